Source: an optimization exercise on an open RTL-to-GDS flow (aim: small area and a short achievable clock period). Production flows keep margins and buffers that such runs may drop.
Where RTL was checked, it was by simulation tests only, not by an equivalence proof against the original.
The runs stand in the order in which they began. Some may have run side by side, so a run need not build on the results above it, and the first need not be the original design.
The series may have gaps, and a smaller design here may also do less where the tests do not look.
No functional check of the RTL was part of runs 1 and 2.

<file path="constraint.sdc">
create_clock -name core_clock -period 6.0 [get_ports {in_clk}]
set_input_delay 1.2000 -clock core_clock [delete_from_list [all_inputs] [get_ports {in_clk}]]
set_output_delay 1.2000 -clock core_clock [all_outputs]
set_load 0.01 [all_outputs]
</file>
<file path="run.sh">
#!/bin/bash
# synth_recipe.tcl (not shown) runs the flow's synth.tcl, then flattens the netlist and writes it again
# the make line also repeats each setting of config.mk as NAME=value (left out here)
make -C /OpenROAD-flow-scripts/flow DESIGN_CONFIG=/design/flow/config.mk WORK_HOME=/design/flow/orfs CLKGATE_MAP_FILE= SYNTH_SCRIPT=/design/flow/synth_recipe.tcl finish
</file>
<file path="design.v">
`timescale 1ns / 1ps
module OneClauseChecker #(
parameter MAXIMUM_BIT_WIDTH_OF_INTEGER_COEFFICIENT = 4, 
parameter MAXIMUM_BIT_WIDTH_OF_BOOLEAN_COEFFICIENT = 2, 
parameter MAXIMUM_BIT_WIDTH_OF_INTEGER_VARIABLE_INDEX = 1, 
parameter MAXIMUM_BIT_WIDTH_OF_BOOLEAN_VARIABLE_INDEX = 1, 
parameter MAXIMUM_BIT_WIDTH_OF_INTEGER_VARIABLE=4, 
parameter MAXIMUM_BIT_WIDTH_OF_BOOLEAN_VARIABLE=1, 
parameter MAXIMUM_BIT_WIDTH_OF_CLAUSES_INDEX = 3 
)
(
input [ (2**MAXIMUM_BIT_WIDTH_OF_BOOLEAN_VARIABLE_INDEX) - 1 : 0] in_boolean_current_assigmnets, 
input [( (2**MAXIMUM_BIT_WIDTH_OF_BOOLEAN_VARIABLE_INDEX) * 2 ) - 1: 0] in_boolean_coefficients, 
input [(((2**MAXIMUM_BIT_WIDTH_OF_INTEGER_VARIABLE_INDEX))* MAXIMUM_BIT_WIDTH_OF_INTEGER_VARIABLE )-1:0] in_integer_current_assigmnets, 
input [(((2**MAXIMUM_BIT_WIDTH_OF_INTEGER_VARIABLE_INDEX) + 1)* MAXIMUM_BIT_WIDTH_OF_INTEGER_COEFFICIENT )-1:0] in_integer_coefficients, 
input in_enable, 
input in_clk, 
input in_reset, 
output reg out_clause_is_satisfied, 
output reg ready_flag 
); 
reg signed [7:0]  sum_values_integer ;  
integer i; 
reg integer_satisfied , boolean_satisfied;  
reg [ (2**MAXIMUM_BIT_WIDTH_OF_BOOLEAN_VARIABLE_INDEX) - 1 : 0] boolean_buffer ;  
reg  [1:0] exist_coeff;
wire signed [MAXIMUM_BIT_WIDTH_OF_INTEGER_COEFFICIENT -1:0] in_integer_coefficients_array [0:2**MAXIMUM_BIT_WIDTH_OF_INTEGER_VARIABLE_INDEX] ;  
wire signed [MAXIMUM_BIT_WIDTH_OF_INTEGER_VARIABLE-1:0] in_integer_current_assignment_array[0:(2**MAXIMUM_BIT_WIDTH_OF_INTEGER_VARIABLE_INDEX)-1]; 
    genvar j; 
    for( j=0;j<=2**MAXIMUM_BIT_WIDTH_OF_INTEGER_VARIABLE_INDEX;j=j+1)
    begin
    if(j<2**MAXIMUM_BIT_WIDTH_OF_INTEGER_VARIABLE_INDEX)
    begin
        assign in_integer_current_assignment_array[j]=in_integer_current_assigmnets[((MAXIMUM_BIT_WIDTH_OF_INTEGER_VARIABLE-1)+j*(MAXIMUM_BIT_WIDTH_OF_INTEGER_VARIABLE)):(j*MAXIMUM_BIT_WIDTH_OF_INTEGER_VARIABLE)];
        assign in_integer_coefficients_array[j]=in_integer_coefficients[((MAXIMUM_BIT_WIDTH_OF_INTEGER_COEFFICIENT-1)+j*(MAXIMUM_BIT_WIDTH_OF_INTEGER_COEFFICIENT)):(j*MAXIMUM_BIT_WIDTH_OF_INTEGER_COEFFICIENT)];
    end
    else
        assign in_integer_coefficients_array[j]=in_integer_coefficients[((MAXIMUM_BIT_WIDTH_OF_INTEGER_COEFFICIENT-1)+j*(MAXIMUM_BIT_WIDTH_OF_INTEGER_COEFFICIENT)):(j*MAXIMUM_BIT_WIDTH_OF_INTEGER_COEFFICIENT)];
    end  
always @(posedge in_clk)
    begin
        if(!in_reset)
            begin
            if(in_enable)
            begin
                sum_values_integer = 0; 
                for(i = 0 ; i < (2**MAXIMUM_BIT_WIDTH_OF_INTEGER_VARIABLE_INDEX) ; i = i + 1  )  
                    begin   
                        sum_values_integer = sum_values_integer + in_integer_current_assignment_array[i] * in_integer_coefficients_array[i]; 
                    end
                sum_values_integer = sum_values_integer + in_integer_coefficients_array[(2**MAXIMUM_BIT_WIDTH_OF_INTEGER_VARIABLE_INDEX)];
                if( $signed (sum_values_integer) <= 0)
                    integer_satisfied = 1;  
                else
                    integer_satisfied = 0;
                for(i = 0 ; i < (2**MAXIMUM_BIT_WIDTH_OF_BOOLEAN_VARIABLE_INDEX) ; i = i + 1  )  
                    begin
                        exist_coeff = in_boolean_coefficients[i*2 +: 2];  
                        if(exist_coeff >= 2)  
                            if(exist_coeff[0] == in_boolean_current_assigmnets[i])
                                boolean_buffer[i] = 1;    
                             else
                                boolean_buffer[i] = 0;  
                        else
                            boolean_buffer[i] = 0;  
                    end
                    if(boolean_buffer == 0)
                            boolean_satisfied = 0;    
                    else
                            boolean_satisfied = 1;
               out_clause_is_satisfied = integer_satisfied | boolean_satisfied;
               ready_flag=1; 
               end
            else 
            begin
                      ready_flag=0;
                      out_clause_is_satisfied=0;
            end     
            end
        else
            begin
                ready_flag=0;
                out_clause_is_satisfied=0;
                integer_satisfied=0;
                boolean_satisfied=0;
                boolean_buffer=0;
                exist_coeff=0;
            end
    end
endmodule
`timescale 1ns / 1ps
module ClauseRegister_IntegerLiteral
#(
    parameter MAXIMUM_BIT_WIDTH_OF_INTEGER_COEFFICIENT=2,
    parameter NUMBER_OF_INTEGER_VARIABLES=2,
    parameter MODULE_IDENTIFIER=1,
    parameter MAX_BIT_WIDTH_OF_CLAUSES_INDEX=1
)(
     input [(MAXIMUM_BIT_WIDTH_OF_INTEGER_COEFFICIENT * (NUMBER_OF_INTEGER_VARIABLES+1 
     )) -1 : 0 ] in_clause_coefficients,
     input [MAX_BIT_WIDTH_OF_CLAUSES_INDEX-1:0]in_clause_index,
     input in_reset,
     input in_clk,                                                                    
     output reg [(MAXIMUM_BIT_WIDTH_OF_INTEGER_COEFFICIENT * (NUMBER_OF_INTEGER_VARIABLES+1 
     )) -1 : 0  ] out_clause_coefficients
    );
    always @(posedge in_clk)
    begin
       if(in_reset)
        out_clause_coefficients <= {(MAXIMUM_BIT_WIDTH_OF_INTEGER_COEFFICIENT * NUMBER_OF_INTEGER_VARIABLES)  {1'b0}};
        else begin
           if(in_clause_index==MODULE_IDENTIFIER)
            out_clause_coefficients <= in_clause_coefficients;
           else
            out_clause_coefficients<=out_clause_coefficients;
        end          
    end
endmodule
module ClauseRegister_BooleanLiteral
#(
 parameter MAXIMUM_BIT_WIDTH_OF_BOOLEAN_COEFFICIENT=2,
 parameter NUMBER_OF_BOOLEAN_VARIABLES=2,
 parameter MODULE_IDENTIFIER=1,
 parameter MAX_BIT_WIDTH_OF_CLAUSES_INDEX=1
)
(
input [(MAXIMUM_BIT_WIDTH_OF_BOOLEAN_COEFFICIENT*NUMBER_OF_BOOLEAN_VARIABLES)-1 : 0 ] in_clause_coefficients,
     input [MAX_BIT_WIDTH_OF_CLAUSES_INDEX-1:0]in_clause_index,
     input in_reset,
     input in_clk,
     output reg [(MAXIMUM_BIT_WIDTH_OF_BOOLEAN_COEFFICIENT*NUMBER_OF_BOOLEAN_VARIABLES) -1 : 0  ] out_clause_coefficients
);
always @(posedge in_clk)
    begin
       if(in_reset)
        out_clause_coefficients <= {(MAXIMUM_BIT_WIDTH_OF_BOOLEAN_COEFFICIENT * NUMBER_OF_BOOLEAN_VARIABLES)  {1'b0}};
        else begin
           if(in_clause_index==MODULE_IDENTIFIER)
            out_clause_coefficients <= in_clause_coefficients;
           else
            out_clause_coefficients<=out_clause_coefficients;
        end          
    end
endmodule
`timescale 1ns / 1ps
module formulaChecker
#(
parameter MAXIMUM_BIT_WIDTH_OF_INTEGER_COEFFICIENT = 4, 
parameter MAXIMUM_BIT_WIDTH_OF_BOOLEAN_COEFFICIENT = 2, 
parameter MAXIMUM_BIT_WIDTH_OF_INTEGER_VARIABLE_INDEX = 2, 
parameter MAXIMUM_BIT_WIDTH_OF_BOOLEAN_VARIABLE_INDEX = 2, 
parameter MAXIMUM_BIT_WIDTH_OF_INTEGER_VARIABLE=4, 
parameter MAXIMUM_BIT_WIDTH_OF_BOOLEAN_VARIABLE=1, 
parameter MAXIMUM_BIT_WIDTH_OF_CLAUSES_INDEX = 4 
)
(
input in_clk, 
input in_reset, 
input [(2**MAXIMUM_BIT_WIDTH_OF_CLAUSES_INDEX)-1:0] in_clause_enable, 
input [((2**MAXIMUM_BIT_WIDTH_OF_INTEGER_VARIABLE_INDEX)+1 
)*MAXIMUM_BIT_WIDTH_OF_INTEGER_COEFFICIENT-1:0]in_clause_coefficients_integer, 
input [(MAXIMUM_BIT_WIDTH_OF_BOOLEAN_COEFFICIENT*(2**MAXIMUM_BIT_WIDTH_OF_BOOLEAN_VARIABLE_INDEX))-1 : 0 ] in_clause_coefficients_boolean, 
input [MAXIMUM_BIT_WIDTH_OF_CLAUSES_INDEX-1:0] in_clause_index, 
input [MAXIMUM_BIT_WIDTH_OF_INTEGER_VARIABLE*(2**MAXIMUM_BIT_WIDTH_OF_INTEGER_VARIABLE_INDEX)-1:0]in_integer_assignment_after_move,
input [MAXIMUM_BIT_WIDTH_OF_BOOLEAN_VARIABLE*(2**MAXIMUM_BIT_WIDTH_OF_BOOLEAN_VARIABLE_INDEX)-1:0]in_boolean_assignment_after_move,
input in_enable,
output wire [2**MAXIMUM_BIT_WIDTH_OF_CLAUSES_INDEX-1:0] all_satisfied,
output  satisfied
 );
 wire [((2**MAXIMUM_BIT_WIDTH_OF_INTEGER_VARIABLE_INDEX)+1 
 )*MAXIMUM_BIT_WIDTH_OF_INTEGER_COEFFICIENT-1:0]clauses_coefficients_integer[0:(2**MAXIMUM_BIT_WIDTH_OF_CLAUSES_INDEX)-1];
 wire [(2**MAXIMUM_BIT_WIDTH_OF_BOOLEAN_VARIABLE_INDEX)*MAXIMUM_BIT_WIDTH_OF_BOOLEAN_COEFFICIENT-1:0]clauses_coefficients_boolean[0:(2**MAXIMUM_BIT_WIDTH_OF_CLAUSES_INDEX)-1];
 wire [2**MAXIMUM_BIT_WIDTH_OF_CLAUSES_INDEX-1:0] clause_satisfied ;
 wire checker_ready_flag[0:2**MAXIMUM_BIT_WIDTH_OF_CLAUSES_INDEX-1];
 integer k; 
assign satisfied =(clause_satisfied | ~(in_clause_enable))==  {2**MAXIMUM_BIT_WIDTH_OF_CLAUSES_INDEX{1'b1}}? 1:0;
 assign all_satisfied = clause_satisfied;
generate 
 genvar i,j;
 for(i=0;i<(2**MAXIMUM_BIT_WIDTH_OF_CLAUSES_INDEX);i=i+1)begin:generate_formula_and_check_satisfiability
 ClauseRegister_IntegerLiteral
 #( 
 .MAXIMUM_BIT_WIDTH_OF_INTEGER_COEFFICIENT(MAXIMUM_BIT_WIDTH_OF_INTEGER_COEFFICIENT),
 .NUMBER_OF_INTEGER_VARIABLES(2**MAXIMUM_BIT_WIDTH_OF_INTEGER_VARIABLE_INDEX),
 .MODULE_IDENTIFIER(i),
 .MAX_BIT_WIDTH_OF_CLAUSES_INDEX(MAXIMUM_BIT_WIDTH_OF_CLAUSES_INDEX)
 )
     clause_register_integer(
          .in_clause_coefficients(in_clause_coefficients_integer),
          .in_clause_index(in_clause_index),
          .in_reset(in_reset),
          .in_clk(in_clk),
          .out_clause_coefficients(clauses_coefficients_integer[i])
         );
  ClauseRegister_BooleanLiteral
          #( 
          .MAXIMUM_BIT_WIDTH_OF_BOOLEAN_COEFFICIENT(MAXIMUM_BIT_WIDTH_OF_BOOLEAN_COEFFICIENT),
          .NUMBER_OF_BOOLEAN_VARIABLES(2**MAXIMUM_BIT_WIDTH_OF_BOOLEAN_VARIABLE_INDEX),
          .MODULE_IDENTIFIER(i),
          .MAX_BIT_WIDTH_OF_CLAUSES_INDEX(MAXIMUM_BIT_WIDTH_OF_CLAUSES_INDEX)
          )
              clause_register_boolean(
                   .in_clause_coefficients(in_clause_coefficients_boolean),
                   .in_clause_index(in_clause_index),
                   .in_reset(in_reset),
                   .in_clk(in_clk),
                   .out_clause_coefficients(clauses_coefficients_boolean[i])
                  );   
       OneClauseChecker #(
                  .MAXIMUM_BIT_WIDTH_OF_INTEGER_COEFFICIENT(MAXIMUM_BIT_WIDTH_OF_INTEGER_COEFFICIENT),
                  .MAXIMUM_BIT_WIDTH_OF_BOOLEAN_COEFFICIENT(MAXIMUM_BIT_WIDTH_OF_BOOLEAN_COEFFICIENT),
                  .MAXIMUM_BIT_WIDTH_OF_INTEGER_VARIABLE_INDEX(MAXIMUM_BIT_WIDTH_OF_INTEGER_VARIABLE_INDEX),
                  .MAXIMUM_BIT_WIDTH_OF_BOOLEAN_VARIABLE_INDEX(MAXIMUM_BIT_WIDTH_OF_BOOLEAN_VARIABLE_INDEX),
                  .MAXIMUM_BIT_WIDTH_OF_INTEGER_VARIABLE(MAXIMUM_BIT_WIDTH_OF_INTEGER_VARIABLE),
                  .MAXIMUM_BIT_WIDTH_OF_BOOLEAN_VARIABLE(MAXIMUM_BIT_WIDTH_OF_BOOLEAN_VARIABLE),
                  .MAXIMUM_BIT_WIDTH_OF_CLAUSES_INDEX(MAXIMUM_BIT_WIDTH_OF_CLAUSES_INDEX)
                  )
                  check_on_clause 
                  (
                    .in_boolean_current_assigmnets(in_boolean_assignment_after_move),
                    .in_boolean_coefficients(clauses_coefficients_boolean[i]),          
                    .in_integer_current_assigmnets(in_integer_assignment_after_move),
                    .in_integer_coefficients(clauses_coefficients_integer[i]),  
                    .in_enable(in_clause_enable[i]&in_enable),
                    .in_clk(in_clk),
                    .in_reset(in_reset),
                    .out_clause_is_satisfied(clause_satisfied[i]),
                    .ready_flag(checker_ready_flag[i])
                  ); 
end
endgenerate
endmodule
</file>
<file path="config.mk">
export PLATFORM = sky130hd
export DESIGN_NAME = formulaChecker
export DESIGN_NICKNAME = formulaChecker
export VERILOG_FILES = /design/flow/design.v
export SDC_FILE = /design/flow/constraint.sdc
export NUM_CORES = 4
export LEC_CHECK = 0
export CAP_MARGIN = 20
export CORE_MARGIN = 2
export CORE_UTILIZATION = 40
export SLEW_MARGIN = 20
</file>
==> results of run 1 <==
[worst register-to-register path: stages (launching register included)]
cell and delay (ps):
dfxtp_1 650, nand2b_1 150, fa_1 520, inv_1 50, fa_1 520, inv_1 50
fa_1 490, fa_1 430, fa_1 500, inv_1 50, fa_1 450, ha_1 330
buf_4 150, a21oi_1 150, mux2i_1 220, nor3_1 70, a21oi_1 330, a21oi_1 120
[what timing repair did]
item,CTS,global route
resized for setup,0,6
endpoints found under the setup margin,0,5
setup buffers,0,0
[metal layers]
| metal | vias to the layer above | wire, µm | global-route usage [%] | part of all wire [%] |
|---|---|---|---|---|
| li1 | 22200 | - | - | - |
| met5 | - | 48 | 0 | 0.026 |
| met4 | 8 | 4550 | 5.17 | 2.4 |
| met3 | 216 | 11600 | 3.07 | 6.2 |
| met2 | 1305 | 89700 | 39.5 | 48 |
| met1 | 24200 | 82100 | 32.7 | 44 |
[final cells by class]
| type | count | area share [%] |
|---|---|---|
| flip-flops and latches | 464 | 12.7 |
| clock buffers | 73 | 2.23 |
| well taps | 2160 | 3.70 |
| multi-input cells | 5115 | 67.5 |
| inverters | 1315 | 6.76 |
| clock inverters | 43 | 0.731 |
| repair buffers | 528 | 6.37 |
[worst paths after layout]
kind	endpoint	slack, ps	cells past startpoint
min reg2reg	register	460	2
max	register	240	21
min	register	460	2
max reg2reg	register	620	17
[layout by cell type, fill, tap and decap left out, drive strengths merged, types with 4 or more instances in the layout]
cell / n
nand2: 1381
inv: 1320
fa: 1168
ha: 592
a21oi: 537
buf: 477
dfxtp: 464
xnor2: 419
and2: 365
nand2b: 194
o21ai: 87
clkbuf: 73
nor2: 55
clkdlybuf4s50: 51
xor2: 50
mux2i: 38
a22oi: 29
a21o: 27
nor2b: 26
nor3: 21
clkinv: 21
nand3: 20
xnor3: 16
o211ai: 10
nor4: 10
clkinvlp: 9
nor3b: 8
bufinv: 8
o31ai: 7
a22o: 7
o22ai: 6
mux2: 6
a31oi: 5
o2111ai: 4
a221oi: 4
[logic make-up after synthesis]
logic type / count (synthesis) / synth area share, %
xor+xnor: 485 / 6.91
buf+inv: 1656 / 9.71
fa+ha+maj: 1760 / 47.5
flops: 464 / 14.3
mux: 44 / 0.692
simple gates: 2091 / 14.7
compound gates: 735 / 6.14
[through the flow]
| stage | area, µm² | std cells | setup WS [ps] | util [%] | setup TNS (ps) |
|---|---|---|---|---|---|
| 2_1_floorplan | 64900 | 7235 | -61.4 | - | -61.4 |
| 3_3_place_gp | 70800 | 9580 | -488 | 44.1 | -5790 |
| 3_5_place_dp | 70800 | 9581 | -637 | 44.1 | -6800 |
| 4_1_cts | 73000 | 9697 | 2.08 | 45.4 | 0 |
| 5_1_grt | 73100 | 9698 | 5.46 | 45.4 | 0 |
| 6_report | 73100 | 9698 | 244 | 45.4 | 0 |
==> impl_metrics.ini, run 1 <==
[status]
result_of_the_run = timing/DRC/antenna clean

[critical_path]
timing.critical_path.from = in_integer_assignment_after_move[15]
cp_num_buf_inv = 8
critPathMaxFanout = 37
timing.critical_path.mode_cell = fa_1
critical_path.top_delay_family = adder cells
critical_path.max_stage_delay_ps = 550
worst-endpoint-required_ps = 6570
timing.critical_path.to_type = register
timing.critical_path.arrival_ps = 6320
worst_path_max_delay_cell = fa_1
critical_path_class = input port to register
cp_cell_instances = buf_8, buf_12, and2_1, buf_4, fa_1, inv_1, fa_1, inv_1, fa_1, inv_1, fa_1, fa_1, fa_1, inv_1, ha_1, inv_1, nor3_1, nor2_1, a22o_1, a31oi_1, a21oi_1
setup.worst_path.start_class = input port

[die]
dieArea_um2 = 165000
initial_utilization_pct = 40.3
core_region_area_um2 = 161000
die-height_um = 406
die_w_um = 406
io-pin-count = 88
fp-row-count = 147

[synth]
synth_sequential_area_ratio_pct = 14.3
synthesis.nets = 9066
synth-edff-count = 0
syn-mean-instance-area_um2 = 8.95
syn_inst = 7235
synth.lib_cells_used.distinct = 50
ys_top_cells_by_count = 1381 x nand2_1, 1315 x inv_1, 1168 x fa_1
synth.yosys.warnings = 34
synth.most_common_cell = nand2_1
netlist_area_um2 = 64800
synth_top_flop_cell = dfxtp_1
synth.top_cells.by_area = fa_1 36%, dfxtp_1 14%, ha_1 11%
async_flop_share_pct = 0
synth_top_cell_area_share_pct = 36.1
netlist.top_cell.by_area = fa_1
ys_seq_elements = 464

[place]
place.detailed.hpwl_mm = 146
gp_routability_congestion = 0.913
i_o_buffers = 87

[layout]
num_antenna_cells = 0
syn2layout_area_growth_pct = 12.8
footprint_of_the_multi_input_gates_um2 = 49300
post_route_cells_drive_above_1_share_pct = 8.38
number_of_nets_in_the_finished_design = 9316
sequential_cell_area_um2 = 9290
fillerInstances = 15600

[timing]
fmax_ghz = 0.174
setup_viol_count_final = 0
timing_hold_violations_final = 0
finClkSkew_ps = 23.1
fin_crit_ps = 5760
whs_ps = 456
tightest_slew_margin_relative_to_the_limit_pct = 17.9
rsz0062_at_grt = no
tightestPinTransition_ps = 1230
pins_over_their_slew_limit = 0
finalCritPeriodShare_pct = 95.9

[global_routing]
first_pass_grt_wire_length_mm = 297
globalRouteTotalUtil_pct = 23.6
antenna_found_initial = 11
first_global_vias = 50700
maximum_number_of_pins_on_one_net_before_global_route_repair = 225
overflow = 0

[route]
drt-initial-drc-count = 3441
detailedRoute.firstPassIterationCount = 5
vias = 48000
route.antenna.remaining_nets = 0
number_of_remaining_drc_errors = 0
routed_wirelength_mm = 188
avgRoutedWirePerCell_um = 19.4
routed_via_density = 4.94

[clock_network]
cts.htree.levels = 2
clock_tree.root_cell = clkbuf_16
clk_transition_reported_paths_ps = 60
clock_tree.buffer_depth = 3
clock_insertion_delay_worst_skew_ps = 710
cts_bufs_inserted = 61
clkSinkCount = 464
tritoncts = done
ctsHoldBuffers = 0

[min_path]
hold_class = register to register

[job]
drv_cap = 0
Power of run 1 is not shown: the default activity estimate is doubtful for this run.
==> run 2: changes to the inputs <==
==> design.v (replaced) <==
module OneClauseChecker (
  input  [19:0] coef_int,    
  input  [7:0]  coef_bool,   
  input         valid,       
  input         gate,        
  input  [3:0]  x,           
  input  [14:0] pos0,        
  input  [14:0] pos1,        
  output d                   
);
  wire [3:0] c0 = coef_int[3:0], c1 = coef_int[7:4], c2 = coef_int[11:8], c3 = coef_int[15:12];
  wire [3:0] bq = coef_int[19:16];
  wire sa00 = c0[0] & ~c1[0];
  wire sb00 = ~c0[0] & c1[0];
  wire sab00 = c0[0] & c1[0];
  wire [4:0] rn00;   
  aoi222 u_rn00_0 (.a1(sa00), .a2(pos0[0]), .b1(sb00), .b2(pos0[5]), .c1(sab00), .c2(pos0[10]), .y(rn00[0]));
  aoi222 u_rn00_1 (.a1(sa00), .a2(pos0[1]), .b1(sb00), .b2(pos0[6]), .c1(sab00), .c2(pos0[11]), .y(rn00[1]));
  aoi222 u_rn00_2 (.a1(sa00), .a2(pos0[2]), .b1(sb00), .b2(pos0[7]), .c1(sab00), .c2(pos0[12]), .y(rn00[2]));
  aoi222 u_rn00_3 (.a1(sa00), .a2(pos0[3]), .b1(sb00), .b2(pos0[8]), .c1(sab00), .c2(pos0[13]), .y(rn00[3]));
  aoi222 u_rn00_4 (.a1(sa00), .a2(pos0[4]), .b1(sb00), .b2(pos0[9]), .c1(sab00), .c2(pos0[14]), .y(rn00[4]));
  wire sa01 = c0[1] & ~c1[1];
  wire sb01 = ~c0[1] & c1[1];
  wire sab01 = c0[1] & c1[1];
  wire [4:0] rn01;   
  aoi222 u_rn01_0 (.a1(sa01), .a2(pos0[0]), .b1(sb01), .b2(pos0[5]), .c1(sab01), .c2(pos0[10]), .y(rn01[0]));
  aoi222 u_rn01_1 (.a1(sa01), .a2(pos0[1]), .b1(sb01), .b2(pos0[6]), .c1(sab01), .c2(pos0[11]), .y(rn01[1]));
  aoi222 u_rn01_2 (.a1(sa01), .a2(pos0[2]), .b1(sb01), .b2(pos0[7]), .c1(sab01), .c2(pos0[12]), .y(rn01[2]));
  aoi222 u_rn01_3 (.a1(sa01), .a2(pos0[3]), .b1(sb01), .b2(pos0[8]), .c1(sab01), .c2(pos0[13]), .y(rn01[3]));
  aoi222 u_rn01_4 (.a1(sa01), .a2(pos0[4]), .b1(sb01), .b2(pos0[9]), .c1(sab01), .c2(pos0[14]), .y(rn01[4]));
  wire sa02 = c0[2] & ~c1[2];
  wire sb02 = ~c0[2] & c1[2];
  wire sab02 = c0[2] & c1[2];
  wire [4:0] rn02;   
  aoi222 u_rn02_0 (.a1(sa02), .a2(pos0[0]), .b1(sb02), .b2(pos0[5]), .c1(sab02), .c2(pos0[10]), .y(rn02[0]));
  aoi222 u_rn02_1 (.a1(sa02), .a2(pos0[1]), .b1(sb02), .b2(pos0[6]), .c1(sab02), .c2(pos0[11]), .y(rn02[1]));
  aoi222 u_rn02_2 (.a1(sa02), .a2(pos0[2]), .b1(sb02), .b2(pos0[7]), .c1(sab02), .c2(pos0[12]), .y(rn02[2]));
  aoi222 u_rn02_3 (.a1(sa02), .a2(pos0[3]), .b1(sb02), .b2(pos0[8]), .c1(sab02), .c2(pos0[13]), .y(rn02[3]));
  aoi222 u_rn02_4 (.a1(sa02), .a2(pos0[4]), .b1(sb02), .b2(pos0[9]), .c1(sab02), .c2(pos0[14]), .y(rn02[4]));
  wire sa03 = c0[3] & ~c1[3];
  wire sb03 = ~c0[3] & c1[3];
  wire sab03 = c0[3] & c1[3];
  wire [4:0] rn03;   
  aoi222 u_rn03_0 (.a1(sa03), .a2(pos0[0]), .b1(sb03), .b2(pos0[5]), .c1(sab03), .c2(pos0[10]), .y(rn03[0]));
  aoi222 u_rn03_1 (.a1(sa03), .a2(pos0[1]), .b1(sb03), .b2(pos0[6]), .c1(sab03), .c2(pos0[11]), .y(rn03[1]));
  aoi222 u_rn03_2 (.a1(sa03), .a2(pos0[2]), .b1(sb03), .b2(pos0[7]), .c1(sab03), .c2(pos0[12]), .y(rn03[2]));
  aoi222 u_rn03_3 (.a1(sa03), .a2(pos0[3]), .b1(sb03), .b2(pos0[8]), .c1(sab03), .c2(pos0[13]), .y(rn03[3]));
  aoi222 u_rn03_4 (.a1(sa03), .a2(pos0[4]), .b1(sb03), .b2(pos0[9]), .c1(sab03), .c2(pos0[14]), .y(rn03[4]));
  wire sa10 = c2[0] & ~c3[0];
  wire sb10 = ~c2[0] & c3[0];
  wire sab10 = c2[0] & c3[0];
  wire [4:0] rn10;   
  aoi222 u_rn10_0 (.a1(sa10), .a2(pos1[0]), .b1(sb10), .b2(pos1[5]), .c1(sab10), .c2(pos1[10]), .y(rn10[0]));
  aoi222 u_rn10_1 (.a1(sa10), .a2(pos1[1]), .b1(sb10), .b2(pos1[6]), .c1(sab10), .c2(pos1[11]), .y(rn10[1]));
  aoi222 u_rn10_2 (.a1(sa10), .a2(pos1[2]), .b1(sb10), .b2(pos1[7]), .c1(sab10), .c2(pos1[12]), .y(rn10[2]));
  aoi222 u_rn10_3 (.a1(sa10), .a2(pos1[3]), .b1(sb10), .b2(pos1[8]), .c1(sab10), .c2(pos1[13]), .y(rn10[3]));
  aoi222 u_rn10_4 (.a1(sa10), .a2(pos1[4]), .b1(sb10), .b2(pos1[9]), .c1(sab10), .c2(pos1[14]), .y(rn10[4]));
  wire sa11 = c2[1] & ~c3[1];
  wire sb11 = ~c2[1] & c3[1];
  wire sab11 = c2[1] & c3[1];
  wire [4:0] rn11;   
  aoi222 u_rn11_0 (.a1(sa11), .a2(pos1[0]), .b1(sb11), .b2(pos1[5]), .c1(sab11), .c2(pos1[10]), .y(rn11[0]));
  aoi222 u_rn11_1 (.a1(sa11), .a2(pos1[1]), .b1(sb11), .b2(pos1[6]), .c1(sab11), .c2(pos1[11]), .y(rn11[1]));
  aoi222 u_rn11_2 (.a1(sa11), .a2(pos1[2]), .b1(sb11), .b2(pos1[7]), .c1(sab11), .c2(pos1[12]), .y(rn11[2]));
  aoi222 u_rn11_3 (.a1(sa11), .a2(pos1[3]), .b1(sb11), .b2(pos1[8]), .c1(sab11), .c2(pos1[13]), .y(rn11[3]));
  aoi222 u_rn11_4 (.a1(sa11), .a2(pos1[4]), .b1(sb11), .b2(pos1[9]), .c1(sab11), .c2(pos1[14]), .y(rn11[4]));
  wire sa12 = c2[2] & ~c3[2];
  wire sb12 = ~c2[2] & c3[2];
  wire sab12 = c2[2] & c3[2];
  wire [4:0] rn12;   
  aoi222 u_rn12_0 (.a1(sa12), .a2(pos1[0]), .b1(sb12), .b2(pos1[5]), .c1(sab12), .c2(pos1[10]), .y(rn12[0]));
  aoi222 u_rn12_1 (.a1(sa12), .a2(pos1[1]), .b1(sb12), .b2(pos1[6]), .c1(sab12), .c2(pos1[11]), .y(rn12[1]));
  aoi222 u_rn12_2 (.a1(sa12), .a2(pos1[2]), .b1(sb12), .b2(pos1[7]), .c1(sab12), .c2(pos1[12]), .y(rn12[2]));
  aoi222 u_rn12_3 (.a1(sa12), .a2(pos1[3]), .b1(sb12), .b2(pos1[8]), .c1(sab12), .c2(pos1[13]), .y(rn12[3]));
  aoi222 u_rn12_4 (.a1(sa12), .a2(pos1[4]), .b1(sb12), .b2(pos1[9]), .c1(sab12), .c2(pos1[14]), .y(rn12[4]));
  wire sa13 = c2[3] & ~c3[3];
  wire sb13 = ~c2[3] & c3[3];
  wire sab13 = c2[3] & c3[3];
  wire [4:0] rn13;   
  aoi222 u_rn13_0 (.a1(sa13), .a2(pos1[0]), .b1(sb13), .b2(pos1[5]), .c1(sab13), .c2(pos1[10]), .y(rn13[0]));
  aoi222 u_rn13_1 (.a1(sa13), .a2(pos1[1]), .b1(sb13), .b2(pos1[6]), .c1(sab13), .c2(pos1[11]), .y(rn13[1]));
  aoi222 u_rn13_2 (.a1(sa13), .a2(pos1[2]), .b1(sb13), .b2(pos1[7]), .c1(sab13), .c2(pos1[12]), .y(rn13[2]));
  aoi222 u_rn13_3 (.a1(sa13), .a2(pos1[3]), .b1(sb13), .b2(pos1[8]), .c1(sab13), .c2(pos1[13]), .y(rn13[3]));
  aoi222 u_rn13_4 (.a1(sa13), .a2(pos1[4]), .b1(sb13), .b2(pos1[9]), .c1(sab13), .c2(pos1[14]), .y(rn13[4]));
  wire fs1, fc2;
  fa u_fs1 (.a(bq[0]), .b(rn00[0]), .c(rn10[0]), .s(fs1), .co(fc2));
  wire fs3, fc4;
  fa u_fs3 (.a(bq[1]), .b(rn01[0]), .c(rn11[0]), .s(fs3), .co(fc4));
  wire fs5, fc6;
  fa u_fs5 (.a(rn00[1]), .b(rn10[1]), .c(fc2), .s(fs5), .co(fc6));
  wire fs7, fc8;
  fa u_fs7 (.a(bq[2]), .b(rn02[0]), .c(rn12[0]), .s(fs7), .co(fc8));
  wire fs9, fc10;
  fa u_fs9 (.a(rn01[1]), .b(rn11[1]), .c(rn00[2]), .s(fs9), .co(fc10));
  wire fs11, fc12;
  fa u_fs11 (.a(rn10[2]), .b(fc4), .c(fs7), .s(fs11), .co(fc12));
  wire fs13, fc14;
  fa u_fs13 (.a(fc6), .b(fs9), .c(fs11), .s(fs13), .co(fc14));
  wire ni15 = ~bq[3];
  wire fs16, fc17;
  fa u_fs16 (.a(ni15), .b(rn03[0]), .c(rn13[0]), .s(fs16), .co(fc17));
  wire fs18, fc19;
  fa u_fs18 (.a(rn02[1]), .b(rn12[1]), .c(rn01[2]), .s(fs18), .co(fc19));
  wire fs20, fc21;
  fa u_fs20 (.a(rn11[2]), .b(fc8), .c(rn00[3]), .s(fs20), .co(fc21));
  wire fs22, fc23;
  fa u_fs22 (.a(rn10[3]), .b(fc10), .c(fs18), .s(fs22), .co(fc23));
  wire ni24 = ~fs16;
  wire fs25, fc26;
  fa u_fs25 (.a(ni24), .b(fc12), .c(fs20), .s(fs25), .co(fc26));
  wire fs27, fc28;
  fa u_fs27 (.a(fs22), .b(fc14), .c(fs25), .s(fs27), .co(fc28));
  wire fs29, fc30;
  fa u_fs29 (.a(rn03[1]), .b(rn13[1]), .c(fc17), .s(fs29), .co(fc30));
  wire fs31, fc32;
  fa u_fs31 (.a(rn02[2]), .b(rn12[2]), .c(rn01[3]), .s(fs31), .co(fc32));
  wire fs33, fc34;
  fa u_fs33 (.a(rn00[4]), .b(rn10[4]), .c(fs29), .s(fs33), .co(fc34));
  wire fs35, fc36;
  fa u_fs35 (.a(rn11[3]), .b(fc19), .c(fc21), .s(fs35), .co(fc36));
  wire fs37, fc38;
  fa u_fs37 (.a(fs31), .b(fc23), .c(fc26), .s(fs37), .co(fc38));
  wire fs39, fc40;
  fa u_fs39 (.a(fs35), .b(fc28), .c(fs37), .s(fs39), .co(fc40));
  wire ni41 = ~rn02[3];
  wire fs42, fc43;
  fa u_fs42 (.a(rn03[2]), .b(rn13[2]), .c(ni41), .s(fs42), .co(fc43));
  wire fs44, fc45;
  fa u_fs44 (.a(rn01[4]), .b(rn11[4]), .c(fc30), .s(fs44), .co(fc45));
  wire ni46 = ~fs42;
  wire fs47, fc48;
  fa u_fs47 (.a(rn12[3]), .b(fc32), .c(ni46), .s(fs47), .co(fc48));
  wire ni49 = ~fc36;
  wire fs50, fc51;
  fa u_fs50 (.a(fc34), .b(fs44), .c(ni49), .s(fs50), .co(fc51));
  wire ni52 = ~fs50;
  wire fs53, fc54;
  fa u_fs53 (.a(fs47), .b(fc38), .c(ni52), .s(fs53), .co(fc54));
  wire hs55, hc56;
  ha u_hs55 (.a(fc40), .b(fs53), .s(hs55), .co(hc56));
  wire fs57, fc58;
  fa u_fs57 (.a(rn03[3]), .b(rn13[3]), .c(rn02[4]), .s(fs57), .co(fc58));
  wire fs59, fc60;
  fa u_fs59 (.a(rn12[4]), .b(fc43), .c(fs57), .s(fs59), .co(fc60));
  wire ni61 = ~fc48;
  wire fs62, fc63;
  fa u_fs62 (.a(fc45), .b(ni61), .c(fs59), .s(fs62), .co(fc63));
  wire ni64 = ~fc54;
  wire fs65, fc66;
  fa u_fs65 (.a(fc51), .b(fs62), .c(ni64), .s(fs65), .co(fc66));
  wire px67 = rn03[4] ^ rn13[4];
  wire px68 = px67 ^ fc58;
  wire px69 = px68 ^ fc60;
  wire px70 = px69 ^ fc63;
  wire px71 = px70 ^ fc66;
  wire hs72, hc73;
  fa1 u_hs72 (.a(fs3), .b(fs5), .s(hs72), .co(hc73));
  wire hs74, hc75;
  fa1 u_hs74 (.a(hc73), .b(fs13), .s(hs74), .co(hc75));
  wire hs76, hc77;
  ha u_hs76 (.a(hc75), .b(fs27), .s(hs76), .co(hc77));
  wire ni78 = ~fs33;
  wire fs79, fc80;
  fa u_fs79 (.a(ni78), .b(fs39), .c(hc77), .s(fs79), .co(fc80));
  wire [4:0] slo = {~fs79, ~hs76, ~hs74, ~hs72, ~fs1};
  wire zlo = (slo == 5'd0);
  wire ok_hi;
  top_le0 u_top (.a5(~hs55), .b5(1'b0), .a6(~hc56), .b6(fs65), .x7(px71), .zlo(zlo), .cin(~fc80), .ok(ok_hi));
  wire bool_ok = (coef_bool[1] & (coef_bool[0] == x[0])) | (coef_bool[3] & (coef_bool[2] == x[1]))
               | (coef_bool[5] & (coef_bool[4] == x[2])) | (coef_bool[7] & (coef_bool[6] == x[3]));
  assign d = gate & (ok_hi | bool_ok | ~valid);
endmodule
module top_le0 (input a5, b5, a6, b6, x7, zlo, cin, output ok);
  wire [2:0] h0 = {x7, a6, a5} + {1'b0, b6, b5};
  wire [2:0] h1 = {x7, a6, a5} + {1'b0, b6, b5} + 3'd1;
  wire ok0 = h0[2] | (zlo & (h0[1:0] == 2'd0));
  wire ok1 = h1[2] | (zlo & (h1[1:0] == 2'd0));
  assign ok = cin ? ok1 : ok0;
endmodule
module fa (input a, b, c, output s, co);
  assign s = a ^ b ^ c;
  assign co = (a & b) | (a & c) | (b & c);
endmodule
module ha (input a, b, output s, co);
  assign s = a ^ b;
  assign co = a & b;
endmodule
module fa1 (input a, b, output s, co);
  xnor2m u_s (.a(a), .b(b), .y(s));
  or2m u_c (.a(a), .b(b), .y(co));
endmodule
module xnor2m (input a, b, output y);
  assign y = ~(a ^ b);
endmodule
module or2m (input a, b, output y);
  assign y = a | b;
endmodule
module aoi222 (input a1, a2, b1, b2, c1, c2, output y);
  assign y = ~((a1 & a2) | (b1 & b2) | (c1 & c2));
endmodule
module ClauseIndexDecoder (
  input  [3:0]  in_clause_index,
  output [15:0] we
);
  assign we = 16'd1 << in_clause_index;
endmodule
module formulaChecker (
  input         in_clk,
  input         in_reset,
  input  [15:0] in_clause_enable,
  input  [19:0] in_clause_coefficients_integer,
  input  [7:0]  in_clause_coefficients_boolean,
  input  [3:0]  in_clause_index,
  input  [15:0] in_integer_assignment_after_move,
  input  [3:0]  in_boolean_assignment_after_move,
  input         in_enable,
  output [15:0] all_satisfied,
  output        satisfied
);
  wire [3:0] y0 = in_integer_assignment_after_move[3:0];
  wire [3:0] y1 = in_integer_assignment_after_move[7:4];
  wire [3:0] y2 = in_integer_assignment_after_move[11:8];
  wire [3:0] y3 = in_integer_assignment_after_move[15:12];
  wire [4:0] a0 = {y0[3], y0}, b0 = {y1[3], y1}, s0 = a0 + b0;
  wire [4:0] a1 = {y2[3], y2}, b1 = {y3[3], y3}, s1 = a1 + b1;
  wire [14:0] pos0 = {s0, b0, a0};
  wire [14:0] pos1 = {s1, b1, a1};
  wire [27:0] wdata = {in_clause_coefficients_boolean,
                       in_clause_coefficients_integer[19], ~in_clause_coefficients_integer[18:16],
                       in_clause_coefficients_integer[15:0]};
  wire [15:0] we;
  ClauseIndexDecoder dec (.in_clause_index(in_clause_index), .we(we));
  reg  [15:0] valid;
  reg  [15:0] result;
  wire [15:0] d;
  wire [15:0] gate = in_clause_enable & {16{in_enable & ~in_reset}};
  always @(posedge in_clk) begin
    if (in_reset)
      valid <= 16'd0;
    else
      valid <= valid | we;
    result <= d;    
  end
  genvar k;
  generate
    for (k = 0; k < 16; k = k + 1) begin : clause
      reg [27:0] q;
      always @(posedge in_clk)
        if (we[k]) q <= wdata;
      OneClauseChecker check (
        .coef_int(q[19:0]), .coef_bool(q[27:20]),
        .valid(valid[k]), .gate(gate[k]),
        .x(in_boolean_assignment_after_move),
        .pos0(pos0), .pos1(pos1),
        .d(d[k]));
    end
  endgenerate
  assign all_satisfied = result;
  assign satisfied = &(result | ~in_clause_enable);
endmodule
--- a/config.mk
+++ b/config.mk
@@ -9,3 +9,4 @@
 export CORE_MARGIN = 2
 export CORE_UTILIZATION = 40
 export SLEW_MARGIN = 20
+export SYNTH_HIERARCHICAL = 1
==> impl_metrics.ini, run 2 <==
[status]
result_of_the_run = complete, but fails checks
so_viols = negative setup slack

[route]
routed_wirelength_mm = 136
routed_via_density = 6.67
drt-initial-drc-count = 7980
vias = 31200
avgRoutedWirePerCell_um = 29.1
number_of_remaining_drc_errors = 0
detailedRoute.firstPassIterationCount = 14
route.antenna.remaining_nets = 0

[global_routing]
first_global_vias = 31900
first_pass_grt_wire_length_mm = 202
antenna_found_initial = 9
maximum_number_of_pins_on_one_net_before_global_route_repair = 82
globalRouteTotalUtil_pct = 27.5
overflow = 0

[synth]
syn-mean-instance-area_um2 = 13.4
ys_top_cells_by_count = 656 x a222oi_1, 482 x fa_1, 448 x edfxtp_1
synth-edff-count = 448
synth_top_flop_cell = edfxtp_1
synth.top_cells.by_area = edfxtp_1 35%, fa_1 25%, a222oi_1 17%
async_flop_share_pct = 0
synth.yosys.warnings = 7
synth_sequential_area_ratio_pct = 37.0
syn_inst = 2834
synthesis.nets = 3443
netlist_area_um2 = 38100
synth.most_common_cell = a222oi_1
netlist.top_cell.by_area = edfxtp_1
synth_top_cell_area_share_pct = 35.3
synth.lib_cells_used.distinct = 37
ys_seq_elements = 480

[clock_network]
clock_tree.buffer_depth = 3
clock_insertion_delay_worst_skew_ps = 670
clk_transition_reported_paths_ps = 60
clock_tree.root_cell = clkbuf_16
cts_bufs_inserted = 56
tritoncts = done
clkSinkCount = 480
cts.htree.levels = 2

[timing]
fmax_ghz = 0.161
tightestPinTransition_ps = 1020
setup_viol_count_final = 10
finalCritPeriodShare_pct = 103
fin_crit_ps = 6200
timing_hold_violations_final = 0
tightest_slew_margin_relative_to_the_limit_pct = 31.8
post-route-worst-setup-slack_ps = -201
finClkSkew_ps = 15.8
pins_over_their_slew_limit = 0
rsz0062_at_grt = yes

[die]
io-pin-count = 88
dieArea_um2 = 97800
core_region_area_um2 = 94700
die-height_um = 313
die_w_um = 313
initial_utilization_pct = 40.2
fp-row-count = 113

[job]
drv_cap = 0

[min_path]
hold_class = register to register

[layout]
fillerInstances = 8178
commonest_non_fill_non_tap_cell_in_the_layout = a222oi_1
footprint_of_the_multi_input_gates_um2 = 24100
syn2layout_area_growth_pct = 23.8
most-common-layout-cells = 656 x a222oi_1, 448 x edfxtp_1, 395 x fa_1, 323 x buf_4, 257 x nor2b_1
largest_register_ff_count = 448
post_route_cells_drive_above_1_share_pct = 22.3
final_cell_count_no_fill = 4673
largestRegisters = clause.q (448), result (16), valid (16)
largest-register = clause.q
sequential_cell_area_um2 = 14100
number_of_nets_in_the_finished_design = 3963

[critical_path]
timing.critical_path.mode_cell = fa_2
critical_path_class = input port to register
worst-endpoint-required_ps = 6540
worst_path_max_delay_cell = fa_1
setup.worst_path.start_class = input port
critical_path.max_stage_delay_ps = 590
timing.critical_path.to_type = register
timing.critical_path.arrival_ps = 6740
cp_num_buf_inv = 9
critical_path.top_delay_family = adder cells
cp_cell_instances = buf_8, ha_4, inv_2, fa_2, clkinvlp_4, buf_12, buf_12, a222oi_1, fa_1, fa_2, fa_1, inv_1, fa_2, inv_2, fa_2, inv_2, fa_2, nor3b_2, o221ai_2, buf_6, nand2b_4, a21oi_4, a21boi_2
critPathMaxFanout = 6

[place]
i_o_buffers = 87
place.detailed.hpwl_mm = 86.7
place_inst = 4528
gp_routability_congestion = 0.918
preCtsSetupSlack_ps = -1160
[run 2: changes by cell type after synthesis, sizes merged, moves of 255 or more]
cell,before,now
nand2,1381,32
inv,1315,256
fa,1168,482
a222oi,0,656
ha,592,56
a21oi,537,18
edfxtp,0,448
dfxtp,464,32
clkbuf,310,0
xnor2,419,164
[run 2: worst reg2reg max path, stage by stage (launching register included)]
cell,delay (ps)
edfxtp_1,400
and2_1,230
a222oi_1,630
fa_1,550
fa_1,410
fa_1,500
fa_2,370
fa_1,490
fa_1,510
nand2_1,50
nor2_1,280
nand2_2,90
o21a_1,210
o221ai_2,260
nand2b_4,230
a21oi_4,60
a21boi_2,140
[run 2: worst paths after layout]
| path | start | end | slack [ps] | cells after the start |
|---|---|---|---|---|
| worst max-delay path | in_integer_assignment_after_move[12] | result[5]$_DFF_P_ | -200 | 23 |
| worst min-delay path | valid[1]$_SDFF_PP0_ | valid[1]$_SDFF_PP0_ | 470 | 2 |
| worst max register to register | clause[13].q[6]$_DFFE_PP_ | result[13]$_DFF_P_ | 520 | 16 |
| worst min register to register | valid[1]$_SDFF_PP0_ | valid[1]$_SDFF_PP0_ | 470 | 2 |
[run 2: metal layers]
| metal | vias up | track usage [%] | share of wire, % |
|---|---|---|---|
| li1 | 12700 | - | - |
| met1 | 15500 | 39.0 | 38 |
| met2 | 2566 | 40.5 | 43 |
| met3 | 371 | 7.32 | 15 |
| met4 | 4 | 10.0 | 3.8 |
| met5 | - | 0.145 | 0.021 |
[run 2: per-module statistics from Yosys (local to each module, per instance), a selection]
module	flops+latches	times used
fa	0	464
xnor2m	0	32
or2m	0	32
top_le0	0	16
formulaChecker	480	1
OneClauseChecker	0	16
aoi222	0	640
ClauseIndexDecoder	0	1
ha	0	32
[run 2: timing repair]
action	4_1_cts	5_1_grt
gates cloned	0	0
pin swaps	107	139
setup buffers	19	18
resized for setup	125	115
hold buffers	0	0
setup endpoints to repair	15	16
[run 2: final cells by class]
class / instances / area share, %
multi-input cells: 2091 / 51.1
flip-flops and latches: 480 / 29.9
diodes: 6 / 0.0318
well taps: 1265 / 3.35
repair buffers: 469 / 9.14
inverters: 256 / 2.05
clock buffers: 65 / 3.13
clock inverters: 41 / 1.34
[run 2: through the flow]
step	hold WS, ps	utilization, %	setup TNS, ps	area, µm²
after floorplan	435	-	-6150	38300
after global placement	445	46.2	-12840	43700
after detailed placement	454	46.2	-14430	43700
after CTS	473	49.2	-166	46600
after global routing	500	49.8	-2820	47200
final	469	49.8	-577	47200
[run 2: cell families after synthesis]
group           synth area share (%)
compound gates                  18.6
flops                           37.0
mux                           0.0295
buf+inv                         2.67
simple gates                    9.89
xor+xnor                        4.50
other cells                    0.158
fa+ha+maj                       27.2
Power of run 2 is not shown: the default activity estimate is doubtful for this run.
==> run 3: changes to the inputs <==
==> design.v (replaced) <==
module OneClauseChecker (
  input  [19:0] coef_int,    
  input  [7:0]  coef_bool,   
  input         valid,       
  input  [3:0]  x,           
  input  [14:0] pos0,        
  input  [14:0] pos1,        
  input  [14:0] neg0,        
  input  [14:0] neg1,        
  output [6:0]  cs,          
  output        pass         
);
  wire [3:0] c0 = coef_int[3:0], c1 = coef_int[7:4], c2 = coef_int[11:8], c3 = coef_int[15:12];
  wire [3:0] bq = coef_int[19:16];
  wire sa00 = c0[0] & ~c1[0];
  wire sb00 = ~c0[0] & c1[0];
  wire sab00 = c0[0] & c1[0];
  wire [4:0] rn00;   
  aoi222 u_rn00_0 (.a1(sa00), .a2(pos0[0]), .b1(sb00), .b2(pos0[5]), .c1(sab00), .c2(pos0[10]), .y(rn00[0]));
  aoi222 u_rn00_1 (.a1(sa00), .a2(pos0[1]), .b1(sb00), .b2(pos0[6]), .c1(sab00), .c2(pos0[11]), .y(rn00[1]));
  aoi222 u_rn00_2 (.a1(sa00), .a2(pos0[2]), .b1(sb00), .b2(pos0[7]), .c1(sab00), .c2(pos0[12]), .y(rn00[2]));
  aoi222 u_rn00_3 (.a1(sa00), .a2(pos0[3]), .b1(sb00), .b2(pos0[8]), .c1(sab00), .c2(pos0[13]), .y(rn00[3]));
  aoi222 u_rn00_4 (.a1(sa00), .a2(pos0[4]), .b1(sb00), .b2(pos0[9]), .c1(sab00), .c2(pos0[14]), .y(rn00[4]));
  wire sg1 = ~rn00[4];
  wire sa01 = c0[1] & ~c1[1];
  wire sb01 = ~c0[1] & c1[1];
  wire sab01 = c0[1] & c1[1];
  wire [4:0] rn01;   
  aoi222 u_rn01_0 (.a1(sa01), .a2(pos0[0]), .b1(sb01), .b2(pos0[5]), .c1(sab01), .c2(pos0[10]), .y(rn01[0]));
  aoi222 u_rn01_1 (.a1(sa01), .a2(pos0[1]), .b1(sb01), .b2(pos0[6]), .c1(sab01), .c2(pos0[11]), .y(rn01[1]));
  aoi222 u_rn01_2 (.a1(sa01), .a2(pos0[2]), .b1(sb01), .b2(pos0[7]), .c1(sab01), .c2(pos0[12]), .y(rn01[2]));
  aoi222 u_rn01_3 (.a1(sa01), .a2(pos0[3]), .b1(sb01), .b2(pos0[8]), .c1(sab01), .c2(pos0[13]), .y(rn01[3]));
  aoi222 u_rn01_4 (.a1(sa01), .a2(pos0[4]), .b1(sb01), .b2(pos0[9]), .c1(sab01), .c2(pos0[14]), .y(rn01[4]));
  wire sg2 = ~rn01[4];
  wire sa02 = c0[2] & ~c1[2];
  wire sb02 = ~c0[2] & c1[2];
  wire sab02 = c0[2] & c1[2];
  wire [4:0] rn02;   
  aoi222 u_rn02_0 (.a1(sa02), .a2(pos0[0]), .b1(sb02), .b2(pos0[5]), .c1(sab02), .c2(pos0[10]), .y(rn02[0]));
  aoi222 u_rn02_1 (.a1(sa02), .a2(pos0[1]), .b1(sb02), .b2(pos0[6]), .c1(sab02), .c2(pos0[11]), .y(rn02[1]));
  aoi222 u_rn02_2 (.a1(sa02), .a2(pos0[2]), .b1(sb02), .b2(pos0[7]), .c1(sab02), .c2(pos0[12]), .y(rn02[2]));
  aoi222 u_rn02_3 (.a1(sa02), .a2(pos0[3]), .b1(sb02), .b2(pos0[8]), .c1(sab02), .c2(pos0[13]), .y(rn02[3]));
  aoi222 u_rn02_4 (.a1(sa02), .a2(pos0[4]), .b1(sb02), .b2(pos0[9]), .c1(sab02), .c2(pos0[14]), .y(rn02[4]));
  wire sg3 = ~rn02[4];
  wire sa03 = c0[3] & ~c1[3];
  wire sb03 = ~c0[3] & c1[3];
  wire sab03 = c0[3] & c1[3];
  wire [4:0] rn03;   
  aoi222 u_rn03_0 (.a1(sa03), .a2(neg0[0]), .b1(sb03), .b2(neg0[5]), .c1(sab03), .c2(neg0[10]), .y(rn03[0]));
  aoi222 u_rn03_1 (.a1(sa03), .a2(neg0[1]), .b1(sb03), .b2(neg0[6]), .c1(sab03), .c2(neg0[11]), .y(rn03[1]));
  aoi222 u_rn03_2 (.a1(sa03), .a2(neg0[2]), .b1(sb03), .b2(neg0[7]), .c1(sab03), .c2(neg0[12]), .y(rn03[2]));
  aoi222 u_rn03_3 (.a1(sa03), .a2(neg0[3]), .b1(sb03), .b2(neg0[8]), .c1(sab03), .c2(neg0[13]), .y(rn03[3]));
  aoi222 u_rn03_4 (.a1(sa03), .a2(neg0[4]), .b1(sb03), .b2(neg0[9]), .c1(sab03), .c2(neg0[14]), .y(rn03[4]));
  wire nsel0 = ~(c0[3] | c1[3]);
  wire sa10 = c2[0] & ~c3[0];
  wire sb10 = ~c2[0] & c3[0];
  wire sab10 = c2[0] & c3[0];
  wire [4:0] rn10;   
  aoi222 u_rn10_0 (.a1(sa10), .a2(pos1[0]), .b1(sb10), .b2(pos1[5]), .c1(sab10), .c2(pos1[10]), .y(rn10[0]));
  aoi222 u_rn10_1 (.a1(sa10), .a2(pos1[1]), .b1(sb10), .b2(pos1[6]), .c1(sab10), .c2(pos1[11]), .y(rn10[1]));
  aoi222 u_rn10_2 (.a1(sa10), .a2(pos1[2]), .b1(sb10), .b2(pos1[7]), .c1(sab10), .c2(pos1[12]), .y(rn10[2]));
  aoi222 u_rn10_3 (.a1(sa10), .a2(pos1[3]), .b1(sb10), .b2(pos1[8]), .c1(sab10), .c2(pos1[13]), .y(rn10[3]));
  aoi222 u_rn10_4 (.a1(sa10), .a2(pos1[4]), .b1(sb10), .b2(pos1[9]), .c1(sab10), .c2(pos1[14]), .y(rn10[4]));
  wire sg4 = ~rn10[4];
  wire sa11 = c2[1] & ~c3[1];
  wire sb11 = ~c2[1] & c3[1];
  wire sab11 = c2[1] & c3[1];
  wire [4:0] rn11;   
  aoi222 u_rn11_0 (.a1(sa11), .a2(pos1[0]), .b1(sb11), .b2(pos1[5]), .c1(sab11), .c2(pos1[10]), .y(rn11[0]));
  aoi222 u_rn11_1 (.a1(sa11), .a2(pos1[1]), .b1(sb11), .b2(pos1[6]), .c1(sab11), .c2(pos1[11]), .y(rn11[1]));
  aoi222 u_rn11_2 (.a1(sa11), .a2(pos1[2]), .b1(sb11), .b2(pos1[7]), .c1(sab11), .c2(pos1[12]), .y(rn11[2]));
  aoi222 u_rn11_3 (.a1(sa11), .a2(pos1[3]), .b1(sb11), .b2(pos1[8]), .c1(sab11), .c2(pos1[13]), .y(rn11[3]));
  aoi222 u_rn11_4 (.a1(sa11), .a2(pos1[4]), .b1(sb11), .b2(pos1[9]), .c1(sab11), .c2(pos1[14]), .y(rn11[4]));
  wire sg5 = ~rn11[4];
  wire sa12 = c2[2] & ~c3[2];
  wire sb12 = ~c2[2] & c3[2];
  wire sab12 = c2[2] & c3[2];
  wire [4:0] rn12;   
  aoi222 u_rn12_0 (.a1(sa12), .a2(pos1[0]), .b1(sb12), .b2(pos1[5]), .c1(sab12), .c2(pos1[10]), .y(rn12[0]));
  aoi222 u_rn12_1 (.a1(sa12), .a2(pos1[1]), .b1(sb12), .b2(pos1[6]), .c1(sab12), .c2(pos1[11]), .y(rn12[1]));
  aoi222 u_rn12_2 (.a1(sa12), .a2(pos1[2]), .b1(sb12), .b2(pos1[7]), .c1(sab12), .c2(pos1[12]), .y(rn12[2]));
  aoi222 u_rn12_3 (.a1(sa12), .a2(pos1[3]), .b1(sb12), .b2(pos1[8]), .c1(sab12), .c2(pos1[13]), .y(rn12[3]));
  aoi222 u_rn12_4 (.a1(sa12), .a2(pos1[4]), .b1(sb12), .b2(pos1[9]), .c1(sab12), .c2(pos1[14]), .y(rn12[4]));
  wire sg6 = ~rn12[4];
  wire sa13 = c2[3] & ~c3[3];
  wire sb13 = ~c2[3] & c3[3];
  wire sab13 = c2[3] & c3[3];
  wire [4:0] rn13;   
  aoi222 u_rn13_0 (.a1(sa13), .a2(neg1[0]), .b1(sb13), .b2(neg1[5]), .c1(sab13), .c2(neg1[10]), .y(rn13[0]));
  aoi222 u_rn13_1 (.a1(sa13), .a2(neg1[1]), .b1(sb13), .b2(neg1[6]), .c1(sab13), .c2(neg1[11]), .y(rn13[1]));
  aoi222 u_rn13_2 (.a1(sa13), .a2(neg1[2]), .b1(sb13), .b2(neg1[7]), .c1(sab13), .c2(neg1[12]), .y(rn13[2]));
  aoi222 u_rn13_3 (.a1(sa13), .a2(neg1[3]), .b1(sb13), .b2(neg1[8]), .c1(sab13), .c2(neg1[13]), .y(rn13[3]));
  aoi222 u_rn13_4 (.a1(sa13), .a2(neg1[4]), .b1(sb13), .b2(neg1[9]), .c1(sab13), .c2(neg1[14]), .y(rn13[4]));
  wire nsel1 = ~(c2[3] | c3[3]);
  wire fs7, fc8;
  fa u_fs7 (.a(bq[0]), .b(rn00[0]), .c(rn10[0]), .s(fs7), .co(fc8));
  wire fs9, fc10;
  fa u_fs9 (.a(bq[1]), .b(rn01[0]), .c(rn11[0]), .s(fs9), .co(fc10));
  wire fs11, fc12;
  fa u_fs11 (.a(rn00[1]), .b(rn10[1]), .c(fc8), .s(fs11), .co(fc12));
  wire fs13, fc14;
  fa u_fs13 (.a(bq[2]), .b(rn02[0]), .c(rn12[0]), .s(fs13), .co(fc14));
  wire fs15, fc16;
  fa u_fs15 (.a(rn01[1]), .b(rn11[1]), .c(rn00[2]), .s(fs15), .co(fc16));
  wire fs17, fc18;
  fa u_fs17 (.a(rn10[2]), .b(fc10), .c(fs13), .s(fs17), .co(fc18));
  wire fs19, fc20;
  fa u_fs19 (.a(fc12), .b(fs15), .c(fs17), .s(fs19), .co(fc20));
  wire fs21, fc22;
  fa u_fs21 (.a(bq[3]), .b(nsel0), .c(nsel1), .s(fs21), .co(fc22));
  wire fs23, fc24;
  fa u_fs23 (.a(fs21), .b(rn03[0]), .c(rn13[0]), .s(fs23), .co(fc24));
  wire fs25, fc26;
  fa u_fs25 (.a(rn02[1]), .b(rn12[1]), .c(rn01[2]), .s(fs25), .co(fc26));
  wire fs27, fc28;
  fa u_fs27 (.a(rn11[2]), .b(fc14), .c(fs23), .s(fs27), .co(fc28));
  wire fs29, fc30;
  fa u_fs29 (.a(rn00[3]), .b(rn10[3]), .c(fc16), .s(fs29), .co(fc30));
  wire fs31, fc32;
  fa u_fs31 (.a(fs25), .b(fc18), .c(fs27), .s(fs31), .co(fc32));
  wire fs33, fc34;
  fa u_fs33 (.a(fs29), .b(fc20), .c(fs31), .s(fs33), .co(fc34));
  wire fs35, fc36;
  fa u_fs35 (.a(fc22), .b(rn03[1]), .c(rn13[1]), .s(fs35), .co(fc36));
  wire fs37, fc38;
  fa u_fs37 (.a(rn02[2]), .b(rn12[2]), .c(fc24), .s(fs37), .co(fc38));
  wire fs39, fc40;
  fa u_fs39 (.a(rn01[3]), .b(rn11[3]), .c(fs35), .s(fs39), .co(fc40));
  wire fs41, fc42;
  fa u_fs41 (.a(fc26), .b(sg1), .c(sg4), .s(fs41), .co(fc42));
  wire fs43, fc44;
  fa u_fs43 (.a(fs37), .b(fc28), .c(fs39), .s(fs43), .co(fc44));
  wire fs45, fc46;
  fa u_fs45 (.a(fc30), .b(fs41), .c(fc32), .s(fs45), .co(fc46));
  wire fs47, fc48;
  fa u_fs47 (.a(fs43), .b(fc34), .c(fs45), .s(fs47), .co(fc48));
  wire fs49, fc50;
  fa u_fs49 (.a(rn03[2]), .b(rn13[2]), .c(rn02[3]), .s(fs49), .co(fc50));
  wire fs51, fc52;
  fa u_fs51 (.a(rn12[3]), .b(fc36), .c(fc38), .s(fs51), .co(fc52));
  wire fs53, fc54;
  fa u_fs53 (.a(sg2), .b(sg5), .c(fs49), .s(fs53), .co(fc54));
  wire fs55, fc56;
  fa u_fs55 (.a(fc40), .b(fc42), .c(fs51), .s(fs55), .co(fc56));
  wire fs57, fc58;
  fa u_fs57 (.a(fs53), .b(fc44), .c(fc46), .s(fs57), .co(fc58));
  wire fs59, fc60;
  fa u_fs59 (.a(fs55), .b(fc48), .c(fs57), .s(fs59), .co(fc60));
  wire fs61, fc62;
  fa u_fs61 (.a(rn03[3]), .b(rn13[3]), .c(sg3), .s(fs61), .co(fc62));
  wire fs63, fc64;
  fa u_fs63 (.a(sg6), .b(fc50), .c(fc52), .s(fs63), .co(fc64));
  wire fs65, fc66;
  fa u_fs65 (.a(fs61), .b(fc54), .c(fc56), .s(fs65), .co(fc66));
  wire fs67, fc68;
  fa u_fs67 (.a(fs63), .b(fc58), .c(fs65), .s(fs67), .co(fc68));
  wire px69 = rn03[4] ^ rn13[4];
  wire px70 = px69 ^ fc62;
  wire px71 = px70 ^ fc64;
  wire px72 = px71 ^ fc66;
  wire px73 = px72 ^ fc68;
  wire hs74, hc75;
  fa1 u_hs74 (.a(fs9), .b(fs11), .s(hs74), .co(hc75));
  wire hs76, hc77;
  fa1 u_hs76 (.a(hc75), .b(fs19), .s(hs76), .co(hc77));
  wire hs78, hc79;
  ha u_hs78 (.a(hc77), .b(fs33), .s(hs78), .co(hc79));
  wire hs80, hc81;
  ha u_hs80 (.a(fs47), .b(hc79), .s(hs80), .co(hc81));
  wire [4:0] slo = {~hs80, ~hs78, ~hs76, ~hs74, ~fs7};
  wire zlo = (slo == 5'd0);
  assign cs = {hc81, px73, fs67, fc60, 1'b0, fs59, zlo};
  assign pass = (coef_bool[1] & (coef_bool[0] == x[0])) | (coef_bool[3] & (coef_bool[2] == x[1]))
              | (coef_bool[5] & (coef_bool[4] == x[2])) | (coef_bool[7] & (coef_bool[6] == x[3])) | ~valid;
endmodule
module ClauseResult (input [6:0] cs, input pass, input en, output sat);
  wire [6:0] v = cs ^ 7'b1011010;
  wire zlo = v[0];
  wire [2:0] h0 = {v[5], v[3], v[1]} + {1'b0, v[4], v[2]};
  wire [2:0] h1 = {v[5], v[3], v[1]} + {1'b0, v[4], v[2]} + 3'd1;
  wire ok0 = h0[2] | (zlo & (h0[1:0] == 2'd0));
  wire ok1 = h1[2] | (zlo & (h1[1:0] == 2'd0));
  assign sat = en & (pass | (v[6] ? ok1 : ok0));
endmodule
module fa (input a, b, c, output s, co);
  assign s = a ^ b ^ c;
  assign co = (a & b) | (a & c) | (b & c);
endmodule
module ha (input a, b, output s, co);
  assign s = a ^ b;
  assign co = a & b;
endmodule
module fa1 (input a, b, output s, co);
  xnor2m u_s (.a(a), .b(b), .y(s));
  or2m u_c (.a(a), .b(b), .y(co));
endmodule
module xnor2m (input a, b, output y);
  assign y = ~(a ^ b);
endmodule
module or2m (input a, b, output y);
  assign y = a | b;
endmodule
module aoi222 (input a1, a2, b1, b2, c1, c2, output y);
  assign y = ~((a1 & a2) | (b1 & b2) | (c1 & c2));
endmodule
module ClauseIndexDecoder (
  input  [3:0]  in_clause_index,
  output [15:0] we
);
  assign we = 16'd1 << in_clause_index;
endmodule
module formulaChecker (
  input         in_clk,
  input         in_reset,
  input  [15:0] in_clause_enable,
  input  [19:0] in_clause_coefficients_integer,
  input  [7:0]  in_clause_coefficients_boolean,
  input  [3:0]  in_clause_index,
  input  [15:0] in_integer_assignment_after_move,
  input  [3:0]  in_boolean_assignment_after_move,
  input         in_enable,
  output [15:0] all_satisfied,
  output        satisfied
);
  wire [3:0] y0 = in_integer_assignment_after_move[3:0];
  wire [3:0] y1 = in_integer_assignment_after_move[7:4];
  wire [3:0] y2 = in_integer_assignment_after_move[11:8];
  wire [3:0] y3 = in_integer_assignment_after_move[15:12];
  wire [4:0] a0 = {y0[3], y0}, b0 = {y1[3], y1}, s0 = a0 + b0;
  wire [4:0] a1 = {y2[3], y2}, b1 = {y3[3], y3}, s1 = a1 + b1;
  wire [14:0] pos0 = {s0, b0, a0};
  wire [14:0] pos1 = {s1, b1, a1};
  wire [14:0] neg0 = ~pos0;
  wire [14:0] neg1 = ~pos1;
  wire [27:0] wdata = {in_clause_coefficients_boolean,
                       in_clause_coefficients_integer[19], ~in_clause_coefficients_integer[18:16],
                       in_clause_coefficients_integer[15:0]};
  wire [15:0] we;
  ClauseIndexDecoder dec (.in_clause_index(in_clause_index), .we(we));
  reg  [15:0] valid;
  reg  [15:0] en_r;
  wire [15:0] gate = in_clause_enable & {16{in_enable & ~in_reset}};
  always @(posedge in_clk) begin
    if (in_reset)
      valid <= 16'd0;
    else
      valid <= valid | we;
    en_r <= gate;    
  end
  genvar k;
  generate
    for (k = 0; k < 16; k = k + 1) begin : clause
      reg [27:0] q;
      reg  [6:0] cs_r;
      reg        pass_r;
      wire [6:0] cs;
      wire       pass;
      always @(posedge in_clk) begin
        if (we[k]) q <= wdata;
        cs_r   <= cs;
        pass_r <= pass;
      end
      OneClauseChecker check (
        .coef_int(q[19:0]), .coef_bool(q[27:20]),
        .valid(valid[k]),
        .x(in_boolean_assignment_after_move),
        .pos0(pos0), .pos1(pos1), .neg0(neg0), .neg1(neg1),
        .cs(cs), .pass(pass));
      ClauseResult res (.cs(cs_r), .pass(pass_r), .en(en_r[k]), .sat(all_satisfied[k]));
    end
  endgenerate
  assign satisfied = &(all_satisfied | ~in_clause_enable);
endmodule
==> impl_metrics.ini, run 3 <==
[global_routing]
maximum_number_of_pins_on_one_net_before_global_route_repair = 98
antenna_found_initial = 13
first_pass_grt_wire_length_mm = 214
globalRouteMet3Util_pct = 7.69
first_global_vias = 31300
overflow = 0
globalRouteTotalUtil_pct = 27.7
busiest_layer = met2
gr-usage-met1_pct = 36.6
use_met2_pct = 41.7

[synth]
ys_top_cells_by_count = 656 x a222oi_1, 514 x fa_1, 448 x edfxtp_1
syn_inst = 3088
netlist.top_cell.by_area = edfxtp_1
ys_seq_elements = 608
synth_top_cell_area_share_pct = 32.1
syn-mean-instance-area_um2 = 13.6
synth.top_cells.by_area = edfxtp_1 32%, fa_1 25%, a222oi_1 16%
synth-edff-count = 448
netlist_area_um2 = 41900
synth_sequential_area_ratio_pct = 39.7
synth.lib_cells_used.distinct = 35
async_flop_share_pct = 0
synth_top_flop_cell = edfxtp_1
synth.yosys.warnings = 7
synth.most_common_cell = a222oi_1
synthesis.nets = 3729

[die]
core_region_area_um2 = 104000
dieArea_um2 = 107000
die_w_um = 328
die-height_um = 328
fp-row-count = 118
initial_utilization_pct = 40.4
io-pin-count = 88

[layout]
footprint_of_the_multi_input_gates_um2 = 23800
largest_register_ff_count = 448
layout.cell_area.non_filler_um2 = 47200
sequential_cell_area_um2 = 16700
largest-register = clause.q
largestRegisters = clause.q (448), clause.cs_r (112)
number_of_nets_in_the_finished_design = 3881
commonest_non_fill_non_tap_cell_in_the_layout = a222oi_1
fillerInstances = 9218
syn2layout_area_growth_pct = 12.4
most-common-layout-cells = 656 x a222oi_1, 512 x fa_1, 448 x edfxtp_1, 256 x nor2b_1, 203 x inv_1
postLayoutCoreUtil_pct = 45.4
post_route_cells_drive_above_1_share_pct = 8.48

[route]
detailedRoute.firstPassIterationCount = 15
avgRoutedWirePerCell_um = 32.2
number_of_remaining_drc_errors = 0
routed_wirelength_mm = 151
routed_via_density = 6.72
drt-initial-drc-count = 8082
route.antenna.remaining_nets = 0
vias = 31400

[critical_path]
cp_cell_instances = inv_1, ha_1, fa_1, xor2_1, o31a_1, a31oi_1, nand2b_1, o2111ai_1, nor4_2, clkdlybuf4s50_1
critical_path.top_delay_family = compound AO/OA/AOI/OAI gates
critPathMaxFanout = 3
cp_num_buf_inv = 2
setup.worst_path.start_class = register
timing.critical_path.arrival_ps = 4570
timing.critical_path.to_type = output port
critical_path_class = register to output port
critical_path.max_stage_delay_ps = 630
worst-endpoint-required_ps = 4800
worst_path_max_delay_cell = clkdlybuf4s50_1

[job]
drv_cap = 0

[status]
result_of_the_run = timing/DRC/antenna clean

[min_path]
hold_class = register to register

[timing]
timing_hold_violations_final = 0
tightest_slew_margin_relative_to_the_limit_pct = 11.5
finalCritPeriodShare_pct = 96.2
pins_over_their_slew_limit = 0
fmax_ghz = 0.173
rsz0062_at_grt = no
setup_viol_count_final = 0
fin_setup_tns_ps = 0
tightestPinTransition_ps = 1330
finClkSkew_ps = 19.2
fin_crit_ps = 5770

[place]
place.detailed.hpwl_mm = 92.5
gp_routability_congestion = 0.890
dpl_cell_area_um2 = 44700
i_o_buffers = 87

[clock_network]
ctsHoldBuffers = 0
cts_bufs_inserted = 72
postCtsSetupRepairBufs = 0
clock_tree.root_cell = clkbuf_16
clk_transition_reported_paths_ps = 60
post_cts.resized_instances = 0
tritoncts = done
clkSinkCount = 608
cts.htree.levels = 3
clock_insertion_delay_worst_skew_ps = 660
clock_tree.buffer_depth = 3
## run 3: through the flow
stage	hold slack (ps)	std cells	setup WS [ps]
after floorplan	368	3088	105
after global placement	378	4546	239
after detailed placement	379	4546	180
after CTS	393	4680	249
after global routing	416	4680	200
final	392	4681	227
## run 3: area by class of cell
type,count,share of cell area [%]
multi-input combinational,2154,50.4
sequential,608,35.3
clock buffer,99,4.52
timing repair buffer,197,3.78
tap,1380,3.66
inverter,207,1.65
clock inverter,35,0.684
antenna,1,0.00531
## run 3: final timing paths
check                                           startpoint                         to  slack [ps]  depth (start not counted)
worst max-delay path            clause[15].cs_r[1]$_DFF_P_                  satisfied         230                         10
worst min-delay path                  valid[13]$_SDFF_PP0_  clause[13].pass_r$_DFF_P_         390                          1
worst max register to register    clause[9].q[3]$_DFFE_PP_  clause[9].cs_r[5]$_DFF_P_        1650                         11
worst min register to register        valid[13]$_SDFF_PP0_  clause[13].pass_r$_DFF_P_         390                          1
## run 3: cell families (layout without fill, tap and decap cells)
kind of cell | count (synthesis) | after routing | synth area share, %
buffers and inverters | 326 | 538 | 3.99
AND/OR/NAND/NOR | 638 | 638 | 8.97
adder cells (fa/ha/maj) | 570 | 570 | 26.2
multiplexers | 2 | 2 | 0.0477
XOR/XNOR | 198 | 198 | 4.13
AO/OA/AOI/OAI | 730 | 730 | 16.8
flip-flops | 608 | 608 | 39.7
other | 16 | 17 | 0.143
## run 3: modules after synthesis, one instance, submodules excluded, excerpt
module | flip-flops and latches | cells inside | cell area (µm²)
xnor2m | 0 | 1 | 8.76
fa | 0 | 1 | 20.0
aoi222 | 0 | 1 | 10.0
ClauseResult | 0 | 14 | 96.3
ClauseIndexDecoder | 0 | 20 | 226
ha | 0 | 1 | 12.5
formulaChecker | 608 | 732 | 17400
OneClauseChecker | 0 | 55 | 347
or2m | 0 | 1 | 6.26
## run 3: routing by layer
metal,vias to the layer above,wire length (µm)
met1,15600,54600
met5,-,93
li1,12700,-
met3,522,21400
met2,2605,65800
met4,10,8760
Power of run 3 is not shown: the default activity estimate is doubtful for this run.
==> run 4: changes to the inputs <==
--- a/config.mk
+++ b/config.mk
@@ -8,5 +8,7 @@
 export CAP_MARGIN = 20
 export CORE_MARGIN = 2
 export CORE_UTILIZATION = 40
+export CTS_BUF_LIST = sky130_fd_sc_hd__clkbuf_8
+export SETUP_SLACK_MARGIN = 1.0
 export SLEW_MARGIN = 20
 export SYNTH_HIERARCHICAL = 1
==> impl_metrics.ini, run 4 <==
[synth]
synth.top_cells.by_area = edfxtp_1 32%, fa_1 25%, a222oi_1 16%
netlist.top_cell.by_area = edfxtp_1
ys_seq_elements = 608
syn_inst = 3088
synth_sequential_area_ratio_pct = 39.7
synth.most_common_cell = a222oi_1
netlist_area_um2 = 41900
synth-edff-count = 448
synth.lib_cells_used.distinct = 35
synth.yosys.warnings = 7
synth_top_flop_cell = edfxtp_1
async_flop_share_pct = 0
ys_top_cells_by_count = 656 x a222oi_1, 514 x fa_1, 448 x edfxtp_1
syn-mean-instance-area_um2 = 13.6
synth_top_cell_area_share_pct = 32.1
synthesis.nets = 3729

[timing]
tightest_slew_margin_relative_to_the_limit_pct = 14.2
rsz0062_at_grt = yes
tightestPinTransition_ps = 1290
fin_setup_tns_ps = 0
finClkSkew_ps = 63.3
finalCritPeriodShare_pct = 83.0
fin_crit_ps = 4980
setup_viol_count_final = 0
pins_over_their_slew_limit = 0
fmax_ghz = 0.201
timing_hold_violations_final = 0

[route]
number_of_remaining_drc_errors = 0
detailedRoute.firstPassIterationCount = 13
amount_of_wire_on_met3_after_detailed_routing_mm = 21.3
drt-initial-drc-count = 8033
route.antenna.remaining_nets = 0
avgRoutedWirePerCell_um = 31.1
routed_wirelength_mm = 148
routed_via_density = 6.63
vias = 31600
top_sig_layer = met5
met2_length_mm = 64.9
met1Wirelength_mm = 53.6

[place]
i_o_buffers = 87
place.detailed.hpwl_mm = 89.9
gp_routability_congestion = 0.893

[clock_network]
clock_insertion_delay_worst_skew_ps = 820
cts.htree.levels = 3
ctsHoldBuffers = 0
tritoncts = done
clock_tree.buffer_depth = 3
clk_transition_reported_paths_ps = 60
clkSinkCount = 608
clock_tree.root_cell = clkbuf_8
cts_bufs_inserted = 107

[layout]
largestRegisters = clause.q (448), clause.cs_r (112)
post_route_cells_drive_above_1_share_pct = 11.8
largest-register = clause.q
commonest_non_fill_non_tap_cell_in_the_layout = a222oi_1
most-common-layout-cells = 656 x a222oi_1, 482 x fa_1, 448 x edfxtp_1, 256 x nor2b_1, 239 x inv_1
number_of_nets_in_the_finished_design = 3927
largest_register_ff_count = 448
syn2layout_area_growth_pct = 14.0

[global_routing]
overflow = 0
maximum_number_of_pins_on_one_net_before_global_route_repair = 98
first_global_vias = 31100
globalRouteTotalUtil_pct = 26.9
first_pass_grt_wire_length_mm = 209
antenna_found_initial = 7

[critical_path]
timing.critical_path.arrival_ps = 5690
setup.worst_path.start_class = input port
timing.critical_path.to_type = register
critical_path.top_delay_family = adder cells
worst_path_max_delay_cell = a222oi_1
cp_num_buf_inv = 3
critical_path.max_stage_delay_ps = 580
cp_cell_instances = buf_4, ha_4, fa_2, buf_4, buf_12, a222oi_1, fa_1, fa_1, fa_1, fa_1, fa_2, xnor2_2, xnor2_1, xnor2_1
worst-endpoint-required_ps = 6720
critPathMaxFanout = 25
timing.critical_path.mode_cell = fa_1
critical_path_class = input port to register

[min_path]
hold_class = register to register

[die]
fp-row-count = 118
io-pin-count = 88
die-height_um = 328
initial_utilization_pct = 40.4
die_w_um = 328
core_region_area_um2 = 104000
dieArea_um2 = 107000

[job]
drv_cap = 0

[status]
result_of_the_run = timing/DRC/antenna clean
==> run 4: cell counts after synthesis <==
Identical to the previous run, type by type.
==> run 4: worst reg2reg max path, stage by stage (launching register included) <==
cell and delay [ps]:
edfxtp_1 430, nor2b_1 210, a222oi_1 520, fa_1 540, fa_1 480, fa_1 400
fa_1 400, fa_1 400, fa_1 440, xnor2_2 170, xnor2_2 140, xnor2_1 130
==> run 4: cell type report <==
| class | instances | area (µm²) |
|---|---|---|
| clock buffer | 126 | 1730 |
| antenna | 9 | 22.5 |
| clock inverter | 76 | 593 |
| inverter | 207 | 796 |
| sequential | 608 | 16700 |
| fill | 9261 | 56000 |
| tap | 1380 | 1730 |
| timing repair buffer | 208 | 2140 |
| multi-input combinational | 2154 | 24100 |
==> run 4: path summary, 6_finish.rpt <==
check / cells after the start / slack [ps] / start / to
hold / removal: 1 / 380 / valid[14]$_SDFF_PP0_ / clause[14].pass_r$_DFF_P_
hold reg to reg: 1 / 380 / valid[14]$_SDFF_PP0_ / clause[14].pass_r$_DFF_P_
setup reg to reg: 11 / 1610 / clause[4].q[11]$_DFFE_PP_ / clause[4].cs_r[5]$_DFF_P_
setup / recovery: 14 / 1020 / in_integer_assignment_after_move[4] / clause[0].cs_r[5]$_DFF_P_
==> run 4: routing by layer <==
layer  vias up  global-route usage (%)
met4         2                    14.0
met5         -                       0
met3       504                    7.89
li1      12800                       -
met1     15800                    35.5
met2      2549                    40.2
==> run 4: through the flow <==
step	utilization [%]	worst slack, ps	hold slack (ps)	instances	area, µm²
floorplan	-	178	368	3088	42000
global placement	43.2	270	378	4539	44800
detailed placement	43.2	198	380	4541	44800
CTS	45.6	1010	379	4743	47300
global route	46.0	982	386	4760	47800
finish	46.1	1020	381	4768	47800
==> run 4: cells by family (layout without fill, tap and decap cells) <==
group | Yosys count | count (layout) | share of synthesized area [%]
AOI/OAI and AO/OA | 730 | 730 | 16.8
xor gates and xnor gates | 198 | 198 | 4.13
adders and majority gates | 570 | 570 | 26.2
buffers and inverters | 326 | 617 | 3.99
DFF | 608 | 608 | 39.7
muxes | 2 | 2 | 0.0477
other | 16 | 25 | 0.143
and+or+nand+nor | 638 | 638 | 8.97
==> run 4: modules after synthesis, one instance, submodules excluded, a selection <==
module	cell area (µm²)	cells inside	copies in the design
aoi222	10.0	1	640
xnor2m	8.76	1	32
formulaChecker	17400	732	1
or2m	6.26	1	32
OneClauseChecker	347	55	16
fa	20.0	1	496
ClauseIndexDecoder	226	20	1
ha	12.5	1	32
ClauseResult	96.3	14	16
==> run 4: timing repair <==
action | 4_1_cts | 5_1_grt
setup buffers | 0 | 14
pin swaps | 0 | 48
endpoints found under the setup margin | 1 | 17
gates resized for setup | 31 | 60
cloned | 0 | 2
Power of run 4 is not shown: the default activity estimate is doubtful for this run.
==> run 5: changes to the inputs <==
--- a/design.v
+++ b/design.v
@@ -7,7 +7,7 @@
   input  [14:0] pos1,        
   input  [14:0] neg0,        
   input  [14:0] neg1,        
-  output [6:0]  cs,          
+  output [7:0] cs,        
   output        pass         
 );
   wire [3:0] c0 = coef_int[3:0], c1 = coef_int[7:4], c2 = coef_int[11:8], c3 = coef_int[15:12];
@@ -101,9 +101,9 @@
   wire fs13, fc14;
   fa u_fs13 (.a(bq[2]), .b(rn02[0]), .c(rn12[0]), .s(fs13), .co(fc14));
   wire fs15, fc16;
-  fa u_fs15 (.a(rn01[1]), .b(rn11[1]), .c(rn00[2]), .s(fs15), .co(fc16));
+  fa u_fs15 (.a(rn01[1]), .b(rn11[1]), .c(fc10), .s(fs15), .co(fc16));
   wire fs17, fc18;
-  fa u_fs17 (.a(rn10[2]), .b(fc10), .c(fs13), .s(fs17), .co(fc18));
+  fa u_fs17 (.a(rn00[2]), .b(rn10[2]), .c(fs13), .s(fs17), .co(fc18));
   wire fs19, fc20;
   fa u_fs19 (.a(fc12), .b(fs15), .c(fs17), .s(fs19), .co(fc20));
   wire fs21, fc22;
@@ -111,39 +111,39 @@
   wire fs23, fc24;
   fa u_fs23 (.a(fs21), .b(rn03[0]), .c(rn13[0]), .s(fs23), .co(fc24));
   wire fs25, fc26;
-  fa u_fs25 (.a(rn02[1]), .b(rn12[1]), .c(rn01[2]), .s(fs25), .co(fc26));
+  fa u_fs25 (.a(rn02[1]), .b(rn12[1]), .c(fc14), .s(fs25), .co(fc26));
   wire fs27, fc28;
-  fa u_fs27 (.a(rn11[2]), .b(fc14), .c(fs23), .s(fs27), .co(fc28));
+  fa u_fs27 (.a(rn01[2]), .b(rn11[2]), .c(fs23), .s(fs27), .co(fc28));
   wire fs29, fc30;
   fa u_fs29 (.a(rn00[3]), .b(rn10[3]), .c(fc16), .s(fs29), .co(fc30));
   wire fs31, fc32;
-  fa u_fs31 (.a(fs25), .b(fc18), .c(fs27), .s(fs31), .co(fc32));
+  fa u_fs31 (.a(fc18), .b(fs25), .c(fs27), .s(fs31), .co(fc32));
   wire fs33, fc34;
   fa u_fs33 (.a(fs29), .b(fc20), .c(fs31), .s(fs33), .co(fc34));
   wire fs35, fc36;
   fa u_fs35 (.a(fc22), .b(rn03[1]), .c(rn13[1]), .s(fs35), .co(fc36));
   wire fs37, fc38;
-  fa u_fs37 (.a(rn02[2]), .b(rn12[2]), .c(fc24), .s(fs37), .co(fc38));
+  fa u_fs37 (.a(fc24), .b(rn02[2]), .c(rn12[2]), .s(fs37), .co(fc38));
   wire fs39, fc40;
-  fa u_fs39 (.a(rn01[3]), .b(rn11[3]), .c(fs35), .s(fs39), .co(fc40));
+  fa u_fs39 (.a(rn01[3]), .b(rn11[3]), .c(fc26), .s(fs39), .co(fc40));
   wire fs41, fc42;
-  fa u_fs41 (.a(fc26), .b(sg1), .c(sg4), .s(fs41), .co(fc42));
+  fa u_fs41 (.a(fs35), .b(fc28), .c(sg1), .s(fs41), .co(fc42));
   wire fs43, fc44;
-  fa u_fs43 (.a(fs37), .b(fc28), .c(fs39), .s(fs43), .co(fc44));
+  fa u_fs43 (.a(sg4), .b(fs37), .c(fc30), .s(fs43), .co(fc44));
   wire fs45, fc46;
-  fa u_fs45 (.a(fc30), .b(fs41), .c(fc32), .s(fs45), .co(fc46));
+  fa u_fs45 (.a(fs39), .b(fc32), .c(fs41), .s(fs45), .co(fc46));
   wire fs47, fc48;
   fa u_fs47 (.a(fs43), .b(fc34), .c(fs45), .s(fs47), .co(fc48));
   wire fs49, fc50;
-  fa u_fs49 (.a(rn03[2]), .b(rn13[2]), .c(rn02[3]), .s(fs49), .co(fc50));
+  fa u_fs49 (.a(rn03[2]), .b(rn13[2]), .c(fc36), .s(fs49), .co(fc50));
   wire fs51, fc52;
-  fa u_fs51 (.a(rn12[3]), .b(fc36), .c(fc38), .s(fs51), .co(fc52));
+  fa u_fs51 (.a(rn02[3]), .b(rn12[3]), .c(fc38), .s(fs51), .co(fc52));
   wire fs53, fc54;
-  fa u_fs53 (.a(sg2), .b(sg5), .c(fs49), .s(fs53), .co(fc54));
+  fa u_fs53 (.a(sg2), .b(sg5), .c(fc40), .s(fs53), .co(fc54));
   wire fs55, fc56;
-  fa u_fs55 (.a(fc40), .b(fc42), .c(fs51), .s(fs55), .co(fc56));
+  fa u_fs55 (.a(fs49), .b(fc42), .c(fs51), .s(fs55), .co(fc56));
   wire fs57, fc58;
-  fa u_fs57 (.a(fs53), .b(fc44), .c(fc46), .s(fs57), .co(fc58));
+  fa u_fs57 (.a(fc44), .b(fs53), .c(fc46), .s(fs57), .co(fc58));
   wire fs59, fc60;
   fa u_fs59 (.a(fs55), .b(fc48), .c(fs57), .s(fs59), .co(fc60));
   wire fs61, fc62;
@@ -158,29 +158,297 @@
   wire px70 = px69 ^ fc62;
   wire px71 = px70 ^ fc64;
   wire px72 = px71 ^ fc66;
-  wire px73 = px72 ^ fc68;
-  wire hs74, hc75;
-  fa1 u_hs74 (.a(fs9), .b(fs11), .s(hs74), .co(hc75));
-  wire hs76, hc77;
-  fa1 u_hs76 (.a(hc75), .b(fs19), .s(hs76), .co(hc77));
-  wire hs78, hc79;
-  ha u_hs78 (.a(hc77), .b(fs33), .s(hs78), .co(hc79));
-  wire hs80, hc81;
-  ha u_hs80 (.a(fs47), .b(hc79), .s(hs80), .co(hc81));
-  wire [4:0] slo = {~hs80, ~hs78, ~hs76, ~hs74, ~fs7};
-  wire zlo = (slo == 5'd0);
-  assign cs = {hc81, px73, fs67, fc60, 1'b0, fs59, zlo};
+  wire zlo, cin5;
+  lo_part u_lo (.a0_in(fs7), .a1_in(fs9), .b1_in(fs11), .a2_in(fs19), .b3_in(fs33), .zlo(zlo), .cin(cin5));
+  assign cs = {zlo, cin5, px72, fc68, fs67, fc60, fs59, fs47};    
   assign pass = (coef_bool[1] & (coef_bool[0] == x[0])) | (coef_bool[3] & (coef_bool[2] == x[1]))
               | (coef_bool[5] & (coef_bool[4] == x[2])) | (coef_bool[7] & (coef_bool[6] == x[3])) | ~valid;
 endmodule
-module ClauseResult (input [6:0] cs, input pass, input en, output sat);
-  wire [6:0] v = cs ^ 7'b1011010;
-  wire zlo = v[0];
-  wire [2:0] h0 = {v[5], v[3], v[1]} + {1'b0, v[4], v[2]};
-  wire [2:0] h1 = {v[5], v[3], v[1]} + {1'b0, v[4], v[2]} + 3'd1;
-  wire ok0 = h0[2] | (zlo & (h0[1:0] == 2'd0));
-  wire ok1 = h1[2] | (zlo & (h1[1:0] == 2'd0));
-  assign sat = en & (pass | (v[6] ? ok1 : ok0));
+module ClauseResult (input [7:0] cs, input pass, input en, output sat);
+  reg ok;
+  always @* begin
+    case (cs)
+      8'd0: ok = 1'b1;
+      8'd1: ok = 1'b1;
+      8'd2: ok = 1'b1;
+      8'd3: ok = 1'b1;
+      8'd4: ok = 1'b1;
+      8'd5: ok = 1'b0;
+      8'd6: ok = 1'b0;
+      8'd7: ok = 1'b0;
+      8'd8: ok = 1'b1;
+      8'd9: ok = 1'b0;
+      8'd10: ok = 1'b0;
+      8'd11: ok = 1'b0;
+      8'd12: ok = 1'b0;
+      8'd13: ok = 1'b0;
+      8'd14: ok = 1'b0;
+      8'd15: ok = 1'b0;
+      8'd16: ok = 1'b0;
+      8'd17: ok = 1'b0;
+      8'd18: ok = 1'b0;
+      8'd19: ok = 1'b0;
+      8'd20: ok = 1'b0;
+      8'd21: ok = 1'b1;
+      8'd22: ok = 1'b1;
+      8'd23: ok = 1'b1;
+      8'd24: ok = 1'b0;
+      8'd25: ok = 1'b1;
+      8'd26: ok = 1'b1;
+      8'd27: ok = 1'b1;
+      8'd28: ok = 1'b1;
+      8'd29: ok = 1'b1;
+      8'd30: ok = 1'b1;
+      8'd31: ok = 1'b1;
+      8'd32: ok = 1'b0;
+      8'd33: ok = 1'b0;
+      8'd34: ok = 1'b0;
+      8'd35: ok = 1'b0;
+      8'd36: ok = 1'b0;
+      8'd37: ok = 1'b1;
+      8'd38: ok = 1'b1;
+      8'd39: ok = 1'b1;
+      8'd40: ok = 1'b0;
+      8'd41: ok = 1'b1;
+      8'd42: ok = 1'b1;
+      8'd43: ok = 1'b1;
+      8'd44: ok = 1'b1;
+      8'd45: ok = 1'b1;
+      8'd46: ok = 1'b1;
+      8'd47: ok = 1'b1;
+      8'd48: ok = 1'b1;
+      8'd49: ok = 1'b1;
+      8'd50: ok = 1'b1;
+      8'd51: ok = 1'b1;
+      8'd52: ok = 1'b1;
+      8'd53: ok = 1'b0;
+      8'd54: ok = 1'b0;
+      8'd55: ok = 1'b0;
+      8'd56: ok = 1'b1;
+      8'd57: ok = 1'b0;
+      8'd58: ok = 1'b0;
+      8'd59: ok = 1'b0;
+      8'd60: ok = 1'b0;
+      8'd61: ok = 1'b0;
+      8'd62: ok = 1'b0;
+      8'd63: ok = 1'b0;
+      8'd64: ok = 1'b1;
+      8'd65: ok = 1'b1;
+      8'd66: ok = 1'b1;
+      8'd67: ok = 1'b1;
+      8'd68: ok = 1'b1;
+      8'd69: ok = 1'b1;
+      8'd70: ok = 1'b0;
+      8'd71: ok = 1'b0;
+      8'd72: ok = 1'b1;
+      8'd73: ok = 1'b1;
+      8'd74: ok = 1'b0;
+      8'd75: ok = 1'b0;
+      8'd76: ok = 1'b0;
+      8'd77: ok = 1'b0;
+      8'd78: ok = 1'b0;
+      8'd79: ok = 1'b0;
+      8'd80: ok = 1'b0;
+      8'd81: ok = 1'b0;
+      8'd82: ok = 1'b0;
+      8'd83: ok = 1'b0;
+      8'd84: ok = 1'b0;
+      8'd85: ok = 1'b0;
+      8'd86: ok = 1'b1;
+      8'd87: ok = 1'b1;
+      8'd88: ok = 1'b0;
+      8'd89: ok = 1'b0;
+      8'd90: ok = 1'b1;
+      8'd91: ok = 1'b1;
+      8'd92: ok = 1'b1;
+      8'd93: ok = 1'b1;
+      8'd94: ok = 1'b1;
+      8'd95: ok = 1'b1;
+      8'd96: ok = 1'b0;
+      8'd97: ok = 1'b0;
+      8'd98: ok = 1'b0;
+      8'd99: ok = 1'b0;
+      8'd100: ok = 1'b0;
+      8'd101: ok = 1'b0;
+      8'd102: ok = 1'b1;
+      8'd103: ok = 1'b1;
+      8'd104: ok = 1'b0;
+      8'd105: ok = 1'b0;
+      8'd106: ok = 1'b1;
+      8'd107: ok = 1'b1;
+      8'd108: ok = 1'b1;
+      8'd109: ok = 1'b1;
+      8'd110: ok = 1'b1;
+      8'd111: ok = 1'b1;
+      8'd112: ok = 1'b1;
+      8'd113: ok = 1'b1;
+      8'd114: ok = 1'b1;
+      8'd115: ok = 1'b1;
+      8'd116: ok = 1'b1;
+      8'd117: ok = 1'b1;
+      8'd118: ok = 1'b0;
+      8'd119: ok = 1'b0;
+      8'd120: ok = 1'b1;
+      8'd121: ok = 1'b1;
+      8'd122: ok = 1'b0;
+      8'd123: ok = 1'b0;
+      8'd124: ok = 1'b0;
+      8'd125: ok = 1'b0;
+      8'd126: ok = 1'b0;
+      8'd127: ok = 1'b0;
+      8'd128: ok = 1'b1;
+      8'd129: ok = 1'b1;
+      8'd130: ok = 1'b1;
+      8'd131: ok = 1'b1;
+      8'd132: ok = 1'b1;
+      8'd133: ok = 1'b0;
+      8'd134: ok = 1'b0;
+      8'd135: ok = 1'b0;
+      8'd136: ok = 1'b1;
+      8'd137: ok = 1'b0;
+      8'd138: ok = 1'b0;
+      8'd139: ok = 1'b0;
+      8'd140: ok = 1'b0;
+      8'd141: ok = 1'b0;
+      8'd142: ok = 1'b0;
+      8'd143: ok = 1'b0;
+      8'd144: ok = 1'b0;
+      8'd145: ok = 1'b0;
+      8'd146: ok = 1'b0;
+      8'd147: ok = 1'b0;
+      8'd148: ok = 1'b1;
+      8'd149: ok = 1'b1;
+      8'd150: ok = 1'b1;
+      8'd151: ok = 1'b1;
+      8'd152: ok = 1'b1;
+      8'd153: ok = 1'b1;
+      8'd154: ok = 1'b1;
+      8'd155: ok = 1'b1;
+      8'd156: ok = 1'b1;
+      8'd157: ok = 1'b1;
+      8'd158: ok = 1'b1;
+      8'd159: ok = 1'b1;
+      8'd160: ok = 1'b0;
+      8'd161: ok = 1'b0;
+      8'd162: ok = 1'b0;
+      8'd163: ok = 1'b0;
+      8'd164: ok = 1'b1;
+      8'd165: ok = 1'b1;
+      8'd166: ok = 1'b1;
+      8'd167: ok = 1'b1;
+      8'd168: ok = 1'b1;
+      8'd169: ok = 1'b1;
+      8'd170: ok = 1'b1;
+      8'd171: ok = 1'b1;
+      8'd172: ok = 1'b1;
+      8'd173: ok = 1'b1;
+      8'd174: ok = 1'b1;
+      8'd175: ok = 1'b1;
+      8'd176: ok = 1'b1;
+      8'd177: ok = 1'b1;
+      8'd178: ok = 1'b1;
+      8'd179: ok = 1'b1;
+      8'd180: ok = 1'b1;
+      8'd181: ok = 1'b0;
+      8'd182: ok = 1'b0;
+      8'd183: ok = 1'b0;
+      8'd184: ok = 1'b1;
+      8'd185: ok = 1'b0;
+      8'd186: ok = 1'b0;
+      8'd187: ok = 1'b0;
+      8'd188: ok = 1'b0;
+      8'd189: ok = 1'b0;
+      8'd190: ok = 1'b0;
+      8'd191: ok = 1'b0;
+      8'd192: ok = 1'b1;
+      8'd193: ok = 1'b1;
+      8'd194: ok = 1'b1;
+      8'd195: ok = 1'b1;
+      8'd196: ok = 1'b1;
+      8'd197: ok = 1'b1;
+      8'd198: ok = 1'b0;
+      8'd199: ok = 1'b0;
+      8'd200: ok = 1'b1;
+      8'd201: ok = 1'b1;
+      8'd202: ok = 1'b0;
+      8'd203: ok = 1'b0;
+      8'd204: ok = 1'b0;
+      8'd205: ok = 1'b0;
+      8'd206: ok = 1'b0;
+      8'd207: ok = 1'b0;
+      8'd208: ok = 1'b0;
+      8'd209: ok = 1'b0;
+      8'd210: ok = 1'b0;
+      8'd211: ok = 1'b0;
+      8'd212: ok = 1'b0;
+      8'd213: ok = 1'b1;
+      8'd214: ok = 1'b1;
+      8'd215: ok = 1'b1;
+      8'd216: ok = 1'b0;
+      8'd217: ok = 1'b1;
+      8'd218: ok = 1'b1;
+      8'd219: ok = 1'b1;
+      8'd220: ok = 1'b1;
+      8'd221: ok = 1'b1;
+      8'd222: ok = 1'b1;
+      8'd223: ok = 1'b1;
+      8'd224: ok = 1'b0;
+      8'd225: ok = 1'b0;
+      8'd226: ok = 1'b0;
+      8'd227: ok = 1'b0;
+      8'd228: ok = 1'b0;
+      8'd229: ok = 1'b1;
+      8'd230: ok = 1'b1;
+      8'd231: ok = 1'b1;
+      8'd232: ok = 1'b0;
+      8'd233: ok = 1'b1;
+      8'd234: ok = 1'b1;
+      8'd235: ok = 1'b1;
+      8'd236: ok = 1'b1;
+      8'd237: ok = 1'b1;
+      8'd238: ok = 1'b1;
+      8'd239: ok = 1'b1;
+      8'd240: ok = 1'b1;
+      8'd241: ok = 1'b1;
+      8'd242: ok = 1'b1;
+      8'd243: ok = 1'b1;
+      8'd244: ok = 1'b1;
+      8'd245: ok = 1'b1;
+      8'd246: ok = 1'b0;
+      8'd247: ok = 1'b0;
+      8'd248: ok = 1'b1;
+      8'd249: ok = 1'b1;
+      8'd250: ok = 1'b0;
+      8'd251: ok = 1'b0;
+      8'd252: ok = 1'b0;
+      8'd253: ok = 1'b0;
+      8'd254: ok = 1'b0;
+      8'd255: ok = 1'b0;
+      default: ok = 1'b0;
+    endcase
+  end
+  assign sat = en & (pass | ok);
+endmodule
+module lo_part (input a0_in, a1_in, b1_in, a2_in, b3_in, output zlo, output cin);
+  wire a0 = ~a0_in;
+  wire b0 = 1'b0;
+  wire a1 = ~a1_in;
+  wire b1 = ~b1_in;
+  wire a2 = ~a2_in;
+  wire b2 = 1'b0;
+  wire a3 = 1'b1;
+  wire b3 = ~b3_in;
+  wire [3:0] a = {a3, a2, a1, a0};
+  wire [3:0] b = {b3, b2, b1, b0};
+  wire [3:0] p = a ^ b, g = a & b, k = a | b;
+  wire [4:0] c;
+  assign c[0] = 1'b0;
+  genvar i;
+  for (i = 0; i < 4; i = i + 1) begin : carry
+    assign c[i + 1] = g[i] | (k[i] & c[i]);
+  end
+  assign cin = c[4];
+  assign zlo = ~p[0] & (p[3:1] == k[2:0]);
 endmodule
 module fa (input a, b, c, output s, co);
   assign s = a ^ b ^ c;
@@ -251,9 +519,9 @@
   generate
     for (k = 0; k < 16; k = k + 1) begin : clause
       reg [27:0] q;
-      reg  [6:0] cs_r;
+      reg  [7:0] cs_r;
       reg        pass_r;
-      wire [6:0] cs;
+      wire [7:0] cs;
       wire       pass;
       always @(posedge in_clk) begin
         if (we[k]) q <= wdata;
--- a/config.mk
+++ b/config.mk
@@ -8,7 +8,6 @@
 export CAP_MARGIN = 20
 export CORE_MARGIN = 2
 export CORE_UTILIZATION = 40
-export CTS_BUF_LIST = sky130_fd_sc_hd__clkbuf_8
 export SETUP_SLACK_MARGIN = 1.0
 export SLEW_MARGIN = 20
 export SYNTH_HIERARCHICAL = 1
==> impl_metrics.ini, run 5 <==
[status]
result_of_the_run = timing/DRC/antenna clean

[layout]
final_cell_count_no_fill = 4639
post_route_cells_drive_above_1_share_pct = 11.1
largest-register = clause.q
footprint_of_the_multi_input_gates_um2 = 23600
fillerInstances = 9384
postLayoutCoreUtil_pct = 45.5
sequential_cell_area_um2 = 17000
most-common-layout-cells = 656 x a222oi_1, 449 x fa_1, 448 x edfxtp_1, 256 x nor2b_1, 186 x inv_1
layout.cell_area.non_filler_um2 = 47300
commonest_non_fill_non_tap_cell_in_the_layout = a222oi_1
largestRegisters = clause.q (448), clause.cs_r (128)
number_of_nets_in_the_finished_design = 3806
largest_register_ff_count = 448
syn2layout_area_growth_pct = 12.3

[clock_network]
cts.htree.levels = 3
tritoncts = done
clock_tree.root_cell = clkbuf_16
clock_insertion_delay_worst_skew_ps = 650
cts_bufs_inserted = 73
clock_tree.buffer_depth = 3
clkSinkCount = 624
clk_transition_reported_paths_ps = 60

[synth]
synth.top_cells.by_area = edfxtp_1 32%, fa_1 24%, a222oi_1 16%
ys_top_cells_by_count = 656 x a222oi_1, 498 x fa_1, 448 x edfxtp_1
yosys.area_share.xor_xnor_pct = 3.12
yosys.area_share.simple_pct = 9.55
ys_seq_elements = 624
netlist.top_cell.by_area = edfxtp_1
synth.lib_cells_used.distinct = 41
synthMuxAreaShare_pct = 0.0505
synthesis.nets = 3669
synth.most_common_cell = a222oi_1
synth.yosys.warnings = 8
synth_top_family_by_area = adder cells
synth_compound_area_share_pct = 17.5
syn_inst = 3060
synth_adder_area_share_pct = 25.3
syn-mean-instance-area_um2 = 13.8
netlist_area_um2 = 42100
synth_top_cell_area_share_pct = 32.0
synth-edff-count = 448
synth_top_flop_cell = edfxtp_1
async_flop_share_pct = 0
synth_sequential_area_ratio_pct = 40.3

[global_routing]
maximum_number_of_pins_on_one_net_before_global_route_repair = 98
first_global_vias = 31200
first_pass_grt_wire_length_mm = 213
antenna_found_initial = 12
overflow = 0
globalRouteTotalUtil_pct = 27.2

[critical_path]
worst-endpoint-required_ps = 6510
worst_r2r_endpoint = clause[10].cs_r[1]$_DFF_P_
setup.worst_path.start_class = input port
timing.critical_path.to_type = register
timing.critical_path.arrival_ps = 5450
critical_path_class = input port to register
critPathMaxFanout = 25
reg2regPathDepth = 8
regToRegSetupSlack_ps = 1920
r2r_start = clause[10].q[3]$_DFFE_PP_

[timing]
tightestPinTransition_ps = 1170
fin_crit_ps = 4940
fmax_ghz = 0.203
timing_hold_violations_final = 0
tightest_slew_margin_relative_to_the_limit_pct = 22.2
setup_viol_count_final = 0
fin_setup_tns_ps = 0
rsz0062_at_grt = yes
finClkSkew_ps = 25.0
pins_over_their_slew_limit = 0
finalCritPeriodShare_pct = 82.3

[die]
dieArea_um2 = 108000
core_region_area_um2 = 104000
die_w_um = 328
fp-row-count = 118
die-height_um = 328
initial_utilization_pct = 40.5
io-pin-count = 88

[place]
i_o_buffers = 87
place.detailed.hpwl_mm = 90.1
gp_routability_congestion = 0.912
place_inst = 4498
dpl_cell_area_um2 = 44800

[min_path]
min_from = valid[10]$_SDFF_PP0_
worstHoldEndpoint = clause[10].pass_r$_DFF_P_
timing.hold.worst_path_depth = 1
hold_class = register to register

[route]
vias = 31300
detailedRoute.firstPassIterationCount = 13
number_of_remaining_drc_errors = 0
routed_wirelength_mm = 149
avgRoutedWirePerCell_um = 32.0
routed_via_density = 6.76
drt-initial-drc-count = 7690
route.antenna.remaining_nets = 0

[job]
drv_cap = 0
-- run 5: cell types whose count changed after synthesis, moves of 17 or more --
cell	delta
or2_1	-32
xor2_1	-17
nand3b_1	+17
nand2b_1	+17
xnor2_1	-31
-- run 5: how the worst max path moves through the flow --
stage                                               from                         end  slack (ps)  cells past startpoint
floorplan            in_integer_assignment_after_move[8]   clause[0].cs_r[1]$_DFF_P_         440                     10
global placement     in_integer_assignment_after_move[8]  clause[10].cs_r[5]$_DFF_P_         390                     13
detailed placement   in_integer_assignment_after_move[8]   clause[4].cs_r[3]$_DFF_P_         390                     11
CTS                  in_integer_assignment_after_move[8]  clause[10].cs_r[5]$_DFF_P_        1040                     13
global route         in_integer_assignment_after_move[8]  clause[10].cs_r[5]$_DFF_P_         980                     13
finish              in_integer_assignment_after_move[12]   clause[9].cs_r[1]$_DFF_P_        1060                     10
-- run 5: what timing repair did --
action	CTS	global route
pin swaps	0	3
resized for setup	2	3
buffers inserted	0	4
setup endpoints to repair	1	45
hold buffers	0	0
-- run 5: cells by family after synthesis --
kind of cell | after synthesis
compound gates | 762
xor+xnor | 150
fa+ha+maj | 554
buf+inv | 326
flops | 624
mux | 2
simple gates | 642
-- run 5: worst max-delay path, cell delays in order --
cell	delay [ps]
buf_2	90
buf_4	480
buf_4	590
a222oi_1	220
fa_1	490
fa_1	610
fa_2	470
fa_2	370
fa_1	420
fa_1	460
-- run 5: final cells by class --
type	instances	share of cell area, %
Multi-Input combinational cell	2110	50.0
Sequential cell	624	35.9
Clock buffer	101	4.33
Timing Repair Buffer	197	3.89
Tap cell	1380	3.65
Inverter	191	1.55
Clock inverter	34	0.686
Antenna cell	2	0.0106
-- run 5: through the flow --
stage,setup slack (ps),hold WS (ps)
after global routing,985,423
after CTS,1040,399
after global placement,387,378
after floorplan,441,368
final,1060,391
after detailed placement,387,382
-- run 5: per-layer routing --
layer	GRT usage, %	wire [µm]	vias to the layer above
li1	-	-	12700
met1	35.6	54500	15700
met2	41.1	65200	2554
met3	8.88	21600	439
met4	12.7	7100	8
met5	0	68	-
-- run 5: Yosys stat by module (local to each module, per instance) --
module	flip-flops and latches	area, µm²
ClauseIndexDecoder	0	277
fa	0	20.0
ClauseResult	0	80.1
OneClauseChecker	0	329
lo_part	0	72.6
formulaChecker	624	17800
aoi222	0	10.0
Power of run 5 is not shown: the default activity estimate is doubtful for this run.
==> run 6: changes to the inputs <==
--- a/design.v
+++ b/design.v
@@ -7,10 +7,10 @@
   input  [14:0] pos1,        
   input  [14:0] neg0,        
   input  [14:0] neg1,        
-  output [7:0] cs,        
+  output [8:0] cs,        
   output        pass         
 );
-  wire [3:0] c0 = coef_int[3:0], c1 = coef_int[7:4], c2 = coef_int[11:8], c3 = coef_int[15:12];
+  wire [3:0] c0 = ~coef_int[3:0], c1 = ~coef_int[7:4], c2 = ~coef_int[11:8], c3 = ~coef_int[15:12];
   wire [3:0] bq = coef_int[19:16];
   wire sa00 = c0[0] & ~c1[0];
   wire sb00 = ~c0[0] & c1[0];
@@ -157,273 +157,528 @@
   wire px69 = rn03[4] ^ rn13[4];
   wire px70 = px69 ^ fc62;
   wire px71 = px70 ^ fc64;
-  wire px72 = px71 ^ fc66;
   wire zlo, cin5;
   lo_part u_lo (.a0_in(fs7), .a1_in(fs9), .b1_in(fs11), .a2_in(fs19), .b3_in(fs33), .zlo(zlo), .cin(cin5));
-  assign cs = {zlo, cin5, px72, fc68, fs67, fc60, fs59, fs47};    
+  assign cs = {zlo, cin5, px71, fc68, fc66, fs67, fc60, fs59, fs47};    
   assign pass = (coef_bool[1] & (coef_bool[0] == x[0])) | (coef_bool[3] & (coef_bool[2] == x[1]))
               | (coef_bool[5] & (coef_bool[4] == x[2])) | (coef_bool[7] & (coef_bool[6] == x[3])) | ~valid;
 endmodule
-module ClauseResult (input [7:0] cs, input pass, input en, output sat);
+module ClauseResult (input [8:0] cs, input pass, input en, output sat);
   reg ok;
   always @* begin
     case (cs)
-      8'd0: ok = 1'b1;
-      8'd1: ok = 1'b1;
-      8'd2: ok = 1'b1;
-      8'd3: ok = 1'b1;
-      8'd4: ok = 1'b1;
-      8'd5: ok = 1'b0;
-      8'd6: ok = 1'b0;
-      8'd7: ok = 1'b0;
-      8'd8: ok = 1'b1;
-      8'd9: ok = 1'b0;
-      8'd10: ok = 1'b0;
-      8'd11: ok = 1'b0;
-      8'd12: ok = 1'b0;
-      8'd13: ok = 1'b0;
-      8'd14: ok = 1'b0;
-      8'd15: ok = 1'b0;
-      8'd16: ok = 1'b0;
-      8'd17: ok = 1'b0;
-      8'd18: ok = 1'b0;
-      8'd19: ok = 1'b0;
-      8'd20: ok = 1'b0;
-      8'd21: ok = 1'b1;
-      8'd22: ok = 1'b1;
-      8'd23: ok = 1'b1;
-      8'd24: ok = 1'b0;
-      8'd25: ok = 1'b1;
-      8'd26: ok = 1'b1;
-      8'd27: ok = 1'b1;
-      8'd28: ok = 1'b1;
-      8'd29: ok = 1'b1;
-      8'd30: ok = 1'b1;
-      8'd31: ok = 1'b1;
-      8'd32: ok = 1'b0;
-      8'd33: ok = 1'b0;
-      8'd34: ok = 1'b0;
-      8'd35: ok = 1'b0;
-      8'd36: ok = 1'b0;
-      8'd37: ok = 1'b1;
-      8'd38: ok = 1'b1;
-      8'd39: ok = 1'b1;
-      8'd40: ok = 1'b0;
-      8'd41: ok = 1'b1;
-      8'd42: ok = 1'b1;
-      8'd43: ok = 1'b1;
-      8'd44: ok = 1'b1;
-      8'd45: ok = 1'b1;
-      8'd46: ok = 1'b1;
-      8'd47: ok = 1'b1;
-      8'd48: ok = 1'b1;
-      8'd49: ok = 1'b1;
-      8'd50: ok = 1'b1;
-      8'd51: ok = 1'b1;
-      8'd52: ok = 1'b1;
-      8'd53: ok = 1'b0;
-      8'd54: ok = 1'b0;
-      8'd55: ok = 1'b0;
-      8'd56: ok = 1'b1;
-      8'd57: ok = 1'b0;
-      8'd58: ok = 1'b0;
-      8'd59: ok = 1'b0;
-      8'd60: ok = 1'b0;
-      8'd61: ok = 1'b0;
-      8'd62: ok = 1'b0;
-      8'd63: ok = 1'b0;
-      8'd64: ok = 1'b1;
-      8'd65: ok = 1'b1;
-      8'd66: ok = 1'b1;
-      8'd67: ok = 1'b1;
-      8'd68: ok = 1'b1;
-      8'd69: ok = 1'b1;
-      8'd70: ok = 1'b0;
-      8'd71: ok = 1'b0;
-      8'd72: ok = 1'b1;
-      8'd73: ok = 1'b1;
-      8'd74: ok = 1'b0;
-      8'd75: ok = 1'b0;
-      8'd76: ok = 1'b0;
-      8'd77: ok = 1'b0;
-      8'd78: ok = 1'b0;
-      8'd79: ok = 1'b0;
-      8'd80: ok = 1'b0;
-      8'd81: ok = 1'b0;
-      8'd82: ok = 1'b0;
-      8'd83: ok = 1'b0;
-      8'd84: ok = 1'b0;
-      8'd85: ok = 1'b0;
-      8'd86: ok = 1'b1;
-      8'd87: ok = 1'b1;
-      8'd88: ok = 1'b0;
-      8'd89: ok = 1'b0;
-      8'd90: ok = 1'b1;
-      8'd91: ok = 1'b1;
-      8'd92: ok = 1'b1;
-      8'd93: ok = 1'b1;
-      8'd94: ok = 1'b1;
-      8'd95: ok = 1'b1;
-      8'd96: ok = 1'b0;
-      8'd97: ok = 1'b0;
-      8'd98: ok = 1'b0;
-      8'd99: ok = 1'b0;
-      8'd100: ok = 1'b0;
-      8'd101: ok = 1'b0;
-      8'd102: ok = 1'b1;
-      8'd103: ok = 1'b1;
-      8'd104: ok = 1'b0;
-      8'd105: ok = 1'b0;
-      8'd106: ok = 1'b1;
-      8'd107: ok = 1'b1;
-      8'd108: ok = 1'b1;
-      8'd109: ok = 1'b1;
-      8'd110: ok = 1'b1;
-      8'd111: ok = 1'b1;
-      8'd112: ok = 1'b1;
-      8'd113: ok = 1'b1;
-      8'd114: ok = 1'b1;
-      8'd115: ok = 1'b1;
-      8'd116: ok = 1'b1;
-      8'd117: ok = 1'b1;
-      8'd118: ok = 1'b0;
-      8'd119: ok = 1'b0;
-      8'd120: ok = 1'b1;
-      8'd121: ok = 1'b1;
-      8'd122: ok = 1'b0;
-      8'd123: ok = 1'b0;
-      8'd124: ok = 1'b0;
-      8'd125: ok = 1'b0;
-      8'd126: ok = 1'b0;
-      8'd127: ok = 1'b0;
-      8'd128: ok = 1'b1;
-      8'd129: ok = 1'b1;
-      8'd130: ok = 1'b1;
-      8'd131: ok = 1'b1;
-      8'd132: ok = 1'b1;
-      8'd133: ok = 1'b0;
-      8'd134: ok = 1'b0;
-      8'd135: ok = 1'b0;
-      8'd136: ok = 1'b1;
-      8'd137: ok = 1'b0;
-      8'd138: ok = 1'b0;
-      8'd139: ok = 1'b0;
-      8'd140: ok = 1'b0;
-      8'd141: ok = 1'b0;
-      8'd142: ok = 1'b0;
-      8'd143: ok = 1'b0;
-      8'd144: ok = 1'b0;
-      8'd145: ok = 1'b0;
-      8'd146: ok = 1'b0;
-      8'd147: ok = 1'b0;
-      8'd148: ok = 1'b1;
-      8'd149: ok = 1'b1;
-      8'd150: ok = 1'b1;
-      8'd151: ok = 1'b1;
-      8'd152: ok = 1'b1;
-      8'd153: ok = 1'b1;
-      8'd154: ok = 1'b1;
-      8'd155: ok = 1'b1;
-      8'd156: ok = 1'b1;
-      8'd157: ok = 1'b1;
-      8'd158: ok = 1'b1;
-      8'd159: ok = 1'b1;
-      8'd160: ok = 1'b0;
-      8'd161: ok = 1'b0;
-      8'd162: ok = 1'b0;
-      8'd163: ok = 1'b0;
-      8'd164: ok = 1'b1;
-      8'd165: ok = 1'b1;
-      8'd166: ok = 1'b1;
-      8'd167: ok = 1'b1;
-      8'd168: ok = 1'b1;
-      8'd169: ok = 1'b1;
-      8'd170: ok = 1'b1;
-      8'd171: ok = 1'b1;
-      8'd172: ok = 1'b1;
-      8'd173: ok = 1'b1;
-      8'd174: ok = 1'b1;
-      8'd175: ok = 1'b1;
-      8'd176: ok = 1'b1;
-      8'd177: ok = 1'b1;
-      8'd178: ok = 1'b1;
-      8'd179: ok = 1'b1;
-      8'd180: ok = 1'b1;
-      8'd181: ok = 1'b0;
-      8'd182: ok = 1'b0;
-      8'd183: ok = 1'b0;
-      8'd184: ok = 1'b1;
-      8'd185: ok = 1'b0;
-      8'd186: ok = 1'b0;
-      8'd187: ok = 1'b0;
-      8'd188: ok = 1'b0;
-      8'd189: ok = 1'b0;
-      8'd190: ok = 1'b0;
-      8'd191: ok = 1'b0;
-      8'd192: ok = 1'b1;
-      8'd193: ok = 1'b1;
-      8'd194: ok = 1'b1;
-      8'd195: ok = 1'b1;
-      8'd196: ok = 1'b1;
-      8'd197: ok = 1'b1;
-      8'd198: ok = 1'b0;
-      8'd199: ok = 1'b0;
-      8'd200: ok = 1'b1;
-      8'd201: ok = 1'b1;
-      8'd202: ok = 1'b0;
-      8'd203: ok = 1'b0;
-      8'd204: ok = 1'b0;
-      8'd205: ok = 1'b0;
-      8'd206: ok = 1'b0;
-      8'd207: ok = 1'b0;
-      8'd208: ok = 1'b0;
-      8'd209: ok = 1'b0;
-      8'd210: ok = 1'b0;
-      8'd211: ok = 1'b0;
-      8'd212: ok = 1'b0;
-      8'd213: ok = 1'b1;
-      8'd214: ok = 1'b1;
-      8'd215: ok = 1'b1;
-      8'd216: ok = 1'b0;
-      8'd217: ok = 1'b1;
-      8'd218: ok = 1'b1;
-      8'd219: ok = 1'b1;
-      8'd220: ok = 1'b1;
-      8'd221: ok = 1'b1;
-      8'd222: ok = 1'b1;
-      8'd223: ok = 1'b1;
-      8'd224: ok = 1'b0;
-      8'd225: ok = 1'b0;
-      8'd226: ok = 1'b0;
-      8'd227: ok = 1'b0;
-      8'd228: ok = 1'b0;
-      8'd229: ok = 1'b1;
-      8'd230: ok = 1'b1;
-      8'd231: ok = 1'b1;
-      8'd232: ok = 1'b0;
-      8'd233: ok = 1'b1;
-      8'd234: ok = 1'b1;
-      8'd235: ok = 1'b1;
-      8'd236: ok = 1'b1;
-      8'd237: ok = 1'b1;
-      8'd238: ok = 1'b1;
-      8'd239: ok = 1'b1;
-      8'd240: ok = 1'b1;
-      8'd241: ok = 1'b1;
-      8'd242: ok = 1'b1;
-      8'd243: ok = 1'b1;
-      8'd244: ok = 1'b1;
-      8'd245: ok = 1'b1;
-      8'd246: ok = 1'b0;
-      8'd247: ok = 1'b0;
-      8'd248: ok = 1'b1;
-      8'd249: ok = 1'b1;
-      8'd250: ok = 1'b0;
-      8'd251: ok = 1'b0;
-      8'd252: ok = 1'b0;
-      8'd253: ok = 1'b0;
-      8'd254: ok = 1'b0;
-      8'd255: ok = 1'b0;
+      9'd0: ok = 1'b1;
+      9'd1: ok = 1'b1;
+      9'd2: ok = 1'b1;
+      9'd3: ok = 1'b1;
+      9'd4: ok = 1'b1;
+      9'd5: ok = 1'b0;
+      9'd6: ok = 1'b0;
+      9'd7: ok = 1'b0;
+      9'd8: ok = 1'b1;
+      9'd9: ok = 1'b0;
+      9'd10: ok = 1'b0;
+      9'd11: ok = 1'b0;
+      9'd12: ok = 1'b0;
+      9'd13: ok = 1'b0;
+      9'd14: ok = 1'b0;
+      9'd15: ok = 1'b0;
+      9'd16: ok = 1'b0;
+      9'd17: ok = 1'b0;
+      9'd18: ok = 1'b0;
+      9'd19: ok = 1'b0;
+      9'd20: ok = 1'b0;
+      9'd21: ok = 1'b1;
+      9'd22: ok = 1'b1;
+      9'd23: ok = 1'b1;
+      9'd24: ok = 1'b0;
+      9'd25: ok = 1'b1;
+      9'd26: ok = 1'b1;
+      9'd27: ok = 1'b1;
+      9'd28: ok = 1'b1;
+      9'd29: ok = 1'b1;
+      9'd30: ok = 1'b1;
+      9'd31: ok = 1'b1;
+      9'd32: ok = 1'b0;
+      9'd33: ok = 1'b0;
+      9'd34: ok = 1'b0;
+      9'd35: ok = 1'b0;
+      9'd36: ok = 1'b0;
+      9'd37: ok = 1'b1;
+      9'd38: ok = 1'b1;
+      9'd39: ok = 1'b1;
+      9'd40: ok = 1'b0;
+      9'd41: ok = 1'b1;
+      9'd42: ok = 1'b1;
+      9'd43: ok = 1'b1;
+      9'd44: ok = 1'b1;
+      9'd45: ok = 1'b1;
+      9'd46: ok = 1'b1;
+      9'd47: ok = 1'b1;
+      9'd48: ok = 1'b1;
+      9'd49: ok = 1'b1;
+      9'd50: ok = 1'b1;
+      9'd51: ok = 1'b1;
+      9'd52: ok = 1'b1;
+      9'd53: ok = 1'b0;
+      9'd54: ok = 1'b0;
+      9'd55: ok = 1'b0;
+      9'd56: ok = 1'b1;
+      9'd57: ok = 1'b0;
+      9'd58: ok = 1'b0;
+      9'd59: ok = 1'b0;
+      9'd60: ok = 1'b0;
+      9'd61: ok = 1'b0;
+      9'd62: ok = 1'b0;
+      9'd63: ok = 1'b0;
+      9'd64: ok = 1'b0;
+      9'd65: ok = 1'b0;
+      9'd66: ok = 1'b0;
+      9'd67: ok = 1'b0;
+      9'd68: ok = 1'b0;
+      9'd69: ok = 1'b1;
+      9'd70: ok = 1'b1;
+      9'd71: ok = 1'b1;
+      9'd72: ok = 1'b0;
+      9'd73: ok = 1'b1;
+      9'd74: ok = 1'b1;
+      9'd75: ok = 1'b1;
+      9'd76: ok = 1'b1;
+      9'd77: ok = 1'b1;
+      9'd78: ok = 1'b1;
+      9'd79: ok = 1'b1;
+      9'd80: ok = 1'b1;
+      9'd81: ok = 1'b1;
+      9'd82: ok = 1'b1;
+      9'd83: ok = 1'b1;
+      9'd84: ok = 1'b1;
+      9'd85: ok = 1'b0;
+      9'd86: ok = 1'b0;
+      9'd87: ok = 1'b0;
+      9'd88: ok = 1'b1;
+      9'd89: ok = 1'b0;
+      9'd90: ok = 1'b0;
+      9'd91: ok = 1'b0;
+      9'd92: ok = 1'b0;
+      9'd93: ok = 1'b0;
+      9'd94: ok = 1'b0;
+      9'd95: ok = 1'b0;
+      9'd96: ok = 1'b1;
+      9'd97: ok = 1'b1;
+      9'd98: ok = 1'b1;
+      9'd99: ok = 1'b1;
+      9'd100: ok = 1'b1;
+      9'd101: ok = 1'b0;
+      9'd102: ok = 1'b0;
+      9'd103: ok = 1'b0;
+      9'd104: ok = 1'b1;
+      9'd105: ok = 1'b0;
+      9'd106: ok = 1'b0;
+      9'd107: ok = 1'b0;
+      9'd108: ok = 1'b0;
+      9'd109: ok = 1'b0;
+      9'd110: ok = 1'b0;
+      9'd111: ok = 1'b0;
+      9'd112: ok = 1'b0;
+      9'd113: ok = 1'b0;
+      9'd114: ok = 1'b0;
+      9'd115: ok = 1'b0;
+      9'd116: ok = 1'b0;
+      9'd117: ok = 1'b1;
+      9'd118: ok = 1'b1;
+      9'd119: ok = 1'b1;
+      9'd120: ok = 1'b0;
+      9'd121: ok = 1'b1;
+      9'd122: ok = 1'b1;
+      9'd123: ok = 1'b1;
+      9'd124: ok = 1'b1;
+      9'd125: ok = 1'b1;
+      9'd126: ok = 1'b1;
+      9'd127: ok = 1'b1;
+      9'd128: ok = 1'b1;
+      9'd129: ok = 1'b1;
+      9'd130: ok = 1'b1;
+      9'd131: ok = 1'b1;
+      9'd132: ok = 1'b1;
+      9'd133: ok = 1'b1;
+      9'd134: ok = 1'b0;
+      9'd135: ok = 1'b0;
+      9'd136: ok = 1'b1;
+      9'd137: ok = 1'b1;
+      9'd138: ok = 1'b0;
+      9'd139: ok = 1'b0;
+      9'd140: ok = 1'b0;
+      9'd141: ok = 1'b0;
+      9'd142: ok = 1'b0;
+      9'd143: ok = 1'b0;
+      9'd144: ok = 1'b0;
+      9'd145: ok = 1'b0;
+      9'd146: ok = 1'b0;
+      9'd147: ok = 1'b0;
+      9'd148: ok = 1'b0;
+      9'd149: ok = 1'b0;
+      9'd150: ok = 1'b1;
+      9'd151: ok = 1'b1;
+      9'd152: ok = 1'b0;
+      9'd153: ok = 1'b0;
+      9'd154: ok = 1'b1;
+      9'd155: ok = 1'b1;
+      9'd156: ok = 1'b1;
+      9'd157: ok = 1'b1;
+      9'd158: ok = 1'b1;
+      9'd159: ok = 1'b1;
+      9'd160: ok = 1'b0;
+      9'd161: ok = 1'b0;
+      9'd162: ok = 1'b0;
+      9'd163: ok = 1'b0;
+      9'd164: ok = 1'b0;
+      9'd165: ok = 1'b0;
+      9'd166: ok = 1'b1;
+      9'd167: ok = 1'b1;
+      9'd168: ok = 1'b0;
+      9'd169: ok = 1'b0;
+      9'd170: ok = 1'b1;
+      9'd171: ok = 1'b1;
+      9'd172: ok = 1'b1;
+      9'd173: ok = 1'b1;
+      9'd174: ok = 1'b1;
+      9'd175: ok = 1'b1;
+      9'd176: ok = 1'b1;
+      9'd177: ok = 1'b1;
+      9'd178: ok = 1'b1;
+      9'd179: ok = 1'b1;
+      9'd180: ok = 1'b1;
+      9'd181: ok = 1'b1;
+      9'd182: ok = 1'b0;
+      9'd183: ok = 1'b0;
+      9'd184: ok = 1'b1;
+      9'd185: ok = 1'b1;
+      9'd186: ok = 1'b0;
+      9'd187: ok = 1'b0;
+      9'd188: ok = 1'b0;
+      9'd189: ok = 1'b0;
+      9'd190: ok = 1'b0;
+      9'd191: ok = 1'b0;
+      9'd192: ok = 1'b0;
+      9'd193: ok = 1'b0;
+      9'd194: ok = 1'b0;
+      9'd195: ok = 1'b0;
+      9'd196: ok = 1'b0;
+      9'd197: ok = 1'b0;
+      9'd198: ok = 1'b1;
+      9'd199: ok = 1'b1;
+      9'd200: ok = 1'b0;
+      9'd201: ok = 1'b0;
+      9'd202: ok = 1'b1;
+      9'd203: ok = 1'b1;
+      9'd204: ok = 1'b1;
+      9'd205: ok = 1'b1;
+      9'd206: ok = 1'b1;
+      9'd207: ok = 1'b1;
+      9'd208: ok = 1'b1;
+      9'd209: ok = 1'b1;
+      9'd210: ok = 1'b1;
+      9'd211: ok = 1'b1;
+      9'd212: ok = 1'b1;
+      9'd213: ok = 1'b1;
+      9'd214: ok = 1'b0;
+      9'd215: ok = 1'b0;
+      9'd216: ok = 1'b1;
+      9'd217: ok = 1'b1;
+      9'd218: ok = 1'b0;
+      9'd219: ok = 1'b0;
+      9'd220: ok = 1'b0;
+      9'd221: ok = 1'b0;
+      9'd222: ok = 1'b0;
+      9'd223: ok = 1'b0;
+      9'd224: ok = 1'b1;
+      9'd225: ok = 1'b1;
+      9'd226: ok = 1'b1;
+      9'd227: ok = 1'b1;
+      9'd228: ok = 1'b1;
+      9'd229: ok = 1'b1;
+      9'd230: ok = 1'b0;
+      9'd231: ok = 1'b0;
+      9'd232: ok = 1'b1;
+      9'd233: ok = 1'b1;
+      9'd234: ok = 1'b0;
+      9'd235: ok = 1'b0;
+      9'd236: ok = 1'b0;
+      9'd237: ok = 1'b0;
+      9'd238: ok = 1'b0;
+      9'd239: ok = 1'b0;
+      9'd240: ok = 1'b0;
+      9'd241: ok = 1'b0;
+      9'd242: ok = 1'b0;
+      9'd243: ok = 1'b0;
+      9'd244: ok = 1'b0;
+      9'd245: ok = 1'b0;
+      9'd246: ok = 1'b1;
+      9'd247: ok = 1'b1;
+      9'd248: ok = 1'b0;
+      9'd249: ok = 1'b0;
+      9'd250: ok = 1'b1;
+      9'd251: ok = 1'b1;
+      9'd252: ok = 1'b1;
+      9'd253: ok = 1'b1;
+      9'd254: ok = 1'b1;
+      9'd255: ok = 1'b1;
+      9'd256: ok = 1'b1;
+      9'd257: ok = 1'b1;
+      9'd258: ok = 1'b1;
+      9'd259: ok = 1'b1;
+      9'd260: ok = 1'b1;
+      9'd261: ok = 1'b0;
+      9'd262: ok = 1'b0;
+      9'd263: ok = 1'b0;
+      9'd264: ok = 1'b1;
+      9'd265: ok = 1'b0;
+      9'd266: ok = 1'b0;
+      9'd267: ok = 1'b0;
+      9'd268: ok = 1'b0;
+      9'd269: ok = 1'b0;
+      9'd270: ok = 1'b0;
+      9'd271: ok = 1'b0;
+      9'd272: ok = 1'b0;
+      9'd273: ok = 1'b0;
+      9'd274: ok = 1'b0;
+      9'd275: ok = 1'b0;
+      9'd276: ok = 1'b1;
+      9'd277: ok = 1'b1;
+      9'd278: ok = 1'b1;
+      9'd279: ok = 1'b1;
+      9'd280: ok = 1'b1;
+      9'd281: ok = 1'b1;
+      9'd282: ok = 1'b1;
+      9'd283: ok = 1'b1;
+      9'd284: ok = 1'b1;
+      9'd285: ok = 1'b1;
+      9'd286: ok = 1'b1;
+      9'd287: ok = 1'b1;
+      9'd288: ok = 1'b0;
+      9'd289: ok = 1'b0;
+      9'd290: ok = 1'b0;
+      9'd291: ok = 1'b0;
+      9'd292: ok = 1'b1;
+      9'd293: ok = 1'b1;
+      9'd294: ok = 1'b1;
+      9'd295: ok = 1'b1;
+      9'd296: ok = 1'b1;
+      9'd297: ok = 1'b1;
+      9'd298: ok = 1'b1;
+      9'd299: ok = 1'b1;
+      9'd300: ok = 1'b1;
+      9'd301: ok = 1'b1;
+      9'd302: ok = 1'b1;
+      9'd303: ok = 1'b1;
+      9'd304: ok = 1'b1;
+      9'd305: ok = 1'b1;
+      9'd306: ok = 1'b1;
+      9'd307: ok = 1'b1;
+      9'd308: ok = 1'b1;
+      9'd309: ok = 1'b0;
+      9'd310: ok = 1'b0;
+      9'd311: ok = 1'b0;
+      9'd312: ok = 1'b1;
+      9'd313: ok = 1'b0;
+      9'd314: ok = 1'b0;
+      9'd315: ok = 1'b0;
+      9'd316: ok = 1'b0;
+      9'd317: ok = 1'b0;
+      9'd318: ok = 1'b0;
+      9'd319: ok = 1'b0;
+      9'd320: ok = 1'b0;
+      9'd321: ok = 1'b0;
+      9'd322: ok = 1'b0;
+      9'd323: ok = 1'b0;
+      9'd324: ok = 1'b1;
+      9'd325: ok = 1'b1;
+      9'd326: ok = 1'b1;
+      9'd327: ok = 1'b1;
+      9'd328: ok = 1'b1;
+      9'd329: ok = 1'b1;
+      9'd330: ok = 1'b1;
+      9'd331: ok = 1'b1;
+      9'd332: ok = 1'b1;
+      9'd333: ok = 1'b1;
+      9'd334: ok = 1'b1;
+      9'd335: ok = 1'b1;
+      9'd336: ok = 1'b1;
+      9'd337: ok = 1'b1;
+      9'd338: ok = 1'b1;
+      9'd339: ok = 1'b1;
+      9'd340: ok = 1'b1;
+      9'd341: ok = 1'b0;
+      9'd342: ok = 1'b0;
+      9'd343: ok = 1'b0;
+      9'd344: ok = 1'b1;
+      9'd345: ok = 1'b0;
+      9'd346: ok = 1'b0;
+      9'd347: ok = 1'b0;
+      9'd348: ok = 1'b0;
+      9'd349: ok = 1'b0;
+      9'd350: ok = 1'b0;
+      9'd351: ok = 1'b0;
+      9'd352: ok = 1'b1;
+      9'd353: ok = 1'b1;
+      9'd354: ok = 1'b1;
+      9'd355: ok = 1'b1;
+      9'd356: ok = 1'b1;
+      9'd357: ok = 1'b0;
+      9'd358: ok = 1'b0;
+      9'd359: ok = 1'b0;
+      9'd360: ok = 1'b1;
+      9'd361: ok = 1'b0;
+      9'd362: ok = 1'b0;
+      9'd363: ok = 1'b0;
+      9'd364: ok = 1'b0;
+      9'd365: ok = 1'b0;
+      9'd366: ok = 1'b0;
+      9'd367: ok = 1'b0;
+      9'd368: ok = 1'b0;
+      9'd369: ok = 1'b0;
+      9'd370: ok = 1'b0;
+      9'd371: ok = 1'b0;
+      9'd372: ok = 1'b1;
+      9'd373: ok = 1'b1;
+      9'd374: ok = 1'b1;
+      9'd375: ok = 1'b1;
+      9'd376: ok = 1'b1;
+      9'd377: ok = 1'b1;
+      9'd378: ok = 1'b1;
+      9'd379: ok = 1'b1;
+      9'd380: ok = 1'b1;
+      9'd381: ok = 1'b1;
+      9'd382: ok = 1'b1;
+      9'd383: ok = 1'b1;
+      9'd384: ok = 1'b1;
+      9'd385: ok = 1'b1;
+      9'd386: ok = 1'b1;
+      9'd387: ok = 1'b1;
+      9'd388: ok = 1'b1;
+      9'd389: ok = 1'b1;
+      9'd390: ok = 1'b0;
+      9'd391: ok = 1'b0;
+      9'd392: ok = 1'b1;
+      9'd393: ok = 1'b1;
+      9'd394: ok = 1'b0;
+      9'd395: ok = 1'b0;
+      9'd396: ok = 1'b0;
+      9'd397: ok = 1'b0;
+      9'd398: ok = 1'b0;
+      9'd399: ok = 1'b0;
+      9'd400: ok = 1'b0;
+      9'd401: ok = 1'b0;
+      9'd402: ok = 1'b0;
+      9'd403: ok = 1'b0;
+      9'd404: ok = 1'b0;
+      9'd405: ok = 1'b1;
+      9'd406: ok = 1'b1;
+      9'd407: ok = 1'b1;
+      9'd408: ok = 1'b0;
+      9'd409: ok = 1'b1;
+      9'd410: ok = 1'b1;
+      9'd411: ok = 1'b1;
+      9'd412: ok = 1'b1;
+      9'd413: ok = 1'b1;
+      9'd414: ok = 1'b1;
+      9'd415: ok = 1'b1;
+      9'd416: ok = 1'b0;
+      9'd417: ok = 1'b0;
+      9'd418: ok = 1'b0;
+      9'd419: ok = 1'b0;
+      9'd420: ok = 1'b0;
+      9'd421: ok = 1'b1;
+      9'd422: ok = 1'b1;
+      9'd423: ok = 1'b1;
+      9'd424: ok = 1'b0;
+      9'd425: ok = 1'b1;
+      9'd426: ok = 1'b1;
+      9'd427: ok = 1'b1;
+      9'd428: ok = 1'b1;
+      9'd429: ok = 1'b1;
+      9'd430: ok = 1'b1;
+      9'd431: ok = 1'b1;
+      9'd432: ok = 1'b1;
+      9'd433: ok = 1'b1;
+      9'd434: ok = 1'b1;
+      9'd435: ok = 1'b1;
+      9'd436: ok = 1'b1;
+      9'd437: ok = 1'b1;
+      9'd438: ok = 1'b0;
+      9'd439: ok = 1'b0;
+      9'd440: ok = 1'b1;
+      9'd441: ok = 1'b1;
+      9'd442: ok = 1'b0;
+      9'd443: ok = 1'b0;
+      9'd444: ok = 1'b0;
+      9'd445: ok = 1'b0;
+      9'd446: ok = 1'b0;
+      9'd447: ok = 1'b0;
+      9'd448: ok = 1'b0;
+      9'd449: ok = 1'b0;
+      9'd450: ok = 1'b0;
+      9'd451: ok = 1'b0;
+      9'd452: ok = 1'b0;
+      9'd453: ok = 1'b1;
+      9'd454: ok = 1'b1;
+      9'd455: ok = 1'b1;
+      9'd456: ok = 1'b0;
+      9'd457: ok = 1'b1;
+      9'd458: ok = 1'b1;
+      9'd459: ok = 1'b1;
+      9'd460: ok = 1'b1;
+      9'd461: ok = 1'b1;
+      9'd462: ok = 1'b1;
+      9'd463: ok = 1'b1;
+      9'd464: ok = 1'b1;
+      9'd465: ok = 1'b1;
+      9'd466: ok = 1'b1;
+      9'd467: ok = 1'b1;
+      9'd468: ok = 1'b1;
+      9'd469: ok = 1'b1;
+      9'd470: ok = 1'b0;
+      9'd471: ok = 1'b0;
+      9'd472: ok = 1'b1;
+      9'd473: ok = 1'b1;
+      9'd474: ok = 1'b0;
+      9'd475: ok = 1'b0;
+      9'd476: ok = 1'b0;
+      9'd477: ok = 1'b0;
+      9'd478: ok = 1'b0;
+      9'd479: ok = 1'b0;
+      9'd480: ok = 1'b1;
+      9'd481: ok = 1'b1;
+      9'd482: ok = 1'b1;
+      9'd483: ok = 1'b1;
+      9'd484: ok = 1'b1;
+      9'd485: ok = 1'b1;
+      9'd486: ok = 1'b0;
+      9'd487: ok = 1'b0;
+      9'd488: ok = 1'b1;
+      9'd489: ok = 1'b1;
+      9'd490: ok = 1'b0;
+      9'd491: ok = 1'b0;
+      9'd492: ok = 1'b0;
+      9'd493: ok = 1'b0;
+      9'd494: ok = 1'b0;
+      9'd495: ok = 1'b0;
+      9'd496: ok = 1'b0;
+      9'd497: ok = 1'b0;
+      9'd498: ok = 1'b0;
+      9'd499: ok = 1'b0;
+      9'd500: ok = 1'b0;
+      9'd501: ok = 1'b1;
+      9'd502: ok = 1'b1;
+      9'd503: ok = 1'b1;
+      9'd504: ok = 1'b0;
+      9'd505: ok = 1'b1;
+      9'd506: ok = 1'b1;
+      9'd507: ok = 1'b1;
+      9'd508: ok = 1'b1;
+      9'd509: ok = 1'b1;
+      9'd510: ok = 1'b1;
+      9'd511: ok = 1'b1;
       default: ok = 1'b0;
     endcase
   end
@@ -502,7 +757,7 @@
   wire [14:0] neg1 = ~pos1;
   wire [27:0] wdata = {in_clause_coefficients_boolean,
                        in_clause_coefficients_integer[19], ~in_clause_coefficients_integer[18:16],
-                       in_clause_coefficients_integer[15:0]};
+                       ~in_clause_coefficients_integer[15:0]};
   wire [15:0] we;
   ClauseIndexDecoder dec (.in_clause_index(in_clause_index), .we(we));
   reg  [15:0] valid;
@@ -519,9 +774,9 @@
   generate
     for (k = 0; k < 16; k = k + 1) begin : clause
       reg [27:0] q;
-      reg  [7:0] cs_r;
+      reg  [8:0] cs_r;
       reg        pass_r;
-      wire [7:0] cs;
+      wire [8:0] cs;
       wire       pass;
       always @(posedge in_clk) begin
         if (we[k]) q <= wdata;
--- a/config.mk
+++ b/config.mk
@@ -8,6 +8,6 @@
 export CAP_MARGIN = 20
 export CORE_MARGIN = 2
 export CORE_UTILIZATION = 40
-export SETUP_SLACK_MARGIN = 1.0
+export SETUP_SLACK_MARGIN = 1.5
 export SLEW_MARGIN = 20
 export SYNTH_HIERARCHICAL = 1
==> impl_metrics.ini, run 6 <==
[status]
result_of_the_run = timing/DRC/antenna clean

[global_routing]
first_global_vias = 31800
globalRouteTotalUtil_pct = 27.1
antenna_found_initial = 9
overflow = 0
maximum_number_of_pins_on_one_net_before_global_route_repair = 98
first_pass_grt_wire_length_mm = 216

[layout]
postLayoutCoreUtil_pct = 46.2
syn2layout_area_growth_pct = 14.8
largestRegisters = clause.q (448), clause.cs_r (144)
largest-register = clause.q
post_route_cells_drive_above_1_share_pct = 14.3
most-common-layout-cells = 656 x a222oi_1, 448 x edfxtp_1, 393 x fa_1, 257 x nor2b_1, 192 x dfxtp_1
largest_register_ff_count = 448
commonest_non_fill_non_tap_cell_in_the_layout = a222oi_1
number_of_nets_in_the_finished_design = 3988

[clock_network]
cts.htree.levels = 3
clock_tree.root_cell = clkbuf_16
tritoncts = done
clk_transition_reported_paths_ps = 60
ctsHoldBuffers = 0
cts_bufs_inserted = 74
clkSinkCount = 640
clock_insertion_delay_worst_skew_ps = 660
clock_tree.buffer_depth = 3

[synth]
synth.yosys.warnings = 8
synth_top_cell_area_share_pct = 31.3
syn_inst = 3204
synth.lib_cells_used.distinct = 45
synth.top_cells.by_area = edfxtp_1 31%, fa_1 23%, a222oi_1 15%
netlist_area_um2 = 43000
ys_top_cells_by_count = 656 x a222oi_1, 498 x fa_1, 448 x edfxtp_1
netlist.top_cell.by_area = edfxtp_1
synthesis.nets = 3813
synth_top_flop_cell = edfxtp_1
async_flop_share_pct = 0
ys_seq_elements = 640
syn-mean-instance-area_um2 = 13.4
synth_sequential_area_ratio_pct = 40.2
synth-edff-count = 448
synth.most_common_cell = a222oi_1

[min_path]
timing.hold.worst_path_depth = 1
hold_class = register to register

[die]
io-pin-count = 88
die-height_um = 332
core_region_area_um2 = 107000
fp-row-count = 120
die_w_um = 332
initial_utilization_pct = 40.2
dieArea_um2 = 110000

[critical_path]
timing.critical_path.mode_cell = fa_1
setup.worst_path.start_class = input port
cp.depth = 11
critical_path_class = input port to register
reg2regPathDepth = 8
cp_num_buf_inv = 4
timing.critical_path.arrival_ps = 5200
worst_path_max_delay_cell = fa_2
critical_path.max_stage_delay_ps = 700
regToRegSetupSlack_ps = 1900
cp_cell_instances = buf_4, clkinvlp_4, fa_2, clkinvlp_4, buf_12, a222oi_1, fa_1, fa_2, fa_1, fa_1, fa_1
critical_path.top_delay_family = adder cells
timing.critical_path.to_type = register
critPathMaxFanout = 33
worst-endpoint-required_ps = 6510

[route]
drt-initial-drc-count = 7362
route.antenna.remaining_nets = 0
routed_via_density = 6.69
number_of_remaining_drc_errors = 0
detailedRoute.firstPassIterationCount = 14
routed_wirelength_mm = 153
avgRoutedWirePerCell_um = 31.6
vias = 32400

[timing]
fin_setup_tns_ps = 0
setup_viol_count_final = 0
pins_over_their_slew_limit = 0
timing_hold_violations_final = 0
tightest_slew_margin_relative_to_the_limit_pct = 21.5
finClkSkew_ps = 24.7
fin_crit_ps = 4690
finalCritPeriodShare_pct = 78.1
rsz0062_at_grt = yes
fmax_ghz = 0.213
post-route-worst-setup-slack_ps = 1310
tightestPinTransition_ps = 1170

[place]
preCtsSetupSlack_ps = 198
i_o_buffers = 87
place.detailed.hpwl_mm = 91.8
gp_routability_congestion = 0.885

[job]
drv_cap = 0
-- run 6: cell types whose count changed after synthesis, sizes merged, moves of 32 or more --
cell / before / now
and2: 144 / 64
nor2: 96 / 177
o21ai: 16 / 48
o31ai: 0 / 32
xnor2: 131 / 99
-- run 6: worst paths after layout --
check	from	endpoint
hold / removal	valid[3]$_SDFF_PP0_	clause[3].pass_r$_DFF_P_
hold reg to reg	valid[3]$_SDFF_PP0_	clause[3].pass_r$_DFF_P_
setup / recovery	in_integer_assignment_after_move[5]	clause[9].cs_r[1]$_DFF_P_
setup reg to reg	clause[3].q[3]$_DFFE_PP_	clause[3].cs_r[1]$_DFF_P_
-- run 6: repair_timing --
action	CTS	global route
hold endpoints to repair	0	0
gates resized for setup	93	43
pin swaps	93	46
endpoints found under the setup margin	106	67
cloned	4	3
setup buffers	30	15
-- run 6: cell families after synthesis --
kind of cell,count (synthesis),synth area share [%]
flip-flops,640,40.2
multiplexers,2,0.0495
AND/OR/NAND/NOR,691,9.08
AO/OA/AOI/OAI,841,18.5
buffers and inverters,358,4.49
XOR/XNOR,134,3.33
adder cells (fa/ha/maj),538,24.3
-- run 6: cell type report --
cell class              instances  area [µm²]
clock buffers                  95        2040
fillers                      9486       57500
inverters                     207         815
diodes                          7        17.5
flip-flops and latches        640       17300
clock inverters                42         483
well taps                    1403        1760
multi-input cells            2206       24300
repair buffers                250        2660
-- run 6: Yosys stat by module (local to each module, per instance) --
module	area [µm²]	flip-flops and latches	cells inside
fa	20.0	0	1
OneClauseChecker	313	0	51
ClauseIndexDecoder	277	0	20
formulaChecker	18100	640	784
aoi222	10.0	0	1
lo_part	68.8	0	10
ClauseResult	134	0	18
-- run 6: through the flow --
step           std cells  cell area, µm²  hold WS, ps
3_5_place_dp        4654           45600          379
6_report            4850           49400          390
2_1_floorplan       3204           43200          368
5_1_grt             4843           49400          409
4_1_cts             4825           49000          394
3_3_place_gp        4654           45600          378
-- run 6: layer usage --
layer | vias to the layer above | wire length (µm) | track usage, %
met5 | - | 15 | 0
li1 | 13300 | - | -
met1 | 16200 | 54200 | 33.8
met2 | 2363 | 70100 | 42.8
met3 | 516 | 19700 | 7.48
met4 | 2 | 9210 | 15.1
Power of run 6 is not shown: the default activity estimate is doubtful for this run.
==> run 7: changes to the inputs <==
--- a/config.mk
+++ b/config.mk
@@ -8,6 +8,8 @@
 export CAP_MARGIN = 20
 export CORE_MARGIN = 2
 export CORE_UTILIZATION = 40
+export CTS_CLUSTER_DIAMETER = 70
+export CTS_CLUSTER_SIZE = 28
 export SETUP_SLACK_MARGIN = 1.5
 export SLEW_MARGIN = 20
 export SYNTH_HIERARCHICAL = 1
==> impl_metrics.ini, run 7 <==
[status]
result_of_the_run = timing/DRC/antenna clean

[synth]
netlist_area_um2 = 43000
ys_top_cells_by_count = 656 x a222oi_1, 498 x fa_1, 448 x edfxtp_1
synth_compound_area_share_pct = 18.5
synth.lib_cells_used.distinct = 45
synthesis.nets = 3813
yosys.area_share.simple_pct = 9.08
synth-edff-count = 448
synth.top_cells.by_area = edfxtp_1 31%, fa_1 23%, a222oi_1 15%
yosys.area_share.xor_xnor_pct = 3.33
synth_adder_area_share_pct = 24.3
synth_top_cell_area_share_pct = 31.3
synthMuxAreaShare_pct = 0.0495
synth.most_common_cell = a222oi_1
synth.yosys.warnings = 8
netlist.top_cell.by_area = edfxtp_1
ys_seq_elements = 640
async_flop_share_pct = 0
synth_sequential_area_ratio_pct = 40.2
syn_inst = 3204
synth_top_family_by_area = adder cells
syn-mean-instance-area_um2 = 13.4
synth_top_flop_cell = edfxtp_1

[timing]
tightest_slew_margin_relative_to_the_limit_pct = 19.4
finClkSkew_ps = 30.2
post-route-worst-setup-slack_ps = 1210
fin_setup_tns_ps = 0
whs_ps = 400
timing_hold_violations_final = 0
tightestPinTransition_ps = 1200
fmax_ghz = 0.209
pins_over_their_slew_limit = 0
finalCritPeriodShare_pct = 79.9
fin_crit_ps = 4790
rsz0062_at_grt = yes
setup_viol_count_final = 0

[die]
dieArea_um2 = 110000
io-pin-count = 88
die-height_um = 332
initial_utilization_pct = 40.2
core_region_area_um2 = 107000
die_w_um = 332
fp-row-count = 120

[clock_network]
clkSinkCount = 640
cts_bufs_inserted = 44
cts.htree.levels = 2
clock_insertion_delay_worst_skew_ps = 650
clk_transition_reported_paths_ps = 100
clock_tree.buffer_depth = 3
tritoncts = done
clock_tree.root_cell = clkbuf_16

[global_routing]
first_global_vias = 31400
antenna_found_initial = 9
first_pass_grt_wire_length_mm = 214
overflow = 0
globalRouteTotalUtil_pct = 26.7
maximum_number_of_pins_on_one_net_before_global_route_repair = 98

[layout]
largest_register_ff_count = 448
syn2layout_area_growth_pct = 13.4
commonest_non_fill_non_tap_cell_in_the_layout = a222oi_1
post_route_cells_drive_above_1_share_pct = 15.0
number_of_nets_in_the_finished_design = 3966
largest-register = clause.q
final_cell_count_no_fill = 4799
largestRegisters = clause.q (448), clause.cs_r (144)
most-common-layout-cells = 656 x a222oi_1, 448 x edfxtp_1, 352 x fa_1, 257 x nor2b_1, 192 x dfxtp_1

[route]
detailedRoute.firstPassIterationCount = 13
avgRoutedWirePerCell_um = 32.0
routed_via_density = 6.74
routed_wirelength_mm = 153
number_of_remaining_drc_errors = 0
vias = 32400
route.antenna.remaining_nets = 0
drt-initial-drc-count = 7029

[critical_path]
timing.critical_path.mode_cell = fa_2
timing.critical_path.to_type = register
critical_path_class = input port to register
regToRegSetupSlack_ps = 1870
timing.critical_path.from = in_integer_assignment_after_move[4]
setup.worst_path.end = clause[2].cs_r[1]$_DFF_P_
critical_path.max_stage_delay_ps = 680
setup.worst_path.start_class = input port
worst-endpoint-required_ps = 6510
worst_path_max_delay_cell = fa_2
cp_cell_instances = buf_12, ha_4, inv_2, fa_2, clkinvlp_4, buf_6, buf_12, a222oi_1, fa_1, fa_2, fa_2, fa_2, fa_2
r2r_start = clause[1].q[7]$_DFFE_PP_
reg2regPathDepth = 8
timing.critical_path.arrival_ps = 5300
worst_r2r_endpoint = clause[1].cs_r[1]$_DFF_P_
critPathMaxFanout = 7

[place]
place.detailed.hpwl_mm = 91.8
gp_routability_congestion = 0.885
preCtsSetupSlack_ps = 198
i_o_buffers = 87
place_inst = 4654

[job]
drv_cap = 0

[min_path]
hold_class = register to register
## run 7: changes by cell type in the layout (fill, tap and decap cells not counted), sizes merged, moves of 4 or more
cell	change
clkbuf	-47
clkinv	-15
inv	+15
buf	+9
clkinvlp	-6
diode	-4
## run 7: cell type report
| class | count | area, µm² |
|---|---|---|
| fill | 9552 | 58100 |
| multi-input combinational | 2206 | 24400 |
| sequential | 640 | 17300 |
| timing repair buffer | 258 | 2760 |
| tap | 1403 | 1760 |
| clock buffer | 48 | 1160 |
| inverter | 207 | 815 |
| clock inverter | 34 | 541 |
| antenna | 3 | 7.51 |
## run 7: critical path, delay by kind of cell
family          cells  cell delay (ps)
fa+ha+maj           7             3090
compound gates      1              400
buf+inv             5              590
## run 7: worst min-delay path by stage
stage                                    start                        end  slack [ps]  depth (start not counted)
final                      valid[3]$_SDFF_PP0_   clause[3].pass_r$_DFF_P_         400                          1
after detailed placement   valid[5]$_SDFF_PP0_   clause[5].pass_r$_DFF_P_         380                          1
after floorplan            valid[0]$_SDFF_PP0_   clause[0].pass_r$_DFF_P_         370                          1
after CTS                  valid[3]$_SDFF_PP0_   clause[3].pass_r$_DFF_P_         400                          1
after global routing       valid[9]$_SDFF_PP0_   clause[9].pass_r$_DFF_P_         420                          1
after global placement    valid[10]$_SDFF_PP0_  clause[10].pass_r$_DFF_P_         380                          1
## run 7: stage by stage
step                area, µm²  util, %
finish                  48800     45.6
global route            48800     45.6
CTS                     48300     45.1
detailed placement      45600     42.7
global placement        45600     42.7
floorplan               43200        -
## run 7: kinds of logic after synthesis
| kind of cell | Yosys count |
|---|---|
| xor gates and xnor gates | 134 |
| buffers and inverters | 358 |
| muxes | 2 |
| AOI/OAI and AO/OA | 841 |
| DFF | 640 |
| adders and majority gates | 538 |
| and+or+nand+nor | 691 |
## run 7: per-layer routing
metal,part of all wire (%),global-route usage (%)
met1,35,33.9
met2,45,42.5
met3,13,6.59
met4,6.5,14.1
met5,0.017,0
## run 7: timing repair
item / 4_1_cts / 5_1_grt
setup buffers: 34 / 16
setup endpoints to repair: 102 / 77
pin swaps: 80 / 125
gates resized for setup: 95 / 94
hold buffers: 0 / 0
cloned: 6 / 4
## run 7: per-module statistics from Yosys, one instance, submodules excluded
module              cell area [µm²]  cells inside
lo_part                        68.8            10
OneClauseChecker                313            51
ClauseIndexDecoder              277            20
formulaChecker                18100           784
fa                             20.0             1
ClauseResult                    134            18
aoi222                         10.0             1
Power of run 7 is not shown: the default activity estimate is doubtful for this run.
==> run 8: changes to the inputs <==
--- a/config.mk
+++ b/config.mk
@@ -8,8 +8,6 @@
 export CAP_MARGIN = 20
 export CORE_MARGIN = 2
 export CORE_UTILIZATION = 40
-export CTS_CLUSTER_DIAMETER = 70
-export CTS_CLUSTER_SIZE = 28
-export SETUP_SLACK_MARGIN = 1.5
+export SETUP_SLACK_MARGIN = 1.25
 export SLEW_MARGIN = 20
 export SYNTH_HIERARCHICAL = 1
==> impl_metrics.ini, run 8 <==
[clock_network]
cts.htree.levels = 3
clkSinkCount = 640
tritoncts = done
cts_bufs_inserted = 74
clock_insertion_delay_worst_skew_ps = 660
clk_transition_reported_paths_ps = 60
clock_tree.buffer_depth = 3
clock_tree.root_cell = clkbuf_16
ctsHoldBuffers = 0

[timing]
timing_hold_violations_final = 0
setup_viol_count_final = 0
finalCritPeriodShare_pct = 79.6
fin_crit_ps = 4780
whs_ps = 388
tightest_slew_margin_relative_to_the_limit_pct = 24.9
post-route-worst-setup-slack_ps = 1220
fin_setup_tns_ps = 0
tightestPinTransition_ps = 1130
finClkSkew_ps = 22.9
pins_over_their_slew_limit = 0
rsz0062_at_grt = yes
fmax_ghz = 0.209

[synth]
synth_sequential_area_ratio_pct = 40.2
ys_seq_elements = 640
netlist_area_um2 = 43000
ys_top_cells_by_count = 656 x a222oi_1, 498 x fa_1, 448 x edfxtp_1
synth_top_flop_cell = edfxtp_1
synth-edff-count = 448
syn_inst = 3204
synth.lib_cells_used.distinct = 45
synthesis.nets = 3813
async_flop_share_pct = 0
synth.yosys.warnings = 8
netlist.top_cell.by_area = edfxtp_1
synth.most_common_cell = a222oi_1
synth.top_cells.by_area = edfxtp_1 31%, fa_1 23%, a222oi_1 15%
syn-mean-instance-area_um2 = 13.4
synth_top_cell_area_share_pct = 31.3

[critical_path]
critPathMaxFanout = 25
critical_path_class = input port to register
reg2regPathDepth = 8
worst_r2r_endpoint = clause[12].cs_r[1]$_DFF_P_
setup.worst_path.start_class = input port
timing.critical_path.arrival_ps = 5290
r2r_start = clause[12].q[7]$_DFFE_PP_
timing.critical_path.from = in_integer_assignment_after_move[12]
regToRegSetupSlack_ps = 1910
worst-endpoint-required_ps = 6510
setup.worst_path.end = clause[1].cs_r[1]$_DFF_P_
timing.critical_path.to_type = register

[die]
fp-row-count = 120
io-pin-count = 88
die-height_um = 332
die_w_um = 332
dieArea_um2 = 110000
initial_utilization_pct = 40.2
core_region_area_um2 = 107000

[route]
route.antenna.remaining_nets = 0
avgRoutedWirePerCell_um = 31.7
number_of_remaining_drc_errors = 0
routed_via_density = 6.77
met1Wirelength_mm = 54.5
top_sig_layer = met4
detailedRoute.firstPassIterationCount = 13
drt-initial-drc-count = 8018
met2_length_mm = 67.1
vias = 32700
routed_wirelength_mm = 153
amount_of_wire_on_met3_after_detailed_routing_mm = 21.6

[layout]
number_of_nets_in_the_finished_design = 3970
layout.cell_area.non_filler_um2 = 49000
syn2layout_area_growth_pct = 13.9
largest-register = clause.q
post_route_cells_drive_above_1_share_pct = 12.7
largestRegisters = clause.q (448), clause.cs_r (144)
most-common-layout-cells = 656 x a222oi_1, 448 x edfxtp_1, 426 x fa_1, 257 x nor2b_1, 192 x dfxtp_1
commonest_non_fill_non_tap_cell_in_the_layout = a222oi_1
largest_register_ff_count = 448

[global_routing]
first_pass_grt_wire_length_mm = 215
first_global_vias = 32000
antenna_found_initial = 10
maximum_number_of_pins_on_one_net_before_global_route_repair = 54
globalRouteTotalUtil_pct = 26.9
overflow = 0

[place]
i_o_buffers = 87
place.detailed.hpwl_mm = 91.3
gp_routability_congestion = 0.872
preCtsSetupSlack_ps = 361
dpl_cell_area_um2 = 45700

[min_path]
timing.hold.worst_path_depth = 1
hold_class = register to register

[job]
drv_cap = 0

[status]
result_of_the_run = timing/DRC/antenna clean
==> run 8: cell counts after synthesis <==
Identical to the previous run, type by type.
==> run 8: cells by family after synthesis <==
| family | count (synthesis) | share of synthesized area (%) |
|---|---|---|
| adder cells (fa/ha/maj) | 538 | 24.3 |
| multiplexers | 2 | 0.0495 |
| XOR/XNOR | 134 | 3.33 |
| flip-flops | 640 | 40.2 |
| buffers and inverters | 358 | 4.49 |
| AND/OR/NAND/NOR | 691 | 9.08 |
| AO/OA/AOI/OAI | 841 | 18.5 |
==> run 8: routing by layer <==
layer	vias up	global-route usage, %
li1	13300	-
met1	16200	34.4
met2	2659	41.4
met3	576	7.64
met4	0	14.7
met5	-	0
==> run 8: critical path: stages <==
cell      delay, ps
buf_8            90
buf_4           490
buf_6           470
a222oi_1        170
fa_1            430
fa_1            480
fa_1            490
fa_1            480
fa_1            520
fa_1            430
==> run 8: through the flow <==
stage,cells,utilization [%]
after CTS,4802,45.4
after global placement,4657,42.8
after global routing,4823,45.8
final,4828,45.8
after floorplan,3204,-
after detailed placement,4658,42.8
==> run 8: modules after synthesis (local to each module, per instance) <==
module	flip-flops and latches	cell area, µm²	copies in the design	cells
formulaChecker	640	18100	1	784
OneClauseChecker	0	313	16	51
ClauseIndexDecoder	0	277	1	20
ClauseResult	0	134	16	18
lo_part	0	68.8	16	10
fa	0	20.0	496	1
aoi222	0	10.0	640	1
==> run 8: worst min-delay path by stage <==
stage	start	endpoint	slack, ps
3_5_place_dp	valid[5]$_SDFF_PP0_	clause[5].pass_r$_DFF_P_	380
3_3_place_gp	valid[11]$_SDFF_PP0_	clause[11].pass_r$_DFF_P_	380
2_1_floorplan	valid[0]$_SDFF_PP0_	clause[0].pass_r$_DFF_P_	370
6_report	valid[5]$_SDFF_PP0_	clause[5].pass_r$_DFF_P_	390
4_1_cts	valid[7]$_SDFF_PP0_	clause[7].pass_r$_DFF_P_	390
5_1_grt	valid[11]$_SDFF_PP0_	clause[11].pass_r$_DFF_P_	400
==> run 8: cell type report <==
cell class | count | area (µm²)
clock inverters | 35 | 482
multi-input cells | 2206 | 24200
flip-flops and latches | 640 | 17300
clock buffers | 100 | 2150
well taps | 1403 | 1760
diodes | 5 | 12.5
inverters | 207 | 796
repair buffers | 232 | 2310
fillers | 9539 | 57900
==> run 8: what timing repair did <==
action,in CTS,in global routing
pin swaps,22,77
setup endpoints to repair,53,43
buffers inserted,9,20
endpoints found under the hold margin,0,0
cloned,0,1
gates resized for setup,26,52
Power of run 8 is not shown: the default activity estimate is doubtful for this run.

## re-timing with driven ports
In the flow no input, the clock included, has a driving cell. The finished layouts below were timed again as built, in two steps.
Step 1 sets driving cells, clkbuf_16 on the clock port and buf_2 on the other inputs (assumed; they add their load-dependent delay and slew).
Step 2, shift: input delay + t, output delay - t, t = (earliest + latest rising clock arrival at the registers) / 2. This alone moves slack from input paths to output paths.
Three values: ideal ports, drivers, drivers and shift; two values: the first two.
| run | t (ns) | setup slack, ns | worst setup path after step 2 | worst register clock-pin slew, ns | worst data-port slew with drivers (ns) |
|---|---|---|---|---|---|
| run 1 | 0.780 | 0.244 / 0.249 / -0.532 | input to register | 0.08 / 0.08 | 0.15 |
| run 2 | 0.718 | -0.201 / -0.194 / -0.911 | input to register | 0.07 / 0.07 | 0.06 |
| run 3 | 0.711 | 0.227 / 0.162 / 0.015 | input to register | 0.07 / 0.07 | 0.10 |
| run 4 | 0.857 | 1.021 / 1.058 / 0.202 | input to register | 0.07 / 0.07 | 0.06 |
| run 5 | 0.708 | 1.062 / 1.007 / 0.393 | input to register | 0.06 / 0.06 | 0.09 |
| run 6 | 0.720 | 1.315 / 1.323 / 0.603 | input to register | 0.07 / 0.07 | 0.11 |
| run 7 | 0.701 | 1.208 / 1.201 / 0.501 | input to register | 0.11 / 0.11 | 0.08 |
| run 8 | 0.712 | 1.223 / 1.238 / 0.527 | input to register | 0.07 / 0.07 | 0.07 |
Met with ideal ports but missed after step 2: setup timing in run 1. The setup slack of run 4, which loses most, moves by +0.037 ns with the drivers and by -0.819 ns with both steps.
